Context: an optimization exercise on an open-source flow, tuned for a short achievable clock period and few clock cycles. The choices shown serve that exercise and are no tape-out recipe. Where RTL was checked, it was by simulation tests only, not by an equivalence proof against the original. Order is by start time. A run may have started before the one above it ended, and the first run may already hold edits. Not every run is shown, and edits may drop behaviour that the tests do not exercise. No functional check of the RTL was part of runs 2 to 6, 8 to 14, 16, 17 and 21. Power figures rest on the tool's default switching activity, not on a simulated workload.

==> flow/design.v <==
module ArithmeticLogicUnit(       
      input [19:0] input1,  
      input [19:0] input2,   
      input [1:0] select,      
      output reg [19:0] result          
   );  
 always @(*)  
 begin   
      case(select)  
      2'b00: result = input1 + input2;  
      2'b01: result = input1 & input2;  
      2'b10: result = input1 | input2;  
      2'b11: result = input1 ^ input2;  
      default:result = input1 + input2;  
      endcase  
 end  
 endmodule  
module RegisterFile(
 input    clock,
 input    reset,
 input    WE,
 input  [3:0] DstAddr,
 input  [19:0] input1,
 input  [3:0] Src1Addr,
 output  [19:0] Src1Out,
 input  [3:0] Src2Addr,
 output  [19:0] Src2Out
);
 reg [19:0] register_array [15:0];
 integer i;
 always @ (posedge clock ) begin
   if (reset) begin
    for(i=0;i<16;i=i+1)
     register_array[i] <= 20'd0;
   end else if(WE) begin
    register_array[DstAddr] <= input1;
   end
 end
 assign Src1Out = register_array[Src1Addr];
 assign Src2Out = register_array[Src2Addr];
endmodule
module Control_Unit(
      input clock,
      input reset,
      input [3:0] opcode,
      input [2:0] nzp,
      input greater, less, equal,
      output reg IR_WE,
      output reg PC_WE,
      output reg branch_sig,
      output reg reg_write,
      output reg mem_load,
      output reg mem_st,
      output reg imm_signal,
      output reg [1:0] alu_control,
      output reg src_sel
    );
 localparam S_FETCH  = 2'd0;
 localparam S_DECODE = 2'd1;
 localparam S_EXEC   = 2'd2;
 localparam S_MEM    = 2'd3;
 reg [1:0] state, next_state;
 always @(posedge clock)
 begin
  if (reset)
   state <= S_FETCH;
  else
   state <= next_state;
 end
 always @(*)
 begin
  next_state  = S_FETCH;
  IR_WE       = 1'b0;
  PC_WE       = 1'b0;
  branch_sig  = 1'b0;
  reg_write   = 1'b0;
  mem_load    = 1'b0;
  mem_st      = 1'b0;
  imm_signal  = opcode[0];
  alu_control = opcode[2:1];
  src_sel     = ~opcode[3];
  case (state)
   S_FETCH:  next_state = S_DECODE;
   S_DECODE: begin
     IR_WE = 1'b1;
     next_state = S_EXEC;
   end
   S_EXEC: begin
     case (opcode)
      4'h0, 4'h1, 4'h2, 4'h3, 4'h4, 4'h5, 4'h6, 4'h7: begin  
        reg_write = 1'b1;
        PC_WE = 1'b1;
      end
      4'h8: begin  
        branch_sig = 1'b1;
        PC_WE = 1'b1;
      end
      4'h9: begin  
        next_state = S_MEM;
      end
      4'ha: begin  
        mem_st = 1'b1;
        PC_WE = 1'b1;
      end
      default: begin  
        branch_sig = (nzp[2] & less) | (nzp[1] & equal) | (nzp[0] & greater);
        PC_WE = 1'b1;
      end
     endcase
   end
   S_MEM: begin
     reg_write = 1'b1;
     mem_load = 1'b1;
     PC_WE = 1'b1;
   end
  endcase
 end
endmodule
module Datapath_Unit(
 input clk,
 input reset,
 input IR_WE, PC_WE, branch_sig, reg_write, mem_load, imm_signal, src_sel,
 input [1:0] alu_control,
 output [3:0] opcode,
 output [2:0] nzp,
 output greater, less, equal,
 output [9:0] imem_addr,
 input  [19:0] imem_rdata,
 output [9:0] dmem_addr,
 output [19:0] dmem_wdata,
 input  [19:0] dmem_rdata
);
 reg  [9:0] pc_current;
 reg  [19:0] instr;
 wire [9:0] plus1, pc_next, offset;
 wire [3:0] Src1Addr, Src2Addr, DstAddr;
 wire [19:0] Src1Out, Src2Out, IMM_bits, input2, ALUK, wb_data;
 always @(posedge clk)
 begin
   if (reset)
     pc_current <= 10'd0;
   else if (PC_WE)
     pc_current <= pc_next;
 end
 assign plus1 = pc_current + 10'd1;
 assign offset = (opcode == 4'h8) ? instr[9:0] : {{5{instr[7]}}, instr[7:3]};
 assign pc_next = branch_sig ? plus1 + offset : plus1;
 always @(posedge clk)
 begin
   if (reset)
     instr <= 20'd0;
   else if (IR_WE)
     instr <= imem_rdata;
 end
 assign imem_addr = pc_current;
 assign DstAddr  = instr[15:12];
 assign Src1Addr = src_sel ? instr[11:8] : instr[15:12];
 assign Src2Addr = src_sel ? instr[7:4]  : instr[11:8];
 RegisterFile reg_file
 (
  .clock(clk),
  .reset(reset),
  .WE(reg_write),
  .DstAddr(DstAddr),
  .input1(wb_data),
  .Src1Addr(Src1Addr),
  .Src1Out(Src1Out),
  .Src2Addr(Src2Addr),
  .Src2Out(Src2Out)
 );
 assign IMM_bits = {{12{instr[7]}}, instr[7:0]};
 assign input2 = imm_signal ? IMM_bits : Src2Out;
 ArithmeticLogicUnit alu_unit(.input1(Src1Out), .input2(input2), .select(alu_control), .result(ALUK));
 assign less    = $signed(Src1Out) < $signed(Src2Out);
 assign equal   = Src1Out == Src2Out;
 assign greater = $signed(Src1Out) > $signed(Src2Out);
 assign dmem_addr  = instr[9:0];
 assign dmem_wdata = Src1Out;
 assign wb_data = mem_load ? dmem_rdata : ALUK;
 assign opcode = instr[19:16];
 assign nzp    = instr[2:0];
endmodule
module CPU(
 input clk,
 input rst,
 output [9:0] imem_addr,
 input  [19:0] imem_rdata,
 output [9:0] dmem_addr,
 output [19:0] dmem_wdata,
 output dmem_we,
 input  [19:0] dmem_rdata
);
 wire IR_WE, PC_WE, branch_sig, reg_write, mem_load, mem_st, imm_signal, src_sel;
 wire greater, less, equal;
 wire [1:0] alu_control;
 wire [3:0] opcode;
 wire [2:0] nzp;
 Datapath_Unit DU
 (
  .clk(clk),
  .reset(rst),
  .IR_WE(IR_WE),
  .PC_WE(PC_WE),
  .branch_sig(branch_sig),
  .reg_write(reg_write),
  .mem_load(mem_load),
  .imm_signal(imm_signal),
  .src_sel(src_sel),
  .alu_control(alu_control),
  .opcode(opcode),
  .nzp(nzp),
  .greater(greater),
  .less(less),
  .equal(equal),
  .imem_addr(imem_addr),
  .imem_rdata(imem_rdata),
  .dmem_addr(dmem_addr),
  .dmem_wdata(dmem_wdata),
  .dmem_rdata(dmem_rdata)
 );
 Control_Unit Control
 (
  .clock(clk),
  .reset(rst),
  .opcode(opcode),
  .nzp(nzp),
  .greater(greater),
  .less(less),
  .equal(equal),
  .IR_WE(IR_WE),
  .PC_WE(PC_WE),
  .branch_sig(branch_sig),
  .reg_write(reg_write),
  .mem_load(mem_load),
  .mem_st(mem_st),
  .imm_signal(imm_signal),
  .alu_control(alu_control),
  .src_sel(src_sel)
 );
 assign dmem_we = mem_st;
endmodule
==> flow/run.sh <==
#!/bin/bash
# synth_recipe.tcl (not shown) runs the flow's synth.tcl, then flattens the netlist and writes it again
# the make line also repeats each setting of config.mk as NAME=value (left out here)
make -C /OpenROAD-flow-scripts/flow DESIGN_CONFIG=/design/flow/config.mk WORK_HOME=/design/flow/orfs CLKGATE_MAP_FILE= SYNTH_SCRIPT=/design/flow/synth_recipe.tcl finish
==> flow/config.mk <==
export PLATFORM = sky130hd
export DESIGN_NAME = CPU
export DESIGN_NICKNAME = CPU
export VERILOG_FILES = /design/flow/design.v
export SDC_FILE = /design/flow/constraint.sdc
export NUM_CORES = 4
export LEC_CHECK = 0
export CAP_MARGIN = 20
export CORE_MARGIN = 2
export CORE_UTILIZATION = 40
export SLEW_MARGIN = 20
==> flow/constraint.sdc <==
create_clock -name core_clock -period 7.0 [get_ports {clk}]
set_input_delay 1.4000 -clock core_clock [delete_from_list [all_inputs] [get_ports {clk}]]
set_output_delay 1.4000 -clock core_clock [all_outputs]
set_load 0.01 [all_outputs]
==> results of run 1 <==
[per-layer routing]
layer,vias up,track usage [%]
met5,-,0
met4,0,6.57
met3,93,2.71
met2,699,41.3
met1,7604,32.1
li1,6432,-
[kinds of logic (layout without fill, tap and decap cells)]
family / count (synthesis) / in the layout / synth area share, %
and+or+nand+nor: 558 / 558 / 11.1
DFF: 352 / 352 / 48.6
muxes: 303 / 303 / 24.8
buffers and inverters: 209 / 288 / 4.37
AOI/OAI and AO/OA: 186 / 186 / 5.44
adders and majority gates: 72 / 72 / 4.35
xor gates and xnor gates: 31 / 31 / 1.29
[area by class of cell]
type | instances | area (um2) | area share, %
clock inverter | 15 | 150 | 0.622
clock buffer | 52 | 1120 | 4.64
tap | 688 | 861 | 3.57
sequential | 352 | 10300 | 42.5
inverter | 67 | 251 | 1.04
multi-input combinational | 1150 | 10100 | 41.6
timing repair buffer | 154 | 1460 | 6.03
[where the power goes]
| group | leakage, nW | switching (mW) | internal [mW] | total [mW] |
|---|---|---|---|---|
| Combinational | 5.21 | 1.18 | 0.741 | 1.92 |
| Clock | 0.619 | 0.863 | 1.23 | 2.09 |
| Sequential | 3.57 | 0.0569 | 2.37 | 2.43 |
| Total | 9.40 | 2.10 | 4.34 | 6.44 |
[synthesized netlist by cell type (3+ instances only)]
master    number  area, um2
ha_1          70        876
inv_1         67        251
a21oi_1       61        305
nand2b_1      21        131
dfxtp_1       32        641
a21o_1        15        113
mux2_2        24        270
clkbuf_1      87        327
o22ai_1        3       18.8
mux2i_1      105       1050
nand4_1        4       25.0
buf_2         25        125
a31oi_1        4       25.0
mux2i_4        3       67.6
o21a_1         4       30.0
a211oi_1      17        128
xnor2_1       20        175
nand3_1       13       65.1
nor2b_1       17        106
o21ai_0       52        260
o21ai_1        4       20.0
or3_1          6       37.5
nor3_1        23        115
xor2_1        11       96.3
buf_6          3       33.8
buf_1          8       30.0
and3_1         8       50.1
buf_4         16        120
nand2_1      106        398
nor2_1       346       1300
or2_2          3       18.8
edfxtp_1     320       9610
o211ai_1       4       30.0
o21bai_1       3       22.5
mux4_2       169       3810
[registers in the layout, indices dropped and copies added (netlist names)]
name / flops
DU.reg_file.register_array: 320
DU.instr: 20
DU.pc_current: 10
Control.state: 2
[worst max-delay path, stage by stage (launching register included)]
cell and delay (ns):
dfxtp_1 0.39, buf_4 0.31, mux2i_4 0.57, buf_4 0.25, buf_4 0.23, mux4_2 0.33, mux2_2 0.27, o21ai_0 0.59
o21ai_0 0.31, ha_1 0.45, a21o_1 0.19, a21o_1 0.19, a21boi_1 0.14, inv_1 0.05, a41oi_1 0.40, xnor2_1 0.11
mux4_2 0.50, mux2i_4 0.52, nor2_1 0.11
[per-stage QoR]
step | power (mW) | setup WS, ns
after global routing | 6.68 | 0.434
after floorplan | 3.72 | 1.57
after CTS | 6.43 | 0.862
after global placement | 4.33 | 0.972
final | 6.44 | 0.801
after detailed placement | 4.36 | 0.872
[worst paths after layout]
check | endpoint | cells after the start
worst max register to register | DU.reg_file.register_array[6][15]$_SDFFCE_PN0P_ | 18
worst min-delay path | DU.instr[3]$_SDFFE_PP0N_ | 2
worst min register to register | DU.instr[3]$_SDFFE_PP0N_ | 2
worst max-delay path | DU.reg_file.register_array[6][15]$_SDFFCE_PN0P_ | 18
==> impl_metrics.json, run 1 <==
{
  "postSynthAreaPerCell_um2": 12.3,
  "power_density_nw_per_um2": 267,
  "placed_area_um2": 22900,
  "port_buffers": 82,
  "ios": 83,
  "setup.worst_path.start": "DU.instr[19]$_SDFFE_PP0N_",
  "crit_type": "reg2reg",
  "drc": 0,
  "end_kind": "register",
  "clk_path_buf_depth": 3,
  "std_cell_rows": 84,
  "highest_layer": "met4",
  "htreeDepth": 2,
  "final.setup_skew_ns": 0.0202,
  "grt_pass1_vias": 14807,
  "rsz0062_at_grt": "false",
  "vias": 14828,
  "status": "finished clean",
  "synth-seq-area-share_pct": 48.6,
  "fin_crit_sh_pct": 88.6,
  "design_area_um2": 24100,
  "floorplan.initialDensity_pct": 40.3,
  "wl_met1_mm": 26.1,
  "dp_hpwl_mm": 41.0,
  "final_common_cell": "nor2_1",
  "final.setup.tns_ns": 0,
  "cts.clk_slew.worst_paths_ns": 0.07,
  "globalRouteTotalUtil_pct": 24.0,
  "cts_tree": "yes",
  "ctsHoldBuffers": 0,
  "grt_pass1_wl_mm": 95.5,
  "viasPerCell": 5.98,
  "placedCellCount": 2411,
  "die_w_um": 234,
  "vdd_drop_max_mv": 0.186,
  "netlist_area_um2": 21100,
  "cts_setup_buffers": 0,
  "fillers": 4634,
  "yosys_most_used_dff": "edfxtp_1",
  "min_path_type": "reg2reg",
  "drv_cap": 0,
  "diodes": 0,
  "utilization_pct": 46.1,
  "rrSetupSlack_ns": 0.80,
  "max-slew-margin-rel_pct": 29.6,
  "min_period_ns": 6.20,
  "dieArea_um2": 54500,
  "drv_slew": 0,
  "core_um2": 52300,
  "drive_above_1_share_pct": 20.3,
  "fin_cells": 2478,
  "wl_met3_mm": 5.44,
  "final-setup-viol-count": 0,
  "worstSetupStartpointType": "register",
  "clkLatencyLatePin_ns": 0.55,
  "clock-sinks": 352,
  "root_buffer": "clkbuf_16",
  "final_cell_mix": "nor2_1, edfxtp_1, mux4_2",
  "p_leak_nw": 9.40,
  "crit_arrival_ns": 6.46,
  "numCtsBuffers": 39,
  "yosys_warnings": 4,
  "r2r-start": "DU.instr[19]$_SDFFE_PP0N_",
  "grt_overflow": 0,
  "hp-start": "DU.instr[3]$_SDFFE_PP0N_",
  "drt_iter0_markers": 1633,
  "drtPass1Iterations": 5,
  "fp.dieH_um": 234,
  "hold_viol_final": 0,
  "drt-wirelength-per-cell_um": 26.2,
  "antenna_found_initial": 1,
  "synth_edf_count": 320,
  "cts_resized": 0,
  "tightest_slew_ns": 1.03,
  "syn_to_final_growth_pct": 14.6,
  "grt_max_degree": 51,
  "nNetsFinal": 1878,
  "totalWireLength_mm": 65.0,
  "gp_congestion": 0.894,
  "ys_ff_latch": 352,
  "crit_fanout": 16,
  "synth.net_count": 1825,
  "ant_nets": 0,
  "timing.fmax_mhz": 161,
  "timing.hold.ws_ns": 0.518,
  "dr_wl_met2_mm": 31.9,
  "required_ns": 7.27,
  "yosysUniqueCellTypes": 64,
  "netlist_instances": 1711,
  "synthArstFlopShare_pct": 0
}
Testbench counts, summed over its fixed seeds: cycles 55,560.
==> run 2: changes to the inputs <==
==> flow/design.v (replaced) <==
module CPU(
 input clk,
 input rst,
 output [9:0] imem_addr,
 input  [19:0] imem_rdata,
 output [9:0] dmem_addr,
 output [19:0] dmem_wdata,
 output dmem_we,
 input  [19:0] dmem_rdata
);
 reg  [9:0] fpc;           
 reg        dv;            
 assign imem_addr = fpc;
 wire [19:0] di = imem_rdata;
 wire [3:0]  dop = di[19:16];
 wire d_jump = dop == 4'h8;
 wire d_br   = dop[3] & (dop[2] | (dop[1] & dop[0]));
 wire d_bpred = d_br & di[7];                  
 wire d_redir = dv & (d_jump | d_bpred);
 wire [9:0] d_off = d_jump ? di[9:0] : {{5{di[7]}}, di[7:3]};
 wire [9:0] d_tgt = fpc + d_off;
 reg  [19:0] ir;
 reg         rv;
 reg  [9:0]  rpc1;         
 reg         rhold;        
 wire [3:0]  rop = ir[19:16];
 wire r_alu = ~rop[3];
 wire r_ld  = rop == 4'h9;
 wire r_st  = rop == 4'hA;
 wire r_br  = rop[3] & (rop[2] | (rop[1] & rop[0]));
 wire r_bpred = r_br & ir[7];
 wire [3:0] ra_addr = rop[3] ? ir[15:12] : ir[11:8];
 wire [3:0] rb_addr = rop[3] ? ir[11:8]  : ir[7:4];
 wire d_alu = ~dop[3];
 wire d_st  = dop == 4'hA;
 wire [3:0] d_aa = dop[3] ? di[15:12] : di[11:8];
 wire [3:0] d_ba = dop[3] ? di[11:8]  : di[7:4];
 wire d_usea = d_alu | d_st | d_br;
 wire d_useb = (d_alu & ~dop[0]) | d_br;
 wire d_lu = dv & rv & ~rhold & r_ld &
             ((d_usea & d_aa == ir[15:12]) | (d_useb & d_ba == ir[15:12]));
 reg  [19:0] ea, eb;
 reg         ev, e_wr, e_ld, e_br, e_bpred;
 reg  [3:0]  e_dst;
 reg  [1:0]  e_fn;
 reg  [2:0]  e_nzp;
 reg  [9:0]  e_alt;        
 reg  [9:0]  dma;
 reg  [19:0] dmw;
 reg         dmwe;
 assign dmem_addr  = dma;
 assign dmem_wdata = dmw;
 assign dmem_we    = dmwe;
 reg [19:0] e_res;
 always @(*) begin
  case (e_fn)
   2'b00: e_res = ea + eb;
   2'b01: e_res = ea & eb;
   2'b10: e_res = ea | eb;
   default: e_res = ea ^ eb;
  endcase
 end
 wire e_lt = $signed(ea) < $signed(eb);
 wire e_eq = ea == eb;
 wire e_gt = ~e_lt & ~e_eq;
 wire e_taken = (e_nzp[2] & e_lt) | (e_nzp[1] & e_eq) | (e_nzp[0] & e_gt);
 wire e_redir = ev & e_br & (e_taken ^ e_bpred);
 reg  [19:0] w_res;
 reg         w_wr, w_ld;
 reg  [3:0]  w_dst;
 wire [19:0] w_val = w_ld ? dmem_rdata : w_res;
 reg [19:0] rf [0:15];
 integer i;
 always @(posedge clk) begin
  if (rst) begin
   for (i = 0; i < 16; i = i + 1) rf[i] <= 20'd0;
  end else if (w_wr) begin
   rf[w_dst] <= w_val;
  end
 end
 wire e_fwd_ok = ev & e_wr & ~e_ld;
 wire [19:0] fa = (e_fwd_ok & e_dst == ra_addr) ? e_res :
                  (w_wr & w_dst == ra_addr) ? w_val : rf[ra_addr];
 wire [19:0] fb = (e_fwd_ok & e_dst == rb_addr) ? e_res :
                  (w_wr & w_dst == rb_addr) ? w_val : rf[rb_addr];
 wire r_go = rv & ~rhold & ~e_redir;      
 always @(posedge clk) begin
  if (rst) begin
   fpc <= 10'd1;           
   dv <= 1'b1;
   rv <= 1'b0;
   rhold <= 1'b0;
   ir <= 20'd0;
   rpc1 <= 10'd0;
   ev <= 1'b0;
   e_wr <= 1'b0; e_ld <= 1'b0; e_br <= 1'b0; e_bpred <= 1'b0;
   e_dst <= 4'd0; e_fn <= 2'd0; e_nzp <= 3'd0; e_alt <= 10'd0;
   ea <= 20'd0; eb <= 20'd0;
   dma <= 10'd0; dmw <= 20'd0; dmwe <= 1'b0;
   w_res <= 20'd0; w_wr <= 1'b0; w_ld <= 1'b0; w_dst <= 4'd0;
  end else begin
   if (e_redir) begin
    fpc <= e_alt;
    dv <= 1'b0;
   end else if (d_redir) begin
    fpc <= d_tgt;
    dv <= 1'b0;
   end else if (d_lu) begin
    dv <= 1'b0;
   end else begin
    fpc <= fpc + 10'd1;
    dv <= 1'b1;
   end
   rhold <= d_lu & ~e_redir;
   if (!rhold) begin
    ir <= di;
    rpc1 <= fpc;
    rv <= dv & ~e_redir & ~d_jump;
   end else if (e_redir) begin
    rv <= 1'b0;
   end
   ev <= r_go;
   e_wr <= r_go & (r_alu | r_ld);
   e_ld <= r_ld;
   e_br <= r_br;
   e_bpred <= r_bpred;
   e_dst <= ir[15:12];
   e_fn <= rop[2:1];
   e_nzp <= ir[2:0];
   e_alt <= r_bpred ? rpc1 : rpc1 + {{5{ir[7]}}, ir[7:3]};
   ea <= fa;
   eb <= (r_alu & rop[0]) ? {{12{ir[7]}}, ir[7:0]} : fb;
   dma <= ir[9:0];
   dmw <= fa;
   dmwe <= r_go & r_st;
   w_res <= e_res;
   w_wr <= e_wr;
   w_ld <= e_ld;
   w_dst <= e_dst;
  end
 end
endmodule
--- a/flow/config.mk
+++ b/flow/config.mk
@@ -7,2 +7,3 @@
 export LEC_CHECK = 0
+export ABC_CLOCK_PERIOD_IN_PS = 2400
 export CAP_MARGIN = 20
@@ -10,2 +11,4 @@
 export CORE_UTILIZATION = 40
+export SETUP_SLACK_MARGIN = 4.6
 export SLEW_MARGIN = 20
+export TNS_END_PERCENT = 100
==> run 2 against run 1 <==
  * Die area grew 23%
  * Clock skew rose by 0.0041 ns
  * Sequential cell count rose by 109
  * Final area rose by 47%
  * Register-to-register slack gained 3.4 ns
  * First-iteration DRC count up 70%
==> impl_metrics.json, run 2 <==
{
  "status": "finished clean",
  "design_area_um2": 35400,
  "min_period_ns": 3.43,
  "yosys_warnings": 1,
  "max-slew-margin-rel_pct": 27.9,
  "drive_above_1_share_pct": 35.4,
  "nNetsFinal": 2812,
  "fin_crit_sh_pct": 48.9,
  "yosysTopAreaCellShare_pct": 36.9,
  "ctsHoldBuffers": 0,
  "hp-start": "e_ld$_SDFF_PP0_",
  "vdd_drop_max_mv": 0.185,
  "ys_ff_latch": 461,
  "cts_tree": "yes",
  "netlist_area_um2": 26000,
  "fp.dieH_um": 259,
  "yosys_most_used_dff": "edfxtp_1",
  "yosysUniqueCellTypes": 78,
  "synthTopCellsByArea": "edfxtp_1, dfxtp_1, mux4_2, nor2_1, mux2i_1",
  "ant_nets": 0,
  "drtPass1Iterations": 6,
  "final-setup-viol-count": 0,
  "syn_to_final_growth_pct": 36.0,
  "required_ns": 7.48,
  "synthArstFlopShare_pct": 0,
  "synth_edf_count": 320,
  "crit_arrival_ns": 3.91,
  "dp_hpwl_mm": 52.6,
  "core_um2": 64300,
  "grt_pass1_wl_mm": 141,
  "std_cell_rows": 93,
  "synth_top_area_cell": "edfxtp_1",
  "drv_cap": 0,
  "setup.worst_path.start": "imem_rdata[16]",
  "gp_congestion": 0.948,
  "clk_path_buf_depth": 3,
  "power_density_nw_per_um2": 227,
  "tightest_slew_ns": 1.08,
  "final.setup.tns_ns": 0,
  "ios": 83,
  "viasPerCell": 6.21,
  "floorplan.initialDensity_pct": 40.4,
  "final_common_cell": "nor2_1",
  "multiInputGateArea_um2": 15400,
  "seq_area_um2": 12600,
  "vias": 22259,
  "drc": 0,
  "drt-wirelength-per-cell_um": 27.9,
  "root_buffer": "clkbuf_16",
  "p_leak_nw": 12.7,
  "totalWireLength_mm": 100,
  "crit_type": "in2reg",
  "antenna_found_initial": 0,
  "clkLatencyLatePin_ns": 0.62,
  "postSynthAreaPerCell_um2": 10.5,
  "htreeDepth": 2,
  "final.setup_skew_ns": 0.0242,
  "port_buffers": 82,
  "grt_max_degree": 61,
  "hold_viol_final": 0,
  "netlist_instances": 2467,
  "worstSetupStartpointType": "input port",
  "fillers": 5195,
  "synth-seq-area-share_pct": 47.8,
  "globalRouteTotalUtil_pct": 28.1,
  "crit_fanout": 3,
  "numCtsBuffers": 50,
  "die_w_um": 259,
  "synth.most_common_cell": "nor2_1",
  "drt_iter0_markers": 2771,
  "r2r-start": "eb[1]$_SDFF_PP0_",
  "drv_slew": 0,
  "end_kind": "register",
  "cts.clk_slew.worst_paths_ns": 0.06,
  "grt_overflow": 0,
  "synth_common_cells": "nor2_1, edfxtp_1, nand2_1, mux2i_1, dfxtp_1",
  "timing.fmax_mhz": 292,
  "grt_pass1_vias": 21323,
  "final_cell_mix": "nor2_1, edfxtp_1, nand2_1",
  "clock-sinks": 461,
  "placed_area_um2": 27900,
  "synth.net_count": 2590,
  "top_register": "rf",
  "largest_register_ffs": 320,
  "min_path_type": "reg2reg",
  "dieArea_um2": 67100,
  "rsz0062_at_grt": "true"
}
run 2: cell types whose count changed after synthesis, moves of 18 or more:
cell and change:
nor2_1 +104, a21oi_1 +38, a211oi_1 +52, nand2_1 +170, a31oi_1 +26, and2_0 +38
clkbuf_1 +33, nand3_1 +20, mux4_2 -64, a311oi_1 +43, mux2i_1 +42, dfxtp_1 +109
nand2b_1 -18
run 2: final timing paths:
kind	to	slack [ns]	cells after the start
worst max register to register	eb[15]$_SDFF_PP0_	4.20	11
worst max-delay path	fpc[8]$_SDFFE_PP0P_	3.57	15
worst min-delay path	w_ld$_SDFF_PP0_	0.47	1
worst min register to register	w_ld$_SDFF_PP0_	0.47	1
run 2: layout make-up:
cell class                 count  share of cell area (%)
tap                          855                    3.02
inverter                      72                   0.806
timing repair buffer         337                    12.3
clock buffer                  60                    3.82
multi-input combinational   1767                    43.4
clock inverter                34                    1.16
sequential                   461                    35.5
antenna                        1                 0.00707
run 2: what timing repair did:
item                       in CTS  in global routing
pin swaps                     137                160
gates resized for setup       606                247
setup buffers                 121                 64
setup endpoints to repair     686                335
gates cloned                   57                 16
run 2: worst max-delay path, stage by stage:
cell and delay (ns):
buf_8 0.10, nor3_4 0.25, a21oi_2 0.05, nand3b_1 0.18, nand3b_1 0.17, ha_2 0.19
fa_2 0.37, a21o_1 0.22, a211oi_2 0.21, nor2_1 0.09, o22ai_1 0.19, xnor2_1 0.09
mux2_4 0.26, nor2_2 0.08, nor3_1 0.05
run 2: logic make-up (layout without fill, tap and decap cells):
| kind of cell | Yosys count | in the layout | synth area share (%) |
|---|---|---|---|
| muxes | 270 | 276 | 15.8 |
| adders and majority gates | 81 | 81 | 3.98 |
| other | 0 | 1 | 0 |
| AOI/OAI and AO/OA | 394 | 394 | 10.5 |
| DFF | 461 | 461 | 47.8 |
| xor gates and xnor gates | 50 | 50 | 1.68 |
| and+or+nand+nor | 941 | 966 | 15.6 |
| buffers and inverters | 270 | 503 | 4.70 |
run 2: report_power, final:
group,total (mW),internal [mW],switching [mW]
sequential,3.18,3.05,0.122
clock,2.86,1.65,1.20
combinational,2.00,0.897,1.10
run 2: per-stage QoR:
step                setup WS, ns  cells  power [mW]  hold slack, ns  utilization [%]
finish                      3.57   3587        8.03           0.466             55.0
global route                3.43   3586        8.22           0.484             55.0
CTS                         3.63   3506        7.80           0.467             52.4
detailed placement          2.17   3234        4.53           0.462             43.4
global placement            2.18   3233        4.51           0.456             43.3
floorplan                   3.18   2467        4.11           0.428                -
run 2: per-layer routing:
layer / up-vias / wire (um) / part of all wire (%) / track usage (%)
met5: - / 0 / 0 / 0
met4: 0 / 7180 / 7.2 / 16.1
met3: 400 / 10000 / 10 / 5.91
met2: 1460 / 46000 / 46 / 45.2
met1: 10954 / 36800 / 37 / 35.1
li1: 9445 / - / - / -
==> run 3: changes to the inputs <==
--- a/flow/config.mk
+++ b/flow/config.mk
@@ -7,3 +7,2 @@
 export LEC_CHECK = 0
-export ABC_CLOCK_PERIOD_IN_PS = 2400
 export CAP_MARGIN = 20
@@ -11,4 +10,2 @@
 export CORE_UTILIZATION = 40
-export SETUP_SLACK_MARGIN = 4.6
 export SLEW_MARGIN = 20
-export TNS_END_PERCENT = 100
==> run 3 against run 2 <==
  * Synthesized area stayed put
  * Core utilization decreased by 9.5 points
  * Wire length down 20%
  * Count of clock-buffer cells in the layout up 8
  * Critical path depth fell by 2
  * Global-route usage decreased by 4.7 points
  * First-iteration DRC count down 26%
  * Sequential share of layout area rose by 7.0 points
  * Total power fell by 10%
  * Critical endpoint unchanged
  * Largest power group unchanged
==> impl_metrics.json, run 3 <==
{
  "cts.clk_slew.worst_paths_ns": 0.06,
  "htreeDepth": 2,
  "yosysTopAreaCellShare_pct": 36.9,
  "timing.rr.end": "dmwe$_SDFF_PP0_",
  "required_ns": 7.44,
  "clkLatencyLatePin_ns": 0.62,
  "max-slew-margin-rel_pct": 25.8,
  "drv_cap": 0,
  "end_kind": "register",
  "min_period_ns": 4.54,
  "wl_met1_mm": 33.6,
  "seq_power_share_pct": 43.7,
  "viasPerCell": 5.87,
  "swShare_pct": 28.6,
  "wl_met3_mm": 6.64,
  "nNetsFinal": 2583,
  "grt_pass1_wl_mm": 120,
  "drt_iter0_markers": 2056,
  "root_buffer": "clkbuf_16",
  "std_cell_rows": 93,
  "synthTopCellsByArea": "edfxtp_1, dfxtp_1, mux4_2, nor2_1, mux2i_1",
  "placedCellCount": 3259,
  "cp_cell_sequence": "clkdlybuf4s50_1, nand3b_1, nand3b_1, ha_1, fa_1, a21o_1, a211oi_1, nor2_1, o22ai_1, xnor2_1, mux2_2, nor2_1, nor3_1",
  "dp_slack_ns": 1.87,
  "cp_top_family": "simple AND/OR/NAND/NOR gates",
  "floorplan.initialDensity_pct": 40.4,
  "p_leak_nw": 10.3,
  "rsz0062_at_grt": "false",
  "drt-wirelength-per-cell_um": 23.8,
  "total_power_mw": 7.21,
  "synth.net_count": 2590,
  "cts_setup_buffers": 0,
  "design_area_um2": 29300,
  "die_w_um": 259,
  "fin_crit_sh_pct": 64.9,
  "highest_layer": "met5",
  "drv_slew": 0,
  "synth.most_common_cell": "nor2_1",
  "timing.fmax_mhz": 220,
  "dieArea_um2": 67100,
  "vias": 19699,
  "hold_viol_final": 0,
  "fp.dieH_um": 259,
  "power_density_nw_per_um2": 246,
  "final-setup-viol-count": 0,
  "ant_nets": 0,
  "yosys_most_used_dff": "edfxtp_1",
  "r2r_cells": 10,
  "placed_area_um2": 27500,
  "grt_pass1_vias": 19134,
  "globalRouteTotalUtil_pct": 23.4,
  "p_int_mw": 5.15,
  "netlist_instances": 2467,
  "cts_tree": "yes",
  "worstSetupStartpointType": "input port",
  "tightest_slew_ns": 1.11,
  "synth_common_cells": "nor2_1, edfxtp_1, nand2_1, mux2i_1, dfxtp_1",
  "utilization_pct": 45.5,
  "largest_register_ffs": 320,
  "core_um2": 64300,
  "final_cell_mix": "nor2_1, edfxtp_1, nand2_1",
  "fin_cells": 3355,
  "status": "finished clean",
  "totalWireLength_mm": 79.8,
  "top_register": "rf",
  "clock-sinks": 461,
  "hp-start": "e_ld$_SDFF_PP0_",
  "dp_hpwl_mm": 53.2,
  "finalWorstSetupSlack_ns": 2.46,
  "crit_fanout": 16,
  "cts_resized": 0,
  "critPathBufInv": 1,
  "critPathMaxStageDelay_ns": 0.90,
  "drc": 0,
  "synthArstFlopShare_pct": 0,
  "synth_top_area_cell": "edfxtp_1",
  "drtPass1Iterations": 5,
  "drive_above_1_share_pct": 11.8,
  "pwr-share-comb_pct": 18.4,
  "yosysUniqueCellTypes": 78,
  "clk_path_buf_depth": 3,
  "min_path_type": "reg2reg",
  "port_buffers": 82,
  "postSynthAreaPerCell_um2": 10.5,
  "netlist_area_um2": 26000,
  "whs_path_depth": 1,
  "final_common_cell": "nor2_1",
  "rrSetupSlack_ns": 2.89,
  "gp_congestion": 0.860,
  "ys_ff_latch": 461,
  "crit_type": "in2reg",
  "synth-seq-area-share_pct": 47.8,
  "grt_overflow": 0,
  "dr_wl_met2_mm": 37.1,
  "crit_path_top_delay_cell": "clkdlybuf4s50_1",
  "switchingPower_mw": 2.06,
  "vdd_drop_max_mv": 0.197,
  "synth_edf_count": 320,
  "antenna_found_initial": 3,
  "r2r-start": "ea[10]$_SDFF_PP0_",
  "clkPwrFrac_pct": 37.9,
  "hold_end": "w_ld$_SDFF_PP0_",
  "ctsHoldBuffers": 0,
  "syn_to_final_growth_pct": 12.5,
  "cp.depth": 13,
  "final.setup_skew_ns": 0.0367,
  "yosys_warnings": 1,
  "grt_max_degree": 115,
  "crit_arrival_ns": 4.99,
  "timing.hold.ws_ns": 0.465,
  "final.setup.tns_ns": 0,
  "ios": 83,
  "numCtsBuffers": 50
}
run 3: final cells by class:
cell class | count | area, um2
Antenna cell | 1 | 2.50
Clock buffer | 68 | 1400
Clock inverter | 23 | 283
Fill cell | 5932 | 35100
Inverter | 72 | 270
Multi-Input combinational cell | 1736 | 12500
Sequential cell | 461 | 12400
Tap cell | 855 | 1070
Timing Repair Buffer | 139 | 1330
run 3: cells by family (layout without fill, tap and decap cells):
group	count (synthesis)	after routing	synth area share, %
DFF	461	461	47.8
and+or+nand+nor	941	941	15.6
other	0	1	0
AOI/OAI and AO/OA	394	394	10.5
xor gates and xnor gates	50	50	1.68
muxes	270	270	15.8
buffers and inverters	270	302	4.70
adders and majority gates	81	81	3.98
run 3: per-layer routing:
metal / vias up / track usage [%]
met1: 9770 / 32.3
met3: 135 / 4.37
li1: 8898 / -
met2: 892 / 37.3
met4: 4 / 7.69
met5: - / 0
run 3: how the worst max path moves through the flow:
stage              startpoint  slack [ns]                   to
2_1_floorplan  imem_rdata[19]        2.88  fpc[8]$_SDFFE_PP0P_
3_3_place_gp   imem_rdata[19]        1.94  fpc[8]$_SDFFE_PP0P_
3_5_place_dp   imem_rdata[19]        1.87  fpc[8]$_SDFFE_PP0P_
4_1_cts        imem_rdata[19]        2.49  fpc[8]$_SDFFE_PP0P_
5_1_grt        imem_rdata[19]        2.24  fpc[8]$_SDFFE_PP0P_
6_report       imem_rdata[19]        2.46  fpc[8]$_SDFFE_PP0P_
run 3: power groups by stage:
stage | sequential [mW] | clock (mW) | combinational (mW)
after floorplan | 3.18 | 0 | 0.866
after global placement | 3.20 | 0 | 1.27
after detailed placement | 3.21 | 0 | 1.29
after CTS | 3.15 | 2.76 | 1.30
after global routing | 3.17 | 2.87 | 1.42
final | 3.15 | 2.73 | 1.33
==> run 4: changes to the inputs <==
==> flow/design.v (replaced) <==
module ks_add #(parameter W = 20) (
 input  [W-1:0] a,
 input  [W-1:0] b,
 output [W-1:0] s
);
 localparam L = $clog2(W);
 wire [W-1:0] g [0:L];
 wire [W-1:0] p [0:L];
 assign g[0] = a & b;
 assign p[0] = a ^ b;
 genvar l, i;
 generate
  for (l = 0; l < L; l = l + 1) begin : lvl
   for (i = 0; i < W; i = i + 1) begin : col
    if (i >= (1 << l)) begin : comb
     assign g[l+1][i] = g[l][i] | (p[l][i] & g[l][i-(1<<l)]);
     assign p[l+1][i] = p[l][i] & p[l][i-(1<<l)];
    end else begin : thru
     assign g[l+1][i] = g[l][i];
     assign p[l+1][i] = p[l][i];
    end
   end
  end
 endgenerate
 assign s = p[0] ^ {g[L][W-2:0], 1'b0};
endmodule
module cmp_signed #(parameter W = 20) (
 input  [W-1:0] a,
 input  [W-1:0] b,
 output lt,
 output eq
);
 localparam L = $clog2(W);
 localparam N = 1 << L;
 wire [N-1:0] l0, e0;
 assign l0[W-1] = a[W-1] & ~b[W-1];
 assign l0[W-2:0] = ~a[W-2:0] & b[W-2:0];
 assign e0[W-1:0] = ~(a ^ b);
 generate
  if (N > W) begin : padding
   assign l0[N-1:W] = {(N-W){1'b0}};
   assign e0[N-1:W] = {(N-W){1'b1}};
  end
 endgenerate
 wire [N-1:0] lv [0:L];
 wire [N-1:0] ev [0:L];
 assign lv[0] = l0;
 assign ev[0] = e0;
 genvar k, j;
 generate
  for (k = 0; k < L; k = k + 1) begin : lvl
   for (j = 0; j < (N >> (k + 1)); j = j + 1) begin : node
    assign lv[k+1][j] = lv[k][2*j+1] | (ev[k][2*j+1] & lv[k][2*j]);
    assign ev[k+1][j] = ev[k][2*j+1] & ev[k][2*j];
   end
   if ((N >> (k + 1)) < N) begin : rest
    assign lv[k+1][N-1:(N >> (k + 1))] = {(N - (N >> (k + 1))){1'b0}};
    assign ev[k+1][N-1:(N >> (k + 1))] = {(N - (N >> (k + 1))){1'b0}};
   end
  end
 endgenerate
 assign lt = lv[L][0];
 assign eq = ev[L][0];
endmodule
module CPU(
 input clk,
 input rst,
 output [9:0] imem_addr,
 input  [19:0] imem_rdata,
 output [9:0] dmem_addr,
 output [19:0] dmem_wdata,
 output dmem_we,
 input  [19:0] dmem_rdata
);
 reg  [9:0] fpc;           
 reg        dv;            
 reg  [9:0] dpc, dpc1;     
 assign imem_addr = fpc;
 wire [9:0] fpc_inc = fpc + 10'd1;
 wire [19:0] di = imem_rdata;
 wire [3:0]  dop = di[19:16];
 wire d_jump = dop == 4'h8;
 wire d_br   = dop[3] & (dop[2] | (dop[1] & dop[0]));
 wire d_back = d_br & di[7];
 wire [9:0] d_jt, d_bt;
 ks_add #(10) d_jadd (.a(dpc1), .b(di[9:0]), .s(d_jt));
 ks_add #(10) d_badd (.a(dpc1), .b({{5{di[7]}}, di[7:3]}), .s(d_bt));
 reg  [19:0] ir;
 reg         rv;           
 reg  [9:0]  rpc, rpc1;
 reg         rhold;        
 reg         r_bp;         
 reg         r_fb;         
 wire [3:0]  rop = ir[19:16];
 wire r_alu = ~rop[3];
 wire r_jmp = rop == 4'h8;
 wire r_ld  = rop == 4'h9;
 wire r_st  = rop == 4'hA;
 wire r_br  = rop[3] & (rop[2] | (rop[1] & rop[0]));
 wire r_fbv = rv & r_fb;
 wire [3:0] ra_addr = rop[3] ? ir[15:12] : ir[11:8];
 wire [3:0] rb_addr = rop[3] ? ir[11:8]  : ir[7:4];
 wire [9:0] r_bt, r_jt;
 ks_add #(10) r_badd (.a(rpc1), .b({{5{ir[7]}}, ir[7:3]}), .s(r_bt));
 ks_add #(10) r_jadd (.a(rpc1), .b(ir[9:0]), .s(r_jt));
 wire [9:0] r_succ = r_jmp ? r_jt : rpc1;
 wire d_alu = ~dop[3];
 wire d_st  = dop == 4'hA;
 wire [3:0] d_aa = dop[3] ? di[15:12] : di[11:8];
 wire [3:0] d_ba = dop[3] ? di[11:8]  : di[7:4];
 wire d_usea = d_alu | d_st | d_br;
 wire d_useb = (d_alu & ~dop[0]) | d_br;
 wire d_lu = dv & rv & ~rhold & r_ld &
             ((d_usea & (d_aa == ir[15:12])) | (d_useb & (d_ba == ir[15:12])));
 wire d_jr = dv & d_jump & ~r_fbv;              
 wire d_bk = dv & d_back & ~r_fbv;              
 reg  [19:0] ea, eb;
 reg         ev, e_wr, e_ld, e_br, e_bp;
 reg  [3:0]  e_dst;
 reg  [3:0]  e_fs;         
 reg  [2:0]  e_nzp;
 reg  [9:0]  e_t, e_f;     
 reg  [9:0]  dma;
 reg  [19:0] dmw;
 reg         dmwe;
 assign dmem_addr  = dma;
 assign dmem_wdata = dmw;
 assign dmem_we    = dmwe;
 wire [19:0] e_sum;
 ks_add #(20) e_add (.a(ea), .b(eb), .s(e_sum));
 wire [19:0] e_res = ({20{e_fs[0]}} & e_sum) | ({20{e_fs[1]}} & (ea & eb)) |
                     ({20{e_fs[2]}} & (ea | eb)) | ({20{e_fs[3]}} & (ea ^ eb));
 wire e_lt, e_eq;
 cmp_signed #(20) e_cmp (.a(ea), .b(eb), .lt(e_lt), .eq(e_eq));
 wire e_gt = ~e_lt & ~e_eq;
 wire e_taken = (e_nzp[2] & e_lt) | (e_nzp[1] & e_eq) | (e_nzp[0] & e_gt);
 wire e_act = ev & e_br;
 wire rt_hit = rv & (rpc == e_t), rf_hit = rv & (rpc == e_f);
 wire dt_hit = dv & (dpc == e_t), df_hit = dv & (dpc == e_f);
 wire ft_hit = fpc == e_t,        ff_hit = fpc == e_f;
 wire r_hit = e_taken ? rt_hit : rf_hit;
 wire d_hit = (e_taken ? dt_hit : df_hit) & ~r_fbv;
 wire f_hit = e_taken ? ft_hit : ff_hit;
 wire fb_nt = e_bp & ~e_taken & r_hit;           
 wire killR = e_act & ~r_hit;
 wire killD = e_act & (fb_nt | (~r_hit & ~d_hit));
 wire e_keepf = e_act & ~r_hit & ~d_hit & f_hit;
 wire e_redir = e_act & (fb_nt | (~r_hit & ~d_hit & ~f_hit));
 wire [9:0] e_addr = fb_nt ? r_succ : (e_taken ? e_t : e_f);
 reg  [19:0] w_res;
 reg         w_wr, w_ld;
 reg  [3:0]  w_dst;
 wire [19:0] w_val = w_ld ? dmem_rdata : w_res;
 reg [19:0] rf [0:15];
 integer i;
 always @(posedge clk) begin
  if (rst) begin
   for (i = 0; i < 16; i = i + 1) rf[i] <= 20'd0;
  end else if (w_wr) begin
   rf[w_dst] <= w_val;
  end
 end
 wire e_fwd = ev & e_wr & ~e_ld;
 wire [19:0] fa = (e_fwd & (e_dst == ra_addr)) ? e_res :
                  (w_wr & (w_dst == ra_addr)) ? w_val : rf[ra_addr];
 wire [19:0] fb = (e_fwd & (e_dst == rb_addr)) ? e_res :
                  (w_wr & (w_dst == rb_addr)) ? w_val : rf[rb_addr];
 wire r_go = rv & ~rhold & ~killR;      
 always @(posedge clk) begin
  if (rst) begin
   fpc <= 10'd1;           
   dv <= 1'b1;
   dpc <= 10'd0; dpc1 <= 10'd1;
   rv <= 1'b0; rhold <= 1'b0; r_bp <= 1'b0; r_fb <= 1'b0;
   ir <= 20'd0; rpc <= 10'd0; rpc1 <= 10'd0;
   ev <= 1'b0;
   e_wr <= 1'b0; e_ld <= 1'b0; e_br <= 1'b0; e_bp <= 1'b0;
   e_dst <= 4'd0; e_fs <= 4'd0; e_nzp <= 3'd0; e_t <= 10'd0; e_f <= 10'd0;
   ea <= 20'd0; eb <= 20'd0;
   dma <= 10'd0; dmw <= 20'd0; dmwe <= 1'b0;
   w_res <= 20'd0; w_wr <= 1'b0; w_ld <= 1'b0; w_dst <= 4'd0;
  end else begin
   dpc <= fpc;
   dpc1 <= fpc_inc;
   if (e_redir) begin
    fpc <= e_addr;
    dv <= 1'b0;
   end else if (e_keepf) begin
    fpc <= fpc_inc;
    dv <= 1'b1;
   end else if (d_jr) begin
    fpc <= d_jt;
    dv <= 1'b0;
   end else if (d_bk) begin
    fpc <= d_bt;
    dv <= ~d_lu;
   end else if (d_lu) begin
    dv <= 1'b0;
   end else begin
    fpc <= fpc_inc;
    dv <= 1'b1;
   end
   rhold <= d_lu & ~killD;
   if (!rhold) begin
    ir <= di;
    rpc <= dpc;
    rpc1 <= dpc1;
    rv <= dv & ~killD & ~(d_jump & ~r_fbv);
    r_bp <= d_bk;
    r_fb <= d_bk & ~d_lu;
   end
   ev <= r_go;
   e_wr <= r_go & (r_alu | r_ld);
   e_ld <= r_ld;
   e_br <= r_br;
   e_bp <= r_bp;
   e_dst <= ir[15:12];
   e_fs <= r_alu ? (4'b0001 << rop[2:1]) : 4'b0000;
   e_nzp <= ir[2:0];
   e_t <= r_bt;
   e_f <= rpc1;
   ea <= fa;
   eb <= (r_alu & rop[0]) ? {{12{ir[7]}}, ir[7:0]} : fb;
   if (r_ld | r_st) dma <= ir[9:0];
   if (r_st) dmw <= fa;
   dmwe <= r_go & r_st;
   w_res <= e_res;
   w_wr <= e_wr;
   w_ld <= e_ld;
   w_dst <= e_dst;
  end
 end
endmodule
--- a/flow/config.mk
+++ b/flow/config.mk
@@ -7,2 +7,3 @@
 export LEC_CHECK = 0
+export ABC_CLOCK_PERIOD_IN_PS = 2200
 export CAP_MARGIN = 20
@@ -10,2 +11,4 @@
 export CORE_UTILIZATION = 40
+export SETUP_SLACK_MARGIN = 4.8
 export SLEW_MARGIN = 20
+export TNS_END_PERCENT = 100
==> run 4 against run 3 <==
  * Sequential share of layout area decreased by 7.9 points
  * Highest routed layer unchanged
  * Critical path depth increased by 5
  * Hold slack got worse by 0.027 ns
  * Clock skew increased by 0.038 ns
  * Final cell count increased by 24%
  * Synthesized area increased by 12%
  * Sequential cell count increased by 67
  * Final area increased by 37%
  * Via count increased by 30%
  * Wire length increased by 45%
  * Core utilization increased by 11 points
  * Largest power group unchanged
==> impl_metrics.json, run 4 <==
{
  "total_power_mw": 8.74,
  "p_leak_nw": 15.2,
  "gp_congestion": 0.898,
  "diodes": 0,
  "fin_crit_sh_pct": 57.5,
  "synth.most_common_cell": "nor2_1",
  "synth_common_cells": "nor2_1, edfxtp_1, nand2_1, dfxtp_1, clkbuf_1",
  "timing.hold.ws_ns": 0.438,
  "tightest_slew_ns": 1.14,
  "dp_slack_ns": 1.89,
  "vdd_drop_max_mv": 0.202,
  "grt_overflow": 0,
  "dp_hpwl_mm": 59.2,
  "clkLatencyLatePin_ns": 0.68,
  "yosysUniqueCellTypes": 83,
  "ant_nets": 0,
  "antenna_found_initial": 1,
  "drive_above_1_share_pct": 37.6,
  "synth-seq-area-share_pct": 47.4,
  "vias": 25697,
  "min_path_type": "reg2reg",
  "final-setup-viol-count": 0,
  "end_kind": "register",
  "crit_fanout": 8,
  "nNetsFinal": 3293,
  "dieArea_um2": 74800,
  "yosys_most_used_dff": "edfxtp_1",
  "totalWireLength_mm": 115,
  "synth_edf_count": 320,
  "fp.dieH_um": 274,
  "drt_iter0_markers": 3740,
  "postSynthAreaPerCell_um2": 10.4,
  "netlist_area_um2": 29100,
  "numCtsBuffers": 58,
  "yosysTopAreaCellShare_pct": 33.1,
  "final_cell_mix": "nor2_1, edfxtp_1, nand2_1",
  "syn_to_final_growth_pct": 38.4,
  "synth_top_area_cell": "edfxtp_1",
  "synth.net_count": 2924,
  "grt_max_degree": 68,
  "drc": 0,
  "multiInputGateArea_um2": 17500,
  "drv_slew": 0,
  "clk_path_buf_depth": 3,
  "crit_type": "reg2reg",
  "setup.worst_path.start": "ea[6]$_SDFF_PP0_",
  "clock-sinks": 528,
  "worstSetupStartpointType": "register",
  "globalRouteTotalUtil_pct": 28.6,
  "status": "finished clean",
  "hold_viol_final": 0,
  "ios": 83,
  "final.setup_skew_ns": 0.0750,
  "finalWorstSetupSlack_ns": 2.97,
  "crit_arrival_ns": 4.62,
  "std_cell_rows": 98,
  "cts_tree": "yes",
  "yosys_warnings": 4,
  "drt-wirelength-per-cell_um": 27.8,
  "timing.fmax_mhz": 248,
  "largest_register_ffs": 320,
  "floorplan.initialDensity_pct": 40.5,
  "hp-start": "e_ld$_SDFF_PP0_",
  "required_ns": 7.60,
  "viasPerCell": 6.20,
  "min_period_ns": 4.03,
  "seq_area_um2": 13900,
  "synthTopCellsByArea": "edfxtp_1, dfxtp_1, mux4_2, nor2_1, ha_1",
  "netlist_instances": 2782,
  "top_register": "rf",
  "final.setup.tns_ns": 0,
  "rsz0062_at_grt": "true",
  "power_density_nw_per_um2": 217,
  "drv_cap": 0,
  "port_buffers": 82,
  "die_w_um": 274,
  "htreeDepth": 2,
  "grt_pass1_wl_mm": 159,
  "cts.clk_slew.worst_paths_ns": 0.06,
  "synthArstFlopShare_pct": 0,
  "final_common_cell": "nor2_1",
  "grt_pass1_vias": 24170,
  "core_um2": 71700,
  "root_buffer": "clkbuf_16",
  "ys_ff_latch": 528,
  "r2r-start": "ea[6]$_SDFF_PP0_",
  "max-slew-margin-rel_pct": 24.0,
  "drtPass1Iterations": 8,
  "fillers": 5753
}
==> run 4: changes by cell type after synthesis, moves of 35 or more <==
cell      delta
o21ai_0     +43
nand3_1     +73
mux4_2      +55
nor2_1      +63
mux2i_1     -54
clkbuf_1    +45
a311oi_1    -42
dfxtp_1     +67
a21oi_1     +35
and2_0      -38
a211oi_1    -54
==> run 4: timing repair <==
| action | in CTS | in global routing |
|---|---|---|
| resized for setup | 662 | 308 |
| hold endpoints to repair | 0 | 0 |
| setup endpoints to repair | 846 | 566 |
| cloned | 58 | 21 |
| setup buffers | 205 | 118 |
| pin swaps | 117 | 115 |
| hold buffers | 0 | 0 |
==> run 4: layout make-up <==
cell class | count | area share (%)
clock inverter | 29 | 0.722
inverter | 104 | 0.971
timing repair buffer | 463 | 13.3
clock buffer | 78 | 3.90
sequential | 528 | 34.6
tap | 950 | 2.96
multi-input combinational | 1996 | 43.6
==> run 4: worst paths after layout <==
check	endpoint	slack [ns]	cells after the start
setup reg to reg	fpc[6]$_SDFFE_PP0P_	2.97	18
hold reg to reg	w_ld$_SDFF_PP0_	0.44	1
setup / recovery	fpc[6]$_SDFFE_PP0P_	2.97	18
hold / removal	w_ld$_SDFF_PP0_	0.44	1
==> run 4: per-layer routing <==
metal	wire, um	global-route usage, %	share of wire, %	up-vias
met5	9	0	0.0078	-
met4	7750	13.4	6.7	2
met3	12800	6.35	11	483
met2	52600	45.6	46	1793
met1	42300	36.9	37	12623
li1	-	-	-	10796
==> run 4: stage by stage <==
stage / cells / instance area (um2) / util, %
2_1_floorplan: 2782 / 30400 / -
3_5_place_dp: 3638 / 31200 / 43.5
5_1_grt: 4148 / 40200 / 56.0
3_3_place_gp: 3638 / 31200 / 43.5
6_report: 4148 / 40200 / 56.0
4_1_cts: 4008 / 37600 / 52.5
==> run 4: power by group <==
group | switching [mW] | internal (mW) | leakage, nW
Combinational | 1.16 | 0.953 | 9.28
Clock | 1.37 | 1.69 | 0.892
Sequential | 0.139 | 3.43 | 5.04
Total | 2.67 | 6.07 | 15.2
==> run 4: logic make-up (layout without fill, tap and decap cells) <==
| logic type | Yosys count | in the layout | synth area share [%] |
|---|---|---|---|
| buffers and inverters | 303 | 674 | 4.04 |
| adder cells (fa/ha/maj) | 100 | 100 | 4.44 |
| AO/OA/AOI/OAI | 408 | 409 | 8.91 |
| XOR/XNOR | 95 | 95 | 2.86 |
| multiplexers | 266 | 266 | 16.1 |
| flip-flops | 528 | 528 | 47.4 |
| AND/OR/NAND/NOR | 1082 | 1126 | 16.2 |
==> run 4: critical path, cell delays in order, from the launching register on <==
cell	delay, ns
dfxtp_1	0.34
inv_1	0.08
ha_4	0.32
nor2_1	0.07
nand4_1	0.18
a21oi_1	0.07
o41a_1	0.42
buf_6	0.15
o211ai_4	0.39
nand2_8	0.18
buf_6	0.19
o221a_4	0.21
o211a_4	0.15
a31oi_4	0.28
and2_4	0.28
buf_4	0.13
nor3_2	0.05
a221oi_1	0.30
o21a_1	0.16
==> run 5: changes to the inputs <==
--- a/flow/design.v
+++ b/flow/design.v
@@ -137,14 +137,17 @@
  wire e_act = ev & e_br;
- wire rt_hit = rv & (rpc == e_t), rf_hit = rv & (rpc == e_f);
- wire dt_hit = dv & (dpc == e_t), df_hit = dv & (dpc == e_f);
- wire ft_hit = fpc == e_t,        ff_hit = fpc == e_f;
- wire r_hit = e_taken ? rt_hit : rf_hit;
- wire d_hit = (e_taken ? dt_hit : df_hit) & ~r_fbv;
- wire f_hit = e_taken ? ft_hit : ff_hit;
- wire fb_nt = e_bp & ~e_taken & r_hit;           
- wire killR = e_act & ~r_hit;
- wire killD = e_act & (fb_nt | (~r_hit & ~d_hit));
- wire e_keepf = e_act & ~r_hit & ~d_hit & f_hit;
- wire e_redir = e_act & (fb_nt | (~r_hit & ~d_hit & ~f_hit));
- wire [9:0] e_addr = fb_nt ? r_succ : (e_taken ? e_t : e_f);
+ wire rt_hit = rv & (rpc == e_t), rn_hit = rv & (rpc == e_f);
+ wire dt_hit = dv & ~r_fbv & (dpc == e_t), dn_hit = dv & ~r_fbv & (dpc == e_f);
+ wire ft_hit = fpc == e_t,        fn_hit = fpc == e_f;
+ wire fbn = e_bp & rn_hit;         
+ wire killR_t = e_act & ~rt_hit;
+ wire killR_n = e_act & ~rn_hit;
+ wire killD_t = e_act & ~rt_hit & ~dt_hit;
+ wire killD_n = e_act & (fbn | (~rn_hit & ~dn_hit));
+ wire keepf_t = e_act & ~rt_hit & ~dt_hit & ft_hit;
+ wire keepf_n = e_act & ~fbn & ~rn_hit & ~dn_hit & fn_hit;
+ wire redir_t = e_act & ~rt_hit & ~dt_hit & ~ft_hit;
+ wire redir_n = e_act & (fbn | (~rn_hit & ~dn_hit & ~fn_hit));
+ wire [9:0] addr_n = fbn ? r_succ : e_f;
+ wire killR = e_taken ? killR_t : killR_n;
+ wire killD = e_taken ? killD_t : killD_n;
  reg  [19:0] w_res;
@@ -168,2 +171,8 @@
  wire r_go = rv & ~rhold & ~killR;      
+ wire [9:0] fpc_d = d_jr ? d_jt : d_bk ? d_bt : d_lu ? fpc : fpc_inc;
+ wire       dv_d  = d_jr ? 1'b0 : d_bk ? ~d_lu : ~d_lu;
+ wire [9:0] fpc_t = redir_t ? e_t    : keepf_t ? fpc_inc : fpc_d;
+ wire [9:0] fpc_n = redir_n ? addr_n : keepf_n ? fpc_inc : fpc_d;
+ wire       dv_t  = redir_t ? 1'b0 : keepf_t ? 1'b1 : dv_d;
+ wire       dv_n  = redir_n ? 1'b0 : keepf_n ? 1'b1 : dv_d;
  always @(posedge clk) begin
@@ -184,20 +193,4 @@
    dpc1 <= fpc_inc;
-   if (e_redir) begin
-    fpc <= e_addr;
-    dv <= 1'b0;
-   end else if (e_keepf) begin
-    fpc <= fpc_inc;
-    dv <= 1'b1;
-   end else if (d_jr) begin
-    fpc <= d_jt;
-    dv <= 1'b0;
-   end else if (d_bk) begin
-    fpc <= d_bt;
-    dv <= ~d_lu;
-   end else if (d_lu) begin
-    dv <= 1'b0;
-   end else begin
-    fpc <= fpc_inc;
-    dv <= 1'b1;
-   end
+   fpc <= e_taken ? fpc_t : fpc_n;
+   dv <= e_taken ? dv_t : dv_n;
    rhold <= d_lu & ~killD;
==> run 5 against run 4 <==
  * Critical path depth down 5
  * Hold slack better by 0.021 ns
  * Core utilization up 4.4 points
  * Total power up 6.7%
  * Non-clock buffer count up 42
  * Critical path type unchanged
  * Critical endpoint is now eb[18]$_SDFF_PP0_
==> impl_metrics.json, run 5 <==
{
  "wl_met1_mm": 47.1,
  "power_density_nw_per_um2": 211,
  "p_leak_nw": 16.2,
  "dieArea_um2": 76500,
  "vias": 28203,
  "yosysTopAreaCellShare_pct": 32.3,
  "clk_path_buf_depth": 3,
  "viasPerCell": 6.58,
  "synth_top_area_cell": "edfxtp_1",
  "largest_register_ffs": 320,
  "crit_fanout": 6,
  "grt_max_degree": 54,
  "netlist_instances": 2847,
  "drt-wirelength-per-cell_um": 32.0,
  "min_path_type": "reg2reg",
  "drive_above_1_share_pct": 47.4,
  "synth.most_common_cell": "nor2_1",
  "worstSetupStartpointType": "register",
  "synth_mux_area_share_pct": 16.2,
  "grt_pass1_vias": 26046,
  "grt_overflow": 0,
  "drv_slew": 0,
  "core_um2": 73200,
  "final-setup-viol-count": 0,
  "placed_area_um2": 32100,
  "rsz0062_at_grt": "true",
  "gp_congestion": 0.898,
  "syn_to_final_growth_pct": 48.8,
  "synth_compound_area_share_pct": 9.38,
  "tightest_slew_ns": 1.12,
  "drv_cap": 0,
  "design_area_um2": 44200,
  "yosys_most_used_dff": "edfxtp_1",
  "hold_viol_final": 0,
  "antenna_found_initial": 1,
  "dp_hpwl_mm": 65.8,
  "vdd_drop_max_mv": 0.235,
  "dr_wl_met2_mm": 60.9,
  "yosys.area_share.simple_pct": 16.1,
  "clkLatencyLatePin_ns": 0.71,
  "synth_edf_count": 320,
  "synth_common_cells": "nor2_1, edfxtp_1, nand2_1, dfxtp_1, mux4_2",
  "utilization_pct": 60.4,
  "numCtsBuffers": 59,
  "ant_nets": 0,
  "max-slew-margin-rel_pct": 25.1,
  "ios": 83,
  "yosysUniqueCellTypes": 84,
  "min_period_ns": 3.10,
  "synth-seq-area-share_pct": 46.3,
  "ys_ff_latch": 528,
  "totalWireLength_mm": 137,
  "synthTopCellsByArea": "edfxtp_1, dfxtp_1, mux4_2, nor2_1, ha_1",
  "drtPass1Iterations": 6,
  "required_ns": 7.52,
  "synth_top_family_by_area": "multiplexers",
  "cts.clk_slew.worst_paths_ns": 0.06,
  "timing.fmax_mhz": 322,
  "drc": 0,
  "nNetsFinal": 3426,
  "highest_layer": "met5",
  "die_w_um": 277,
  "status": "finished clean",
  "postSynthAreaPerCell_um2": 10.4,
  "wl_met3_mm": 17.1,
  "port_buffers": 82,
  "setup.worst_path.start": "ir[4]$_SDFFE_PP0N_",
  "htreeDepth": 2,
  "final.setup.tns_ns": 0,
  "clock-sinks": 528,
  "drt_iter0_markers": 4179,
  "synthArstFlopShare_pct": 0,
  "globalRouteTotalUtil_pct": 31.8,
  "root_buffer": "clkbuf_16",
  "fin_crit_sh_pct": 44.3,
  "cts_tree": "yes",
  "std_cell_rows": 99,
  "final.setup_skew_ns": 0.0867,
  "synth_fa_ha_area_share_pct": 4.34,
  "top_register": "rf",
  "yosys_warnings": 4,
  "timing.hold.ws_ns": 0.459,
  "ctsHoldBuffers": 0,
  "final_cell_mix": "edfxtp_1, nor2_1, nand2_1",
  "final_common_cell": "edfxtp_1",
  "hp-start": "e_ld$_SDFF_PP0_",
  "grt_pass1_wl_mm": 180,
  "floorplan.initialDensity_pct": 40.6,
  "end_kind": "register",
  "r2r-start": "ir[4]$_SDFFE_PP0N_",
  "rrSetupSlack_ns": 3.90,
  "synth_xor_area_share_pct": 3.71,
  "fp.dieH_um": 277,
  "crit_arrival_ns": 3.62,
  "diodes": 0,
  "crit_type": "reg2reg",
  "synth.net_count": 2989,
  "netlist_area_um2": 29700
}
run 5: power by group:
part	internal, mW	switching [mW]	total (mW)
logic	1.11	1.35	2.46
clock network	1.80	1.42	3.22
registers	3.45	0.197	3.65
run 5: repair_timing:
| item | 4_1_cts | 5_1_grt |
|---|---|---|
| pin swaps | 218 | 189 |
| endpoints found under the setup margin | 855 | 744 |
| cloned | 93 | 20 |
| buffers inserted | 245 | 114 |
| gates resized for setup | 973 | 540 |
run 5: path summary, 6_finish.rpt:
check,cells past startpoint,endpoint
min reg2reg,1,w_ld$_SDFF_PP0_
max,13,eb[18]$_SDFF_PP0_
min,1,w_ld$_SDFF_PP0_
max reg2reg,13,eb[18]$_SDFF_PP0_
run 5: kinds of logic (layout without fill, tap and decap cells):
family,after synthesis,in the layout
xor gates and xnor gates,126,126
adders and majority gates,100,100
buffers and inverters,292,690
and+or+nand+nor,1094,1175
DFF,528,528
AOI/OAI and AO/OA,430,430
muxes,277,278
run 5: critical path, stage by stage, from the launching register on:
cell      delay (ns)
dfxtp_4         0.38
buf_4           0.17
mux2i_4         0.22
buf_12          0.15
buf_16          0.14
buf_12          0.16
buf_4           0.13
buf_6           0.08
mux4_2          0.48
and2_4          0.18
a211oi_4        0.52
a31oi_4         0.08
a21oi_2         0.17
a221oi_2        0.07
run 5: final cells by class:
| class | instances | area [um2] |
|---|---|---|
| timing repair buffer | 505 | 6180 |
| clock inverter | 28 | 345 |
| multi-input combinational | 2109 | 20600 |
| fill | 5306 | 29000 |
| inverter | 81 | 319 |
| tap | 959 | 1200 |
| clock buffer | 76 | 1600 |
| sequential | 528 | 13900 |
run 5: layer usage:
layer,up-vias,GRT usage (%)
li1,11272,-
met3,763,7.40
met4,2,18.9
met2,2369,50.0
met1,13797,40.0
met5,-,0.250
run 5: stage by stage:
stage                     power, mW  worst slack (ns)  cells
final                          9.32              3.90   4286
after global routing           9.51              3.89   4286
after CTS                      8.95              3.98   4151
after detailed placement       5.22              2.35   3709
after global placement         5.19              2.41   3709
after floorplan                4.75              3.51   2847
==> run 6: changes to the inputs <==
--- a/flow/config.mk
+++ b/flow/config.mk
@@ -7,3 +7,3 @@
 export LEC_CHECK = 0
-export ABC_CLOCK_PERIOD_IN_PS = 2200
+export ABC_CLOCK_PERIOD_IN_PS = 2500
 export CAP_MARGIN = 20
@@ -11,3 +11,3 @@
 export CORE_UTILIZATION = 40
-export SETUP_SLACK_MARGIN = 4.8
+export SETUP_SLACK_MARGIN = 4.3
 export SLEW_MARGIN = 20
==> run 6 against run 5 <==
  * Still clean
  * Critical endpoint is now fpc[0]$_SDFF_PP1_
  * Clock skew down 0.010 ns
  * Critical path type is now in2reg
  * First-iteration DRC count down 27%
  * Sequential cell count unchanged
  * Synthesized cell count unchanged
  * Sequential share of layout area up 3.8 points
  * Final area down 11%
  * Count of clock-buffer cells in the layout up 5
  * Core utilization down 6.8 points
  * Die area unchanged
  * Largest power group unchanged
  * Synthesized area unchanged
==> impl_metrics.json, run 6 <==
{
  "status": "finished clean",
  "synth.net_count": 2989,
  "synth-seq-area-share_pct": 46.3,
  "power_density_nw_per_um2": 229,
  "totalWireLength_mm": 112,
  "ant_nets": 0,
  "gp_congestion": 0.903,
  "rrSetupSlack_ns": 4.01,
  "postSynthAreaPerCell_um2": 10.4,
  "netlist_instances": 2847,
  "seq_area_um2": 13900,
  "ys_ff_latch": 528,
  "root_buffer": "clkbuf_16",
  "syn_to_final_growth_pct": 32.1,
  "critPathBufInv": 1,
  "final_common_cell": "nor2_1",
  "grt_pass1_wl_mm": 157,
  "fin_crit_sh_pct": 44.6,
  "synth_edf_count": 320,
  "crit_arrival_ns": 3.66,
  "yosys_warnings": 4,
  "clock-sinks": 528,
  "cts_tree": "yes",
  "drive_above_1_share_pct": 33.7,
  "yosys_most_used_dff": "edfxtp_1",
  "netlist_area_um2": 29700,
  "numCtsBuffers": 59,
  "ios": 83,
  "yosysUniqueCellTypes": 84,
  "rsz0062_at_grt": "true",
  "grt_overflow": 0,
  "diodes": 0,
  "drt-wirelength-per-cell_um": 27.5,
  "cp_top_family": "compound AO/OA/AOI/OAI gates",
  "viasPerCell": 6.17,
  "htreeDepth": 2,
  "vdd_drop_max_mv": 0.231,
  "nNetsFinal": 3208,
  "crit_path_top_delay_cell": "or4_4",
  "timing.fmax_mhz": 320,
  "fillers": 6071,
  "dp_hpwl_mm": 64.1,
  "critPathMaxStageDelay_ns": 0.59,
  "clk_path_buf_depth": 3,
  "max-slew-margin-rel_pct": 38.0,
  "drc": 0,
  "yosysTopAreaCellShare_pct": 32.3,
  "floorplan.initialDensity_pct": 40.6,
  "drv_cap": 0,
  "cp_cell_sequence": "buf_12, mux2i_2, xnor2_1, or4_4, o22a_4, o211ai_1, o21ai_1, a221oi_2, a211oi_2, a311o_1",
  "port_buffers": 82,
  "clkLatencyLatePin_ns": 0.68,
  "die_w_um": 277,
  "tightest_slew_ns": 0.927,
  "grt_pass1_vias": 23398,
  "end_kind": "register",
  "synth_top_area_cell": "edfxtp_1",
  "synthArstFlopShare_pct": 0,
  "fp.dieH_um": 277,
  "min_path_type": "reg2reg",
  "cts.clk_slew.worst_paths_ns": 0.07,
  "min_period_ns": 3.12,
  "globalRouteTotalUtil_pct": 27.1,
  "vias": 25147,
  "crit_type": "in2reg",
  "synthTopCellsByArea": "edfxtp_1, dfxtp_1, mux4_2, nor2_1, ha_1",
  "final_cell_mix": "nor2_1, edfxtp_1, nand2_1",
  "core_um2": 73200,
  "required_ns": 7.54,
  "crit_fanout": 7,
  "final.setup.tns_ns": 0,
  "grt_max_degree": 81,
  "drv_slew": 0,
  "synth.most_common_cell": "nor2_1",
  "drt_iter0_markers": 3047,
  "utilization_pct": 53.6,
  "drtPass1Iterations": 6,
  "final-setup-viol-count": 0,
  "worstSetupStartpointType": "input port",
  "final.setup_skew_ns": 0.0766,
  "antenna_found_initial": 0,
  "hold_viol_final": 0,
  "dieArea_um2": 76500,
  "std_cell_rows": 99,
  "multiInputGateArea_um2": 17600,
  "top_register": "rf",
  "ctsHoldBuffers": 0,
  "p_leak_nw": 14.6,
  "largest_register_ffs": 320,
  "synth_common_cells": "nor2_1, edfxtp_1, nand2_1, dfxtp_1, mux4_2"
}
-- run 6: cell counts after synthesis --
Identical to the previous run, type by type.
-- run 6: worst paths after layout --
check        cells after the start           endpoint                from
max                             10  fpc[0]$_SDFF_PP1_      imem_rdata[19]
min                              1    w_ld$_SDFF_PP0_     e_ld$_SDFF_PP0_
max reg2reg                     10  fpc[9]$_SDFF_PP0_  ir[2]$_SDFFE_PP0N_
min reg2reg                      1    w_ld$_SDFF_PP0_     e_ld$_SDFF_PP0_
-- run 6: kinds of logic after synthesis --
| family | count (synthesis) | share of synthesized area, % |
|---|---|---|
| AND/OR/NAND/NOR | 1094 | 16.1 |
| flip-flops | 528 | 46.3 |
| AO/OA/AOI/OAI | 430 | 9.38 |
| buffers and inverters | 292 | 4.01 |
| multiplexers | 277 | 16.2 |
| XOR/XNOR | 126 | 3.71 |
| adder cells (fa/ha/maj) | 100 | 4.34 |
-- run 6: report_power, final --
part / switching, mW / internal, mW / leakage [nW]
registers: 0.173 / 3.45 / 5.03
logic: 1.21 / 1.03 / 8.63
clock network: 1.40 / 1.74 / 0.932
total: 2.78 / 6.22 / 14.6
-- run 6: worst register-to-register path, stage by stage (launching register included) --
cell,delay (ns)
dfxtp_2,0.49
ha_1,0.32
o21ai_0,0.32
o21a_1,0.20
nor3_1,0.07
nor3_1,0.27
mux2_2,0.37
o31ai_1,0.21
a311oi_1,0.13
a211o_1,0.30
a22o_1,0.20
-- run 6: final cells by class --
cell class | instances | share of cell area (%)
multi-input combinational | 2029 | 44.9
sequential | 528 | 35.3
timing repair buffer | 367 | 11.0
clock buffer | 81 | 4.23
tap | 959 | 3.06
inverter | 81 | 0.825
clock inverter | 30 | 0.688
-- run 6: metal layers --
layer  vias to the layer above  part of all wire (%)  track usage, %
li1                      10703                     -               -
met1                     12565                    40            39.0
met2                      1614                    45            41.2
met3                       265                    12            6.02
met4                         0                   3.7            7.24
met5                         -                     0               0
-- run 6: timing repair --
item	CTS	global route
setup endpoints to repair	231	170
pin swaps	117	164
setup buffers	103	90
gates cloned	24	21
resized for setup	484	328
-- run 6: per-stage QoR --
| step | hold WS, ns | setup WS (ns) | power, mW | cells | area [um2] |
|---|---|---|---|---|---|
| 2_1_floorplan | 0.438 | 3.51 | 4.66 | 2847 | 30100 |
| 3_3_place_gp | 0.446 | 2.42 | 5.15 | 3725 | 31700 |
| 3_5_place_dp | 0.452 | 2.34 | 5.17 | 3726 | 31800 |
| 4_1_cts | 0.458 | 4.00 | 8.63 | 3964 | 36800 |
| 5_1_grt | 0.465 | 3.83 | 9.25 | 4075 | 39300 |
| 6_report | 0.458 | 3.88 | 9.00 | 4075 | 39300 |
==> run 7: changes to the inputs <==
--- a/flow/design.v
+++ b/flow/design.v
@@ -1,2 +1,2 @@
-module ks_add #(parameter W = 20) (
+module ks_add #(parameter W = 20, parameter L = 5) (
  input  [W-1:0] a,
@@ -5,3 +5,2 @@
 );
- localparam L = $clog2(W);
  wire [W-1:0] g [0:L];
@@ -26,3 +25,3 @@
 endmodule
-module cmp_signed #(parameter W = 20) (
+module cmp_signed #(parameter W = 20, parameter L = 5) (
  input  [W-1:0] a,
@@ -32,3 +31,2 @@
 );
- localparam L = $clog2(W);
  localparam N = 1 << L;
@@ -85,4 +83,4 @@
  wire [9:0] d_jt, d_bt;
- ks_add #(10) d_jadd (.a(dpc1), .b(di[9:0]), .s(d_jt));
- ks_add #(10) d_badd (.a(dpc1), .b({{5{di[7]}}, di[7:3]}), .s(d_bt));
+ ks_add #(10, 4) d_jadd (.a(dpc1), .b(di[9:0]), .s(d_jt));
+ ks_add #(10, 4) d_badd (.a(dpc1), .b({{5{di[7]}}, di[7:3]}), .s(d_bt));
  reg  [19:0] ir;
@@ -103,4 +101,4 @@
  wire [9:0] r_bt, r_jt;
- ks_add #(10) r_badd (.a(rpc1), .b({{5{ir[7]}}, ir[7:3]}), .s(r_bt));
- ks_add #(10) r_jadd (.a(rpc1), .b(ir[9:0]), .s(r_jt));
+ ks_add #(10, 4) r_badd (.a(rpc1), .b({{5{ir[7]}}, ir[7:3]}), .s(r_bt));
+ ks_add #(10, 4) r_jadd (.a(rpc1), .b(ir[9:0]), .s(r_jt));
  wire [9:0] r_succ = r_jmp ? r_jt : rpc1;
--- a/flow/config.mk
+++ b/flow/config.mk
@@ -7,3 +7,3 @@
 export LEC_CHECK = 0
-export ABC_CLOCK_PERIOD_IN_PS = 2500
+export ABC_CLOCK_PERIOD_IN_PS = 2200
 export CAP_MARGIN = 20
@@ -11,3 +11,3 @@
 export CORE_UTILIZATION = 40
-export SETUP_SLACK_MARGIN = 4.3
+export SETUP_SLACK_MARGIN = 4.8
 export SLEW_MARGIN = 20
==> run 7 against run 6 <==
  * Still clean on timing, DRC and antenna
  * Final area rose by 13%
  * Total power up 3.6%
  * Wire length rose by 22%
  * Maximum frequency rose by 0.63%
  * Critical path type is now reg2reg
  * Largest power group unchanged
==> impl_metrics.json, run 7 <==
{
  "synth-seq-area-share_pct": 46.3,
  "dieArea_um2": 76500,
  "required_ns": 7.52,
  "numCtsBuffers": 59,
  "postSynthAreaPerCell_um2": 10.4,
  "largest_register_ffs": 320,
  "r2r_cells": 13,
  "hold_viol_final": 0,
  "synth.most_common_cell": "nor2_1",
  "min_path_type": "reg2reg",
  "cts.clk_slew.worst_paths_ns": 0.06,
  "synth_top_family_by_area": "multiplexers",
  "drv_cap": 0,
  "drc": 0,
  "yosys_most_used_dff": "edfxtp_1",
  "synth_fa_ha_area_share_pct": 4.34,
  "drt-wirelength-per-cell_um": 32.0,
  "clk_path_buf_depth": 3,
  "min_period_ns": 3.10,
  "vias": 28203,
  "yosysUniqueCellTypes": 84,
  "totalWireLength_mm": 137,
  "final.setup_skew_ns": 0.0867,
  "port_buffers": 82,
  "total_power_mw": 9.32,
  "synth.net_count": 2989,
  "clkLatencyLatePin_ns": 0.71,
  "crit_type": "reg2reg",
  "dp_hpwl_mm": 65.8,
  "yosys_warnings": 4,
  "fin_crit_sh_pct": 44.3,
  "ios": 83,
  "viasPerCell": 6.58,
  "netlist_instances": 2847,
  "gp_congestion": 0.898,
  "htreeDepth": 2,
  "crit_arrival_ns": 3.62,
  "globalRouteTotalUtil_pct": 31.8,
  "ys_ff_latch": 528,
  "vdd_drop_max_mv": 0.235,
  "die_w_um": 277,
  "tightest_slew_ns": 1.12,
  "grt_pass1_vias": 26046,
  "final_cell_mix": "edfxtp_1, nor2_1, nand2_1",
  "worstSetupStartpointType": "register",
  "root_buffer": "clkbuf_16",
  "floorplan.initialDensity_pct": 40.6,
  "synth_mux_area_share_pct": 16.2,
  "whs_path_depth": 1,
  "top_register": "rf",
  "clock-sinks": 528,
  "antenna_found_initial": 1,
  "grt_max_degree": 54,
  "synth_xor_area_share_pct": 3.71,
  "grt_pass1_wl_mm": 180,
  "synthTopCellsByArea": "edfxtp_1, dfxtp_1, mux4_2, nor2_1, ha_1",
  "end_kind": "register",
  "ant_nets": 0,
  "yosysTopAreaCellShare_pct": 32.3,
  "yosys.area_share.simple_pct": 16.1,
  "final-setup-viol-count": 0,
  "diodes": 0,
  "synth_edf_count": 320,
  "ctsHoldBuffers": 0,
  "final.setup.tns_ns": 0,
  "std_cell_rows": 99,
  "synth_compound_area_share_pct": 9.38,
  "synthArstFlopShare_pct": 0,
  "grt_overflow": 0,
  "nNetsFinal": 3426,
  "timing.fmax_mhz": 322,
  "status": "finished clean",
  "drv_slew": 0,
  "max-slew-margin-rel_pct": 25.1,
  "power_density_nw_per_um2": 211,
  "rsz0062_at_grt": "true",
  "p_leak_nw": 16.2,
  "drive_above_1_share_pct": 47.4,
  "final_common_cell": "edfxtp_1",
  "netlist_area_um2": 29700,
  "syn_to_final_growth_pct": 48.8,
  "cts_tree": "yes",
  "core_um2": 73200,
  "drt_iter0_markers": 4179,
  "fillers": 5306,
  "crit_fanout": 6,
  "synth_common_cells": "nor2_1, edfxtp_1, nand2_1, dfxtp_1, mux4_2",
  "synth_top_area_cell": "edfxtp_1",
  "fp.dieH_um": 277,
  "drtPass1Iterations": 6
}
==> run 7: cell counts after synthesis <==
No cell type changed its count.
==> run 7: cell type report <==
type	count	area [um2]	share of cell area, %
flip-flops and latches	528	13900	31.5
repair buffers	505	6180	14.0
clock buffers	76	1600	3.62
multi-input cells	2109	20600	46.7
well taps	959	1200	2.71
inverters	81	319	0.721
clock inverters	28	345	0.781
==> run 7: final timing paths <==
path                      start           endpoint  slack [ns]
max          ir[4]$_SDFFE_PP0N_  eb[18]$_SDFF_PP0_        3.90
min             e_ld$_SDFF_PP0_    w_ld$_SDFF_PP0_        0.46
max reg2reg  ir[4]$_SDFFE_PP0N_  eb[18]$_SDFF_PP0_        3.90
min reg2reg     e_ld$_SDFF_PP0_    w_ld$_SDFF_PP0_        0.46
==> run 7: per-layer routing <==
metal	wire [um]	share of wire [%]	vias to the layer above	track usage, %
met5	13	0.0095	-	0.250
met3	17100	12	763	7.40
li1	-	-	11272	-
met2	60900	44	2369	50.0
met1	47100	34	13797	40.0
met4	12200	8.9	2	18.9
==> run 7: timing repair <==
item,in CTS,in global routing
endpoints found under the setup margin,855,744
setup buffers,245,114
gates cloned,93,20
resized for setup,973,540
endpoints found under the hold margin,0,0
pin swaps,218,189
==> run 7: cell families (layout without fill, tap and decap cells) <==
kind of cell | count (synthesis) | in the layout
multiplexers | 277 | 278
AO/OA/AOI/OAI | 430 | 430
AND/OR/NAND/NOR | 1094 | 1175
buffers and inverters | 292 | 690
flip-flops | 528 | 528
XOR/XNOR | 126 | 126
adder cells (fa/ha/maj) | 100 | 100
==> run 7: power breakdown <==
part           switching [mW]  internal [mW]  leakage [nW]  total, mW
clock network            1.42           1.80         0.947       3.22
registers               0.197           3.45          5.05       3.65
logic                    1.35           1.11          10.2       2.46
==> run 7: per-stage QoR <==
step	setup slack [ns]	area (um2)	hold slack, ns	cells	util [%]
2_1_floorplan	3.51	31300	0.438	2847	-
3_3_place_gp	2.41	32000	0.450	3709	43.8
3_5_place_dp	2.35	32100	0.451	3709	43.8
4_1_cts	3.98	40800	0.459	4151	55.7
5_1_grt	3.89	44200	0.469	4286	60.4
6_report	3.90	44200	0.459	4286	60.4
==> run 7: worst max-delay path: stages (launching register included) <==
cell      delay (ns)
dfxtp_4         0.38
buf_4           0.17
mux2i_4         0.22
buf_12          0.15
buf_16          0.14
buf_12          0.16
buf_4           0.13
buf_6           0.08
mux4_2          0.48
and2_4          0.18
a211oi_4        0.52
a31oi_4         0.08
a21oi_2         0.17
a221oi_2        0.07
Testbench counts for the RTL of run 7, summed over its fixed seeds: cycles 23,081.
==> run 8: changes to the inputs <==
--- a/flow/design.v
+++ b/flow/design.v
@@ -82,5 +82,10 @@
  wire d_back = d_br & di[7];
- wire [9:0] d_jt, d_bt;
- ks_add #(10, 4) d_jadd (.a(dpc1), .b(di[9:0]), .s(d_jt));
- ks_add #(10, 4) d_badd (.a(dpc1), .b({{5{di[7]}}, di[7:3]}), .s(d_bt));
+ reg  [4:0] dhi_p1, dhi_m1;        
+ wire [5:0] d_jlo = {1'b0, dpc1[4:0]} + {1'b0, di[4:0]};
+ wire [4:0] d_jhi0 = dpc1[9:5] + di[9:5];
+ wire [4:0] d_jhi1 = dhi_p1 + di[9:5];
+ wire [9:0] d_jt = {d_jlo[5] ? d_jhi1 : d_jhi0, d_jlo[4:0]};
+ wire [5:0] d_blo = {1'b0, dpc1[4:0]} + {1'b0, di[7:3]};
+ wire [4:0] d_bhi = di[7] ? (d_blo[5] ? dpc1[9:5] : dhi_m1) : (d_blo[5] ? dhi_p1 : dpc1[9:5]);
+ wire [9:0] d_bt = {d_bhi, d_blo[4:0]};
  reg  [19:0] ir;
@@ -98,4 +103,3 @@
  wire r_fbv = rv & r_fb;
- wire [3:0] ra_addr = rop[3] ? ir[15:12] : ir[11:8];
- wire [3:0] rb_addr = rop[3] ? ir[11:8]  : ir[7:4];
+ reg  [3:0] ra_addr, rb_addr;     
  wire [9:0] r_bt, r_jt;
@@ -169,4 +173,4 @@
  wire r_go = rv & ~rhold & ~killR;      
- wire [9:0] fpc_d = d_jr ? d_jt : d_bk ? d_bt : d_lu ? fpc : fpc_inc;
- wire       dv_d  = d_jr ? 1'b0 : d_bk ? ~d_lu : ~d_lu;
+ wire [9:0] fpc_d = (rhold & dv) ? dpc : d_jr ? d_jt : d_bk ? d_bt : fpc_inc;
+ wire       dv_d  = ~(rhold & dv) & ~d_jr & ~(d_bk & d_lu);
  wire [9:0] fpc_t = redir_t ? e_t    : keepf_t ? fpc_inc : fpc_d;
@@ -179,3 +183,4 @@
    dv <= 1'b1;
-   dpc <= 10'd0; dpc1 <= 10'd1;
+   dpc <= 10'd0; dpc1 <= 10'd1; dhi_p1 <= 5'd1; dhi_m1 <= 5'd31;
+   ra_addr <= 4'd0; rb_addr <= 4'd0;
    rv <= 1'b0; rhold <= 1'b0; r_bp <= 1'b0; r_fb <= 1'b0;
@@ -191,2 +196,4 @@
    dpc1 <= fpc_inc;
+   dhi_p1 <= fpc_inc[9:5] + 5'd1;
+   dhi_m1 <= fpc_inc[9:5] - 5'd1;
    fpc <= e_taken ? fpc_t : fpc_n;
@@ -196,2 +203,4 @@
     ir <= di;
+    ra_addr <= dop[3] ? di[15:12] : di[11:8];
+    rb_addr <= dop[3] ? di[11:8]  : di[7:4];
     rpc <= dpc;
==> run 8 against run 7 <==
  * Still clean
  * Critical path depth is 3 higher
  * First-iteration DRC count is 10% lower
  * Clock power is 3% higher
  * Largest cell class unchanged
==> impl_metrics.json, run 8 <==
{
  "nNetsFinal": 3170,
  "fillers": 5690,
  "synth-seq-area-share_pct": 47.6,
  "globalRouteTotalUtil_pct": 30.0,
  "cp.depth": 16,
  "multiInputGateArea_um2": 19000,
  "synthArstFlopShare_pct": 0,
  "synth_edf_count": 320,
  "min_path_type": "reg2reg",
  "cts_tree": "yes",
  "crit_path_top_delay_cell": "fa_2",
  "r2r-start": "dpc1[1]$_SDFF_PP0_",
  "grt_pass1_vias": 24261,
  "netlist_instances": 2629,
  "fp.dieH_um": 277,
  "yosys_warnings": 4,
  "crit_type": "in2reg",
  "rrSetupSlack_ns": 3.22,
  "antenna_found_initial": 4,
  "power_density_nw_per_um2": 238,
  "cp_cell_sequence": "buf_8, ha_4, a211oi_4, o21bai_2, a21oi_4, mux2_4, ha_4, fa_2, a21o_1, a21oi_2, xnor2_1, xnor2_1, o22ai_1, o21a_1, a211oi_2, a311oi_1",
  "drt_iter0_markers": 3747,
  "fin_cells": 4043,
  "required_ns": 7.58,
  "ant_nets": 0,
  "postSynthAreaPerCell_um2": 11.4,
  "crit_fanout": 2,
  "totalWireLength_mm": 129,
  "end_kind": "register",
  "grt_pass1_wl_mm": 168,
  "final.setup.tns_ns": 0,
  "total_power_mw": 10.1,
  "htreeDepth": 2,
  "floorplan.initialDensity_pct": 40.3,
  "setup.worst_path.start": "imem_rdata[1]",
  "vdd_drop_max_mv": 0.209,
  "ios": 83,
  "worstSetupStartpointType": "input port",
  "dp_hpwl_mm": 63.1,
  "min_period_ns": 3.84,
  "crit_arrival_ns": 4.42,
  "drc": 0,
  "dieArea_um2": 76900,
  "r2r_cells": 15,
  "top_register": "rf",
  "drv_cap": 0,
  "cp-endpoint": "fpc[9]$_SDFF_PP0_",
  "status": "finished clean",
  "clock-sinks": 551,
  "tightest_slew_ns": 1.12,
  "vias": 25830,
  "critPathMaxStageDelay_ns": 0.39,
  "hold_viol_final": 0,
  "ys_ff_latch": 551,
  "final_common_cell": "nor2_1",
  "die_w_um": 277,
  "clkLatencyLatePin_ns": 0.69,
  "critPathBufInv": 1,
  "synth.most_common_cell": "nor2_1",
  "largest_register_ffs": 320,
  "gp_congestion": 0.935,
  "final.setup_skew_ns": 0.0560,
  "yosysTopAreaCellShare_pct": 32.1,
  "timing.fmax_mhz": 260,
  "std_cell_rows": 100,
  "yosysUniqueCellTypes": 84,
  "cp_top_family": "compound AO/OA/AOI/OAI gates",
  "timing.rr.end": "fpc[9]$_SDFF_PP0_",
  "synth_top_area_cell": "edfxtp_1",
  "drv_slew": 0,
  "synth_common_cells": "nor2_1, edfxtp_1, dfxtp_1, mux4_2, nand2_1",
  "placedCellCount": 3508,
  "clk_path_buf_depth": 3,
  "grt_overflow": 0,
  "seq_area_um2": 14400,
  "grt_max_degree": 77,
  "drt-wirelength-per-cell_um": 32.0,
  "viasPerCell": 6.39,
  "yosys_most_used_dff": "edfxtp_1",
  "fin_crit_sh_pct": 54.9,
  "final_cell_mix": "nor2_1, edfxtp_1, buf_4",
  "synthTopCellsByArea": "edfxtp_1, dfxtp_1, mux4_2, nor2_1, mux2i_1",
  "final-setup-viol-count": 0,
  "core_um2": 74200,
  "cts.clk_slew.worst_paths_ns": 0.06,
  "drtPass1Iterations": 10,
  "synth.net_count": 2772,
  "p_leak_nw": 15.3,
  "root_buffer": "clkbuf_16",
  "netlist_area_um2": 29900,
  "drive_above_1_share_pct": 44.7,
  "port_buffers": 82,
  "utilization_pct": 57.5,
  "max-slew-margin-rel_pct": 25.3,
  "rsz0062_at_grt": "true",
  "syn_to_final_growth_pct": 42.6,
  "numCtsBuffers": 61,
  "diodes": 0,
  "ctsHoldBuffers": 0,
  "timing.hold.ws_ns": 0.469
}
==> run 8: what timing repair did <==
action	in CTS	in global routing
buffers inserted	214	114
setup endpoints to repair	864	615
resized for setup	765	427
pin swaps	135	159
gates cloned	68	29
hold endpoints to repair	0	0
==> run 8: through the flow <==
stage	setup slack, ns	area (um2)
floorplan	2.80	31600
CTS	3.16	39500
detailed placement	1.76	32400
global route	3.02	42600
global placement	1.79	32400
finish	3.16	42600
==> run 8: how the worst min path moves through the flow <==
stage / slack [ns] / cells past startpoint / from / endpoint
after floorplan: 0.43 / 1 / e_ld$_SDFF_PP0_ / w_ld$_SDFF_PP0_
after global placement: 0.45 / 1 / e_ld$_SDFF_PP0_ / w_ld$_SDFF_PP0_
after detailed placement: 0.45 / 1 / e_ld$_SDFF_PP0_ / w_ld$_SDFF_PP0_
after CTS: 0.47 / 1 / e_wr$_SDFF_PP0_ / w_wr$_SDFF_PP0_
after global routing: 0.48 / 1 / e_ld$_SDFF_PP0_ / w_ld$_SDFF_PP0_
final: 0.47 / 1 / e_wr$_SDFF_PP0_ / w_wr$_SDFF_PP0_
==> run 8: layout make-up <==
class                           count  area share [%]
Clock buffer                       77            3.84
Clock inverter                     33           0.863
Inverter                           93           0.898
Multi-Input combinational cell   1855            44.6
Sequential cell                   551            33.8
Tap cell                          969            2.84
Timing Repair Buffer              463            13.1
Timing Repair inverter              2          0.0528
==> run 8: cells by family (layout without fill, tap and decap cells) <==
group	Yosys count	after routing	synth area share (%)
adders and majority gates	101	101	4.38
xor gates and xnor gates	128	128	3.75
muxes	348	348	20.2
buffers and inverters	289	668	3.85
and+or+nand+nor	861	927	12.6
DFF	551	551	47.6
AOI/OAI and AO/OA	351	351	7.63
==> run 8: metal layers <==
metal / vias to the layer above / GRT usage [%] / wire, um
li1: 10508 / - / -
met1: 12807 / 38.5 / 45500
met2: 1927 / 46.6 / 57200
met3: 576 / 8.06 / 17200
met4: 12 / 15.4 / 9160
met5: - / 0 / 255
==> run 8: power by group <==
group / switching [mW] / internal [mW]
combinational: 1.49 / 1.37
clock: 1.48 / 1.85
sequential: 0.303 / 3.65
total: 3.27 / 6.86
==> run 9: changes to the inputs <==
--- a/flow/design.v
+++ b/flow/design.v
@@ -82,10 +82,5 @@
  wire d_back = d_br & di[7];
- reg  [4:0] dhi_p1, dhi_m1;        
- wire [5:0] d_jlo = {1'b0, dpc1[4:0]} + {1'b0, di[4:0]};
- wire [4:0] d_jhi0 = dpc1[9:5] + di[9:5];
- wire [4:0] d_jhi1 = dhi_p1 + di[9:5];
- wire [9:0] d_jt = {d_jlo[5] ? d_jhi1 : d_jhi0, d_jlo[4:0]};
- wire [5:0] d_blo = {1'b0, dpc1[4:0]} + {1'b0, di[7:3]};
- wire [4:0] d_bhi = di[7] ? (d_blo[5] ? dpc1[9:5] : dhi_m1) : (d_blo[5] ? dhi_p1 : dpc1[9:5]);
- wire [9:0] d_bt = {d_bhi, d_blo[4:0]};
+ wire [9:0] d_jt, d_bt;
+ ks_add #(10, 4) d_jadd (.a(dpc1), .b(di[9:0]), .s(d_jt));
+ ks_add #(10, 4) d_badd (.a(dpc1), .b({{5{di[7]}}, di[7:3]}), .s(d_bt));
  reg  [19:0] ir;
@@ -183,3 +178,3 @@
    dv <= 1'b1;
-   dpc <= 10'd0; dpc1 <= 10'd1; dhi_p1 <= 5'd1; dhi_m1 <= 5'd31;
+   dpc <= 10'd0; dpc1 <= 10'd1;
    ra_addr <= 4'd0; rb_addr <= 4'd0;
@@ -196,4 +191,2 @@
    dpc1 <= fpc_inc;
-   dhi_p1 <= fpc_inc[9:5] + 5'd1;
-   dhi_m1 <= fpc_inc[9:5] - 5'd1;
    fpc <= e_taken ? fpc_t : fpc_n;
==> run 9 against run 8 <==
  * Still clean
  * Via count fell by 1.5%
  * Synthesized area fell by 0.60%
  * First-iteration DRC count fell by 12%
  * Hold slack got worse by 0.011 ns
  * Core utilization fell by 1.4 points
  * Clock skew fell by 0.025 ns
  * Clock power rose by 8.1%
  * Total power fell by 6.2%
  * Maximum frequency rose by 26%
  * Largest cell class unchanged
  * Largest power group unchanged
==> impl_metrics.json, run 9 <==
{
  "synth.most_common_cell": "nor2_1",
  "drv_cap": 0,
  "min_path_type": "reg2reg",
  "crit_fanout": 2,
  "synthArstFlopShare_pct": 0,
  "final-setup-viol-count": 0,
  "grt_pass1_wl_mm": 167,
  "globalRouteTotalUtil_pct": 29.6,
  "rsz0062_at_grt": "true",
  "grt.met2_usage_pct": 49.2,
  "cts.clk_slew.worst_paths_ns": 0.06,
  "max-slew-margin-rel_pct": 29.6,
  "critPathMaxStageDelay_ns": 0.40,
  "fillers": 5849,
  "hold_viol_final": 0,
  "design_area_um2": 41000,
  "multiInputGateArea_um2": 18000,
  "drv_slew": 0,
  "grt_pass1_vias": 24642,
  "synth-seq-area-share_pct": 47.3,
  "setup.worst_path.start": "imem_rdata[3]",
  "diodes": 0,
  "netlist_area_um2": 29700,
  "r2r-start": "eb[9]$_SDFF_PP0_",
  "gp_congestion": 0.906,
  "ys_ff_latch": 542,
  "cp-endpoint": "fpc[8]$_SDFF_PP0_",
  "fin_crit_sh_pct": 43.6,
  "seq_area_um2": 14200,
  "status": "finished clean",
  "drt-wirelength-per-cell_um": 30.2,
  "top_register": "rf",
  "drc": 0,
  "synth_common_cells": "nor2_1, edfxtp_1, dfxtp_1, mux4_2, nand2_1",
  "crit_arrival_ns": 3.58,
  "port_buffers": 82,
  "root_buffer": "clkbuf_16",
  "dp_hpwl_mm": 64.1,
  "synth_edf_count": 320,
  "cts_tree": "yes",
  "crit_type": "in2reg",
  "worstSetupStartpointType": "input port",
  "r2r_cells": 12,
  "viasPerCell": 6.32,
  "final.setup_skew_ns": 0.0314,
  "yosysTopAreaCellShare_pct": 32.3,
  "ant_nets": 0,
  "largest_register_ffs": 320,
  "yosysUniqueCellTypes": 73,
  "tightest_slew_ns": 1.05,
  "yosys_warnings": 4,
  "vdd_drop_max_mv": 0.150,
  "cp_cell_sequence": "buf_8, ha_4, fa_2, a21oi_2, o211ai_1, a2111oi_2, nor3_1, xnor2_1, nor2_1, o21ai_2, mux2i_1, a22o_1",
  "required_ns": 7.53,
  "rrSetupSlack_ns": 4.03,
  "drtPass1Iterations": 6,
  "power_density_nw_per_um2": 231,
  "grtUsageMet3_pct": 5.97,
  "clk_path_buf_depth": 3,
  "clock-sinks": 542,
  "timing.rr.end": "e_wr$_SDFF_PP0_",
  "antenna_found_initial": 2,
  "numCtsBuffers": 66,
  "dieArea_um2": 76500,
  "netlist_instances": 2690,
  "grt_max_degree": 157,
  "grt_overflow": 0,
  "nNetsFinal": 3162,
  "synth.net_count": 2832,
  "syn_to_final_growth_pct": 38.1,
  "synthTopCellsByArea": "edfxtp_1, mux4_2, dfxtp_1, nor2_1, ha_1",
  "floorplan.initialDensity_pct": 40.6,
  "clkLatencyLatePin_ns": 0.64,
  "busiest_layer": "met2",
  "final_common_cell": "nor2_1",
  "postSynthAreaPerCell_um2": 11.0,
  "placed_area_um2": 32200,
  "final.setup.tns_ns": 0,
  "timing.fmax_mhz": 328,
  "min_period_ns": 3.05,
  "final_cell_mix": "nor2_1, edfxtp_1, mux4_2",
  "vias": 25448,
  "core_um2": 73200,
  "end_kind": "register",
  "ctsHoldBuffers": 0,
  "std_cell_rows": 99,
  "timing.hold.ws_ns": 0.458,
  "ios": 83,
  "total_power_mw": 9.50,
  "htreeDepth": 3,
  "totalWireLength_mm": 122,
  "p_leak_nw": 14.6,
  "gr-usage-met1_pct": 36.8,
  "crit_path_top_delay_cell": "fa_2",
  "yosys_most_used_dff": "edfxtp_1",
  "fp.dieH_um": 277,
  "drive_above_1_share_pct": 39.1,
  "die_w_um": 277,
  "drt_iter0_markers": 3284,
  "synth_top_area_cell": "edfxtp_1"
}
-- run 9: changes by cell type in the layout (fill, tap and decap cells not counted), moves of 14 or more --
cell	delta
nor2_1	+91
nor2_4	-80
nand2_8	-19
buf_12	-16
o21ai_1	+26
and2_1	+14
a21oi_2	+16
buf_4	-45
mux2_4	-18
o211ai_1	+17
mux2i_1	-22
a21oi_1	+21
-- run 9: worst min-delay path by stage --
stage,startpoint,end,slack (ns),cells after the start
finish,dma[7]$_SDFFE_PP0P_,dma[7]$_SDFFE_PP0P_,0.46,2
global route,dma[0]$_SDFFE_PP0P_,dma[0]$_SDFFE_PP0P_,0.48,2
CTS,dma[7]$_SDFFE_PP0P_,dma[7]$_SDFFE_PP0P_,0.46,2
detailed placement,dma[7]$_SDFFE_PP0P_,dma[7]$_SDFFE_PP0P_,0.45,2
global placement,dma[9]$_SDFFE_PP0P_,dma[9]$_SDFFE_PP0P_,0.44,2
floorplan,e_wr$_SDFF_PP0_,w_wr$_SDFF_PP0_,0.44,1
-- run 9: where the power goes --
| group | internal, mW | leakage, nW | switching (mW) | total, mW |
|---|---|---|---|---|
| clock network | 2.08 | 1.08 | 1.51 | 3.59 |
| logic | 1.00 | 8.33 | 1.16 | 2.16 |
| registers | 3.54 | 5.16 | 0.210 | 3.75 |
| total | 6.63 | 14.6 | 2.87 | 9.50 |
-- run 9: worst max-delay path, delay by kind of cell --
kind | cells | cell delay, ns
muxes | 1 | 0.10
buffers and inverters | 1 | 0.10
adders and majority gates | 2 | 0.57
xor gates and xnor gates | 1 | 0.16
and+or+nand+nor | 2 | 0.20
AOI/OAI and AO/OA | 5 | 1.04
-- run 9: timing repair --
action | in CTS | in global routing
buffers inserted | 180 | 81
endpoints found under the setup margin | 606 | 561
gates resized for setup | 701 | 282
pin swaps | 128 | 147
cloned | 61 | 23
-- run 9: logic make-up after synthesis --
kind of cell / Yosys count / share of synthesized area, %
AND/OR/NAND/NOR: 921 / 13.6
buffers and inverters: 293 / 3.84
flip-flops: 542 / 47.3
AO/OA/AOI/OAI: 410 / 8.75
multiplexers: 302 / 18.6
XOR/XNOR: 122 / 3.60
adder cells (fa/ha/maj): 100 / 4.34
-- run 9: routing by layer --
layer,vias to the layer above,part of all wire (%)
met1,12674,36
met3,444,11
met5,-,0.024
met4,4,6.6
li1,10570,-
met2,1756,46
-- run 9: cell type report --
| cell class | count | share of cell area, % |
|---|---|---|
| repair inverters | 2 | 0.0488 |
| inverters | 98 | 0.966 |
| multi-input cells | 1901 | 43.8 |
| well taps | 959 | 2.92 |
| clock inverters | 33 | 1.09 |
| clock buffers | 81 | 4.31 |
| repair buffers | 409 | 12.3 |
| flip-flops and latches | 542 | 34.6 |
-- run 9: stage by stage --
stage                     util (%)  instances  worst slack (ns)
after detailed placement      44.0       3566              2.58
after global placement        44.0       3566              2.58
after floorplan                  -       2690              3.62
after CTS                     53.1       3921              3.96
final                         56.1       4025              3.95
after global routing          56.1       4025              3.89
==> run 10: changes to the inputs <==
==> flow/flow/run.sh (new file) <==
#!/bin/bash
# Standard layout, with the port buffers made from a stronger buffer cell
# than the one ORFS picks by default (a slow delay buffer).
set -e
export BUFFER_PORTS_ARGS="-buffer_cell sky130_fd_sc_hd__buf_8"
bash standard.sh > standard.log 2>&1
==> flow/standard.sh (new file) <==
#!/bin/bash
# synth_recipe.tcl (not shown) runs the flow's synth.tcl, then flattens the netlist and writes it again
# the make line also repeats each setting of config.mk as NAME=value (left out here)
make -C /OpenROAD-flow-scripts/flow DESIGN_CONFIG=/design/flow/config.mk WORK_HOME=/design/flow/orfs CLKGATE_MAP_FILE= SYNTH_SCRIPT=/design/flow/synth_recipe.tcl "${@:-finish}"
removed: flow/run.sh
==> run 10 against run 9 <==
  * Still clean
  * Register-to-register slack worse by 0.02 ns
  * Setup slack improved by 0.051 ns
  * Final cell count fell by 1.6%
  * Wire length down 7.5%
  * First-iteration DRC count up 0.91%
  * Synthesized cell count did not move
  * Sequential cell count unchanged
  * Global-route usage is 1.7 points lower
  * Critical endpoint is now fpc[6]$_SDFF_PP0_
==> impl_metrics.json, run 10 <==
{
  "ys_ff_latch": 542,
  "hold_end": "dma[2]$_SDFFE_PP0P_",
  "clk_path_buf_depth": 3,
  "required_ns": 7.54,
  "netlist_instances": 2690,
  "die_w_um": 277,
  "end_kind": "register",
  "crit_type": "in2reg",
  "globalRouteTotalUtil_pct": 27.9,
  "whs_path_depth": 2,
  "grt_pass1_vias": 23393,
  "clock-sinks": 542,
  "yosys_warnings": 4,
  "totalWireLength_mm": 113,
  "swShare_pct": 29.9,
  "diodes": 0,
  "rrSetupSlack_ns": 4.01,
  "synth_top_area_cell": "edfxtp_1",
  "drc": 0,
  "htreeDepth": 2,
  "largest_register_ffs": 320,
  "yosys_most_used_dff": "edfxtp_1",
  "r2r-start": "ea[9]$_SDFF_PP0_",
  "grt_pass1_wl_mm": 160,
  "min_period_ns": 3.00,
  "core_um2": 73200,
  "dp_hpwl_mm": 68.1,
  "final.setup.tns_ns": 0,
  "nNetsFinal": 3093,
  "postSynthAreaPerCell_um2": 11.0,
  "hold_viol_final": 0,
  "synth_common_cells": "nor2_1, edfxtp_1, dfxtp_1, mux4_2, nand2_1",
  "synth_edf_count": 320,
  "fin_crit_sh_pct": 42.9,
  "min_path_type": "reg2reg",
  "utilization_pct": 54.6,
  "clkPwrFrac_pct": 36.1,
  "switchingPower_mw": 2.74,
  "final-setup-viol-count": 0,
  "synth.net_count": 2832,
  "port_buffers": 82,
  "grt_overflow": 0,
  "tightest_slew_ns": 1.15,
  "final_cell_mix": "nor2_1, edfxtp_1, mux4_2",
  "placed_area_um2": 32600,
  "power_density_nw_per_um2": 229,
  "ios": 83,
  "drt-wirelength-per-cell_um": 28.4,
  "gp_congestion": 0.920,
  "root_buffer": "clkbuf_16",
  "yosysUniqueCellTypes": 73,
  "p_leak_nw": 14.2,
  "timing.fmax_mhz": 333,
  "top_register": "rf",
  "viasPerCell": 6.22,
  "design_area_um2": 39900,
  "final.setup_skew_ns": 0.0313,
  "antenna_found_initial": 0,
  "numCtsBuffers": 61,
  "drive_above_1_share_pct": 36.6,
  "synthArstFlopShare_pct": 0,
  "synth-seq-area-share_pct": 47.3,
  "finalWorstSetupSlack_ns": 4.00,
  "r2r_cells": 12,
  "p_int_mw": 6.43,
  "clkLatencyLatePin_ns": 0.65,
  "synth.most_common_cell": "nor2_1",
  "drt_iter0_markers": 3314,
  "vdd_drop_max_mv": 0.222,
  "status": "finished clean",
  "rsz0062_at_grt": "true",
  "ant_nets": 0,
  "drv_cap": 0,
  "yosysTopAreaCellShare_pct": 32.3,
  "crit_fanout": 3,
  "ctsHoldBuffers": 0,
  "netlist_area_um2": 29700,
  "max-slew-margin-rel_pct": 23.4,
  "cts.clk_slew.worst_paths_ns": 0.06,
  "final_common_cell": "nor2_1",
  "drtPass1Iterations": 6,
  "cts_tree": "yes",
  "pwr-share-comb_pct": 23.0,
  "vias": 24630,
  "crit_arrival_ns": 3.54,
  "drv_slew": 0,
  "grt_max_degree": 70,
  "dp_slack_ns": 3.07,
  "seq_power_share_pct": 40.9,
  "std_cell_rows": 99,
  "hp-start": "dma[2]$_SDFFE_PP0P_",
  "syn_to_final_growth_pct": 34.4,
  "floorplan.initialDensity_pct": 40.6,
  "dieArea_um2": 76500,
  "timing.rr.end": "dmwe$_SDFF_PP0_",
  "worstSetupStartpointType": "input port",
  "fp.dieH_um": 277,
  "synthTopCellsByArea": "edfxtp_1, mux4_2, dfxtp_1, nor2_1, ha_1"
}
==> run 10: cell counts after synthesis <==
No cell type changed its count.
==> run 10: cell families after synthesis <==
kind of cell | after synthesis | synth area share, %
fa+ha+maj | 100 | 4.34
xor+xnor | 122 | 3.60
mux | 302 | 18.6
flops | 542 | 47.3
simple gates | 921 | 13.6
compound gates | 410 | 8.75
buf+inv | 293 | 3.84
==> run 10: timing repair <==
action / 4_1_cts / 5_1_grt
gates resized for setup: 343 / 205
endpoints found under the setup margin: 822 / 573
gates cloned: 44 / 14
buffers inserted: 137 / 88
pin swaps: 110 / 108
==> run 10: how the worst max path moves through the flow <==
stage,from,endpoint,slack [ns],cells after the start
6_report,imem_rdata[3],fpc[6]$_SDFF_PP0_,4.00,12
5_1_grt,imem_rdata[3],fpc[8]$_SDFF_PP0_,3.91,12
4_1_cts,ea[9]$_SDFF_PP0_,dmwe$_SDFF_PP0_,3.91,12
3_5_place_dp,rst,rf[11][8]$_SDFFCE_PN0P_,3.07,5
3_3_place_gp,rst,rf[11][10]$_SDFFCE_PN0P_,3.09,5
2_1_floorplan,imem_rdata[3],fpc[8]$_SDFF_PP0_,3.62,11
==> run 10: stage by stage <==
stage               power, mW  instances  hold WS [ns]
global placement         5.31       3564         0.465
floorplan                4.81       2690         0.438
finish                   9.17       3962         0.465
detailed placement       5.34       3564         0.462
global route             9.42       3962         0.492
CTS                      8.97       3860         0.465
==> run 10: per-layer routing <==
layer | routed length (um) | track usage [%] | part of all wire (%)
met1 | 43400 | 37.2 | 38
met2 | 53700 | 45.2 | 48
met3 | 11000 | 5.50 | 9.7
met4 | 4660 | 10.4 | 4.1
met5 | 0 | 0 | 0
==> run 10: critical path, cell delays in order <==
cell and delay [ns]:
buf_8 0.10, ha_4 0.16, fa_2 0.37, a21oi_2 0.16
o211ai_1 0.16, buf_4 0.18, a21oi_2 0.13, xor2_1 0.23
o21ai_1 0.13, o22ai_2 0.18, mux2i_1 0.11, a22o_1 0.23
==> run 10: power by group through the flow <==
stage / clock, mW / sequential [mW] / combinational [mW]
6_report: 3.30 / 3.75 / 2.11
3_3_place_gp: 0 / 3.83 / 1.48
5_1_grt: 3.45 / 3.76 / 2.21
4_1_cts: 3.33 / 3.74 / 1.90
2_1_floorplan: 0 / 3.70 / 1.11
3_5_place_dp: 0 / 3.84 / 1.50
==> run 10: layout make-up <==
| type | instances | area [um2] |
|---|---|---|
| inverter | 98 | 397 |
| tap | 959 | 1200 |
| fill | 6004 | 33300 |
| timing repair inverter | 2 | 17.5 |
| timing repair buffer | 360 | 4610 |
| clock buffer | 77 | 1630 |
| clock inverter | 38 | 405 |
| sequential | 542 | 14200 |
| multi-input combinational | 1886 | 17500 |
==> run 11: changes to the inputs <==
--- a/flow/design.v
+++ b/flow/design.v
@@ -131,4 +131,3 @@
  cmp_signed #(20) e_cmp (.a(ea), .b(eb), .lt(e_lt), .eq(e_eq));
- wire e_gt = ~e_lt & ~e_eq;
- wire e_taken = (e_nzp[2] & e_lt) | (e_nzp[1] & e_eq) | (e_nzp[0] & e_gt);
+ wire e_taken = e_eq ? e_nzp[1] : e_lt ? e_nzp[2] : e_nzp[0];
  wire e_act = ev & e_br;
@@ -147,4 +146,2 @@
  wire [9:0] addr_n = fbn ? r_succ : e_f;
- wire killR = e_taken ? killR_t : killR_n;
- wire killD = e_taken ? killD_t : killD_n;
  reg  [19:0] w_res;
@@ -167,9 +164,27 @@
                   (w_wr & (w_dst == rb_addr)) ? w_val : rf[rb_addr];
- wire r_go = rv & ~rhold & ~killR;      
- wire [9:0] fpc_d = (rhold & dv) ? dpc : d_jr ? d_jt : d_bk ? d_bt : fpc_inc;
- wire       dv_d  = ~(rhold & dv) & ~d_jr & ~(d_bk & d_lu);
- wire [9:0] fpc_t = redir_t ? e_t    : keepf_t ? fpc_inc : fpc_d;
- wire [9:0] fpc_n = redir_n ? addr_n : keepf_n ? fpc_inc : fpc_d;
- wire       dv_t  = redir_t ? 1'b0 : keepf_t ? 1'b1 : dv_d;
- wire       dv_n  = redir_n ? 1'b0 : keepf_n ? 1'b1 : dv_d;
+ wire r_go_t = rv & ~rhold & ~killR_t;   
+ wire r_go_n = rv & ~rhold & ~killR_n;
+ wire r_wr = r_alu | r_ld;
+ wire rv_in = dv & ~(d_jump & ~r_fbv);
+ wire rv_t = rhold ? rv : rv_in & ~killD_t;
+ wire rv_n = rhold ? rv : rv_in & ~killD_n;
+ wire rh_t = d_lu & ~killD_t;
+ wire rh_n = d_lu & ~killD_n;
+ wire rh_refetch = rhold & dv;
+ wire ovr_t = redir_t | keepf_t;
+ wire ovr_n = redir_n | keepf_n;
+ wire [9:0] val_t = redir_t ? e_t : fpc_inc;
+ wire [9:0] val_n = redir_n ? addr_n : fpc_inc;
+ wire       dvv_t = keepf_t;
+ wire       dvv_n = keepf_n;
+ wire e_ovr = e_taken ? ovr_t : ovr_n;
+ wire [9:0] e_val = e_taken ? val_t : val_n;
+ wire e_dvv = e_taken ? dvv_t : dvv_n;
+ wire s_j = ~rh_refetch & d_jr;
+ wire s_b = ~rh_refetch & ~d_jr & d_bk;
+ wire [9:0] d_oth = rh_refetch ? dpc : fpc_inc;
+ wire [9:0] fpc_d = ({10{s_j}} & d_jt) | ({10{s_b}} & d_bt) | ({10{~s_j & ~s_b}} & d_oth);
+ wire       dv_d  = ~rh_refetch & ~d_jr & ~(d_bk & d_lu);
+ wire [9:0] fpc_next = ({10{e_ovr}} & e_val) | ({10{~e_ovr}} & fpc_d);
+ wire       dv_next  = e_ovr ? e_dvv : dv_d;
  always @(posedge clk) begin
@@ -191,5 +206,6 @@
    dpc1 <= fpc_inc;
-   fpc <= e_taken ? fpc_t : fpc_n;
-   dv <= e_taken ? dv_t : dv_n;
-   rhold <= d_lu & ~killD;
+   fpc <= fpc_next;
+   dv <= dv_next;
+   rhold <= e_taken ? rh_t : rh_n;
+   rv <= e_taken ? rv_t : rv_n;
    if (!rhold) begin
@@ -200,3 +216,2 @@
     rpc1 <= dpc1;
-    rv <= dv & ~killD & ~(d_jump & ~r_fbv);
     r_bp <= d_bk;
@@ -204,4 +219,4 @@
    end
-   ev <= r_go;
-   e_wr <= r_go & (r_alu | r_ld);
+   ev <= e_taken ? r_go_t : r_go_n;
+   e_wr <= e_taken ? r_go_t & r_wr : r_go_n & r_wr;
    e_ld <= r_ld;
@@ -218,3 +233,3 @@
    if (r_st) dmw <= fa;
-   dmwe <= r_go & r_st;
+   dmwe <= e_taken ? r_go_t & r_st : r_go_n & r_st;
    w_res <= e_res;
==> run 11 against run 10 <==
  * Setup slack worse by 0.034 ns
  * Core utilization increased by 3.3 points
  * First-iteration DRC count grew 13%
  * Via count rose by 4.3%
  * Total power is 0.52% lower
  * Largest cell class unchanged
==> impl_metrics.json, run 11 <==
{
  "port_buffers": 82,
  "final_cell_mix": "nor2_1, edfxtp_1, mux4_2",
  "cp_top_family": "simple AND/OR/NAND/NOR gates",
  "netlist_instances": 2604,
  "drt_iter0_markers": 3759,
  "dr_wl_met2_mm": 55.1,
  "globalRouteTotalUtil_pct": 30.1,
  "final_common_cell": "nor2_1",
  "netlist_area_um2": 29300,
  "p_leak_nw": 15.1,
  "crit_type": "reg2reg",
  "dp_hpwl_mm": 60.8,
  "r2r-start": "ea[13]$_SDFF_PP0_",
  "core_um2": 72800,
  "synth.net_count": 2746,
  "worstSetupStartpointType": "register",
  "fin_cells": 4031,
  "die_w_um": 275,
  "placed_area_um2": 32200,
  "cts_tree": "yes",
  "min_period_ns": 3.03,
  "grt_overflow": 0,
  "floorplan.initialDensity_pct": 40.3,
  "clock-sinks": 542,
  "final.setup_skew_ns": 0.0347,
  "seq_power_share_pct": 40.3,
  "power_density_nw_per_um2": 216,
  "crit_path_top_delay_cell": "dfxtp_1",
  "drive_above_1_share_pct": 44.6,
  "numCtsBuffers": 66,
  "drv_slew": 0,
  "end_kind": "register",
  "grt_pass1_vias": 23400,
  "synth_common_cells": "nor2_1, edfxtp_1, dfxtp_1, mux4_2, clkbuf_1",
  "top_register": "rf",
  "timing.hold.ws_ns": 0.469,
  "synth_top_area_cell": "edfxtp_1",
  "ctsHoldBuffers": 0,
  "ant_nets": 0,
  "ios": 83,
  "required_ns": 7.50,
  "critPathMaxStageDelay_ns": 0.36,
  "synth-seq-area-share_pct": 47.9,
  "clk_path_buf_depth": 3,
  "pwr-share-comb_pct": 21.1,
  "viasPerCell": 6.37,
  "p_int_mw": 6.44,
  "yosys_most_used_dff": "edfxtp_1",
  "ys_ff_latch": 542,
  "min_path_type": "reg2reg",
  "wl_met1_mm": 46.2,
  "clkPwrFrac_pct": 38.6,
  "design_area_um2": 42200,
  "synth.most_common_cell": "nor2_1",
  "cp_cell_sequence": "inv_1, ha_4, nor4_4, nand4_2, a21oi_2, o41ai_2, and3_4, o31ai_4, buf_12, mux2i_4, nand3_1, and4bb_2, nor2b_4",
  "crit_fanout": 7,
  "antenna_found_initial": 4,
  "critPathBufInv": 2,
  "nNetsFinal": 3160,
  "wl_met3_mm": 16.3,
  "drc": 0,
  "switchingPower_mw": 2.68,
  "drv_cap": 0,
  "grt_max_degree": 76,
  "tightest_slew_ns": 0.995,
  "yosys_warnings": 4,
  "final.setup.tns_ns": 0,
  "status": "finished clean",
  "htreeDepth": 3,
  "dieArea_um2": 75500,
  "synthTopCellsByArea": "edfxtp_1, mux4_2, dfxtp_1, nor2_1, ha_1",
  "highest_layer": "met5",
  "setup.worst_path.start": "ea[13]$_SDFF_PP0_",
  "vias": 25687,
  "drtPass1Iterations": 8,
  "finalWorstSetupSlack_ns": 3.97,
  "std_cell_rows": 99,
  "crit_arrival_ns": 3.54,
  "fp.dieH_um": 275,
  "timing.fmax_mhz": 330,
  "hp-start": "dma[6]$_SDFFE_PP0P_",
  "placedCellCount": 3483,
  "max-slew-margin-rel_pct": 33.3,
  "syn_to_final_growth_pct": 43.7,
  "hold_viol_final": 0,
  "totalWireLength_mm": 127,
  "yosysUniqueCellTypes": 87,
  "clkLatencyLatePin_ns": 0.65,
  "dp_slack_ns": 3.13,
  "swShare_pct": 29.4,
  "final-setup-viol-count": 0,
  "root_buffer": "clkbuf_16",
  "postSynthAreaPerCell_um2": 11.3,
  "vdd_drop_max_mv": 0.199,
  "gp_congestion": 0.900,
  "yosysTopAreaCellShare_pct": 32.7,
  "cts.clk_slew.worst_paths_ns": 0.05,
  "fin_crit_sh_pct": 43.3,
  "largest_register_ffs": 320,
  "drt-wirelength-per-cell_um": 31.5,
  "synthArstFlopShare_pct": 0,
  "synth_edf_count": 320,
  "rsz0062_at_grt": "true",
  "grt_pass1_wl_mm": 164
}
-- run 11: area by class of cell --
class	count	area [um2]
diodes	2	5.00
clock buffers	84	1760
clock inverters	36	415
fillers	5562	30700
inverters	77	299
multi-input cells	1863	18100
flip-flops and latches	542	14200
well taps	959	1200
repair buffers	468	6130
-- run 11: per-layer routing --
metal  vias to the layer above  global-route usage (%)
li1                      10430                       -
met3                       597                    8.09
met2                      2026                    45.1
met1                     12628                    40.4
met4                         6                    14.8
met5                         -                       0
-- run 11: kinds of logic after synthesis --
group,Yosys count,share of synthesized area (%)
compound gates,389,8.52
buf+inv,264,3.55
mux,294,18.6
xor+xnor,129,3.85
fa+ha+maj,100,4.39
simple gates,886,13.2
flops,542,47.9
-- run 11: power groups by stage --
stage	Combinational (mW)	Clock, mW	Sequential [mW]
after floorplan	0.950	0	3.66
after global placement	1.25	0	3.75
after detailed placement	1.27	0	3.76
after CTS	1.67	3.51	3.66
after global routing	2.00	3.64	3.68
final	1.93	3.52	3.67
-- run 11: worst paths after layout --
path | to | slack, ns | cells past startpoint
max reg2reg | dmwe$_SDFF_PP0_ | 3.97 | 13
max | dmwe$_SDFF_PP0_ | 3.97 | 13
min reg2reg | dma[6]$_SDFFE_PP0P_ | 0.47 | 2
min | dma[6]$_SDFFE_PP0P_ | 0.47 | 2
-- run 11: repair_timing --
| item | 4_1_cts | 5_1_grt |
|---|---|---|
| pin swaps | 105 | 121 |
| resized for setup | 404 | 443 |
| setup buffers | 200 | 135 |
| cloned | 69 | 22 |
| setup endpoints to repair | 839 | 635 |
-- run 11: through the flow --
step | util (%) | total power [mW]
floorplan | - | 4.61
global placement | 44.2 | 5.01
detailed placement | 44.2 | 5.03
CTS | 53.5 | 8.85
global route | 57.9 | 9.32
finish | 57.9 | 9.12
-- run 11: worst register-to-register path, cell delays in order (launching register included) --
cell,delay (ns)
dfxtp_1,0.36
inv_1,0.10
ha_4,0.26
nor4_4,0.34
nand4_2,0.17
a21oi_2,0.16
o41ai_2,0.10
and3_4,0.21
o31ai_4,0.27
buf_12,0.19
mux2i_4,0.28
nand3_1,0.08
and4bb_2,0.27
nor2b_4,0.13
==> run 12: changes to the inputs <==
==> flow/run.sh (new file) <==
#!/bin/bash
# synth_recipe.tcl (not shown) runs the flow's synth.tcl, then flattens the netlist and writes it again
# the make line also repeats each setting of config.mk as NAME=value (left out here)
make -C /OpenROAD-flow-scripts/flow DESIGN_CONFIG=/design/flow/config.mk WORK_HOME=/design/flow/orfs CLKGATE_MAP_FILE= SYNTH_SCRIPT=/design/flow/synth_recipe.tcl finish
removed: flow/flow/run.sh
removed: flow/standard.sh
==> run 12 against run 11 <==
  * Still clean
  * Setup slack worse by 0.050 ns
  * Sequential power about the same
  * Total power down 2.2%
  * Die area unchanged
  * Clock power down 4%
  * Final cell count down 1.1%
  * Non-clock buffer count down 23
  * Synthesized area unchanged
  * Combinational power down 3%
  * Synthesized cell count unchanged
  * Critical path depth down 1
  * Sequential cell count unchanged
  * Largest power group unchanged
==> impl_metrics.json, run 12 <==
{
  "crit_fanout": 2,
  "postSynthAreaPerCell_um2": 11.3,
  "syn_to_final_growth_pct": 38.5,
  "synth_top_area_cell": "edfxtp_1",
  "ctsHoldBuffers": 0,
  "nNetsFinal": 3117,
  "synth.most_common_cell": "nor2_1",
  "grt_overflow": 0,
  "tightest_slew_ns": 1.08,
  "clkLatencyLatePin_ns": 0.68,
  "grt_pass1_wl_mm": 159,
  "worstSetupStartpointType": "input port",
  "synthArstFlopShare_pct": 0,
  "fillers": 5716,
  "yosys_most_used_dff": "edfxtp_1",
  "yosysUniqueCellTypes": 87,
  "synth-seq-area-share_pct": 47.9,
  "seq_power_share_pct": 41.2,
  "std_cell_rows": 99,
  "crit_type": "in2reg",
  "drt-wirelength-per-cell_um": 29.1,
  "port_buffers": 82,
  "final.setup.tns_ns": 0,
  "pwr-share-comb_pct": 21.0,
  "numCtsBuffers": 61,
  "status": "finished clean",
  "ant_nets": 0,
  "htreeDepth": 2,
  "top_register": "rf",
  "design_area_um2": 40600,
  "cts.clk_slew.worst_paths_ns": 0.06,
  "clock-sinks": 542,
  "final-setup-viol-count": 0,
  "drc": 0,
  "synth_edf_count": 320,
  "cp_top_family": "compound AO/OA/AOI/OAI gates",
  "min_path_type": "reg2reg",
  "final_common_cell": "nor2_1",
  "switchingPower_mw": 2.57,
  "p_leak_nw": 14.7,
  "core_um2": 72800,
  "timing.fmax_mhz": 324,
  "drt_iter0_markers": 3378,
  "end_kind": "register",
  "timing.hold.ws_ns": 0.457,
  "drtPass1Iterations": 6,
  "cts_tree": "yes",
  "vdd_drop_max_mv": 0.213,
  "synthTopCellsByArea": "edfxtp_1, mux4_2, dfxtp_1, nor2_1, ha_1",
  "fp.dieH_um": 275,
  "largest_register_ffs": 320,
  "ios": 83,
  "totalWireLength_mm": 116,
  "grt_max_degree": 103,
  "yosysTopAreaCellShare_pct": 32.7,
  "critPathMaxStageDelay_ns": 0.39,
  "cp_common_cell": "a221oi_2",
  "clkPwrFrac_pct": 37.8,
  "rsz0062_at_grt": "true",
  "grt_pass1_vias": 23764,
  "cp_cell_sequence": "buf_6, ha_4, fa_2, a21o_1, a21oi_2, nor2b_1, o21a_1, o41ai_2, xnor2_1, a221oi_2, a221oi_2, o31a_1",
  "drive_above_1_share_pct": 41.1,
  "root_buffer": "clkbuf_16",
  "netlist_area_um2": 29300,
  "final_cell_mix": "nor2_1, edfxtp_1, mux4_2",
  "yosys_warnings": 4,
  "crit_arrival_ns": 3.68,
  "drv_cap": 0,
  "fin_crit_sh_pct": 44.1,
  "hold_viol_final": 0,
  "netlist_instances": 2604,
  "antenna_found_initial": 2,
  "dieArea_um2": 75500,
  "max-slew-margin-rel_pct": 27.9,
  "synth.net_count": 2746,
  "drv_slew": 0,
  "p_int_mw": 6.34,
  "dp_hpwl_mm": 60.0,
  "floorplan.initialDensity_pct": 40.3,
  "min_period_ns": 3.08,
  "swShare_pct": 28.9,
  "power_density_nw_per_um2": 219,
  "vias": 24610,
  "globalRouteTotalUtil_pct": 28.7,
  "synth_common_cells": "nor2_1, edfxtp_1, dfxtp_1, mux4_2, clkbuf_1",
  "viasPerCell": 6.17,
  "required_ns": 7.60,
  "crit_path_top_delay_cell": "fa_2",
  "die_w_um": 275,
  "ys_ff_latch": 542,
  "final.setup_skew_ns": 0.0633,
  "clk_path_buf_depth": 3,
  "critPathBufInv": 1,
  "gp_congestion": 0.882,
  "placed_area_um2": 31800
}
run 12: metal layers:
metal | wire (um) | vias to the layer above | global-route usage, %
met4 | 6430 | 2 | 12.5
met3 | 14400 | 388 | 7.27
met1 | 43500 | 12278 | 38.4
met2 | 51600 | 1663 | 44.3
li1 | - | 10279 | -
met5 | 13 | - | 0
run 12: cell type report:
cell class,instances,area [um2],area share (%)
well taps,959,1200,2.95
clock buffers,76,1620,3.99
diodes,1,2.50,0.00616
inverters,77,298,0.733
flip-flops and latches,542,14200,35.0
clock inverters,39,463,1.14
multi-input cells,1848,17600,43.2
repair buffers,445,5270,13.0
run 12: worst register-to-register path, stage by stage, from the launching register on:
cell and delay [ns]:
dfxtp_2 0.35, inv_2 0.05, ha_4 0.25, buf_4 0.14
inv_1 0.18, a21oi_1 0.13, o31ai_2 0.37, o41ai_4 0.11
and3_4 0.18, o31ai_4 0.26, buf_12 0.19, mux2i_4 0.29
nand3_1 0.09, and4bb_1 0.23, nor2b_4 0.13
run 12: worst paths after layout:
kind                       startpoint                  end  slack [ns]  cells past startpoint
setup / recovery        imem_rdata[0]    fpc[8]$_SDFF_PP0_        3.92                     12
hold / removal    dma[0]$_SDFFE_PP0P_  dma[0]$_SDFFE_PP0P_        0.46                      2
setup reg to reg    eb[13]$_SDFF_PP0_      dmwe$_SDFF_PP0_        3.95                     14
hold reg to reg   dma[0]$_SDFFE_PP0P_  dma[0]$_SDFFE_PP0P_        0.46                      2
run 12: power groups by stage:
stage               clock network [mW]  logic [mW]  registers [mW]
CTS                               3.38        1.69            3.66
floorplan                            0       0.950            3.66
global route                      3.50        1.97            3.68
finish                            3.37        1.87            3.67
global placement                     0        1.25            3.74
detailed placement                   0        1.27            3.75
run 12: through the flow:
stage / util (%) / setup slack (ns) / cells / power [mW]
floorplan: - / 3.55 / 2604 / 4.61
global placement: 43.6 / 2.80 / 3484 / 4.99
detailed placement: 43.6 / 2.68 / 3484 / 5.02
CTS: 53.0 / 4.01 / 3880 / 8.72
global route: 55.8 / 3.85 / 3987 / 9.15
finish: 55.8 / 3.92 / 3987 / 8.91
run 12: what timing repair did:
item / 4_1_cts / 5_1_grt
pin swaps: 136 / 122
gates cloned: 56 / 17
gates resized for setup: 707 / 242
buffers inserted: 225 / 89
endpoints found under the setup margin: 848 / 531
run 12: cell families after synthesis:
logic type	after synthesis	synth area share (%)
flops	542	47.9
buf+inv	264	3.55
simple gates	886	13.2
compound gates	389	8.52
xor+xnor	129	3.85
mux	294	18.6
fa+ha+maj	100	4.39
==> run 13: changes to the inputs <==
--- a/flow/design.v
+++ b/flow/design.v
@@ -7,7 +7,17 @@
  wire [W-1:0] p [0:L];
+ wire [W-1:0] t = a | b;
  assign g[0] = a & b;
- assign p[0] = a ^ b;
+ assign p[0] = t;
  genvar l, i;
  generate
-  for (l = 0; l < L; l = l + 1) begin : lvl
+  for (i = 0; i < W; i = i + 1) begin : lv1
+   if (i >= 1) begin : comb
+    assign g[1][i] = g[0][i] | ((t[i] & a[i-1]) & b[i-1]);
+    assign p[1][i] = t[i] & t[i-1];
+   end else begin : thru
+    assign g[1][i] = g[0][i];
+    assign p[1][i] = p[0][i];
+   end
+  end
+  for (l = 1; l < L; l = l + 1) begin : lvl
    for (i = 0; i < W; i = i + 1) begin : col
@@ -23,3 +33,3 @@
  endgenerate
- assign s = p[0] ^ {g[L][W-2:0], 1'b0};
+ assign s = (a ^ b) ^ {g[L][W-2:0], 1'b0};
 endmodule
@@ -32,19 +42,17 @@
  localparam N = 1 << L;
- wire [N-1:0] l0, e0;
- assign l0[W-1] = a[W-1] & ~b[W-1];
- assign l0[W-2:0] = ~a[W-2:0] & b[W-2:0];
- assign e0[W-1:0] = ~(a ^ b);
- generate
-  if (N > W) begin : padding
-   assign l0[N-1:W] = {(N-W){1'b0}};
-   assign e0[N-1:W] = {(N-W){1'b1}};
-  end
- endgenerate
+ wire [N-1:0] al, bl;      
+ assign al = {{(N-W){1'b0}}, b[W-1], a[W-2:0]};
+ assign bl = {{(N-W){1'b0}}, a[W-1], b[W-2:0]};
+ wire [N-1:0] e0 = ~(al ^ bl);
  wire [N-1:0] lv [0:L];
  wire [N-1:0] ev [0:L];
- assign lv[0] = l0;
- assign ev[0] = e0;
  genvar k, j;
  generate
-  for (k = 0; k < L; k = k + 1) begin : lvl
+  for (j = 0; j < N / 2; j = j + 1) begin : lv1
+   assign lv[1][j] = (~al[2*j+1] & bl[2*j+1]) | ((e0[2*j+1] & ~al[2*j]) & bl[2*j]);
+   assign ev[1][j] = e0[2*j+1] & e0[2*j];
+  end
+  assign lv[1][N-1:N/2] = {(N/2){1'b0}};
+  assign ev[1][N-1:N/2] = {(N/2){1'b0}};
+  for (k = 1; k < L; k = k + 1) begin : lvl
    for (j = 0; j < (N >> (k + 1)); j = j + 1) begin : node
@@ -53,6 +61,4 @@
    end
-   if ((N >> (k + 1)) < N) begin : rest
-    assign lv[k+1][N-1:(N >> (k + 1))] = {(N - (N >> (k + 1))){1'b0}};
-    assign ev[k+1][N-1:(N >> (k + 1))] = {(N - (N >> (k + 1))){1'b0}};
-   end
+   assign lv[k+1][N-1:(N >> (k + 1))] = {(N - (N >> (k + 1))){1'b0}};
+   assign ev[k+1][N-1:(N >> (k + 1))] = {(N - (N >> (k + 1))){1'b0}};
   end
==> run 13 against run 12 <==
  * Final cell count grew 1.8%
  * Still clean on timing, DRC and antenna
  * Via count is 3.8% higher
  * Critical endpoint is now fpc[5]$_SDFF_PP0_
  * Global-route usage increased by 0.58 points
==> impl_metrics.json, run 13 <==
{
  "status": "finished clean",
  "min_period_ns": 3.25,
  "synth_top_area_cell": "edfxtp_1",
  "dp_slack_ns": 2.81,
  "ys_ff_latch": 542,
  "ios": 83,
  "power_density_nw_per_um2": 216,
  "fin_crit_sh_pct": 46.5,
  "drv_cap": 0,
  "clk_path_buf_depth": 3,
  "r2r_cells": 13,
  "tightest_slew_ns": 1.07,
  "worstSetupStartpointType": "register",
  "fillers": 5834,
  "crit_type": "reg2reg",
  "drt_iter0_markers": 3738,
  "fp.dieH_um": 278,
  "nNetsFinal": 3200,
  "viasPerCell": 6.29,
  "end_kind": "register",
  "whs_path_depth": 2,
  "synth.net_count": 2844,
  "core_um2": 74300,
  "cts_tree": "yes",
  "max-slew-margin-rel_pct": 28.7,
  "port_buffers": 82,
  "grt_max_degree": 85,
  "vdd_drop_max_mv": 0.209,
  "drive_above_1_share_pct": 39.5,
  "antenna_found_initial": 4,
  "synth_edf_count": 320,
  "rsz0062_at_grt": "true",
  "std_cell_rows": 100,
  "crit_arrival_ns": 3.82,
  "floorplan.initialDensity_pct": 40.3,
  "yosys_most_used_dff": "edfxtp_1",
  "clock-sinks": 542,
  "final_common_cell": "nor2_1",
  "timing.fmax_mhz": 307,
  "synth-seq-area-share_pct": 46.9,
  "placed_area_um2": 32300,
  "syn_to_final_growth_pct": 38.1,
  "drt-wirelength-per-cell_um": 30.7,
  "required_ns": 7.56,
  "fin_cells": 4058,
  "p_leak_nw": 14.9,
  "crit_fanout": 5,
  "finalWorstSetupSlack_ns": 3.75,
  "drv_slew": 0,
  "diodes": 0,
  "netlist_area_um2": 30000,
  "dp_hpwl_mm": 63.3,
  "die_w_um": 278,
  "synthTopCellsByArea": "edfxtp_1, mux4_2, dfxtp_1, nor2_1, ha_1",
  "cts.clk_slew.worst_paths_ns": 0.06,
  "largest_register_ffs": 320,
  "htreeDepth": 2,
  "final.setup.tns_ns": 0,
  "final_cell_mix": "nor2_1, edfxtp_1, mux4_2",
  "root_buffer": "clkbuf_16",
  "synth.most_common_cell": "nor2_1",
  "vias": 25543,
  "r2r-start": "eb[3]$_SDFF_PP0_",
  "yosys_warnings": 4,
  "grt_overflow": 0,
  "postSynthAreaPerCell_um2": 11.2,
  "drtPass1Iterations": 6,
  "placedCellCount": 3578,
  "synthArstFlopShare_pct": 0,
  "final.setup_skew_ns": 0.0642,
  "design_area_um2": 41400,
  "drc": 0,
  "hold_viol_final": 0,
  "ant_nets": 0,
  "rrSetupSlack_ns": 3.75,
  "yosysTopAreaCellShare_pct": 32.1,
  "numCtsBuffers": 60,
  "synth_common_cells": "nor2_1, edfxtp_1, dfxtp_1, mux4_2, nand2_1",
  "hp-start": "dma[2]$_SDFFE_PP0P_",
  "hold_end": "dma[2]$_SDFFE_PP0P_",
  "netlist_instances": 2685,
  "min_path_type": "reg2reg",
  "top_register": "rf",
  "totalWireLength_mm": 125,
  "final-setup-viol-count": 0,
  "grt_pass1_vias": 24520,
  "timing.rr.end": "fpc[5]$_SDFF_PP0_",
  "clkLatencyLatePin_ns": 0.72,
  "yosysUniqueCellTypes": 74,
  "grt_pass1_wl_mm": 167,
  "gp_congestion": 0.896,
  "globalRouteTotalUtil_pct": 29.3,
  "dieArea_um2": 77200
}
run 13: cell count changes after synthesis, sizes merged, moves of 10 or more:
cell    delta
o22ai     +10
o21ai     -12
inv       +49
a21oi     -38
o31ai     +10
xor2      -10
mux2i     +23
nor2      -27
nand2     +10
ha        +22
xnor2     +22
nand2b    +20
run 13: timing repair:
item	in CTS	in global routing
gates cloned	62	19
pin swaps	80	53
hold buffers	0	0
gates resized for setup	709	312
endpoints found under the setup margin	902	553
setup buffers	195	94
run 13: worst max-delay path, stage by stage (launching register included):
cell and delay [ns]:
dfxtp_2 0.35, inv_2 0.06, ha_4 0.23, or4b_4 0.53
a31oi_4 0.20, a2111oi_4 0.08, o221a_1 0.31, and4b_4 0.22
a211oi_4 0.22, buf_12 0.17, mux2i_4 0.31, buf_6 0.17
nor3_1 0.05, a2111oi_0 0.25
run 13: kinds of logic (layout without fill, tap and decap cells):
group / Yosys count / after routing / synth area share (%)
flip-flops: 542 / 542 / 46.9
adder cells (fa/ha/maj): 117 / 117 / 4.88
XOR/XNOR: 141 / 141 / 4.12
AO/OA/AOI/OAI: 352 / 352 / 7.60
buffers and inverters: 309 / 663 / 3.97
AND/OR/NAND/NOR: 905 / 955 / 13.5
multiplexers: 319 / 319 / 19.0
run 13: metrics by stage:
stage                     power, mW  util [%]  hold WS, ns
after floorplan                4.61         -        0.438
after global placement         5.00      43.5        0.442
after detailed placement       5.02      43.5        0.449
after CTS                      8.70      52.7        0.461
after global routing           9.12      55.7        0.476
final                          8.93      55.7        0.462
run 13: report_power, final:
| part | internal, mW | switching [mW] | total [mW] | leakage, nW |
|---|---|---|---|---|
| logic | 0.870 | 0.963 | 1.83 | 8.74 |
| registers | 3.51 | 0.180 | 3.69 | 5.16 |
| clock network | 1.92 | 1.47 | 3.40 | 1.01 |
| total | 6.31 | 2.62 | 8.93 | 14.9 |
run 13: worst max-delay path by stage:
stage,start,to,slack [ns],cells past startpoint
floorplan,imem_rdata[4],fpc[9]$_SDFF_PP0_,3.84,11
global placement,imem_rdata[7],fpc[9]$_SDFF_PP0_,2.81,9
detailed placement,imem_rdata[5],fpc[6]$_SDFF_PP0_,2.81,11
CTS,eb[4]$_SDFF_PP0_,fpc[5]$_SDFF_PP0_,3.78,13
global route,eb[4]$_SDFF_PP0_,fpc[5]$_SDFF_PP0_,3.70,13
finish,eb[3]$_SDFF_PP0_,fpc[5]$_SDFF_PP0_,3.75,13
run 13: routing by layer:
metal  global-route usage, %  routed length, um  vias up
met5                       0                 49        -
met4                    14.4               8210        8
met3                    8.58              16300      518
met2                    46.0              55100     1881
met1                    37.1              45000    12612
li1                        -                  -    10524
run 13: layout make-up:
class | count | area (um2) | area share, %
Multi-Input combinational cell | 1884 | 18100 | 43.8
Sequential cell | 542 | 14200 | 34.4
Timing Repair Buffer | 428 | 5270 | 12.7
Clock buffer | 70 | 1620 | 3.92
Tap cell | 969 | 1210 | 2.93
Inverter | 125 | 487 | 1.18
Clock inverter | 40 | 450 | 1.09
==> run 14: changes to the inputs <==
--- a/flow/design.v
+++ b/flow/design.v
@@ -88,5 +88,12 @@
  wire d_back = d_br & di[7];
- wire [9:0] d_jt, d_bt;
- ks_add #(10, 4) d_jadd (.a(dpc1), .b(di[9:0]), .s(d_jt));
- ks_add #(10, 4) d_badd (.a(dpc1), .b({{5{di[7]}}, di[7:3]}), .s(d_bt));
+ reg  [4:0] dhi_p1, dhi_m1;
+ wire [5:0] d_jlo, d_blo;
+ wire [4:0] d_jhi0, d_jhi1;
+ ks_add #(6, 3) d_jladd (.a({1'b0, dpc1[4:0]}), .b({1'b0, di[4:0]}), .s(d_jlo));
+ ks_add #(5, 3) d_jh0add (.a(dpc1[9:5]), .b(di[9:5]), .s(d_jhi0));
+ ks_add #(5, 3) d_jh1add (.a(dhi_p1), .b(di[9:5]), .s(d_jhi1));
+ ks_add #(6, 3) d_bladd (.a({1'b0, dpc1[4:0]}), .b({1'b0, di[7:3]}), .s(d_blo));
+ wire [9:0] d_jt = {d_jlo[5] ? d_jhi1 : d_jhi0, d_jlo[4:0]};
+ wire [4:0] d_bhi = di[7] ? (d_blo[5] ? dpc1[9:5] : dhi_m1) : (d_blo[5] ? dhi_p1 : dpc1[9:5]);
+ wire [9:0] d_bt = {d_bhi, d_blo[4:0]};
  reg  [19:0] ir;
@@ -136,3 +143,4 @@
  wire e_lt, e_eq;
- cmp_signed #(20) e_cmp (.a(ea), .b(eb), .lt(e_lt), .eq(e_eq));
+ reg  [19:0] ca, cb;     
+ cmp_signed #(20) e_cmp (.a(ca), .b(cb), .lt(e_lt), .eq(e_eq));
  wire e_taken = e_eq ? e_nzp[1] : e_lt ? e_nzp[2] : e_nzp[0];
@@ -165,7 +173,8 @@
  end
- wire e_fwd = ev & e_wr & ~e_ld;
- wire [19:0] fa = (e_fwd & (e_dst == ra_addr)) ? e_res :
-                  (w_wr & (w_dst == ra_addr)) ? w_val : rf[ra_addr];
- wire [19:0] fb = (e_fwd & (e_dst == rb_addr)) ? e_res :
-                  (w_wr & (w_dst == rb_addr)) ? w_val : rf[rb_addr];
+ reg  fe_a, fe_b, fw_a, fw_b;
+ wire e_fwd = e_wr & ~e_ld;
+ wire [19:0] fa = (e_fwd & fe_a) ? e_res : (w_wr & fw_a) ? w_val : rf[ra_addr];
+ wire [19:0] fb = (e_fwd & fe_b) ? e_res : (w_wr & fw_b) ? w_val : rf[rb_addr];
+ wire [3:0] d_ra = dop[3] ? di[15:12] : di[11:8];
+ wire [3:0] d_rb = dop[3] ? di[11:8]  : di[7:4];
  wire r_go_t = rv & ~rhold & ~killR_t;   
@@ -187,10 +196,9 @@
  wire [9:0] e_val = e_taken ? val_t : val_n;
- wire e_dvv = e_taken ? dvv_t : dvv_n;
- wire s_j = ~rh_refetch & d_jr;
- wire s_b = ~rh_refetch & ~d_jr & d_bk;
- wire [9:0] d_oth = rh_refetch ? dpc : fpc_inc;
- wire [9:0] fpc_d = ({10{s_j}} & d_jt) | ({10{s_b}} & d_bt) | ({10{~s_j & ~s_b}} & d_oth);
- wire       dv_d  = ~rh_refetch & ~d_jr & ~(d_bk & d_lu);
- wire [9:0] fpc_next = ({10{e_ovr}} & e_val) | ({10{~e_ovr}} & fpc_d);
- wire       dv_next  = e_ovr ? e_dvv : dv_d;
+ wire s_j = ~e_ovr & ~rh_refetch & d_jr;
+ wire s_b = ~e_ovr & ~rh_refetch & ~d_jr & d_bk;
+ wire s_o = ~s_j & ~s_b;
+ wire [9:0] d_oth = e_ovr ? e_val : rh_refetch ? dpc : fpc_inc;
+ wire [9:0] fpc_next = ({10{s_j}} & d_jt) | ({10{s_b}} & d_bt) | ({10{s_o}} & d_oth);
+ wire       dv_d  = ~rh_refetch & ~d_jr;
+ wire       dv_next  = e_taken ? (ovr_t ? dvv_t : dv_d) : (ovr_n ? dvv_n : dv_d);
  always @(posedge clk) begin
@@ -199,4 +207,5 @@
    dv <= 1'b1;
-   dpc <= 10'd0; dpc1 <= 10'd1;
+   dpc <= 10'd0; dpc1 <= 10'd1; dhi_p1 <= 5'd1; dhi_m1 <= 5'd31;
    ra_addr <= 4'd0; rb_addr <= 4'd0;
+   fe_a <= 1'b0; fe_b <= 1'b0; fw_a <= 1'b0; fw_b <= 1'b0;
    rv <= 1'b0; rhold <= 1'b0; r_bp <= 1'b0; r_fb <= 1'b0;
@@ -206,3 +215,3 @@
    e_dst <= 4'd0; e_fs <= 4'd0; e_nzp <= 3'd0; e_t <= 10'd0; e_f <= 10'd0;
-   ea <= 20'd0; eb <= 20'd0;
+   ea <= 20'd0; eb <= 20'd0; ca <= 20'd0; cb <= 20'd0;
    dma <= 10'd0; dmw <= 20'd0; dmwe <= 1'b0;
@@ -212,2 +221,4 @@
    dpc1 <= fpc_inc;
+   dhi_p1 <= fpc_inc[9:5] + 5'd1;
+   dhi_m1 <= fpc_inc[9:5] - 5'd1;
    fpc <= fpc_next;
@@ -218,4 +229,4 @@
     ir <= di;
-    ra_addr <= dop[3] ? di[15:12] : di[11:8];
-    rb_addr <= dop[3] ? di[11:8]  : di[7:4];
+    ra_addr <= d_ra;
+    rb_addr <= d_rb;
     rpc <= dpc;
@@ -224,2 +235,13 @@
     r_fb <= d_bk & ~d_lu;
+   end
+   if (!rhold) begin
+    fe_a <= r_wr & (ir[15:12] == d_ra);
+    fe_b <= r_wr & (ir[15:12] == d_rb);
+    fw_a <= e_dst == d_ra;
+    fw_b <= e_dst == d_rb;
+   end else begin
+    fe_a <= 1'b0;
+    fe_b <= 1'b0;
+    fw_a <= e_dst == ra_addr;
+    fw_b <= e_dst == rb_addr;
    end
@@ -236,2 +258,6 @@
    ea <= fa;
+   if (r_br) begin
+    ca <= fa;
+    cb <= fb;
+   end
    eb <= (r_alu & rop[0]) ? {{12{ir[7]}}, ir[7:0]} : fb;
==> run 14 against run 13 <==
  * First-iteration DRC count increased by 18%
  * Register-to-register slack improved by 0.06 ns
  * Critical path depth is 1 higher
  * Hold slack lost 0.0027 ns
  * Non-clock buffer count rose by 52
  * Clock power increased by 9.7%
  * Sequential power up 9.8%
  * Synthesized cell count up 8.1%
  * Combinational power is about 20% higher
  * Core utilization up 3.8 points
  * Critical endpoint is now fpc[6]$_SDFF_PP0_
  * Synthesized area grew 5.4%
==> impl_metrics.json, run 14 <==
{
  "ant_nets": 0,
  "highest_layer": "met5",
  "crit_fanout": 6,
  "final_common_cell": "edfxtp_1",
  "globalRouteTotalUtil_pct": 32.5,
  "drt-wirelength-per-cell_um": 33.1,
  "synthTopCellsByArea": "edfxtp_1, dfxtp_1, mux4_2, nor2_1, ha_1",
  "synthArstFlopShare_pct": 0,
  "drtPass1Iterations": 7,
  "p_leak_nw": 16.3,
  "critPathMaxStageDelay_ns": 0.57,
  "crit_arrival_ns": 3.71,
  "status": "finished clean",
  "grt_pass1_vias": 27462,
  "drv_slew": 0,
  "vdd_drop_max_mv": 0.196,
  "dieArea_um2": 81300,
  "cts.clk_slew.worst_paths_ns": 0.06,
  "min_period_ns": 3.20,
  "vias": 29019,
  "ys_ff_latch": 595,
  "worstSetupStartpointType": "register",
  "ctsHoldBuffers": 0,
  "cts_tree": "yes",
  "setup.worst_path.start": "ca[13]$_SDFFE_PP0P_",
  "switchingPower_mw": 3.08,
  "pwr-share-comb_pct": 22.1,
  "hold_viol_final": 0,
  "synth_common_cells": "nor2_1, edfxtp_1, dfxtp_1, nand2_1, mux4_2",
  "cp_cell_sequence": "inv_2, ha_4, nand2_2, or4b_4, nor3_4, o32a_4, o21a_4, a21oi_4, buf_12, mux2i_4, buf_6, or3_1, o211ai_1, o32ai_2",
  "grt_pass1_wl_mm": 191,
  "synth_top_area_cell": "edfxtp_1",
  "drv_cap": 0,
  "hp-start": "cb[1]$_SDFFE_PP0P_",
  "die_w_um": 285,
  "htreeDepth": 3,
  "clkLatencyLatePin_ns": 0.66,
  "totalWireLength_mm": 147,
  "drive_above_1_share_pct": 44.7,
  "syn_to_final_growth_pct": 48.0,
  "synth.net_count": 3062,
  "p_int_mw": 6.91,
  "grt_overflow": 0,
  "wl_met1_mm": 49.9,
  "seq_area_um2": 15300,
  "fin_crit_sh_pct": 45.7,
  "seq_power_share_pct": 40.6,
  "tightest_slew_ns": 1.17,
  "clkPwrFrac_pct": 37.4,
  "port_buffers": 82,
  "r2r-start": "ca[13]$_SDFFE_PP0P_",
  "dr_wl_met2_mm": 63.5,
  "final.setup.tns_ns": 0,
  "crit_type": "reg2reg",
  "rsz0062_at_grt": "true",
  "yosys_warnings": 6,
  "viasPerCell": 6.55,
  "clk_path_buf_depth": 3,
  "final_cell_mix": "edfxtp_1, nor2_1, nor2_4",
  "critPathBufInv": 3,
  "swShare_pct": 30.8,
  "floorplan.initialDensity_pct": 40.2,
  "drc": 0,
  "placed_area_um2": 34200,
  "largest_register_ffs": 320,
  "min_path_type": "reg2reg",
  "required_ns": 7.51,
  "netlist_instances": 2902,
  "dp_hpwl_mm": 66.2,
  "cp_top_family": "simple AND/OR/NAND/NOR gates",
  "nNetsFinal": 3485,
  "synth_edf_count": 320,
  "yosysTopAreaCellShare_pct": 30.4,
  "antenna_found_initial": 4,
  "multiInputGateArea_um2": 20900,
  "grt_max_degree": 69,
  "wl_met3_mm": 21.4,
  "top_register": "rf",
  "final.setup_skew_ns": 0.0669,
  "postSynthAreaPerCell_um2": 10.9,
  "crit_path_top_delay_cell": "or4b_4",
  "timing.fmax_mhz": 313,
  "synth.most_common_cell": "nor2_1",
  "end_kind": "register",
  "max-slew-margin-rel_pct": 22.1,
  "ios": 83,
  "numCtsBuffers": 69,
  "power_density_nw_per_um2": 213,
  "fillers": 5781,
  "gp_congestion": 0.927,
  "drt_iter0_markers": 4407,
  "clock-sinks": 595,
  "final-setup-viol-count": 0,
  "core_um2": 78600,
  "fp.dieH_um": 285,
  "netlist_area_um2": 31600,
  "root_buffer": "clkbuf_16",
  "yosysUniqueCellTypes": 83,
  "synth-seq-area-share_pct": 47.8,
  "yosys_most_used_dff": "edfxtp_1",
  "design_area_um2": 46800,
  "std_cell_rows": 103
}
==> run 14: cell count changes after synthesis, sizes merged, moves of 12 or more <==
cell	before	now
nand2b	49	14
mux2i	113	83
nand2	161	250
and2	3	26
nor2	510	533
dfxtp	222	275
nand3	22	40
nor2b	51	39
a21oi	105	146
==> run 14: worst paths after layout <==
| kind | end | slack [ns] | cells past startpoint |
|---|---|---|---|
| setup / recovery | fpc[6]$_SDFF_PP0_ | 3.80 | 14 |
| hold / removal | cb[1]$_SDFFE_PP0P_ | 0.46 | 2 |
| setup reg to reg | fpc[6]$_SDFF_PP0_ | 3.80 | 14 |
| hold reg to reg | cb[1]$_SDFFE_PP0P_ | 0.46 | 2 |
==> run 14: kinds of logic (layout without fill, tap and decap cells) <==
| family | count (synthesis) | count (layout) | share of synthesized area (%) |
|---|---|---|---|
| other cells | 0 | 4 | 0 |
| compound gates | 430 | 431 | 8.78 |
| flops | 595 | 595 | 47.8 |
| buf+inv | 319 | 729 | 3.90 |
| mux | 291 | 291 | 17.2 |
| xor+xnor | 143 | 143 | 3.96 |
| fa+ha+maj | 118 | 118 | 4.67 |
| simple gates | 1006 | 1069 | 13.7 |
==> run 14: metal layers <==
metal / track usage [%] / up-vias
met4: 19.2 / 4
li1: - / 11472
met5: 0 / -
met3: 12.0 / 849
met2: 49.6 / 2531
met1: 39.4 / 14163
==> run 14: area by class of cell <==
| class | count | share of cell area, % |
|---|---|---|
| antenna | 4 | 0.0214 |
| clock buffer | 96 | 4.15 |
| clock inverter | 26 | 0.679 |
| inverter | 125 | 1.11 |
| multi-input combinational | 2052 | 44.7 |
| sequential | 595 | 32.6 |
| tap | 1050 | 2.81 |
| timing repair buffer | 480 | 13.9 |
| timing repair inverter | 2 | 0.0428 |
==> run 14: what timing repair did <==
item                                    4_1_cts  5_1_grt
pin swaps                                   147      159
buffers inserted                            228       96
resized for setup                           990      569
gates cloned                                 93       13
endpoints found under the setup margin      892      821
==> run 14: worst min-delay path, cell delays in order, from the launching register on <==
cell	delay, ns
dfxtp_1	0.31
nand2_1	0.05
a21oi_1	0.05
==> run 14: through the flow <==
step                cells  hold WS, ns  utilization, %  setup slack [ns]  total power [mW]
floorplan            2902        0.430               -              3.96              5.03
global placement     3874        0.436            43.5              2.54              5.46
detailed placement   3874        0.448            43.5              2.49              5.49
CTS                  4317        0.457            55.3              3.84              9.58
global route         4426        0.478            59.5              3.72              10.2
finish               4430        0.459            59.5              3.80              9.99
==> run 14: power groups by stage <==
stage | Combinational (mW) | Clock [mW] | Sequential [mW]
global placement | 1.35 | 0 | 4.12
global route | 2.28 | 3.86 | 4.06
finish | 2.20 | 3.73 | 4.05
detailed placement | 1.36 | 0 | 4.13
CTS | 1.89 | 3.66 | 4.03
floorplan | 1.02 | 0 | 4.01
==> run 15: changes to the inputs <==
--- a/flow/design.v
+++ b/flow/design.v
@@ -88,12 +88,5 @@
  wire d_back = d_br & di[7];
- reg  [4:0] dhi_p1, dhi_m1;
- wire [5:0] d_jlo, d_blo;
- wire [4:0] d_jhi0, d_jhi1;
- ks_add #(6, 3) d_jladd (.a({1'b0, dpc1[4:0]}), .b({1'b0, di[4:0]}), .s(d_jlo));
- ks_add #(5, 3) d_jh0add (.a(dpc1[9:5]), .b(di[9:5]), .s(d_jhi0));
- ks_add #(5, 3) d_jh1add (.a(dhi_p1), .b(di[9:5]), .s(d_jhi1));
- ks_add #(6, 3) d_bladd (.a({1'b0, dpc1[4:0]}), .b({1'b0, di[7:3]}), .s(d_blo));
- wire [9:0] d_jt = {d_jlo[5] ? d_jhi1 : d_jhi0, d_jlo[4:0]};
- wire [4:0] d_bhi = di[7] ? (d_blo[5] ? dpc1[9:5] : dhi_m1) : (d_blo[5] ? dhi_p1 : dpc1[9:5]);
- wire [9:0] d_bt = {d_bhi, d_blo[4:0]};
+ wire [9:0] d_jt, d_bt;
+ ks_add #(10, 4) d_jadd (.a(dpc1), .b(di[9:0]), .s(d_jt));
+ ks_add #(10, 4) d_badd (.a(dpc1), .b({{5{di[7]}}, di[7:3]}), .s(d_bt));
  reg  [19:0] ir;
@@ -173,8 +166,7 @@
  end
- reg  fe_a, fe_b, fw_a, fw_b;
- wire e_fwd = e_wr & ~e_ld;
- wire [19:0] fa = (e_fwd & fe_a) ? e_res : (w_wr & fw_a) ? w_val : rf[ra_addr];
- wire [19:0] fb = (e_fwd & fe_b) ? e_res : (w_wr & fw_b) ? w_val : rf[rb_addr];
- wire [3:0] d_ra = dop[3] ? di[15:12] : di[11:8];
- wire [3:0] d_rb = dop[3] ? di[11:8]  : di[7:4];
+ wire e_fwd = ev & e_wr & ~e_ld;
+ wire [19:0] fa = (e_fwd & (e_dst == ra_addr)) ? e_res :
+                  (w_wr & (w_dst == ra_addr)) ? w_val : rf[ra_addr];
+ wire [19:0] fb = (e_fwd & (e_dst == rb_addr)) ? e_res :
+                  (w_wr & (w_dst == rb_addr)) ? w_val : rf[rb_addr];
  wire r_go_t = rv & ~rhold & ~killR_t;   
@@ -194,10 +186,10 @@
  wire       dvv_n = keepf_n;
- wire e_ovr = e_taken ? ovr_t : ovr_n;
- wire [9:0] e_val = e_taken ? val_t : val_n;
- wire s_j = ~e_ovr & ~rh_refetch & d_jr;
- wire s_b = ~e_ovr & ~rh_refetch & ~d_jr & d_bk;
- wire s_o = ~s_j & ~s_b;
- wire [9:0] d_oth = e_ovr ? e_val : rh_refetch ? dpc : fpc_inc;
- wire [9:0] fpc_next = ({10{s_j}} & d_jt) | ({10{s_b}} & d_bt) | ({10{s_o}} & d_oth);
- wire       dv_d  = ~rh_refetch & ~d_jr;
+ wire s_j = ~rh_refetch & d_jr;
+ wire s_b = ~rh_refetch & ~d_jr & d_bk;
+ wire [9:0] d_oth = rh_refetch ? dpc : fpc_inc;
+ wire [9:0] fpc_d = ({10{s_j}} & d_jt) | ({10{s_b}} & d_bt) | ({10{~s_j & ~s_b}} & d_oth);
+ wire       dv_d  = ~rh_refetch & ~d_jr & ~(d_bk & d_lu);
+ wire [9:0] fpc_nt = ovr_t ? val_t : fpc_d;
+ wire [9:0] fpc_nn = ovr_n ? val_n : fpc_d;
+ wire [9:0] fpc_next = e_taken ? fpc_nt : fpc_nn;
  wire       dv_next  = e_taken ? (ovr_t ? dvv_t : dv_d) : (ovr_n ? dvv_n : dv_d);
@@ -207,5 +199,4 @@
    dv <= 1'b1;
-   dpc <= 10'd0; dpc1 <= 10'd1; dhi_p1 <= 5'd1; dhi_m1 <= 5'd31;
+   dpc <= 10'd0; dpc1 <= 10'd1;
    ra_addr <= 4'd0; rb_addr <= 4'd0;
-   fe_a <= 1'b0; fe_b <= 1'b0; fw_a <= 1'b0; fw_b <= 1'b0;
    rv <= 1'b0; rhold <= 1'b0; r_bp <= 1'b0; r_fb <= 1'b0;
@@ -221,4 +212,2 @@
    dpc1 <= fpc_inc;
-   dhi_p1 <= fpc_inc[9:5] + 5'd1;
-   dhi_m1 <= fpc_inc[9:5] - 5'd1;
    fpc <= fpc_next;
@@ -229,4 +218,4 @@
     ir <= di;
-    ra_addr <= d_ra;
-    rb_addr <= d_rb;
+    ra_addr <= dop[3] ? di[15:12] : di[11:8];
+    rb_addr <= dop[3] ? di[11:8]  : di[7:4];
     rpc <= dpc;
@@ -235,13 +224,2 @@
     r_fb <= d_bk & ~d_lu;
-   end
-   if (!rhold) begin
-    fe_a <= r_wr & (ir[15:12] == d_ra);
-    fe_b <= r_wr & (ir[15:12] == d_rb);
-    fw_a <= e_dst == d_ra;
-    fw_b <= e_dst == d_rb;
-   end else begin
-    fe_a <= 1'b0;
-    fe_b <= 1'b0;
-    fw_a <= e_dst == ra_addr;
-    fw_b <= e_dst == rb_addr;
    end
==> run 15 against run 14 <==
  * Clock skew about the same
  * Critical endpoint is now fpc[9]$_SDFF_PP0_
  * Clock power up 2%
  * Count of clock-buffer cells in the layout decreased by 15
  * Largest cell class unchanged
  * Hold slack got worse by 0.0058 ns
  * Combinational power is 14% higher
  * Global-route usage decreased by 1.4 points
  * Critical path depth fell by 3
  * Total power up 3.8%
  * Critical path type is now in2reg
  * Sequential cell count down 13
  * Still clean
==> impl_metrics.json, run 15 <==
{
  "status": "finished clean",
  "top_register": "rf",
  "synth.net_count": 3137,
  "power_density_nw_per_um2": 231,
  "largest_register_ffs": 320,
  "vdd_drop_max_mv": 0.192,
  "final_common_cell": "nor2_1",
  "worstSetupStartpointType": "input port",
  "nNetsFinal": 3495,
  "grt_max_degree": 90,
  "final.setup.tns_ns": 0,
  "end_kind": "register",
  "viasPerCell": 6.47,
  "hp-start": "ca[5]$_SDFFE_PP0P_",
  "crit_fanout": 3,
  "crit_type": "in2reg",
  "postSynthAreaPerCell_um2": 10.7,
  "r2r_cells": 9,
  "hold_end": "ca[5]$_SDFFE_PP0P_",
  "yosysTopAreaCellShare_pct": 30.1,
  "crit_arrival_ns": 3.44,
  "gp_congestion": 0.923,
  "ios": 83,
  "yosysUniqueCellTypes": 82,
  "die_w_um": 287,
  "dieArea_um2": 82100,
  "max-slew-margin-rel_pct": 22.3,
  "tightest_slew_ns": 1.17,
  "placedCellCount": 3937,
  "synth_common_cells": "nor2_1, edfxtp_1, dfxtp_1, nand2_1, mux4_2",
  "fillers": 6148,
  "required_ns": 7.50,
  "synth.most_common_cell": "nor2_1",
  "timing.rr.end": "fpc[9]$_SDFF_PP0_",
  "ctsHoldBuffers": 0,
  "core_um2": 79000,
  "final-setup-viol-count": 0,
  "cp_cell_sequence": "buf_8, inv_4, ha_4, nand2b_4, a2111oi_4, nor3_2, or4_4, a2111oi_4, a21oi_1, a31oi_1, a31oi_1",
  "port_buffers": 82,
  "globalRouteTotalUtil_pct": 31.1,
  "min_period_ns": 2.94,
  "ys_ff_latch": 582,
  "crit_path_top_delay_cell": "or4_4",
  "antenna_found_initial": 3,
  "synth_top_area_cell": "edfxtp_1",
  "yosys_most_used_dff": "edfxtp_1",
  "std_cell_rows": 103,
  "grt_overflow": 0,
  "drive_above_1_share_pct": 39.4,
  "grt_pass1_vias": 27234,
  "htreeDepth": 3,
  "clock-sinks": 582,
  "floorplan.initialDensity_pct": 40.4,
  "seq_area_um2": 15000,
  "synth-seq-area-share_pct": 46.5,
  "min_path_type": "reg2reg",
  "drt-wirelength-per-cell_um": 31.5,
  "netlist_instances": 2978,
  "rrSetupSlack_ns": 4.14,
  "p_leak_nw": 15.8,
  "rsz0062_at_grt": "true",
  "ant_nets": 0,
  "yosys_warnings": 4,
  "cts_tree": "yes",
  "critPathMaxStageDelay_ns": 0.45,
  "drv_slew": 0,
  "final.setup_skew_ns": 0.0670,
  "cp_top_family": "compound AO/OA/AOI/OAI gates",
  "fp.dieH_um": 287,
  "cts.clk_slew.worst_paths_ns": 0.06,
  "whs_path_depth": 2,
  "timing.fmax_mhz": 340,
  "totalWireLength_mm": 140,
  "vias": 28733,
  "multiInputGateArea_um2": 20300,
  "r2r-start": "dpc1[4]$_SDFF_PP0_",
  "syn_to_final_growth_pct": 40.7,
  "clk_path_buf_depth": 3,
  "final_cell_mix": "nor2_1, edfxtp_1, mux4_2",
  "drt_iter0_markers": 4316,
  "cp.depth": 11,
  "numCtsBuffers": 69,
  "fin_crit_sh_pct": 42.0,
  "total_power_mw": 10.4,
  "root_buffer": "clkbuf_16",
  "grt_pass1_wl_mm": 186,
  "drc": 0,
  "drv_cap": 0,
  "critPathBufInv": 2,
  "synthTopCellsByArea": "edfxtp_1, dfxtp_1, mux4_2, nor2_1, ha_1",
  "fin_cells": 4440,
  "dp_hpwl_mm": 68.9,
  "clkLatencyLatePin_ns": 0.68,
  "synth_edf_count": 320,
  "drtPass1Iterations": 6,
  "netlist_area_um2": 31900,
  "hold_viol_final": 0,
  "synthArstFlopShare_pct": 0
}
-- run 15: cell count changes after synthesis, sizes merged, moves of 9 or more --
cell / delta
a211oi: +13
a31oi: +22
clkbuf: +14
dfxtp: -13
nand2b: +9
nand3: +27
nor2: -17
nor3: +14
o22ai: -9
xnor2: -13
-- run 15: worst max-delay path by stage --
stage / from / end / slack [ns]
floorplan: imem_rdata[1] / fpc[9]$_SDFF_PP0_ / 3.62
global placement: imem_rdata[7] / fpc[9]$_SDFF_PP0_ / 2.64
detailed placement: imem_rdata[7] / fpc[9]$_SDFF_PP0_ / 2.68
CTS: imem_rdata[1] / fpc[9]$_SDFF_PP0_ / 3.96
global route: imem_rdata[4] / fpc[9]$_SDFF_PP0_ / 3.98
finish: imem_rdata[1] / fpc[9]$_SDFF_PP0_ / 4.06
-- run 15: logic make-up after synthesis --
group	after synthesis	share of synthesized area [%]
DFF	582	46.5
adders and majority gates	117	4.58
buffers and inverters	335	4.04
AOI/OAI and AO/OA	479	9.89
and+or+nand+nor	1045	14.4
xor gates and xnor gates	131	3.59
muxes	289	16.9
-- run 15: layout make-up --
| cell class | instances | share of cell area, % |
|---|---|---|
| clock buffers | 81 | 4.06 |
| clock inverters | 42 | 1.23 |
| well taps | 1050 | 2.92 |
| diodes | 2 | 0.0111 |
| repair buffers | 424 | 11.9 |
| flip-flops and latches | 582 | 33.4 |
| multi-input cells | 2129 | 45.3 |
| repair inverters | 1 | 0.0195 |
| inverters | 129 | 1.19 |
-- run 15: worst min-delay path, cell delays in order (launching register included) --
cell and delay [ns]:
dfxtp_1 0.31, nand2_1 0.05, a21oi_1 0.05
-- run 15: what timing repair did --
| action | CTS | global route |
|---|---|---|
| endpoints found under the setup margin | 761 | 640 |
| gates resized for setup | 826 | 364 |
| cloned | 80 | 16 |
| pin swaps | 161 | 136 |
| buffers inserted | 211 | 71 |
-- run 15: metal layers --
metal  wire, um  track usage, %
met1      49200            39.0
met2      61000            47.8
met3      18100            8.20
met4      11700            19.4
met5        123               0
-- run 15: power by group --
group	switching, mW	internal [mW]
clock network	1.67	2.13
registers	0.265	3.80
logic	1.37	1.13
total	3.31	7.05
-- run 15: per-stage QoR --
stage	instance area [um2]	setup WS (ns)	hold slack (ns)	util, %
floorplan	33600	3.62	0.436	-
global placement	34600	2.64	0.439	43.9
detailed placement	34600	2.68	0.445	43.9
CTS	42600	3.96	0.459	53.9
global route	44900	3.98	0.474	56.9
finish	44900	4.06	0.454	56.9
Testbench counts for the RTL of run 15, summed over its fixed seeds: cycles 23,217.
==> run 16: changes to the inputs <==
==> flow/design.v: back to that of run 14 <==
==> flow/flow/run.sh (new file) <==
#!/bin/bash
# Standard layout, with the port buffers made from a stronger buffer cell
# than the one ORFS picks by default (a slow delay buffer).
set -e
export BUFFER_PORTS_ARGS="-buffer_cell sky130_fd_sc_hd__buf_8"
bash standard.sh > standard.log 2>&1
==> flow/standard.sh (new file) <==
#!/bin/bash
# synth_recipe.tcl (not shown) runs the flow's synth.tcl, then flattens the netlist and writes it again
# the make line also repeats each setting of config.mk as NAME=value (left out here)
make -C /OpenROAD-flow-scripts/flow DESIGN_CONFIG=/design/flow/config.mk WORK_HOME=/design/flow/orfs CLKGATE_MAP_FILE= SYNTH_SCRIPT=/design/flow/synth_recipe.tcl "${@:-finish}"
removed: flow/run.sh
==> run 16 against run 15 <==
  * Still clean on timing, DRC and antenna
  * First-iteration DRC count shrank 26%
  * Synthesized area is 1.0% lower
  * Highest routed layer unchanged
  * Non-clock buffer count down 84
  * Maximum frequency down 3.2%
==> impl_metrics.json, run 16 <==
{
  "cts_tree": "yes",
  "required_ns": 7.56,
  "synth-seq-area-share_pct": 47.8,
  "grt_pass1_wl_mm": 171,
  "synth.most_common_cell": "nor2_1",
  "drive_above_1_share_pct": 35.4,
  "htreeDepth": 3,
  "placed_area_um2": 34600,
  "drtPass1Iterations": 7,
  "numCtsBuffers": 70,
  "clkLatencyLatePin_ns": 0.67,
  "status": "finished clean",
  "port_buffers": 82,
  "worstSetupStartpointType": "register",
  "r2r-start": "ca[9]$_SDFFE_PP0P_",
  "nNetsFinal": 3332,
  "ys_ff_latch": 595,
  "grt_overflow": 0,
  "grtUsageMet3_pct": 6.86,
  "hold_viol_final": 0,
  "rrSetupSlack_ns": 3.97,
  "synth_edf_count": 320,
  "fin_crit_sh_pct": 43.3,
  "synthTopCellsByArea": "edfxtp_1, dfxtp_1, mux4_2, nor2_1, ha_1",
  "hp-start": "ca[15]$_SDFFE_PP0P_",
  "postSynthAreaPerCell_um2": 10.9,
  "yosysTopAreaCellShare_pct": 30.4,
  "ant_nets": 0,
  "r2r_cells": 15,
  "std_cell_rows": 103,
  "end_kind": "register",
  "globalRouteTotalUtil_pct": 28.5,
  "drv_cap": 0,
  "crit_arrival_ns": 3.60,
  "synth_top_area_cell": "edfxtp_1",
  "final_cell_mix": "nor2_1, edfxtp_1, nand2_1",
  "rsz0062_at_grt": "true",
  "tightest_slew_ns": 1.19,
  "drt_iter0_markers": 3197,
  "whs_path_depth": 2,
  "clk_path_buf_depth": 3,
  "final.setup.tns_ns": 0,
  "gr-usage-met1_pct": 37.6,
  "hold_end": "ca[15]$_SDFFE_PP0P_",
  "yosys_most_used_dff": "edfxtp_1",
  "design_area_um2": 43100,
  "netlist_instances": 2902,
  "crit_type": "reg2reg",
  "largest_register_ffs": 320,
  "grt_pass1_vias": 25548,
  "timing.rr.end": "fpc[4]$_SDFF_PP0_",
  "viasPerCell": 6.22,
  "timing.fmax_mhz": 330,
  "min_path_type": "reg2reg",
  "fillers": 6380,
  "vdd_drop_max_mv": 0.209,
  "final-setup-viol-count": 0,
  "dp_hpwl_mm": 67.1,
  "clock-sinks": 595,
  "min_period_ns": 3.03,
  "grt_max_degree": 49,
  "netlist_area_um2": 31600,
  "fp.dieH_um": 285,
  "grt.met2_usage_pct": 44.7,
  "synth_common_cells": "nor2_1, edfxtp_1, dfxtp_1, nand2_1, mux4_2",
  "synth.net_count": 3062,
  "top_register": "rf",
  "drt-wirelength-per-cell_um": 29.2,
  "die_w_um": 285,
  "core_um2": 78600,
  "ios": 83,
  "root_buffer": "clkbuf_16",
  "drv_slew": 0,
  "yosys_warnings": 6,
  "synthArstFlopShare_pct": 0,
  "final_common_cell": "nor2_1",
  "drc": 0,
  "floorplan.initialDensity_pct": 40.2,
  "crit_fanout": 6,
  "cts.clk_slew.worst_paths_ns": 0.06,
  "gp_congestion": 0.947,
  "final.setup_skew_ns": 0.0796,
  "syn_to_final_growth_pct": 36.3,
  "dieArea_um2": 81300,
  "power_density_nw_per_um2": 228,
  "totalWireLength_mm": 125,
  "max-slew-margin-rel_pct": 20.5,
  "p_leak_nw": 15.3,
  "setup.worst_path.start": "ca[9]$_SDFFE_PP0P_",
  "antenna_found_initial": 6,
  "busiest_layer": "met2",
  "yosysUniqueCellTypes": 83,
  "vias": 26601
}
## run 16: layer usage
layer  share of wire (%)  routed length (um)
met2                  45               56300
met5               0.091                 113
met1                  37               45700
met4                 5.9                7350
met3                  12               15400
## run 16: critical path, stage by stage (launching register included)
cell and delay [ns]:
dfxtp_2 0.34, inv_2 0.05, ha_4 0.26, nand2_2 0.05, or4b_4 0.50, nor3_4 0.22, o32a_4 0.22, o21a_4 0.15
a21oi_4 0.06, buf_12 0.15, mux2i_4 0.20, buf_12 0.17, buf_6 0.11, nor3b_4 0.27, nand2_1 0.10, o21ai_1 0.09
## run 16: layout make-up
| cell class | instances | area, um2 | area share [%] |
|---|---|---|---|
| diodes | 1 | 2.50 | 0.00581 |
| clock buffers | 91 | 1910 | 4.44 |
| clock inverters | 33 | 453 | 1.05 |
| inverters | 125 | 523 | 1.21 |
| multi-input cells | 2038 | 18900 | 43.9 |
| flip-flops and latches | 595 | 15300 | 35.4 |
| well taps | 1050 | 1310 | 3.05 |
| repair buffers | 340 | 4670 | 10.8 |
| repair inverters | 2 | 17.5 | 0.0407 |
## run 16: through the flow
step / power, mW / setup slack, ns / util, % / hold WS [ns] / instances
after global routing: 10.1 / 3.86 / 54.8 / 0.474 / 4274
after global placement: 5.48 / 2.90 / 44.0 / 0.445 / 3874
after CTS: 9.64 / 4.04 / 52.4 / 0.452 / 4192
final: 9.81 / 3.97 / 54.8 / 0.456 / 4275
after detailed placement: 5.51 / 2.77 / 44.0 / 0.450 / 3874
after floorplan: 5.03 / 3.96 / - / 0.430 / 2902
## run 16: worst max-delay path by stage
stage / endpoint / slack (ns) / cells past startpoint
global route: fpc[4]$_SDFF_PP0_ / 3.86 / 15
global placement: fpc[5]$_SDFF_PP0_ / 2.90 / 11
CTS: fpc[2]$_SDFF_PP0_ / 4.04 / 14
detailed placement: fpc[5]$_SDFF_PP0_ / 2.77 / 11
floorplan: fpc[9]$_SDFF_PP0_ / 3.96 / 12
finish: fpc[4]$_SDFF_PP0_ / 3.97 / 15
## run 16: kinds of logic (layout without fill, tap and decap cells)
group / count (synthesis) / after routing / share of synthesized area (%)
other cells: 0 / 1 / 0
mux: 291 / 292 / 17.2
simple gates: 1006 / 1053 / 13.7
fa+ha+maj: 118 / 118 / 4.67
compound gates: 430 / 432 / 8.78
buf+inv: 319 / 591 / 3.90
xor+xnor: 143 / 143 / 3.96
flops: 595 / 595 / 47.8
## run 16: power breakdown
group	switching, mW	total, mW	leakage (nW)	internal [mW]
logic	1.08	1.97	8.59	0.896
registers	0.202	4.04	5.59	3.84
clock network	1.62	3.80	1.14	2.18
## run 16: repair_timing
action / CTS / global route
hold endpoints to repair: 0 / 0
gates cloned: 62 / 19
gates resized for setup: 435 / 209
hold buffers: 0 / 0
buffers inserted: 132 / 63
endpoints found under the setup margin: 717 / 548
pin swaps: 130 / 110
==> run 17: changes to the inputs <==
--- a/flow/design.v
+++ b/flow/design.v
@@ -194,9 +194,9 @@
  wire       dvv_n = keepf_n;
- wire e_ovr = e_taken ? ovr_t : ovr_n;
- wire [9:0] e_val = e_taken ? val_t : val_n;
- wire s_j = ~e_ovr & ~rh_refetch & d_jr;
- wire s_b = ~e_ovr & ~rh_refetch & ~d_jr & d_bk;
- wire s_o = ~s_j & ~s_b;
- wire [9:0] d_oth = e_ovr ? e_val : rh_refetch ? dpc : fpc_inc;
- wire [9:0] fpc_next = ({10{s_j}} & d_jt) | ({10{s_b}} & d_bt) | ({10{s_o}} & d_oth);
+ wire s_j = ~rh_refetch & d_jr;
+ wire s_b = ~rh_refetch & ~d_jr & d_bk;
+ wire [9:0] d_oth = rh_refetch ? dpc : fpc_inc;
+ wire [9:0] fpc_d = ({10{s_j}} & d_jt) | ({10{s_b}} & d_bt) | ({10{~s_j & ~s_b}} & d_oth);
+ wire [9:0] fpc_nt = ovr_t ? val_t : fpc_d;
+ wire [9:0] fpc_nn = ovr_n ? val_n : fpc_d;
+ wire [9:0] fpc_next = e_taken ? fpc_nt : fpc_nn;
  wire       dv_d  = ~rh_refetch & ~d_jr;
==> run 17 against run 16 <==
  * Combinational power is 15% higher
  * Synthesized cell count is 0.17% lower
  * Die area hardly changed
  * Largest power group unchanged
  * Sequential power hardly changed
  * Sequential cell count stayed put
  * Final area is 4.9% higher
  * Sequential share of layout area is 1.6 points lower
  * Count of clock-buffer cells in the layout is 2 higher
  * Clock power is 1% higher
  * Non-clock buffer count is 90 higher
==> impl_metrics.json, run 17 <==
{
  "synth_mux_area_share_pct": 17.3,
  "cts_tree": "yes",
  "viasPerCell": 6.25,
  "drv_slew": 0,
  "grt_max_degree": 79,
  "gp_congestion": 0.911,
  "drt_iter0_markers": 3499,
  "netlist_instances": 2897,
  "required_ns": 7.54,
  "diodes": 0,
  "rrSetupSlack_ns": 3.97,
  "core_um2": 78600,
  "synthTopCellsByArea": "edfxtp_1, dfxtp_1, mux4_2, nor2_1, ha_1",
  "timing.fmax_mhz": 330,
  "globalRouteTotalUtil_pct": 28.8,
  "dp_hpwl_mm": 68.9,
  "final_common_cell": "nor2_1",
  "grt_pass1_wl_mm": 173,
  "std_cell_rows": 103,
  "p_leak_nw": 15.8,
  "fillers": 6162,
  "syn_to_final_growth_pct": 42.8,
  "synth_edf_count": 320,
  "crit_arrival_ns": 3.57,
  "ys_ff_latch": 595,
  "synth_top_family_by_area": "multiplexers",
  "worstSetupStartpointType": "register",
  "totalWireLength_mm": 129,
  "min_path_type": "reg2reg",
  "antenna_found_initial": 2,
  "synth-seq-area-share_pct": 47.8,
  "placed_area_um2": 34600,
  "clkLatencyLatePin_ns": 0.65,
  "clock-sinks": 595,
  "yosys_most_used_dff": "edfxtp_1",
  "root_buffer": "clkbuf_16",
  "dieArea_um2": 81300,
  "largest_register_ffs": 320,
  "grt_pass1_vias": 25428,
  "synth_fa_ha_area_share_pct": 4.74,
  "whs_path_depth": 2,
  "r2r_cells": 11,
  "final-setup-viol-count": 0,
  "ant_nets": 0,
  "top_register": "rf",
  "timing.hold.ws_ns": 0.461,
  "vdd_drop_max_mv": 0.162,
  "synth.most_common_cell": "nor2_1",
  "crit_type": "reg2reg",
  "yosysTopAreaCellShare_pct": 30.4,
  "synth_compound_area_share_pct": 9.13,
  "synthArstFlopShare_pct": 0,
  "grt_overflow": 0,
  "ctsHoldBuffers": 0,
  "setup.worst_path.start": "ca[17]$_SDFFE_PP0P_",
  "synth_xor_area_share_pct": 4.07,
  "yosys_warnings": 6,
  "port_buffers": 82,
  "floorplan.initialDensity_pct": 40.2,
  "yosysUniqueCellTypes": 74,
  "die_w_um": 285,
  "ios": 83,
  "cp-endpoint": "fpc[9]$_SDFF_PP0_",
  "final.setup.tns_ns": 0,
  "final_cell_mix": "nor2_1, edfxtp_1, nand2_1, mux4_2, dfxtp_1",
  "rsz0062_at_grt": "true",
  "end_kind": "register",
  "crit_path_top_delay_cell": "a211o_4",
  "drive_above_1_share_pct": 42.0,
  "synth.net_count": 3057,
  "numCtsBuffers": 71,
  "max-slew-margin-rel_pct": 30.7,
  "crit_fanout": 4,
  "cp_top_family": "compound AO/OA/AOI/OAI gates",
  "postSynthAreaPerCell_um2": 10.9,
  "critPathBufInv": 2,
  "multiInputGateArea_um2": 20100,
  "drtPass1Iterations": 6,
  "fin_crit_sh_pct": 43.2,
  "cts.clk_slew.worst_paths_ns": 0.06,
  "tightest_slew_ns": 1.04,
  "synth_top_area_cell": "edfxtp_1",
  "vias": 27386,
  "yosys.area_share.simple_pct": 13.0,
  "drt-wirelength-per-cell_um": 29.5,
  "clk_path_buf_depth": 3,
  "power_density_nw_per_um2": 225,
  "critPathMaxStageDelay_ns": 0.40,
  "netlist_area_um2": 31600,
  "timing.rr.end": "fpc[9]$_SDFF_PP0_",
  "nNetsFinal": 3435,
  "min_period_ns": 3.03,
  "cp.depth": 11,
  "dp_slack_ns": 3.07,
  "hold_viol_final": 0,
  "r2r-start": "ca[17]$_SDFFE_PP0P_",
  "finalWorstSetupSlack_ns": 3.97,
  "cp_cell_sequence": "inv_2, ha_4, a31o_1, maj3_2, a221oi_4, o221ai_4, mux2i_4, a211o_4, buf_16, or3_1, o211ai_1",
  "fp.dieH_um": 285,
  "design_area_um2": 45200,
  "htreeDepth": 3,
  "seq_area_um2": 15300,
  "final.setup_skew_ns": 0.0346,
  "status": "finished clean",
  "drc": 0,
  "drv_cap": 0,
  "synth_common_cells": "nor2_1, edfxtp_1, dfxtp_1, nand2_1, mux4_2"
}
run 17: per-stage QoR:
step / power (mW) / std cells / utilization [%]
detailed placement: 5.71 / 3857 / 44.1
floorplan: 5.16 / 2897 / -
global route: 10.4 / 4381 / 57.5
finish: 10.2 / 4381 / 57.5
global placement: 5.68 / 3857 / 44.1
CTS: 9.87 / 4242 / 53.4
run 17: kinds of logic after synthesis:
logic type / Yosys count
AO/OA/AOI/OAI: 444
XOR/XNOR: 147
adder cells (fa/ha/maj): 120
buffers and inverters: 328
flip-flops: 595
multiplexers: 294
AND/OR/NAND/NOR: 969
run 17: cell type report:
class	instances	share of cell area, %
clock inverter	36	0.986
inverter	129	1.16
sequential	595	33.9
tap	1050	2.91
timing repair buffer	430	12.3
clock buffer	93	4.25
multi-input combinational	2048	44.5
run 17: routing by layer:
layer  share of wire, %  track usage [%]
met1                 38             38.8
met2                 45             45.5
met3                 11             6.50
met4                6.4             10.5
met5              0.022                0
run 17: what timing repair did:
action                                  in CTS  in global routing
pin swaps                                  156                135
resized for setup                          488                470
hold endpoints to repair                     0                  0
buffers inserted                           185                114
cloned                                      71                 25
endpoints found under the setup margin     858                702
run 17: how the worst min path moves through the flow:
stage,to,slack [ns],startpoint
floorplan,w_wr$_SDFF_PP0_,0.43,e_wr$_SDFF_PP0_
global placement,ca[1]$_SDFFE_PP0P_,0.44,ca[1]$_SDFFE_PP0P_
detailed placement,e_bp$_SDFF_PP0_,0.45,r_bp$_SDFFE_PP0N_
CTS,cb[19]$_SDFFE_PP0P_,0.46,cb[19]$_SDFFE_PP0P_
global route,dma[0]$_SDFFE_PP0P_,0.47,dma[0]$_SDFFE_PP0P_
finish,r_bp$_SDFFE_PP0N_,0.46,r_bp$_SDFFE_PP0N_
run 17: power by group:
group	switching [mW]	internal [mW]	leakage (nW)
clock	1.59	2.25	1.15
sequential	0.218	3.85	5.60
combinational	1.23	1.03	9.03
run 17: tightest hold or removal path, stage by stage, from the launching register on:
cell and delay, ns:
dfxtp_1 0.31, nand2_1 0.06, a21oi_1 0.05
==> run 18: changes to the inputs <==
==> flow/design.v: back to that of run 15 <==
--- a/flow/config.mk
+++ b/flow/config.mk
@@ -10,3 +10,4 @@
 export CORE_MARGIN = 2
-export CORE_UTILIZATION = 40
+export CORE_UTILIZATION = 55
+export PLACE_DENSITY = 0.7
 export SETUP_SLACK_MARGIN = 4.8
==> run 18 against run 17 <==
  * Sequential cell count decreased by 13
  * Hold slack improved by 0.0053 ns
  * Core utilization is 23 points higher
  * Largest power group unchanged
  * Via count is 17% higher
  * Final area rose by 2.1%
==> impl_metrics.json, run 18 <==
{
  "grt_max_degree": 75,
  "final.setup_skew_ns": 0.0531,
  "postSynthAreaPerCell_um2": 10.7,
  "end_kind": "register",
  "root_buffer": "clkbuf_16",
  "drive_above_1_share_pct": 42.5,
  "timing.fmax_mhz": 323,
  "fillers": 2984,
  "numCtsBuffers": 60,
  "synthTopCellsByArea": "edfxtp_1, dfxtp_1, mux4_2, nor2_1, ha_1",
  "synth_top_area_cell": "edfxtp_1",
  "std_cell_rows": 88,
  "crit_type": "reg2reg",
  "synth.most_common_cell": "nor2_1",
  "fin_crit_sh_pct": 44.3,
  "clkLatencyLatePin_ns": 0.71,
  "largest_register_ffs": 320,
  "final-setup-viol-count": 0,
  "vdd_drop_max_mv": 0.254,
  "max-slew-margin-rel_pct": 19.6,
  "drv_cap": 0,
  "htreeDepth": 2,
  "final.setup.tns_ns": 0,
  "floorplan.initialDensity_pct": 55.5,
  "worstSetupStartpointType": "register",
  "clock-sinks": 582,
  "vias": 32030,
  "dieArea_um2": 60000,
  "synth.net_count": 3137,
  "yosysTopAreaCellShare_pct": 30.1,
  "drv_slew": 0,
  "drc": 0,
  "drt_iter0_markers": 5445,
  "ys_ff_latch": 582,
  "status": "finished clean",
  "crit_arrival_ns": 3.65,
  "synth-seq-area-share_pct": 46.5,
  "grt_pass1_vias": 27297,
  "grt.met2_usage_pct": 64.7,
  "core_um2": 57600,
  "ctsHoldBuffers": 0,
  "power_density_nw_per_um2": 226,
  "hold_viol_final": 0,
  "yosys_warnings": 4,
  "cts.clk_slew.worst_paths_ns": 0.08,
  "yosys_most_used_dff": "edfxtp_1",
  "antenna_found_initial": 12,
  "netlist_instances": 2978,
  "busiest_layer": "met2",
  "p_leak_nw": 16.4,
  "cts_tree": "yes",
  "grt_pass1_wl_mm": 183,
  "syn_to_final_growth_pct": 44.4,
  "rsz0062_at_grt": "true",
  "synth_common_cells": "nor2_1, edfxtp_1, dfxtp_1, nand2_1, mux4_2",
  "final_common_cell": "nor2_1",
  "total_power_mw": 10.4,
  "clk_path_buf_depth": 3,
  "top_register": "rf",
  "viasPerCell": 7.55,
  "final_cell_mix": "nor2_1, edfxtp_1, buf_4",
  "die_w_um": 245,
  "gp_congestion": 0.946,
  "drt-wirelength-per-cell_um": 38.2,
  "drtPass1Iterations": 15,
  "grtUsageMet3_pct": 10.3,
  "required_ns": 7.55,
  "timing.hold.ws_ns": 0.466,
  "fp.dieH_um": 245,
  "min_path_type": "reg2reg",
  "rrSetupSlack_ns": 3.90,
  "yosysUniqueCellTypes": 82,
  "netlist_area_um2": 31900,
  "totalWireLength_mm": 162,
  "ios": 83,
  "nNetsFinal": 3576,
  "tightest_slew_ns": 1.18,
  "grt_overflow": 0,
  "ant_nets": 0,
  "port_buffers": 82,
  "globalRouteTotalUtil_pct": 41.8,
  "synthArstFlopShare_pct": 0,
  "finalWorstSetupSlack_ns": 3.90,
  "dp_slack_ns": 3.18,
  "synth_edf_count": 320,
  "crit_fanout": 6,
  "min_period_ns": 3.10,
  "dp_hpwl_mm": 70.5,
  "gr-usage-met1_pct": 51.7
}
run 18: through the flow:
stage | std cells | util (%) | cell area, um2
finish | 4241 | 80.1 | 46100
global route | 4233 | 80.1 | 46100
CTS | 4008 | 72.3 | 41600
detailed placement | 3654 | 60.3 | 34700
global placement | 3653 | 60.3 | 34700
floorplan | 2978 | - | 33600
run 18: power breakdown:
group / leakage (nW) / internal, mW / total (mW) / switching (mW)
Sequential: 5.49 / 3.79 / 4.07 / 0.277
Clock: 1.06 / 2.09 / 3.64 / 1.55
Combinational: 9.80 / 1.18 / 2.69 / 1.51
Total: 16.4 / 7.06 / 10.4 / 3.35
run 18: layer usage:
metal / routed length, um / up-vias / part of all wire [%]
met5: 185 / - / 0.11
met4: 20600 / 12 / 13
met2: 65200 / 3529 / 40
li1: - / 11889 / -
met1: 49300 / 15204 / 30
met3: 26700 / 1396 / 16
run 18: final timing paths:
kind,from,to,cells after the start
max reg2reg,register,dmw[0]$_SDFFE_PP0P_,10
min reg2reg,dma[0]$_SDFFE_PP0P_,dma[0]$_SDFFE_PP0P_,2
min,dma[0]$_SDFFE_PP0P_,dma[0]$_SDFFE_PP0P_,2
max,register,dmw[0]$_SDFFE_PP0P_,10
run 18: what timing repair did:
action                                 4_1_cts  5_1_grt
buffers inserted                           188      167
endpoints found under the hold margin        0        0
gates cloned                                53       58
pin swaps                                  142      145
setup endpoints to repair                  851      621
resized for setup                          498      490
run 18: cells by family (layout without fill, tap and decap cells):
| group | Yosys count | in the layout | share of synthesized area [%] |
|---|---|---|---|
| compound gates | 479 | 479 | 9.89 |
| xor+xnor | 131 | 131 | 3.59 |
| fa+ha+maj | 117 | 117 | 4.58 |
| buf+inv | 335 | 751 | 4.04 |
| flops | 582 | 582 | 46.5 |
| mux | 289 | 289 | 16.9 |
| other cells | 0 | 8 | 0 |
| simple gates | 1045 | 1119 | 14.4 |
run 18: cell type report:
type	instances	area, um2	share of cell area, %
Tap cell	765	957	2.08
Clock inverter	26	355	0.770
Antenna cell	8	20.0	0.0434
Inverter	129	529	1.15
Multi-Input combinational cell	2135	20700	44.9
Clock buffer	87	1800	3.91
Sequential cell	582	15000	32.6
Timing Repair Buffer	509	6720	14.6
run 18: critical path, cell delays in order, from the launching register on:
cell	delay (ns)
dfxtp_4	0.40
buf_6	0.12
buf_12	0.15
buf_12	0.13
buf_12	0.14
mux4_2	0.64
mux4_2	0.65
a211oi_2	0.30
a31oi_2	0.10
nand2_2	0.20
a21oi_2	0.08
Testbench counts for the RTL of run 18, summed over its fixed seeds: cycles 23,217.
==> run 19: changes to the inputs <==
--- a/flow/config.mk
+++ b/flow/config.mk
@@ -10,4 +10,3 @@
 export CORE_MARGIN = 2
-export CORE_UTILIZATION = 55
-export PLACE_DENSITY = 0.7
+export CORE_UTILIZATION = 40
 export SETUP_SLACK_MARGIN = 4.8
==> run 19 against run 18 <==
  * Final cell count rose by 4.6%
  * Critical endpoint is now fpc[9]$_SDFF_PP0_
  * Count of clock-buffer cells in the layout up 2
  * Still clean on timing, DRC and antenna
  * Via count is 12% lower
  * First-iteration DRC count down 25%
  * Largest cell class unchanged
  * Sequential power about the same
  * Combinational power is 7% lower
  * Synthesized area did not move
  * Clock power rose by 4%
  * Setup slack gained 0.22 ns
  * Sequential cell count is the same
  * Maximum frequency up 7.7%
  * Global-route usage decreased by 12 points
==> impl_metrics.json, run 19 <==
{
  "power_density_nw_per_um2": 230,
  "final.setup_skew_ns": 0.0656,
  "synth.net_count": 3137,
  "setup.worst_path.start": "imem_rdata[1]",
  "min_period_ns": 2.88,
  "antenna_found_initial": 4,
  "std_cell_rows": 103,
  "timing.fmax_mhz": 347,
  "die_w_um": 287,
  "dieArea_um2": 82100,
  "postSynthAreaPerCell_um2": 10.7,
  "fin_crit_sh_pct": 41.1,
  "yosys_most_used_dff": "edfxtp_1",
  "drive_above_1_share_pct": 40.0,
  "crit_type": "in2reg",
  "grt.met2_usage_pct": 46.5,
  "totalWireLength_mm": 132,
  "end_kind": "register",
  "drv_slew": 0,
  "top_register": "rf",
  "yosysUniqueCellTypes": 82,
  "vdd_drop_max_mv": 0.170,
  "drt-wirelength-per-cell_um": 29.7,
  "grt_pass1_vias": 26952,
  "required_ns": 7.52,
  "status": "finished clean",
  "min_path_type": "reg2reg",
  "final_cell_mix": "nor2_1, edfxtp_1, mux4_2",
  "worstSetupStartpointType": "input port",
  "synth_common_cells": "nor2_1, edfxtp_1, dfxtp_1, nand2_1, mux4_2",
  "timing.hold.ws_ns": 0.463,
  "ant_nets": 0,
  "floorplan.initialDensity_pct": 40.4,
  "r2r-start": "rpc1[5]$_SDFFE_PP0N_",
  "drtPass1Iterations": 6,
  "timing.rr.end": "fpc[8]$_SDFF_PP0_",
  "fillers": 6033,
  "hold_viol_final": 0,
  "netlist_area_um2": 31900,
  "drv_cap": 0,
  "fp.dieH_um": 287,
  "globalRouteTotalUtil_pct": 30.2,
  "clock-sinks": 582,
  "crit_arrival_ns": 3.40,
  "diodes": 0,
  "final_common_cell": "nor2_1",
  "grt_pass1_wl_mm": 184,
  "final.setup.tns_ns": 0,
  "yosys_warnings": 4,
  "hp-start": "cb[5]$_SDFFE_PP0P_",
  "largest_register_ffs": 320,
  "htreeDepth": 3,
  "gp_congestion": 0.948,
  "grt_overflow": 0,
  "rsz0062_at_grt": "true",
  "gr-usage-met1_pct": 41.2,
  "synth_edf_count": 320,
  "total_power_mw": 10.4,
  "synthTopCellsByArea": "edfxtp_1, dfxtp_1, mux4_2, nor2_1, ha_1",
  "yosysTopAreaCellShare_pct": 30.1,
  "hold_end": "cb[5]$_SDFFE_PP0P_",
  "synthArstFlopShare_pct": 0,
  "port_buffers": 82,
  "grtUsageMet3_pct": 7.19,
  "drt_iter0_markers": 4070,
  "p_leak_nw": 15.8,
  "grt_max_degree": 59,
  "crit_fanout": 4,
  "final-setup-viol-count": 0,
  "finalWorstSetupSlack_ns": 4.12,
  "clkLatencyLatePin_ns": 0.65,
  "max-slew-margin-rel_pct": 23.0,
  "ios": 83,
  "busiest_layer": "met2",
  "nNetsFinal": 3491,
  "rrSetupSlack_ns": 4.15,
  "cts.clk_slew.worst_paths_ns": 0.06,
  "ys_ff_latch": 582,
  "whs_path_depth": 2,
  "dp_hpwl_mm": 74.3,
  "seq_area_um2": 15000,
  "viasPerCell": 6.39,
  "dp_slack_ns": 3.18,
  "numCtsBuffers": 70,
  "syn_to_final_growth_pct": 41.1,
  "drc": 0,
  "synth.most_common_cell": "nor2_1",
  "tightest_slew_ns": 1.16,
  "r2r_cells": 10,
  "root_buffer": "clkbuf_16",
  "synth_top_area_cell": "edfxtp_1",
  "synth-seq-area-share_pct": 46.5,
  "core_um2": 79000,
  "cts_tree": "yes",
  "netlist_instances": 2978,
  "multiInputGateArea_um2": 20200,
  "vias": 28335,
  "clk_path_buf_depth": 3
}
==> run 19: cell counts after synthesis <==
Identical to the previous run, type by type.
==> run 19: layer usage <==
| metal | vias up | wire length, um |
|---|---|---|
| met4 | 6 | 6900 |
| li1 | 11689 | - |
| met3 | 481 | 16000 |
| met1 | 14077 | 49600 |
| met5 | - | 44 |
| met2 | 2082 | 59100 |
==> run 19: repair_timing <==
item / in CTS / in global routing
gates resized for setup: 540 / 302
pin swaps: 147 / 115
cloned: 69 / 21
buffers inserted: 219 / 75
hold buffers: 0 / 0
endpoints found under the setup margin: 839 / 589
==> run 19: logic make-up (layout without fill, tap and decap cells) <==
logic type | count (synthesis) | in the layout | synth area share, %
compound gates | 479 | 479 | 9.89
xor+xnor | 131 | 131 | 3.59
fa+ha+maj | 117 | 117 | 4.58
buf+inv | 335 | 674 | 4.04
flops | 582 | 582 | 46.5
mux | 289 | 289 | 16.9
simple gates | 1045 | 1113 | 14.4
==> run 19: power breakdown <==
| part | total [mW] | switching, mW | leakage (nW) | internal, mW |
|---|---|---|---|---|
| clock | 3.78 | 1.61 | 1.14 | 2.17 |
| sequential | 4.09 | 0.292 | 5.49 | 3.79 |
| combinational | 2.50 | 1.34 | 9.15 | 1.16 |
==> run 19: stage by stage <==
| stage | utilization, % | instances | instance area (um2) |
|---|---|---|---|
| final | 57.0 | 4435 | 45100 |
| after CTS | 54.2 | 4339 | 42800 |
| after detailed placement | 44.3 | 3926 | 35000 |
| after global routing | 57.0 | 4435 | 45100 |
| after floorplan | - | 2978 | 33600 |
| after global placement | 44.3 | 3926 | 35000 |
==> run 19: how the worst max path moves through the flow <==
stage,to,depth (start not counted),slack [ns]
after detailed placement,dmw[7]$_SDFFE_PP0P_,7,3.18
after floorplan,fpc[9]$_SDFF_PP0_,10,3.62
after global placement,dmw[7]$_SDFFE_PP0P_,7,3.21
final,fpc[9]$_SDFF_PP0_,11,4.12
after CTS,fpc[8]$_SDFF_PP0_,10,4.08
after global routing,fpc[9]$_SDFF_PP0_,11,4.06
==> run 19: final cells by class <==
cell class	count	share of cell area, %
well taps	1050	2.92
flip-flops and latches	582	33.3
clock buffers	89	4.29
inverters	129	1.19
multi-input cells	2129	44.9
clock inverters	36	1.01
repair buffers	418	12.3
repair inverters	2	0.0389
==> run 19: critical path, stage by stage <==
cell	delay, ns
buf_8	0.09
inv_4	0.03
ha_4	0.15
nand2b_4	0.15
a2111oi_4	0.36
nor3_2	0.08
or4_4	0.43
a2111oi_4	0.35
a21oi_1	0.11
a31oi_1	0.16
a31oi_1	0.09
==> run 20: changes to the inputs <==
--- a/flow/design.v
+++ b/flow/design.v
@@ -88,5 +88,12 @@
  wire d_back = d_br & di[7];
- wire [9:0] d_jt, d_bt;
- ks_add #(10, 4) d_jadd (.a(dpc1), .b(di[9:0]), .s(d_jt));
- ks_add #(10, 4) d_badd (.a(dpc1), .b({{5{di[7]}}, di[7:3]}), .s(d_bt));
+ reg  [4:0] dhi_p1, dhi_m1;
+ wire [5:0] d_jlo, d_blo;
+ wire [4:0] d_jhi0, d_jhi1;
+ ks_add #(6, 3) d_jladd (.a({1'b0, dpc1[4:0]}), .b({1'b0, di[4:0]}), .s(d_jlo));
+ ks_add #(5, 3) d_jh0add (.a(dpc1[9:5]), .b(di[9:5]), .s(d_jhi0));
+ ks_add #(5, 3) d_jh1add (.a(dhi_p1), .b(di[9:5]), .s(d_jhi1));
+ ks_add #(6, 3) d_bladd (.a({1'b0, dpc1[4:0]}), .b({1'b0, di[7:3]}), .s(d_blo));
+ wire [9:0] d_jt = {d_jlo[5] ? d_jhi1 : d_jhi0, d_jlo[4:0]};
+ wire [4:0] d_bhi = di[7] ? (d_blo[5] ? dpc1[9:5] : dhi_m1) : (d_blo[5] ? dhi_p1 : dpc1[9:5]);
+ wire [9:0] d_bt = {d_bhi, d_blo[4:0]};
  reg  [19:0] ir;
@@ -199,3 +206,3 @@
    dv <= 1'b1;
-   dpc <= 10'd0; dpc1 <= 10'd1;
+   dpc <= 10'd0; dpc1 <= 10'd1; dhi_p1 <= 5'd1; dhi_m1 <= 5'd31;
    ra_addr <= 4'd0; rb_addr <= 4'd0;
@@ -212,2 +219,4 @@
    dpc1 <= fpc_inc;
+   dhi_p1 <= fpc_inc[9:5] + 5'd1;
+   dhi_m1 <= fpc_inc[9:5] - 5'd1;
    fpc <= fpc_next;
==> run 20 against run 19 <==
  * Still clean
  * Via count is 0.13% lower
  * Sequential share of layout area is 0.21 points higher
  * Clock skew is 0.0047 ns lower
  * Wire length is 8.1% higher
  * Clock power is 2% lower
  * Count of clock-buffer cells in the layout is 1 lower
  * Maximum frequency is 0.98% lower
  * Core utilization is 0.39 points higher
  * Critical path depth is 1 lower
  * Highest routed layer unchanged
==> impl_metrics.json, run 20 <==
{
  "numCtsBuffers": 68,
  "drv_slew": 0,
  "grt_overflow": 0,
  "grt_pass1_wl_mm": 186,
  "worstSetupStartpointType": "register",
  "switchingPower_mw": 3.25,
  "timing.fmax_mhz": 344,
  "postSynthAreaPerCell_um2": 10.9,
  "netlist_area_um2": 31800,
  "pwr-share-comb_pct": 24.3,
  "root_buffer": "clkbuf_16",
  "crit_path_top_delay_cell": "or4_4",
  "finalWorstSetupSlack_ns": 4.09,
  "synth.most_common_cell": "nor2_1",
  "end_kind": "register",
  "cts_tree": "yes",
  "core_um2": 78900,
  "yosys_most_used_dff": "edfxtp_1",
  "ys_ff_latch": 591,
  "status": "finished clean",
  "crit_type": "reg2reg",
  "clkPwrFrac_pct": 35.8,
  "total_power_mw": 10.3,
  "seq_power_share_pct": 39.9,
  "clk_path_buf_depth": 3,
  "drv_cap": 0,
  "min_period_ns": 2.91,
  "top_register": "rf",
  "required_ns": 7.52,
  "vias": 28298,
  "synth.net_count": 3079,
  "crit_fanout": 5,
  "final_cell_mix": "nor2_1, edfxtp_1, mux4_2",
  "largest_register_ffs": 320,
  "std_cell_rows": 103,
  "final.setup_skew_ns": 0.0610,
  "tightest_slew_ns": 1.14,
  "syn_to_final_growth_pct": 42.2,
  "totalWireLength_mm": 142,
  "cts.clk_slew.worst_paths_ns": 0.06,
  "floorplan.initialDensity_pct": 40.4,
  "swShare_pct": 31.4,
  "yosysUniqueCellTypes": 85,
  "grt_pass1_vias": 26638,
  "die_w_um": 286,
  "drc": 0,
  "ant_nets": 0,
  "clock-sinks": 591,
  "synth-seq-area-share_pct": 47.2,
  "globalRouteTotalUtil_pct": 31.3,
  "viasPerCell": 6.46,
  "port_buffers": 82,
  "crit_arrival_ns": 3.43,
  "hold_viol_final": 0,
  "fillers": 6033,
  "drt-wirelength-per-cell_um": 32.4,
  "dieArea_um2": 81900,
  "yosys_warnings": 6,
  "drive_above_1_share_pct": 41.3,
  "p_leak_nw": 16.0,
  "netlist_instances": 2919,
  "min_path_type": "reg2reg",
  "drtPass1Iterations": 6,
  "synth_top_area_cell": "edfxtp_1",
  "synth_common_cells": "nor2_1, edfxtp_1, dfxtp_1, nand2_1, mux4_2",
  "power_density_nw_per_um2": 228,
  "dp_hpwl_mm": 69.3,
  "synthArstFlopShare_pct": 0,
  "p_int_mw": 7.09,
  "nNetsFinal": 3437,
  "final_common_cell": "nor2_1",
  "htreeDepth": 3,
  "gp_congestion": 0.926,
  "drt_iter0_markers": 3831,
  "final.setup.tns_ns": 0,
  "clkLatencyLatePin_ns": 0.68,
  "dp_slack_ns": 3.25,
  "yosysTopAreaCellShare_pct": 30.2,
  "grt_max_degree": 81,
  "critPathMaxStageDelay_ns": 0.58,
  "cp_cell_sequence": "inv_2, ha_4, nand2_4, nor4b_4, nand4_1, or4_4, or2_4, nand2_8, mux2_4, o2111a_1",
  "synth_edf_count": 320,
  "fp.dieH_um": 286,
  "rsz0062_at_grt": "true",
  "synthTopCellsByArea": "edfxtp_1, dfxtp_1, mux4_2, nor2_1, ha_1",
  "fin_crit_sh_pct": 41.5,
  "vdd_drop_max_mv": 0.178,
  "max-slew-margin-rel_pct": 22.2,
  "final-setup-viol-count": 0,
  "antenna_found_initial": 6,
  "ios": 83
}
run 20: layout make-up:
type / instances / area, um2 / area share (%)
diodes: 6 / 15.0 / 0.0331
clock buffers: 88 / 1860 / 4.10
clock inverters: 32 / 353 / 0.779
inverters: 146 / 594 / 1.31
multi-input cells: 2061 / 20300 / 44.9
flip-flops and latches: 591 / 15200 / 33.6
well taps: 1050 / 1310 / 2.90
repair buffers: 409 / 5620 / 12.4
run 20: per-stage QoR:
| step | cells | cell area, um2 | hold slack [ns] | utilization (%) |
|---|---|---|---|---|
| after floorplan | 2919 | 33600 | 0.436 | - |
| final | 4383 | 45300 | 0.462 | 57.4 |
| after CTS | 4268 | 42200 | 0.463 | 53.5 |
| after global routing | 4377 | 45300 | 0.469 | 57.4 |
| after global placement | 3881 | 34900 | 0.444 | 44.3 |
| after detailed placement | 3881 | 34900 | 0.454 | 44.3 |
run 20: cell families (layout without fill, tap and decap cells):
kind of cell	count (synthesis)	in the layout	share of synthesized area [%]
simple gates	981	1056	13.5
flops	591	591	47.2
compound gates	411	411	8.27
buf+inv	342	675	4.16
mux	319	319	17.9
xor+xnor	157	157	4.32
fa+ha+maj	118	118	4.64
other cells	0	6	0
run 20: power groups by stage:
| stage | registers [mW] | logic (mW) | clock network, mW |
|---|---|---|---|
| floorplan | 4.04 | 1.30 | 0 |
| global placement | 4.21 | 1.68 | 0 |
| detailed placement | 4.21 | 1.71 | 0 |
| CTS | 4.10 | 2.22 | 3.64 |
| global route | 4.14 | 2.62 | 3.82 |
| finish | 4.13 | 2.51 | 3.70 |
run 20: path summary, 6_finish.rpt:
kind	start	to	slack, ns	depth (start not counted)
setup / recovery	ca[15]$_SDFFE_PP0P_	fpc[5]$_SDFF_PP0_	4.09	10
hold / removal	dma[7]$_SDFFE_PP0P_	dma[7]$_SDFFE_PP0P_	0.46	2
setup reg to reg	ca[15]$_SDFFE_PP0P_	fpc[5]$_SDFF_PP0_	4.09	10
hold reg to reg	dma[7]$_SDFFE_PP0P_	dma[7]$_SDFFE_PP0P_	0.46	2
run 20: repair_timing:
action                                  4_1_cts  5_1_grt
gates resized for setup                     439      459
setup buffers                               186       91
pin swaps                                   138      108
endpoints found under the setup margin      843      690
hold buffers                                  0        0
gates cloned                                 81       18
run 20: routing by layer:
layer	GRT usage, %	vias to the layer above	routed length, um
met2	47.3	2292	60200
met1	40.1	13844	50100
met3	9.14	774	19000
met5	0	-	111
met4	18.4	10	12900
li1	-	11378	-
run 20: critical path, delay by kind of cell, from the launching register on:
kind            cells  cell delay, ns
simple gates        6            1.52
mux                 1            0.36
flops               1            0.35
fa+ha+maj           1            0.27
compound gates      1            0.25
buf+inv             1            0.05
Testbench counts for the RTL of run 20, summed over its fixed seeds: cycles 23,217.
==> run 21: changes to the inputs <==
--- a/flow/design.v
+++ b/flow/design.v
@@ -198,5 +198,5 @@
  wire       dv_d  = ~rh_refetch & ~d_jr & ~(d_bk & d_lu);
- wire [9:0] fpc_nt = ovr_t ? val_t : fpc_d;
- wire [9:0] fpc_nn = ovr_n ? val_n : fpc_d;
- wire [9:0] fpc_next = e_taken ? fpc_nt : fpc_nn;
+ wire use_d = e_taken ? ~ovr_t : ~ovr_n;
+ wire [9:0] e_val = e_taken ? val_t : val_n;
+ wire [9:0] fpc_next = use_d ? fpc_d : e_val;
  wire       dv_next  = e_taken ? (ovr_t ? dvv_t : dv_d) : (ovr_n ? dvv_n : dv_d);
==> flow/run.sh (new file) <==
#!/bin/bash
# synth_recipe.tcl (not shown) runs the flow's synth.tcl, then flattens the netlist and writes it again
# the make line also repeats each setting of config.mk as NAME=value (left out here)
make -C /OpenROAD-flow-scripts/flow DESIGN_CONFIG=/design/flow/config.mk WORK_HOME=/design/flow/orfs CLKGATE_MAP_FILE= SYNTH_SCRIPT=/design/flow/synth_recipe.tcl finish
removed: flow/flow/run.sh
removed: flow/standard.sh
==> run 21 against run 20 <==
  * Core utilization is 1.1 points lower
  * Clock skew is 0.0040 ns lower
  * Via count is 1.4% lower
  * Register-to-register slack worse by 0.47 ns
  * Largest cell class unchanged
  * Largest power group unchanged
  * Highest routed layer is now met4
==> impl_metrics.json, run 21 <==
{
  "status": "finished clean",
  "fin_crit_sh_pct": 48.2,
  "min_path_type": "reg2reg",
  "netlist_instances": 2886,
  "hold_end": "dma[8]$_SDFFE_PP0P_",
  "numCtsBuffers": 71,
  "design_area_um2": 44300,
  "syn_to_final_growth_pct": 40.1,
  "synth_common_cells": "nor2_1, edfxtp_1, dfxtp_1, nand2_1, mux4_2",
  "drive_above_1_share_pct": 38.9,
  "clkLatencyLatePin_ns": 0.66,
  "drc": 0,
  "timing.fmax_mhz": 296,
  "synth-seq-area-share_pct": 47.6,
  "vdd_drop_max_mv": 0.180,
  "grt_overflow": 0,
  "port_buffers": 82,
  "crit_arrival_ns": 3.87,
  "fp.dieH_um": 285,
  "min_period_ns": 3.38,
  "htreeDepth": 3,
  "utilization_pct": 56.3,
  "ctsHoldBuffers": 0,
  "grt_pass1_vias": 26867,
  "drv_slew": 0,
  "tightest_slew_ns": 1.10,
  "r2r_cells": 15,
  "critPathBufInv": 5,
  "synth_edf_count": 320,
  "final-setup-viol-count": 0,
  "final_common_cell": "nor2_1",
  "worstSetupStartpointType": "register",
  "max-slew-margin-rel_pct": 26.3,
  "vias": 27899,
  "floorplan.initialDensity_pct": 40.2,
  "seq_area_um2": 15200,
  "power_density_nw_per_um2": 224,
  "std_cell_rows": 103,
  "rsz0062_at_grt": "true",
  "yosysUniqueCellTypes": 85,
  "grt_pass1_wl_mm": 189,
  "crit_path_top_delay_cell": "or4b_4",
  "rrSetupSlack_ns": 3.62,
  "final_cell_mix": "nor2_1, edfxtp_1, mux4_2",
  "drtPass1Iterations": 6,
  "core_um2": 78600,
  "fillers": 6243,
  "ant_nets": 0,
  "yosys_warnings": 6,
  "dieArea_um2": 81200,
  "cts_tree": "yes",
  "ios": 83,
  "dp_slack_ns": 2.75,
  "critPathMaxStageDelay_ns": 0.50,
  "top_register": "rf",
  "placed_area_um2": 34300,
  "clock-sinks": 591,
  "drt_iter0_markers": 3928,
  "dp_hpwl_mm": 67.5,
  "clk_path_buf_depth": 3,
  "timing.rr.end": "e_wr$_SDFF_PP0_",
  "drv_cap": 0,
  "grt_max_degree": 79,
  "p_leak_nw": 15.7,
  "cts.clk_slew.worst_paths_ns": 0.05,
  "cp_cell_sequence": "inv_2, ha_4, nand2_2, or4b_4, or4_4, a21o_1, buf_4, a21oi_4, a211oi_4, buf_6, buf_4, buf_6, mux2_4, o21ai_4, a21oi_1",
  "crit_fanout": 4,
  "hold_viol_final": 0,
  "die_w_um": 285,
  "synth_top_area_cell": "edfxtp_1",
  "globalRouteTotalUtil_pct": 32.1,
  "gp_congestion": 0.939,
  "drt-wirelength-per-cell_um": 31.1,
  "final.setup.tns_ns": 0,
  "hp-start": "dma[8]$_SDFFE_PP0P_",
  "synth.most_common_cell": "nor2_1",
  "netlist_area_um2": 31600,
  "finalWorstSetupSlack_ns": 3.62,
  "largest_register_ffs": 320,
  "synthArstFlopShare_pct": 0,
  "r2r-start": "ca[13]$_SDFFE_PP0P_",
  "antenna_found_initial": 1,
  "end_kind": "register",
  "multiInputGateArea_um2": 19600,
  "whs_path_depth": 2,
  "cp_top_family": "simple AND/OR/NAND/NOR gates",
  "ys_ff_latch": 591,
  "postSynthAreaPerCell_um2": 10.9,
  "totalWireLength_mm": 137,
  "nNetsFinal": 3442,
  "yosysTopAreaCellShare_pct": 30.4,
  "synth.net_count": 3046,
  "viasPerCell": 6.36,
  "crit_type": "reg2reg",
  "required_ns": 7.50,
  "synthTopCellsByArea": "edfxtp_1, dfxtp_1, mux4_2, nor2_1, ha_1",
  "root_buffer": "clkbuf_16",
  "final.setup_skew_ns": 0.0570,
  "yosys_most_used_dff": "edfxtp_1",
  "fin_cells": 4390,
  "placedCellCount": 3857
}
## run 21: worst max-delay path by stage
| stage | end | startpoint | cells after the start | slack [ns] |
|---|---|---|---|---|
| after floorplan | fpc[6]$_SDFF_PP0_ | ca[13]$_SDFFE_PP0P_ | 12 | 3.84 |
| after global placement | dv$_SDFF_PP1_ | imem_rdata[19] | 11 | 2.65 |
| after detailed placement | dv$_SDFF_PP1_ | imem_rdata[19] | 11 | 2.75 |
| after CTS | fpc[5]$_SDFF_PP0_ | ca[15]$_SDFFE_PP0P_ | 13 | 3.62 |
| after global routing | fpc[5]$_SDFF_PP0_ | ca[15]$_SDFFE_PP0P_ | 13 | 3.52 |
| final | e_wr$_SDFF_PP0_ | ca[13]$_SDFFE_PP0P_ | 15 | 3.62 |
## run 21: stage by stage
stage	hold WS [ns]	power (mW)
3_5_place_dp	0.446	5.41
5_1_grt	0.471	10.2
4_1_cts	0.456	9.70
6_report	0.454	9.92
3_3_place_gp	0.441	5.39
2_1_floorplan	0.435	4.96
## run 21: kinds of logic after synthesis
family	after synthesis	share of synthesized area (%)
buffers and inverters	338	4.12
xor gates and xnor gates	149	4.13
muxes	306	17.7
adders and majority gates	119	4.71
AOI/OAI and AO/OA	419	8.67
DFF	591	47.6
and+or+nand+nor	964	13.1
## run 21: final cells by class
class,instances,area share [%]
multi-input combinational,2033,44.2
tap,1050,2.97
sequential,591,34.3
clock buffer,90,4.43
clock inverter,39,1.15
antenna,2,0.0113
inverter,146,1.36
timing repair buffer,439,11.6
## run 21: power breakdown
group          switching, mW  internal, mW
clock network           1.65          2.31
registers              0.186          3.81
logic                   1.08         0.888
total                   2.92          7.01
## run 21: per-layer routing
| metal | global-route usage [%] | wire length [um] |
|---|---|---|
| met1 | 39.5 | 47900 |
| met2 | 49.0 | 59600 |
| met3 | 9.31 | 16900 |
| met4 | 21.6 | 12100 |
| met5 | 0 | 0 |
## run 21: what timing repair did
| action | 4_1_cts | 5_1_grt |
|---|---|---|
| setup endpoints to repair | 844 | 844 |
| gates resized for setup | 748 | 275 |
| buffers inserted | 231 | 76 |
| endpoints found under the hold margin | 0 | 0 |
| gates cloned | 86 | 9 |
| pin swaps | 132 | 100 |
## run 21: worst reg2reg max path: stages, from the launching register on
cell,delay [ns]
dfxtp_2,0.33
inv_2,0.04
ha_4,0.26
nand2_2,0.05
or4b_4,0.50
or4_4,0.48
a21o_1,0.19
buf_4,0.14
a21oi_4,0.17
a211oi_4,0.07
buf_6,0.15
buf_4,0.14
buf_6,0.11
mux2_4,0.30
o21ai_4,0.24
a21oi_1,0.07
==> run 22: changes to the inputs <==
--- a/flow/design.v
+++ b/flow/design.v
@@ -198,5 +198,5 @@
  wire       dv_d  = ~rh_refetch & ~d_jr & ~(d_bk & d_lu);
- wire use_d = e_taken ? ~ovr_t : ~ovr_n;
- wire [9:0] e_val = e_taken ? val_t : val_n;
- wire [9:0] fpc_next = use_d ? fpc_d : e_val;
+ wire [9:0] fpc_nt = ovr_t ? val_t : fpc_d;
+ wire [9:0] fpc_nn = ovr_n ? val_n : fpc_d;
+ wire [9:0] fpc_next = e_taken ? fpc_nt : fpc_nn;
  wire       dv_next  = e_taken ? (ovr_t ? dvv_t : dv_d) : (ovr_n ? dvv_n : dv_d);
==> run 22 against run 21 <==
  * Global-route usage shrank 1.6 points
  * Critical path depth down 5
  * Final area increased by 3.2%
  * Sequential share of layout area decreased by 1.0 points
  * Non-clock buffer count shrank 12
  * Wire length up 1.9%
  * Sequential cell count unchanged
==> impl_metrics.json, run 22 <==
{
  "status": "finished clean",
  "whs_path_depth": 1,
  "grt_pass1_vias": 26484,
  "r2r-start": "ca[15]$_SDFFE_PP0P_",
  "postSynthAreaPerCell_um2": 10.9,
  "crit_fanout": 4,
  "top_register": "rf",
  "synth_top_area_cell": "edfxtp_1",
  "netlist_area_um2": 31800,
  "synth.net_count": 3079,
  "synthArstFlopShare_pct": 0,
  "synthTopCellsByArea": "edfxtp_1, dfxtp_1, mux4_2, nor2_1, ha_1",
  "min_path_type": "reg2reg",
  "globalRouteTotalUtil_pct": 30.5,
  "worstSetupStartpointType": "input port",
  "cts.clk_slew.worst_paths_ns": 0.06,
  "clock-sinks": 591,
  "drc": 0,
  "power_density_nw_per_um2": 229,
  "tightest_slew_ns": 1.05,
  "grt_max_degree": 93,
  "crit_arrival_ns": 3.37,
  "hold_viol_final": 0,
  "dp_slack_ns": 2.59,
  "totalWireLength_mm": 139,
  "rsz0062_at_grt": "true",
  "clkLatencyLatePin_ns": 0.66,
  "core_um2": 78900,
  "timing.fmax_mhz": 352,
  "rrSetupSlack_ns": 4.20,
  "synth.most_common_cell": "nor2_1",
  "ys_ff_latch": 591,
  "syn_to_final_growth_pct": 43.4,
  "fp.dieH_um": 286,
  "dieArea_um2": 81900,
  "finalWorstSetupSlack_ns": 4.16,
  "yosysUniqueCellTypes": 85,
  "ant_nets": 0,
  "hold_end": "w_ld$_SDFF_PP0_",
  "final-setup-viol-count": 0,
  "clk_path_buf_depth": 3,
  "r2r_cells": 10,
  "synth_edf_count": 320,
  "synth_common_cells": "nor2_1, edfxtp_1, dfxtp_1, nand2_1, mux4_2",
  "yosysTopAreaCellShare_pct": 30.2,
  "yosys_warnings": 6,
  "drv_cap": 0,
  "htreeDepth": 3,
  "crit_type": "in2reg",
  "drt-wirelength-per-cell_um": 31.6,
  "floorplan.initialDensity_pct": 40.4,
  "die_w_um": 286,
  "crit_path_top_delay_cell": "a2111oi_4",
  "final_cell_mix": "nor2_1, edfxtp_1, mux4_2",
  "fin_crit_sh_pct": 40.6,
  "critPathMaxStageDelay_ns": 0.36,
  "ios": 83,
  "final.setup.tns_ns": 0,
  "min_period_ns": 2.84,
  "antenna_found_initial": 1,
  "drive_above_1_share_pct": 42.8,
  "yosys_most_used_dff": "edfxtp_1",
  "drv_slew": 0,
  "drt_iter0_markers": 4069,
  "gp_congestion": 0.927,
  "cts_tree": "yes",
  "drtPass1Iterations": 9,
  "std_cell_rows": 103,
  "hp-start": "e_ld$_SDFF_PP0_",
  "final_common_cell": "nor2_1",
  "vdd_drop_max_mv": 0.166,
  "dp_hpwl_mm": 66.6,
  "largest_register_ffs": 320,
  "cp_cell_sequence": "buf_12, inv_12, ha_4, nand2b_4, a2111oi_4, nor3_4, xnor2_2, mux2_4, a221o_1, o2111a_1",
  "port_buffers": 82,
  "vias": 28238,
  "timing.rr.end": "fpc[5]$_SDFF_PP0_",
  "final.setup_skew_ns": 0.0585,
  "end_kind": "register",
  "p_leak_nw": 15.9,
  "netlist_instances": 2919,
  "viasPerCell": 6.41,
  "max-slew-margin-rel_pct": 30.1,
  "grt_pass1_wl_mm": 182,
  "nNetsFinal": 3461,
  "required_ns": 7.52,
  "numCtsBuffers": 69,
  "synth-seq-area-share_pct": 47.2,
  "grt_overflow": 0,
  "root_buffer": "clkbuf_16"
}
run 22: cell types whose count changed after synthesis, sizes merged, moves of 5 or more:
cell | before | now
xnor2 | 95 | 89
and3 | 13 | 6
mux2i | 99 | 110
nor2 | 553 | 537
nor3 | 21 | 28
a211oi | 34 | 27
buf | 37 | 46
a2bb2oi | 0 | 5
a21oi | 141 | 152
nand2 | 204 | 226
clkbuf | 155 | 150
xor2 | 54 | 68
run 22: cells by family (layout without fill, tap and decap cells):
family,count (synthesis),in the layout,synth area share [%]
and+or+nand+nor,981,1061,13.5
xor gates and xnor gates,157,157,4.32
AOI/OAI and AO/OA,411,411,8.27
muxes,319,319,17.9
adders and majority gates,118,118,4.64
other,0,2,0
buffers and inverters,342,699,4.16
DFF,591,591,47.2
run 22: layer usage:
| layer | wire length, um | share of wire (%) | up-vias | global-route usage (%) |
|---|---|---|---|---|
| li1 | - | - | 11444 | - |
| met1 | 48600 | 35 | 13831 | 38.4 |
| met2 | 59900 | 43 | 2251 | 46.7 |
| met3 | 19100 | 14 | 712 | 9.75 |
| met4 | 11600 | 8.3 | 0 | 16.8 |
| met5 | 0 | 0 | - | 0 |
run 22: worst max-delay path by stage:
stage                              from                 to  cells past startpoint
floorplan                 imem_rdata[4]  fpc[5]$_SDFF_PP0_                      9
global placement          imem_rdata[4]  fpc[5]$_SDFF_PP0_                     10
detailed placement        imem_rdata[4]  fpc[5]$_SDFF_PP0_                     10
CTS                 cb[15]$_SDFFE_PP0P_  fpc[0]$_SDFF_PP1_                     12
global route              imem_rdata[4]  fpc[8]$_SDFF_PP0_                     12
finish                    imem_rdata[4]  fpc[5]$_SDFF_PP0_                     10
run 22: metrics by stage:
step / power (mW) / area (um2) / std cells / hold WS [ns] / utilization, %
floorplan: 5.34 / 33600 / 2919 / 0.436 / -
global route: 10.7 / 45700 / 4406 / 0.474 / 57.9
detailed placement: 5.91 / 34500 / 3882 / 0.447 / 43.8
finish: 10.4 / 45700 / 4408 / 0.450 / 57.9
global placement: 5.88 / 34500 / 3882 / 0.442 / 43.8
CTS: 10.1 / 42300 / 4306 / 0.444 / 53.7
run 22: final cells by class:
cell class / instances / area [um2]
Antenna cell: 2 / 5.00
Clock inverter: 32 / 422
Inverter: 146 / 593
Timing Repair Buffer: 427 / 5280
Fill cell: 6048 / 33200
Clock buffer: 94 / 1910
Sequential cell: 591 / 15200
Tap cell: 1050 / 1310
Multi-Input combinational cell: 2066 / 21000
run 22: timing repair:
action                                  CTS  global route
gates resized for setup                 787           564
hold buffers                              0             0
endpoints found under the setup margin  820           765
gates cloned                             86            19
pin swaps                               144           132
setup buffers                           212            81
run 22: worst max-delay path, delay by kind of cell:
kind | cells | cell delay, ns
AO/OA/AOI/OAI | 3 | 0.91
XOR/XNOR | 1 | 0.23
adder cells (fa/ha/maj) | 1 | 0.14
buffers and inverters | 2 | 0.13
multiplexers | 1 | 0.32
AND/OR/NAND/NOR | 2 | 0.22
run 22: power breakdown:
group / internal [mW] / switching, mW
Combinational: 1.15 / 1.39
Sequential: 3.85 / 0.247
Clock: 2.16 / 1.64
Testbench counts for the RTL of run 22, summed over its fixed seeds: cycles 23,217.
==> run 23: changes to the inputs <==
--- a/flow/config.mk
+++ b/flow/config.mk
@@ -10,3 +10,3 @@
 export CORE_MARGIN = 2
-export CORE_UTILIZATION = 40
+export CORE_UTILIZATION = 45
 export SETUP_SLACK_MARGIN = 4.8
==> run 23 against run 22 <==
  * Register-to-register slack worse by 0.05 ns
  * Critical path type unchanged
  * Setup slack got worse by 0.076 ns
  * Via count grew 1.3%
  * Combinational power up 4%
  * Sequential cell count is the same
  * Clock power down 5.5%
  * Largest cell class unchanged
  * Largest power group unchanged
  * Maximum frequency is 2.6% lower
  * Synthesized area unchanged
==> impl_metrics.json, run 23 <==
{
  "rrSetupSlack_ns": 4.15,
  "final_common_cell": "nor2_1",
  "ys_ff_latch": 591,
  "std_cell_rows": 97,
  "top_register": "rf",
  "r2r_cells": 11,
  "dp_slack_ns": 2.63,
  "critPathMaxStageDelay_ns": 0.42,
  "synthTopCellsByArea": "edfxtp_1, dfxtp_1, mux4_2, nor2_1, ha_1",
  "synth.net_count": 3079,
  "drt-wirelength-per-cell_um": 33.4,
  "tightest_slew_ns": 1.08,
  "yosysTopAreaCellShare_pct": 30.2,
  "r2r-start": "ca[17]$_SDFFE_PP0P_",
  "drtPass1Iterations": 7,
  "drc": 0,
  "ctsHoldBuffers": 0,
  "synth.most_common_cell": "nor2_1",
  "status": "finished clean",
  "drv_cap": 0,
  "crit_fanout": 4,
  "design_area_um2": 45900,
  "fp.dieH_um": 270,
  "syn_to_final_growth_pct": 44.0,
  "core_um2": 70000,
  "final-setup-viol-count": 0,
  "cts_tree": "yes",
  "dp_hpwl_mm": 68.4,
  "globalRouteTotalUtil_pct": 35.6,
  "grt_pass1_wl_mm": 188,
  "die_w_um": 270,
  "final.setup_skew_ns": 0.0468,
  "synthArstFlopShare_pct": 0,
  "postSynthAreaPerCell_um2": 10.9,
  "yosysUniqueCellTypes": 85,
  "floorplan.initialDensity_pct": 45.5,
  "power_density_nw_per_um2": 226,
  "placed_area_um2": 34400,
  "htreeDepth": 3,
  "largest_register_ffs": 320,
  "max-slew-margin-rel_pct": 27.9,
  "final_cell_mix": "nor2_1, edfxtp_1, mux4_2",
  "fin_crit_sh_pct": 41.7,
  "vias": 28615,
  "setup.worst_path.start": "imem_rdata[4]",
  "finalWorstSetupSlack_ns": 4.08,
  "multiInputGateArea_um2": 21000,
  "ant_nets": 0,
  "required_ns": 7.50,
  "cp-endpoint": "fpc[5]$_SDFF_PP0_",
  "grt_overflow": 0,
  "netlist_instances": 2919,
  "cts.clk_slew.worst_paths_ns": 0.06,
  "grt_pass1_vias": 26760,
  "total_power_mw": 10.3,
  "min_period_ns": 2.92,
  "timing.rr.end": "fpc[5]$_SDFF_PP0_",
  "utilization_pct": 65.5,
  "synth_common_cells": "nor2_1, edfxtp_1, dfxtp_1, nand2_1, mux4_2",
  "drv_slew": 0,
  "hold_viol_final": 0,
  "clock-sinks": 591,
  "drive_above_1_share_pct": 43.3,
  "synth-seq-area-share_pct": 47.2,
  "crit_arrival_ns": 3.42,
  "crit_path_top_delay_cell": "a2111oi_4",
  "clk_path_buf_depth": 3,
  "seq_area_um2": 15200,
  "viasPerCell": 6.61,
  "numCtsBuffers": 69,
  "fillers": 4946,
  "cp_cell_sequence": "buf_12, inv_12, ha_4, nand2b_4, a2111oi_4, nor3_4, xnor2_2, mux2_4, a221o_1, o2111a_1",
  "p_leak_nw": 16.1,
  "worstSetupStartpointType": "input port",
  "final.setup.tns_ns": 0,
  "vdd_drop_max_mv": 0.196,
  "synth_top_area_cell": "edfxtp_1",
  "end_kind": "register",
  "nNetsFinal": 3500,
  "yosys_most_used_dff": "edfxtp_1",
  "root_buffer": "clkbuf_16",
  "crit_type": "in2reg",
  "drt_iter0_markers": 4220,
  "dieArea_um2": 72900,
  "grt_max_degree": 66,
  "antenna_found_initial": 4,
  "min_path_type": "reg2reg",
  "totalWireLength_mm": 144,
  "yosys_warnings": 6,
  "ios": 83,
  "rsz0062_at_grt": "true",
  "gp_congestion": 0.941,
  "timing.fmax_mhz": 343,
  "port_buffers": 82,
  "clkLatencyLatePin_ns": 0.65,
  "synth_edf_count": 320,
  "netlist_area_um2": 31800
}
## run 23: worst max-delay path, delay by kind of cell
kind | cells | cell delay (ns)
compound gates | 3 | 0.95
mux | 1 | 0.34
xor+xnor | 1 | 0.24
simple gates | 2 | 0.23
fa+ha+maj | 1 | 0.14
buf+inv | 2 | 0.12
## run 23: kinds of logic after synthesis
group / after synthesis / synth area share (%)
AND/OR/NAND/NOR: 981 / 13.5
flip-flops: 591 / 47.2
AO/OA/AOI/OAI: 411 / 8.27
buffers and inverters: 342 / 4.16
multiplexers: 319 / 17.9
XOR/XNOR: 157 / 4.32
adder cells (fa/ha/maj): 118 / 4.64
## run 23: layout make-up
cell class / count / share of cell area (%)
multi-input cells: 2069 / 45.7
flip-flops and latches: 591 / 33.1
repair buffers: 463 / 12.5
clock buffers: 96 / 4.31
well taps: 940 / 2.56
inverters: 146 / 1.31
clock inverters: 22 / 0.450
diodes: 1 / 0.00546
## run 23: how the worst min path moves through the flow
| stage | cells past startpoint | slack, ns | start | endpoint |
|---|---|---|---|---|
| floorplan | 2 | 0.44 | ca[11]$_SDFFE_PP0P_ | ca[11]$_SDFFE_PP0P_ |
| global placement | 2 | 0.44 | dma[1]$_SDFFE_PP0P_ | dma[1]$_SDFFE_PP0P_ |
| detailed placement | 2 | 0.45 | ca[11]$_SDFFE_PP0P_ | ca[11]$_SDFFE_PP0P_ |
| CTS | 2 | 0.45 | ca[11]$_SDFFE_PP0P_ | ca[11]$_SDFFE_PP0P_ |
| global route | 1 | 0.47 | e_wr$_SDFF_PP0_ | w_wr$_SDFF_PP0_ |
| finish | 2 | 0.46 | dmw[11]$_SDFFE_PP0P_ | dmw[11]$_SDFFE_PP0P_ |
## run 23: timing repair
item | CTS | global route
pin swaps | 151 | 156
resized for setup | 781 | 571
endpoints found under the setup margin | 906 | 762
buffers inserted | 222 | 107
cloned | 85 | 25
## run 23: where the power goes
part           switching, mW  internal [mW]
clock network           1.57           2.02
registers              0.263           3.85
logic                   1.44           1.20
total                   3.27           7.07
## run 23: per-stage QoR
stage	hold WS, ns	instances
2_1_floorplan	0.436	2919
3_3_place_gp	0.443	3770
3_5_place_dp	0.447	3770
4_1_cts	0.455	4195
5_1_grt	0.472	4327
6_report	0.455	4328
## run 23: routing by layer
layer,up-vias,wire (um),GRT usage (%)
met1,14042,49400,45.2
li1,11487,-,-
met5,-,233,0
met4,12,12800,20.7
met2,2261,62600,54.1
met3,813,19300,10.4
==> run 24: changes to the inputs <==
--- a/flow/config.mk
+++ b/flow/config.mk
@@ -10,4 +10,4 @@
 export CORE_MARGIN = 2
-export CORE_UTILIZATION = 45
-export SETUP_SLACK_MARGIN = 4.8
+export CORE_UTILIZATION = 40
+export SETUP_SLACK_MARGIN = 4.5
 export SLEW_MARGIN = 20
==> run 24 against run 23 <==
  * Die area grew 12%
  * Setup slack gained 0.047 ns
  * Final area shrank 10%
  * Wire length shrank 19%
  * Critical path depth is the same
  * Highest routed layer unchanged
  * Critical path type unchanged
  * Combinational power shrank 12%
  * Register-to-register slack is essentially flat
  * Synthesized cell count is the same
  * Global-route usage shrank 7.8 points
==> impl_metrics.json, run 24 <==
{
  "status": "finished clean",
  "antenna_found_initial": 1,
  "drt-wirelength-per-cell_um": 27.6,
  "crit_arrival_ns": 3.39,
  "drt_iter0_markers": 3088,
  "design_area_um2": 41200,
  "drive_above_1_share_pct": 32.4,
  "ctsHoldBuffers": 0,
  "top_register": "rf",
  "yosys_warnings": 6,
  "crit_type": "in2reg",
  "std_cell_rows": 103,
  "clkPwrFrac_pct": 37.2,
  "yosys_most_used_dff": "edfxtp_1",
  "grt_max_degree": 94,
  "synthArstFlopShare_pct": 0,
  "netlist_area_um2": 31800,
  "synthTopCellsByArea": "edfxtp_1, dfxtp_1, mux4_2, nor2_1, ha_1",
  "worstSetupStartpointType": "input port",
  "die_w_um": 286,
  "final.setup_skew_ns": 0.0320,
  "vdd_drop_max_mv": 0.196,
  "fp.dieH_um": 286,
  "ios": 83,
  "postSynthAreaPerCell_um2": 10.9,
  "drv_slew": 0,
  "nNetsFinal": 3301,
  "synth_edf_count": 320,
  "multiInputGateArea_um2": 18100,
  "power_density_nw_per_um2": 249,
  "vias": 25617,
  "dieArea_um2": 81900,
  "timing.fmax_mhz": 349,
  "root_buffer": "clkbuf_16",
  "synth_top_area_cell": "edfxtp_1",
  "p_leak_nw": 14.7,
  "htreeDepth": 3,
  "final_common_cell": "nor2_1",
  "min_period_ns": 2.87,
  "grt_overflow": 0,
  "drc": 0,
  "floorplan.initialDensity_pct": 40.4,
  "synth.net_count": 3079,
  "grt_pass1_wl_mm": 168,
  "cts_tree": "yes",
  "fin_crit_sh_pct": 41.0,
  "cts.clk_slew.worst_paths_ns": 0.06,
  "p_int_mw": 7.14,
  "wl_met3_mm": 11.2,
  "final.setup.tns_ns": 0,
  "rsz0062_at_grt": "true",
  "viasPerCell": 6.03,
  "required_ns": 7.52,
  "numCtsBuffers": 71,
  "ant_nets": 0,
  "final_cell_mix": "nor2_1, edfxtp_1, mux4_2, dfxtp_1, nand2_1",
  "clkLatencyLatePin_ns": 0.65,
  "final-setup-viol-count": 0,
  "yosysUniqueCellTypes": 85,
  "gp_congestion": 0.934,
  "diodes": 0,
  "switchingPower_mw": 3.10,
  "grt_pass1_vias": 25272,
  "highest_layer": "met5",
  "seq_area_um2": 15200,
  "pwr-share-comb_pct": 22.7,
  "synth_common_cells": "nor2_1, edfxtp_1, dfxtp_1, nand2_1, mux4_2",
  "clk_path_buf_depth": 3,
  "tightest_slew_ns": 1.16,
  "drtPass1Iterations": 6,
  "placed_area_um2": 34200,
  "hold_viol_final": 0,
  "swShare_pct": 30.3,
  "ys_ff_latch": 591,
  "crit_fanout": 4,
  "core_um2": 78900,
  "clock-sinks": 591,
  "port_buffers": 82,
  "max-slew-margin-rel_pct": 21.8,
  "yosysTopAreaCellShare_pct": 30.2,
  "globalRouteTotalUtil_pct": 27.8,
  "wl_met1_mm": 45.5,
  "fillers": 6822,
  "drv_cap": 0,
  "seq_power_share_pct": 40.1,
  "synth.most_common_cell": "nor2_1",
  "min_path_type": "reg2reg",
  "end_kind": "register",
  "largest_register_ffs": 320,
  "dr_wl_met2_mm": 54.8,
  "syn_to_final_growth_pct": 29.4,
  "dp_hpwl_mm": 68.7,
  "synth-seq-area-share_pct": 47.2,
  "totalWireLength_mm": 117,
  "netlist_instances": 2919
}
## run 24: layout make-up
cell class,instances,share of cell area [%]
clock inverters,34,1.03
clock buffers,95,4.75
repair buffers,321,8.76
multi-input cells,2010,44.0
flip-flops and latches,591,36.8
well taps,1050,3.19
inverters,146,1.43
## run 24: kinds of logic (layout without fill, tap and decap cells)
| logic type | after synthesis | count (layout) | synth area share [%] |
|---|---|---|---|
| multiplexers | 319 | 319 | 17.9 |
| buffers and inverters | 342 | 596 | 4.16 |
| XOR/XNOR | 157 | 157 | 4.32 |
| flip-flops | 591 | 591 | 47.2 |
| AO/OA/AOI/OAI | 411 | 411 | 8.27 |
| AND/OR/NAND/NOR | 981 | 1005 | 13.5 |
| adder cells (fa/ha/maj) | 118 | 118 | 4.64 |
## run 24: stage by stage
| step | utilization (%) | hold WS (ns) | total power [mW] | instances | setup slack [ns] |
|---|---|---|---|---|---|
| after CTS | 50.3 | 0.449 | 10.1 | 4189 | 4.16 |
| after floorplan | - | 0.432 | 5.29 | 2919 | 3.63 |
| after global placement | 43.3 | 0.442 | 5.88 | 3903 | 2.65 |
| after detailed placement | 43.4 | 0.448 | 5.90 | 3904 | 2.56 |
| final | 52.2 | 0.446 | 10.2 | 4247 | 4.13 |
| after global routing | 52.2 | 0.463 | 10.6 | 4247 | 4.06 |
## run 24: worst paths after layout
path	slack, ns	to	start	depth (start not counted)
setup / recovery	4.13	fpc[5]$_SDFF_PP0_	imem_rdata[4]	10
hold / removal	0.45	dma[0]$_SDFFE_PP0P_	dma[0]$_SDFFE_PP0P_	2
setup reg to reg	4.15	fpc[5]$_SDFF_PP0_	ca[13]$_SDFFE_PP0P_	11
hold reg to reg	0.45	dma[0]$_SDFFE_PP0P_	dma[0]$_SDFFE_PP0P_	2
## run 24: timing repair
item	in CTS	in global routing
buffers inserted	125	48
resized for setup	620	219
cloned	31	10
setup endpoints to repair	597	441
pin swaps	124	120
endpoints found under the hold margin	0	0
## run 24: metal layers
layer,track usage [%],up-vias
li1,-,10988
met1,36.4,12822
met2,44.5,1484
met3,6.30,321
met4,11.5,2
met5,0,-
## run 24: power groups by stage
stage | combinational (mW) | sequential (mW) | clock, mW
after floorplan | 1.26 | 4.03 | 0
after detailed placement | 1.70 | 4.20 | 0
after global placement | 1.68 | 4.20 | 0
after global routing | 2.46 | 4.12 | 3.98
final | 2.32 | 4.11 | 3.81
after CTS | 2.12 | 4.10 | 3.84
## run 24: worst max-delay path, stage by stage
cell and delay (ns):
buf_12 0.10, inv_12 0.03, ha_4 0.14, nand2b_4 0.14, a2111oi_4 0.37, nor3_4 0.08
xnor2_2 0.25, mux2_4 0.33, a221o_1 0.30, o2111a_1 0.24
==> run 25: changes to the inputs <==
--- a/flow/config.mk
+++ b/flow/config.mk
@@ -7,3 +7,3 @@
 export LEC_CHECK = 0
-export ABC_CLOCK_PERIOD_IN_PS = 2200
+export ABC_CLOCK_PERIOD_IN_PS = 1500
 export CAP_MARGIN = 20
@@ -11,3 +11,3 @@
 export CORE_UTILIZATION = 40
-export SETUP_SLACK_MARGIN = 4.5
+export SETUP_SLACK_MARGIN = 4.8
 export SLEW_MARGIN = 20
==> run 25 against run 24 <==
  * Critical path depth is the same
  * Via count up 10%
  * Core utilization rose by 5.7 points
  * Largest power group unchanged
  * Final area up 11%
  * Hold slack better by 0.0034 ns
  * Still clean
  * Sequential power about the same
  * Total power grew 1.9%
  * Maximum frequency is 1.0% higher
  * Sequential share of layout area decreased by 3.6 points
==> impl_metrics.json, run 25 <==
{
  "status": "finished clean",
  "gr-usage-met1_pct": 38.4,
  "grt_pass1_wl_mm": 182,
  "end_kind": "register",
  "globalRouteTotalUtil_pct": 30.5,
  "dieArea_um2": 81900,
  "crit_arrival_ns": 3.37,
  "p_leak_nw": 15.9,
  "required_ns": 7.52,
  "netlist_instances": 2919,
  "postSynthAreaPerCell_um2": 10.9,
  "core_um2": 78900,
  "min_period_ns": 2.84,
  "busiest_layer": "met2",
  "top_register": "rf",
  "grtUsageMet3_pct": 9.75,
  "dp_slack_ns": 2.59,
  "worstSetupStartpointType": "input port",
  "yosys_most_used_dff": "edfxtp_1",
  "timing.fmax_mhz": 352,
  "min_path_type": "reg2reg",
  "final-setup-viol-count": 0,
  "crit_type": "in2reg",
  "synth_top_area_cell": "edfxtp_1",
  "ys_ff_latch": 591,
  "finalWorstSetupSlack_ns": 4.16,
  "synth_top_family_by_area": "multiplexers",
  "synth-seq-area-share_pct": 47.2,
  "setup.worst_path.start": "imem_rdata[4]",
  "synth_edf_count": 320,
  "clkLatencyLatePin_ns": 0.66,
  "nNetsFinal": 3461,
  "synth_xor_area_share_pct": 4.32,
  "hp-start": "e_ld$_SDFF_PP0_",
  "antenna_found_initial": 1,
  "yosys_warnings": 6,
  "timing.hold.ws_ns": 0.450,
  "grt_pass1_vias": 26484,
  "grt_overflow": 0,
  "tightest_slew_ns": 1.05,
  "power_density_nw_per_um2": 229,
  "grt.met2_usage_pct": 46.7,
  "seq_area_um2": 15200,
  "synth_mux_area_share_pct": 17.9,
  "yosysUniqueCellTypes": 85,
  "synthTopCellsByArea": "edfxtp_1, dfxtp_1, mux4_2, nor2_1, ha_1",
  "root_buffer": "clkbuf_16",
  "drc": 0,
  "final_cell_mix": "nor2_1, edfxtp_1, mux4_2",
  "yosysTopAreaCellShare_pct": 30.2,
  "cts.clk_slew.worst_paths_ns": 0.06,
  "fin_crit_sh_pct": 40.6,
  "synth_fa_ha_area_share_pct": 4.64,
  "synth.most_common_cell": "nor2_1",
  "rsz0062_at_grt": "true",
  "synthArstFlopShare_pct": 0,
  "final.setup_skew_ns": 0.0585,
  "final.setup.tns_ns": 0,
  "totalWireLength_mm": 139,
  "clock-sinks": 591,
  "fillers": 6048,
  "dp_hpwl_mm": 66.6,
  "drv_cap": 0,
  "crit_fanout": 4,
  "r2r-start": "ca[15]$_SDFFE_PP0P_",
  "multiInputGateArea_um2": 21000,
  "drtPass1Iterations": 9,
  "grt_max_degree": 93,
  "numCtsBuffers": 69,
  "synth_common_cells": "nor2_1, edfxtp_1, dfxtp_1, nand2_1, mux4_2",
  "synth_compound_area_share_pct": 8.27,
  "std_cell_rows": 103,
  "drt_iter0_markers": 4069,
  "gp_congestion": 0.927,
  "viasPerCell": 6.41,
  "drt-wirelength-per-cell_um": 31.6,
  "cts_tree": "yes",
  "floorplan.initialDensity_pct": 40.4,
  "clk_path_buf_depth": 3,
  "hold_viol_final": 0,
  "yosys.area_share.simple_pct": 13.5,
  "ios": 83,
  "drv_slew": 0,
  "max-slew-margin-rel_pct": 30.1,
  "vias": 28238,
  "largest_register_ffs": 320,
  "netlist_area_um2": 31800,
  "synth.net_count": 3079,
  "final_common_cell": "nor2_1",
  "vdd_drop_max_mv": 0.166,
  "syn_to_final_growth_pct": 43.4,
  "fp.dieH_um": 286,
  "ant_nets": 0,
  "port_buffers": 82,
  "htreeDepth": 3,
  "drive_above_1_share_pct": 42.8,
  "die_w_um": 286
}
## run 25: cell counts after synthesis
No cell type changed its count.
## run 25: kinds of logic after synthesis
logic type / Yosys count
and+or+nand+nor: 981
DFF: 591
buffers and inverters: 342
AOI/OAI and AO/OA: 411
muxes: 319
adders and majority gates: 118
xor gates and xnor gates: 157
## run 25: power by group
part | switching [mW] | internal, mW | total, mW
Combinational | 1.39 | 1.15 | 2.54
Clock | 1.64 | 2.16 | 3.80
Sequential | 0.247 | 3.85 | 4.10
Total | 3.28 | 7.17 | 10.4
## run 25: area by class of cell
type                       count  area share, %
timing repair buffer         427           11.6
multi-input combinational   2066           45.9
tap                         1050           2.88
clock inverter                32          0.923
antenna                        2         0.0110
inverter                     146           1.30
sequential                   591           33.3
clock buffer                  94           4.17
## run 25: worst max-delay path, cell delays in order
cell and delay [ns]:
buf_12 0.10, inv_12 0.03, ha_4 0.14, nand2b_4 0.14, a2111oi_4 0.36, nor3_4 0.08, xnor2_2 0.23, mux2_4 0.32
a221o_1 0.30, o2111a_1 0.25
## run 25: path summary, 6_finish.rpt
| check | depth (start not counted) | to | slack [ns] |
|---|---|---|---|
| setup / recovery | 10 | fpc[5]$_SDFF_PP0_ | 4.16 |
| hold / removal | 1 | w_ld$_SDFF_PP0_ | 0.45 |
| setup reg to reg | 10 | fpc[5]$_SDFF_PP0_ | 4.20 |
| hold reg to reg | 1 | w_ld$_SDFF_PP0_ | 0.45 |
## run 25: repair_timing
action / CTS / global route
cloned: 86 / 19
hold buffers: 0 / 0
gates resized for setup: 787 / 564
endpoints found under the setup margin: 820 / 765
pin swaps: 144 / 132
endpoints found under the hold margin: 0 / 0
buffers inserted: 212 / 81
## run 25: stage by stage
stage | utilization [%] | total power [mW] | cells | cell area, um2
2_1_floorplan | - | 5.34 | 2919 | 33600
3_3_place_gp | 43.8 | 5.88 | 3882 | 34500
3_5_place_dp | 43.8 | 5.91 | 3882 | 34500
4_1_cts | 53.7 | 10.1 | 4306 | 42300
5_1_grt | 57.9 | 10.7 | 4406 | 45700
6_report | 57.9 | 10.4 | 4408 | 45700
## run 25: per-layer routing
metal	vias up	wire length (um)
met5	-	0
met4	0	11600
met3	712	19100
met2	2251	59900
met1	13831	48600
li1	11444	-
==> run 26: changes to the inputs <==
--- a/flow/config.mk
+++ b/flow/config.mk
@@ -7,3 +7,3 @@
 export LEC_CHECK = 0
-export ABC_CLOCK_PERIOD_IN_PS = 1500
+export ABC_CLOCK_PERIOD_IN_PS = 2200
 export CAP_MARGIN = 20
@@ -11,2 +11,4 @@
 export CORE_UTILIZATION = 40
+export CTS_CLUSTER_DIAMETER = 60
+export CTS_CLUSTER_SIZE = 30
 export SETUP_SLACK_MARGIN = 4.8
==> run 26 against run 25 <==
  * Global-route usage fell by 0.95 points
  * Via count is 3.7% lower
  * Still clean on timing, DRC and antenna
  * Die area unchanged
  * Synthesized area stayed put
  * Sequential share of layout area rose by 0.80 points
  * Total power fell by 4.9%
  * Core utilization fell by 1.4 points
  * Count of clock-buffer cells in the layout is 36 lower
  * Combinational power about the same
  * Sequential power about the same
  * Final cell count decreased by 0.84%
==> impl_metrics.json, run 26 <==
{
  "status": "finished clean",
  "totalWireLength_mm": 130,
  "root_buffer": "clkbuf_16",
  "cp_top_family": "compound AO/OA/AOI/OAI gates",
  "gp_congestion": 0.927,
  "min_period_ns": 2.81,
  "synth_edf_count": 320,
  "critPathBufInv": 2,
  "grt_pass1_vias": 26177,
  "synth-seq-area-share_pct": 47.2,
  "hold_viol_final": 0,
  "placed_area_um2": 34500,
  "drc": 0,
  "critPathMaxStageDelay_ns": 0.37,
  "yosysTopAreaCellShare_pct": 30.2,
  "postSynthAreaPerCell_um2": 10.9,
  "design_area_um2": 44600,
  "clk_path_buf_depth": 3,
  "crit_fanout": 4,
  "floorplan.initialDensity_pct": 40.4,
  "std_cell_rows": 103,
  "required_ns": 7.55,
  "worstSetupStartpointType": "input port",
  "yosys_most_used_dff": "edfxtp_1",
  "max-slew-margin-rel_pct": 23.8,
  "viasPerCell": 6.22,
  "vias": 27205,
  "cts.clk_slew.worst_paths_ns": 0.09,
  "clkLatencyLatePin_ns": 0.72,
  "globalRouteTotalUtil_pct": 29.6,
  "final.setup.tns_ns": 0,
  "nNetsFinal": 3433,
  "ctsHoldBuffers": 0,
  "ant_nets": 0,
  "ios": 83,
  "synthTopCellsByArea": "edfxtp_1, dfxtp_1, mux4_2, nor2_1, ha_1",
  "drv_slew": 0,
  "synth_compound_area_share_pct": 8.27,
  "synth_xor_area_share_pct": 4.32,
  "die_w_um": 286,
  "end_kind": "register",
  "yosys_warnings": 6,
  "cts_tree": "yes",
  "grt_overflow": 0,
  "clock-sinks": 591,
  "tightest_slew_ns": 1.13,
  "netlist_instances": 2919,
  "antenna_found_initial": 3,
  "largest_register_ffs": 320,
  "synth_mux_area_share_pct": 17.9,
  "top_register": "rf",
  "netlist_area_um2": 31800,
  "yosysUniqueCellTypes": 85,
  "synth.net_count": 3079,
  "final.setup_skew_ns": 0.108,
  "fin_crit_sh_pct": 40.1,
  "final_cell_mix": "nor2_1, edfxtp_1, mux4_2",
  "synthArstFlopShare_pct": 0,
  "power_density_nw_per_um2": 223,
  "crit_type": "in2reg",
  "synth_top_family_by_area": "multiplexers",
  "rsz0062_at_grt": "true",
  "synth_fa_ha_area_share_pct": 4.64,
  "grt_max_degree": 93,
  "final_common_cell": "nor2_1",
  "drtPass1Iterations": 6,
  "fp.dieH_um": 286,
  "drt_iter0_markers": 3547,
  "drive_above_1_share_pct": 40.9,
  "crit_arrival_ns": 3.36,
  "p_leak_nw": 15.7,
  "vdd_drop_max_mv": 0.213,
  "dp_hpwl_mm": 66.6,
  "timing.fmax_mhz": 356,
  "drv_cap": 0,
  "cp_cell_sequence": "buf_12, inv_12, ha_4, nand2b_4, a2111oi_4, nor3_4, xnor2_2, mux2_4, a221o_1, o2111a_1",
  "ys_ff_latch": 591,
  "htreeDepth": 2,
  "syn_to_final_growth_pct": 40.0,
  "busiest_layer": "met2",
  "synth.most_common_cell": "nor2_1",
  "final-setup-viol-count": 0,
  "grt.met2_usage_pct": 46.1,
  "dieArea_um2": 81900,
  "synth_top_area_cell": "edfxtp_1",
  "gr-usage-met1_pct": 37.8,
  "synth_common_cells": "nor2_1, edfxtp_1, dfxtp_1, nand2_1, mux4_2",
  "min_path_type": "reg2reg",
  "crit_path_top_delay_cell": "a2111oi_4",
  "yosys.area_share.simple_pct": 13.5,
  "core_um2": 78900,
  "drt-wirelength-per-cell_um": 29.8,
  "grtUsageMet3_pct": 7.68,
  "port_buffers": 82,
  "grt_pass1_wl_mm": 177,
  "numCtsBuffers": 54
}
-- run 26: cell counts after synthesis --
No cell type changed its count.
-- run 26: area by class of cell --
type / instances / area, um2
fill: 6270 / 34300
inverter: 146 / 588
antenna: 2 / 5.00
multi-input combinational: 2052 / 20200
timing repair buffer: 428 / 5270
clock buffer: 58 / 1440
sequential: 591 / 15200
clock inverter: 44 / 532
tap: 1050 / 1310
-- run 26: worst register-to-register path, stage by stage, from the launching register on --
cell      delay (ns)
dfxtp_2         0.35
ha_4            0.28
nand2_4         0.05
nor4b_4         0.27
nand4_1         0.21
or4_4           0.50
or2_4           0.30
nand2_8         0.12
mux2_4          0.36
o2111a_1        0.24
-- run 26: kinds of logic after synthesis --
logic type / Yosys count
compound gates: 411
buf+inv: 342
fa+ha+maj: 118
simple gates: 981
flops: 591
xor+xnor: 157
mux: 319
-- run 26: through the flow --
stage	cells	hold slack (ns)	setup slack, ns	utilization (%)	power (mW)
floorplan	2919	0.436	3.63	-	5.34
global placement	3882	0.442	2.67	43.8	5.88
detailed placement	3882	0.447	2.59	43.8	5.91
CTS	4257	0.441	4.21	52.7	9.64
global route	4369	0.478	4.12	56.5	10.2
finish	4371	0.444	4.19	56.5	9.93
-- run 26: final timing paths --
path | startpoint | to | slack [ns] | cells after the start
worst max register to register | cb[15]$_SDFFE_PP0P_ | fpc[5]$_SDFF_PP0_ | 4.21 | 9
worst min register to register | e_ld$_SDFF_PP0_ | w_ld$_SDFF_PP0_ | 0.44 | 1
worst max-delay path | imem_rdata[4] | fpc[5]$_SDFF_PP0_ | 4.19 | 10
worst min-delay path | e_ld$_SDFF_PP0_ | w_ld$_SDFF_PP0_ | 0.44 | 1
-- run 26: power breakdown --
part	internal [mW]	switching [mW]	leakage, nW
Combinational	1.17	1.37	9.16
Clock	1.61	1.69	0.937
Sequential	3.85	0.239	5.56
Total	6.63	3.30	15.7
-- run 26: layer usage --
metal,wire [um],vias up
li1,-,11331
met1,47000,13393
met2,57700,1911
met3,16000,568
met4,9640,2
met5,10,-
-- run 26: timing repair --
item,CTS,global route
endpoints found under the setup margin,796,706
setup buffers,199,96
cloned,74,16
gates resized for setup,736,457
pin swaps,135,123
hold endpoints to repair,0,0

## re-timing with driven ports
How much do the figures lean on ideal ports? The routed layouts below were timed once more, with nothing changed but the port constraints. Step 1: set_driving_cell puts a clkbuf_16 on clk and a buf_2 on each other input, an assumption about the parent block. Step 2 adds t to the input delays and takes it off the output delays; t is the mean of the earliest and latest rising clock arrival at the registers after step 1. Input paths then give back, and output paths get back, about the clock's delay inside the block. Slacks: no drivers / after step 1 / after step 2; pairs: no drivers / after step 1.
run | t, ns | setup WS [ns] | hold WS [ns] | worst setup path after step 2 | worst slew at a driven data input, ns
run 1 | 0.603 | 0.801 / 0.801 / 0.801 | 0.518 / 0.518 / 0.518 | register to register | 0.04
run 2 | 0.679 | 3.574 / 3.601 / 2.922 | 0.466 / 0.466 / 0.466 | input to register | 0.08
run 3 | 0.663 | 2.459 / 2.486 / 1.824 | 0.465 / 0.465 / 0.465 | input to register | 0.06
run 4 | 0.714 | 2.974 / 2.974 / 2.408 | 0.438 / 0.438 / 0.438 | input to register | 0.19
run 5 | 0.745 | 3.896 / 3.896 / 3.215 | 0.459 / 0.459 / 0.459 | input to register | 0.25
run 6 | 0.707 | 3.876 / 3.864 / 3.157 | 0.458 / 0.458 / 0.458 | input to register | 0.07
run 7 | 0.745 | 3.896 / 3.896 / 3.215 | 0.459 / 0.459 / 0.459 | input to register | 0.25
run 8 | 0.735 | 3.158 / 3.181 / 2.446 | 0.469 / 0.469 / 0.469 | input to register | 0.24
run 9 | 0.685 | 3.949 / 3.968 / 3.283 | 0.458 / 0.458 / 0.458 | input to register | 0.16
run 10 | 0.703 | 4.000 / 4.011 / 3.317 | 0.465 / 0.465 / 0.465 | input to register | 0.27
run 11 | 0.694 | 3.966 / 3.966 / 3.308 | 0.469 / 0.469 / 0.469 | input to register | 0.39
run 12 | 0.707 | 3.916 / 3.937 / 3.230 | 0.457 / 0.457 / 0.457 | input to register | 0.28
run 13 | 0.749 | 3.746 / 3.688 / 3.204 | 0.462 / 0.462 / 0.462 | input to register | 0.36
run 14 | 0.697 | 3.802 / 3.802 / 3.286 | 0.459 / 0.459 / 0.459 | input to register | 0.23
run 15 | 0.719 | 4.062 / 4.085 / 3.366 | 0.454 / 0.454 / 0.454 | input to register | 0.16
run 16 | 0.697 | 3.966 / 3.966 / 3.402 | 0.456 / 0.456 / 0.456 | input to register | 0.22
run 17 | 0.694 | 3.973 / 3.973 / 3.407 | 0.461 / 0.461 / 0.461 | input to register | 0.20
run 18 | 0.752 | 3.900 / 3.900 / 3.429 | 0.466 / 0.466 / 0.466 | input to register | 0.29
run 19 | 0.693 | 4.121 / 4.143 / 3.450 | 0.463 / 0.463 / 0.463 | input to register | 0.27
run 20 | 0.722 | 4.092 / 4.092 / 3.402 | 0.462 / 0.462 / 0.462 | input to register | 0.20
run 21 | 0.691 | 3.623 / 3.623 / 3.068 | 0.454 / 0.454 / 0.454 | input to register | 0.22
run 22 | 0.707 | 4.159 / 4.168 / 3.461 | 0.450 / 0.450 / 0.450 | input to register | 0.17
run 23 | 0.703 | 4.084 / 4.093 / 3.390 | 0.455 / 0.455 / 0.455 | input to register | 0.26
run 24 | 0.704 | 4.131 / 4.140 / 3.436 | 0.446 / 0.446 / 0.446 | input to register | 0.06
run 25 | 0.707 | 4.159 / 4.168 / 3.461 | 0.450 / 0.450 / 0.450 | input to register | 0.17
run 26 | 0.731 | 4.191 / 4.196 / 3.465 | 0.444 / 0.444 / 0.444 | input to register | 0.17
After both steps setup and hold are still met in every run listed. For run 26, which loses most, drivers alone change the setup slack by +0.005 ns; drivers and shift together by -0.726 ns.
